Background: an optimization exercise with open tools, aiming at small area. Do not read the settings as production practice.
In this exercise RTL edits were held to simulation tests only and were not proved equivalent to the original.
The runs stand in the order in which they began. Some may have run side by side, so a run need not build on the results above it, and the first need not be the original design.
The series may have gaps, and a smaller design here may also do less where the tests do not look.
The clock port is modelled as an ideal driver; clocking choices that lean on that would not hold on a real chip.
Power and IR drop assume default switching activity.

==> flow/design.v <==
module LT24Display #(
    parameter CLOCK_FREQ = 50000000,
    parameter WIDTH = 240,
    parameter HEIGHT = 320,
    parameter XBITS = 
    (WIDTH <= 2) ? 1 : 
    (WIDTH <= 4) ? 2 : 
    (WIDTH <= 8) ? 3 : 
    (WIDTH <= 16) ? 4 : 
    (WIDTH <= 32) ? 5 : 
    (WIDTH <= 64) ? 6 : 
    (WIDTH <= 128) ? 7 : 
    (WIDTH <= 256) ? 8 : 
    (WIDTH <= 512) ? 9 : 
    (WIDTH <= 1024) ? 10 : 
    (WIDTH <= 2048) ? 11 : 
    (WIDTH <= 4096) ? 12 : 
    (WIDTH <= 8192) ? 13 : 
    (WIDTH <= 16384) ? 14 : 
    (WIDTH <= 32768) ? 15 : 
    (WIDTH <= 65536) ? 16 : 
    (WIDTH <= 131072) ? 17 : 
    (WIDTH <= 262144) ? 18 : 
    (WIDTH <= 524288) ? 19 : 
    (WIDTH <= 1048576) ? 20 : 
    (WIDTH <= 2097152) ? 21 : 
    (WIDTH <= 4194304) ? 22 : 
    (WIDTH <= 8388608) ? 23 : 
    (WIDTH <= 16777216) ? 24 : 
    -1,
    parameter YBITS = 
    (HEIGHT <= 2) ? 1 : 
    (HEIGHT <= 4) ? 2 : 
    (HEIGHT <= 8) ? 3 : 
    (HEIGHT <= 16) ? 4 : 
    (HEIGHT <= 32) ? 5 : 
    (HEIGHT <= 64) ? 6 : 
    (HEIGHT <= 128) ? 7 : 
    (HEIGHT <= 256) ? 8 : 
    (HEIGHT <= 512) ? 9 : 
    (HEIGHT <= 1024) ? 10 : 
    (HEIGHT <= 2048) ? 11 : 
    (HEIGHT <= 4096) ? 12 : 
    (HEIGHT <= 8192) ? 13 : 
    (HEIGHT <= 16384) ? 14 : 
    (HEIGHT <= 32768) ? 15 : 
    (HEIGHT <= 65536) ? 16 : 
    (HEIGHT <= 131072) ? 17 : 
    (HEIGHT <= 262144) ? 18 : 
    (HEIGHT <= 524288) ? 19 : 
    (HEIGHT <= 1048576) ? 20 : 
    (HEIGHT <= 2097152) ? 21 : 
    (HEIGHT <= 4194304) ? 22 : 
    (HEIGHT <= 8388608) ? 23 : 
    (HEIGHT <= 16777216) ? 24 : 
    -1
)(
    input              clock,
    input              globalReset,
    output             resetApp,
    input  [XBITS-1:0] xAddr,
    input  [YBITS-1:0] yAddr,
    input  [     15:0] pixelData,
    input              pixelWrite,
    output reg         pixelReady,
    input              pixelRawMode,
    input  [      7:0] cmdData,
    input              cmdWrite,
    input              cmdDone,
    output reg         cmdReady,
    output             LT24Wr_n,
    output             LT24Rd_n,
    output             LT24CS_n,
    output             LT24RS,
    output             LT24Reset_n,
    output [     15:0] LT24Data,
    output             LT24LCDOn
);
assign LT24LCDOn = 1'b1;  
wire reset;  
ResetSynchroniser resetGen (
    .clock   (clock      ),  
    .resetIn (globalReset),  
    .resetOut(reset      )   
);
reg  [6:0] initDataRomAddr;
wire [6:0] initRomMaxAddr;
wire [8:0] initData;
LT24InitialData #(
    .WIDTH(WIDTH),
    .HEIGHT(HEIGHT)
) initDataRom (
    .clock   (clock          ),
    .addr    (initDataRomAddr),
    .initData(initData       ),
    .maxAddr (initRomMaxAddr )
);
reg        displayInitialised;
wire       displayReady;
reg        displayRegSelect;
reg [15:0] displayData;
reg        displayWrite;
reg [15:0] xAddrTemp;  
reg [15:0] yAddrTemp;  
reg [15:0] pixelDataTemp;
reg [3:0] stateMachine;
localparam INIT_STATE   = 4'b0000;  
localparam LOAD_STATE   = 4'b0001;  
localparam IDLE_STATE   = 4'b1111;  
localparam CASET_STATE  = 4'b1110;  
localparam XHADDR_STATE = 4'b1101;  
localparam XLADDR_STATE = 4'b1100;  
localparam PASET_STATE  = 4'b1011;  
localparam YHADDR_STATE = 4'b1010;  
localparam YLADDR_STATE = 4'b1001;  
localparam WRITE_STATE  = 4'b1000;  
localparam CMD_STATE    = 4'b0111;  
always @ (posedge clock or posedge reset) begin
    if (reset) begin
        displayRegSelect                <= 1'b1;
        displayData                     <= 16'b0;
        displayWrite                    <= 1'b0;
        displayInitialised              <= 1'b0;
        initDataRomAddr                 <= 7'b0;
        cmdReady                        <= 1'b0;                         
        pixelReady                      <= 1'b0;                         
        stateMachine                    <= INIT_STATE;                   
    end else begin
        case (stateMachine)
            INIT_STATE: begin  
                displayInitialised      <= 1'b0;                         
                initDataRomAddr         <= 7'b0;                         
                stateMachine            <= LOAD_STATE;                   
            end
            LOAD_STATE: begin  
                if (displayReady) begin  
                    displayData         <= {8'b0,initData[7:0]};         
                    displayRegSelect    <= initData[8];                  
                    displayWrite        <= 1'b1;                         
                    if (initDataRomAddr < initRomMaxAddr) begin
                        initDataRomAddr <= initDataRomAddr + 7'b1;       
                    end else begin
                        stateMachine    <= IDLE_STATE;                   
                    end
                end
            end
            IDLE_STATE: begin
                displayInitialised      <= 1'b1;                         
                if (displayReady && cmdWrite) begin
                    cmdReady            <= 1'b1;                         
                    pixelReady          <= 1'b0;                         
                    displayData         <= {8'b0,cmdData};               
                    displayWrite        <= 1'b1;                         
                    displayRegSelect    <= 1'b0;                         
                    stateMachine        <= CMD_STATE;                    
                end else if (displayReady && pixelWrite) begin
                    cmdReady            <= 1'b0;                         
                    pixelReady          <= 1'b1;                         
                    xAddrTemp           <= {{(16-XBITS){1'b0}},xAddr};   
                    yAddrTemp           <= {{(16-YBITS){1'b0}},yAddr};   
                    pixelDataTemp       <= pixelData;                    
                    if (pixelRawMode) begin
                        displayRegSelect<= 1'b1;                         
                        displayData     <= pixelData;                    
                    end else begin
                        displayRegSelect<= 1'b0;                         
                        displayData     <= 16'h2A;                       
                        stateMachine    <= CASET_STATE;                  
                    end
                    displayWrite        <= 1'b1;                         
                end else begin
                    cmdReady            <= 1'b0;                         
                    pixelReady          <= 1'b0;                         
                    displayWrite        <= 1'b0;                         
                end
            end
            CMD_STATE: begin
                cmdReady                <= displayReady;                 
                if (displayReady && cmdWrite) begin
                    displayData         <= {8'b0,cmdData};               
                    displayWrite        <= 1'b1;                         
                    if (cmdDone) begin
                        stateMachine    <= IDLE_STATE;
                    end
                end else begin
                    displayWrite        <= 1'b0;                         
                end
            end
            CASET_STATE: begin  
                pixelReady              <= 1'b0;                         
                if (displayReady) begin
                    displayRegSelect    <= 1'b1;                         
                    displayData         <= {8'b0,xAddrTemp[15:8]};       
                    displayWrite        <= 1'b1;                         
                    stateMachine        <= XHADDR_STATE;                 
                end
            end
            XHADDR_STATE: begin  
                if (displayReady) begin
                    displayRegSelect    <= 1'b1;                         
                    displayData         <= {8'b0,xAddrTemp[7:0]};        
                    displayWrite        <= 1'b1;                         
                    stateMachine        <= XLADDR_STATE;                 
                end
            end
            XLADDR_STATE: begin  
                if (displayReady) begin
                    stateMachine        <= PASET_STATE;                  
                    displayRegSelect    <= 1'b0;                         
                    displayData         <= 16'h2B;                       
                    displayWrite        <= 1'b1;                         
                end
            end
            PASET_STATE: begin  
                if (displayReady) begin
                    stateMachine        <= YHADDR_STATE;                 
                    displayRegSelect    <= 1'b1;                         
                    displayData         <= {8'b0,yAddrTemp[15:8]};       
                    displayWrite        <= 1'b1;                         
                end
            end
            YHADDR_STATE: begin  
                if (displayReady) begin
                    stateMachine        <= YLADDR_STATE;                 
                    displayRegSelect    <= 1'b1;                         
                    displayData         <= {8'b0,yAddrTemp[7:0]};        
                    displayWrite        <= 1'b1;                         
                end
            end
            YLADDR_STATE: begin  
                if (displayReady) begin
                    stateMachine        <= WRITE_STATE;                  
                    displayRegSelect    <= 1'b0;                         
                    displayData         <= 16'h2C;                       
                    displayWrite        <= 1'b1;                         
                end
            end
            WRITE_STATE: begin  
                if (displayReady) begin
                    stateMachine        <= IDLE_STATE;                   
                    displayRegSelect    <= 1'b1;                         
                    displayData         <= pixelDataTemp;                
                    displayWrite        <= 1'b1;                         
                end
            end
            default: begin
                stateMachine            <= INIT_STATE;                   
            end
        endcase        
    end
end
assign resetApp = reset || !displayInitialised;
LT24DisplayInterface #(
    .CLOCK_FREQ(CLOCK_FREQ)
) LT24Interface (
    .clock      (clock           ),  
    .reset      (reset           ),  
    .regSelect  (displayRegSelect),
    .data       (displayData     ),
    .write      (displayWrite    ),
    .ready      (displayReady    ),
    .LT24Wr_n   (LT24Wr_n        ),
    .LT24Rd_n   (LT24Rd_n        ),
    .LT24CS_n   (LT24CS_n        ),
    .LT24RS     (LT24RS          ),
    .LT24Reset_n(LT24Reset_n     ),
    .LT24Data   (LT24Data        )
);
endmodule
module LT24DisplayInterface #(
    parameter CLOCK_FREQ = 64'd50000000
)(
    input              clock,
    input              reset,
    input              regSelect,  
    input      [ 15:0] data,
    input              write,      
    output             ready,      
    output             LT24Wr_n,
    output             LT24Rd_n,
    output             LT24CS_n,
    output             LT24RS,
    output             LT24Reset_n,
    output     [ 15:0] LT24Data
);
localparam RESETTIME = 64'd120;  
localparam RESETCOUNT = (RESETTIME * CLOCK_FREQ) / 64'd1000;
localparam RESETBITS = 
    (RESETCOUNT+1 <= 2) ? 1 : 
    (RESETCOUNT+1 <= 4) ? 2 : 
    (RESETCOUNT+1 <= 8) ? 3 : 
    (RESETCOUNT+1 <= 16) ? 4 : 
    (RESETCOUNT+1 <= 32) ? 5 : 
    (RESETCOUNT+1 <= 64) ? 6 : 
    (RESETCOUNT+1 <= 128) ? 7 : 
    (RESETCOUNT+1 <= 256) ? 8 : 
    (RESETCOUNT+1 <= 512) ? 9 : 
    (RESETCOUNT+1 <= 1024) ? 10 : 
    (RESETCOUNT+1 <= 2048) ? 11 : 
    (RESETCOUNT+1 <= 4096) ? 12 : 
    (RESETCOUNT+1 <= 8192) ? 13 : 
    (RESETCOUNT+1 <= 16384) ? 14 : 
    (RESETCOUNT+1 <= 32768) ? 15 : 
    (RESETCOUNT+1 <= 65536) ? 16 : 
    (RESETCOUNT+1 <= 131072) ? 17 : 
    (RESETCOUNT+1 <= 262144) ? 18 : 
    (RESETCOUNT+1 <= 524288) ? 19 : 
    (RESETCOUNT+1 <= 1048576) ? 20 : 
    (RESETCOUNT+1 <= 2097152) ? 21 : 
    (RESETCOUNT+1 <= 4194304) ? 22 : 
    (RESETCOUNT+1 <= 8388608) ? 23 : 
    (RESETCOUNT+1 <= 16777216) ? 24 : 
    -1;  
localparam ZERO = 0;
localparam ONE = 1;
reg [RESETBITS-1:0] counter;
always @ (posedge clock or posedge reset) begin
    if (reset) begin
        counter <= ZERO[RESETBITS-1:0];                  
    end else if (counter < RESETCOUNT) begin  
        counter <= counter + ONE[RESETBITS-1:0];         
    end
end
reg writeDly;
always @ (posedge clock or posedge reset) begin
    if (reset) begin
        writeDly <= 1'b0;
    end else begin
        writeDly <= write && !writeDly;
    end
end
assign ready = !(counter < RESETCOUNT) && !(write && !writeDly);
assign LT24CS_n     = 1'b0;
assign LT24Rd_n     = 1'b1;
assign LT24Data     = data;
assign LT24RS       = regSelect;
assign LT24Wr_n     = writeDly;
assign LT24Reset_n  = !reset;
endmodule
module ResetSynchroniser (
    input clock,
    input resetIn,
    output resetOut
);
reg [3:0] resetSync;
always @ (posedge clock or posedge resetIn) begin
    if (resetIn) begin
        resetSync <= 4'hF;  
    end else begin
        resetSync <= {resetSync[2:0],1'b0};  
    end
end
assign resetOut = resetSync[3];
endmodule
module LT24InitialData #(
    parameter WIDTH  = 240,
    parameter HEIGHT = 320
)(
    input            clock,
    input      [6:0] addr,
    output reg [8:0] initData,
    output     [6:0] maxAddr
);
localparam MAX_X_PIXEL = WIDTH - 1;
localparam MAX_Y_PIXEL = HEIGHT - 1;
localparam INIT_LENGTH = 102;
assign maxAddr = INIT_LENGTH[6:0];  
always @ (posedge clock) begin
    case (addr)
        7'd000: initData <= {1'b0,8'hEF};
        7'd001: initData <= {1'b1,8'h03};
        7'd002: initData <= {1'b1,8'h80};
        7'd003: initData <= {1'b1,8'h02};
        7'd004: initData <= {1'b0,8'hCF};
        7'd005: initData <= {1'b1,8'h00};
        7'd006: initData <= {1'b1,8'h81};
        7'd007: initData <= {1'b1,8'hc0};
        7'd008: initData <= {1'b0,8'hED};
        7'd009: initData <= {1'b1,8'h64};
        7'd010: initData <= {1'b1,8'h03};
        7'd011: initData <= {1'b1,8'h12};
        7'd012: initData <= {1'b1,8'h81};
        7'd013: initData <= {1'b0,8'hE8};
        7'd014: initData <= {1'b1,8'h85};
        7'd015: initData <= {1'b1,8'h01};
        7'd016: initData <= {1'b1,8'h78};
        7'd017: initData <= {1'b0,8'hCB};
        7'd018: initData <= {1'b1,8'h39};
        7'd019: initData <= {1'b1,8'h2C};
        7'd020: initData <= {1'b1,8'h00};
        7'd021: initData <= {1'b1,8'h34};
        7'd022: initData <= {1'b1,8'h02};
        7'd023: initData <= {1'b0,8'hF7};
        7'd024: initData <= {1'b1,8'h20};
        7'd025: initData <= {1'b0,8'hEA};
        7'd026: initData <= {1'b1,8'h00};
        7'd027: initData <= {1'b1,8'h00};
        7'd028: initData <= {1'b0,8'hC0};
        7'd029: initData <= {1'b1,8'h23};
        7'd030: initData <= {1'b0,8'hC1};
        7'd031: initData <= {1'b1,8'h10};
        7'd032: initData <= {1'b0,8'hC5};
        7'd033: initData <= {1'b1,8'h3E};
        7'd034: initData <= {1'b1,8'h28};
        7'd035: initData <= {1'b0,8'hC7};
        7'd036: initData <= {1'b1,8'h86};
        7'd037: initData <= {1'b0,8'h36};
        7'd038: initData <= {1'b1,8'h48};
        7'd039: initData <= {1'b0,8'h3A};
        7'd040: initData <= {1'b1,8'h55};
        7'd041: initData <= {1'b0,8'hB1};
        7'd042: initData <= {1'b1,8'h00};
        7'd043: initData <= {1'b1,8'h1b};
        7'd044: initData <= {1'b0,8'hB6};
        7'd045: initData <= {1'b1,8'h08};
        7'd046: initData <= {1'b1,8'h82};
        7'd047: initData <= {1'b1,8'h27};
        7'd048: initData <= {1'b0,8'hF2};
        7'd049: initData <= {1'b1,8'h00};
        7'd050: initData <= {1'b0,8'h26};
        7'd051: initData <= {1'b1,8'h01};
        7'd052: initData <= {1'b0,8'hE0};
        7'd053: initData <= {1'b1,8'h0F};
        7'd054: initData <= {1'b1,8'h31};
        7'd055: initData <= {1'b1,8'h2B};
        7'd056: initData <= {1'b1,8'h0C};
        7'd057: initData <= {1'b1,8'h0E};
        7'd058: initData <= {1'b1,8'h08};
        7'd059: initData <= {1'b1,8'h4E};
        7'd060: initData <= {1'b1,8'hF1};
        7'd061: initData <= {1'b1,8'h37};
        7'd062: initData <= {1'b1,8'h07};
        7'd063: initData <= {1'b1,8'h10};
        7'd064: initData <= {1'b1,8'h03};
        7'd065: initData <= {1'b1,8'h0E};
        7'd066: initData <= {1'b1,8'h09};
        7'd067: initData <= {1'b1,8'h00};
        7'd068: initData <= {1'b0,8'hE1};
        7'd069: initData <= {1'b1,8'h00};
        7'd070: initData <= {1'b1,8'h0E};
        7'd071: initData <= {1'b1,8'h14};
        7'd072: initData <= {1'b1,8'h03};
        7'd073: initData <= {1'b1,8'h11};
        7'd074: initData <= {1'b1,8'h07};
        7'd075: initData <= {1'b1,8'h31};
        7'd076: initData <= {1'b1,8'hC1};
        7'd077: initData <= {1'b1,8'h48};
        7'd078: initData <= {1'b1,8'h08};
        7'd079: initData <= {1'b1,8'h0F};
        7'd080: initData <= {1'b1,8'h0C};
        7'd081: initData <= {1'b1,8'h31};
        7'd082: initData <= {1'b1,8'h36};
        7'd083: initData <= {1'b1,8'h0f};
        7'd084: initData <= {1'b0,8'hB1};
        7'd085: initData <= {1'b1,8'h00};
        7'd086: initData <= {1'b1,8'h01};
        7'd087: initData <= {1'b0,8'hf6};
        7'd088: initData <= {1'b1,8'h01};
        7'd089: initData <= {1'b1,8'h10};
        7'd090: initData <= {1'b1,8'h00};
        7'd091: initData <= {1'b0,8'h11};
        7'd092: initData <= {1'b0,8'h2A};
        7'd093: initData <= {1'b1,8'h00};
        7'd094: initData <= {1'b1,8'h00};
        7'd095: initData <= {1'b1,MAX_X_PIXEL[15:8]};
        7'd096: initData <= {1'b1,MAX_X_PIXEL[ 7:0]};
        7'd097: initData <= {1'b0,8'h2B};
        7'd098: initData <= {1'b1,8'h00};
        7'd099: initData <= {1'b1,8'h00};
        7'd100: initData <= {1'b1,MAX_Y_PIXEL[15:8]};
        7'd101: initData <= {1'b1,MAX_Y_PIXEL[ 7:0]};
        7'd102: initData <= {1'b0,8'h29};
        default: initData <= {1'b0,8'h00};  
    endcase
end
endmodule
module Xaddr#(
	parameter X_MAX = 240
	)(
	input wire			clock,
	input wire 			reset,
	input wire 			enable,
	output reg [7:0] 	x_addr
	);
	always @(posedge clock or posedge reset) begin 
		if (reset) begin 
			x_addr <= 0;
		end else if (enable) begin
			if (x_addr >= X_MAX) begin
				x_addr <= 8'd0;
			end else begin 
			x_addr <= x_addr + 8'd1;
			end
		end
	end
endmodule
module Yaddr#(
	parameter Y_MAX = 9'd320
	)(
	input wire			clock,
	input wire 			reset,
	input wire 			enable,
	output reg [8:0] 	y_addr
	);
	always @(posedge clock or posedge reset) begin 
		if (reset) begin 
			y_addr <= 9'd0;
		end else if (enable) begin
			if (y_addr >= Y_MAX) begin
				y_addr <= 9'd0;
			end else begin 
				y_addr <= y_addr + 9'd1;
			end
		end
	end
endmodule
module ClockDivider #(
	parameter CLOCK_IN = 50000000,						 
	parameter CLOCK_OUT = 128000,						 
	parameter HALF_CLOCK_RATIO = (CLOCK_IN/CLOCK_OUT)/2	 
	)(
	input 		clk_in,									 
	input			rst,								 
	output reg	clk_out,									 
	output		tick										 
);
	reg [23:0]	count;									 
	always @(posedge clk_in) begin		 
		 if(rst) begin
			count <=	24'd0;							 
			clk_out <= 1'b1;
		 end else begin
			if (count == (HALF_CLOCK_RATIO)-1) begin
				count <=	24'd0;						 
				clk_out <= ~clk_out;
			end else begin
				count <= count + 1'b1;					 
			end
		end
	end
	assign tick = !rst && (count == (HALF_CLOCK_RATIO)-1) && !clk_out;
endmodule
module Ball #(
	parameter SIZE = 9'd10,							 
	parameter MAX_Y = 9'd290,						 
	parameter MAX_X = 8'd239,						 
	parameter MIN_Y = 9'd30,						 
	parameter MIN_X = 8'd0,							 
	parameter START_Y = 9'd155,					 
	parameter START_X = 8'd115,					 
	parameter PADDLE_WIDTH = 9'd5,
	parameter PADDLE_HEIGHT = 8'd41
	)(
	input wire			reset,						 
	input wire			clock,						 
	input wire			tick,						 
	input wire	[7:0]	player_1_x,					 
	input	wire	[7:0]	player_2_x,					 
	output reg	[8:0]	ball_y,						 
	output reg	[7:0]	ball_x,						 
	output reg			player_1_scored,
	output reg			player_2_scored
	);
	reg direction_y, direction_x;					 
	reg [8:0]	next_y;
	reg [7:0]	next_x;
	reg			next_dir_y, next_dir_x, next_p1_scored, next_p2_scored;
	always @(posedge clock) begin								
		next_y = ball_y;
		next_x = ball_x;
		next_dir_y = direction_y;
		next_dir_x = direction_x;
		next_p1_scored = player_1_scored;
		next_p2_scored = player_2_scored;
		if (reset) begin
			next_y = START_Y;							 
			next_x = START_X;							 
			next_dir_y = 1;							 
			next_dir_x = 0;							 
			next_p1_scored = 1'b0;
			next_p2_scored = 1'b0;
		end else if (tick) begin
			if ((next_y == MIN_Y + PADDLE_WIDTH)  && (((next_x + SIZE) > player_1_x) && ((next_x) < player_1_x + PADDLE_HEIGHT))) begin				
				next_dir_y = ~next_dir_y;
				next_p1_scored = 1'b0;
				next_p2_scored = 1'b0;
			end else if (((next_y + SIZE) == MAX_Y) && (((next_x + SIZE) > player_2_x) && ((next_x) < player_1_x + PADDLE_HEIGHT))) begin
				next_dir_y = ~next_dir_y;
				next_p1_scored = 1'b0;
				next_p2_scored = 1'b0;
			end else if ((next_x	+ SIZE) == MAX_X || next_x == MIN_X) begin	 
				next_dir_x = ~next_dir_x;
				next_p1_scored = 1'b0;
				next_p2_scored = 1'b0;
			end
			if (next_dir_x == 1) begin
				next_x = next_x + 8'd1;
				next_p1_scored = 1'b0;
				next_p2_scored = 1'b0;
			end else begin
				next_x = next_x - 8'd1;
				next_p1_scored = 1'b0;
				next_p2_scored = 1'b0;
			end
			if (next_dir_y == 1) begin
				next_y = next_y + 9'd1;
				if (next_y > 9'd319) begin
					next_p1_scored = 1'b0;
					next_p2_scored = 1'b1;
					next_y = START_Y;
					next_x = START_X;
					next_dir_y = ~next_dir_y;
				end
			end else begin
				next_y = next_y - 9'd1;
				if (next_y < 9'd1) begin
					next_p1_scored = 1'b1;
					next_p2_scored = 1'b0;
					next_y = START_Y;
					next_x = START_X;
					next_dir_y = ~next_dir_y;
				end
			end
		end
		ball_y <= next_y;
		ball_x <= next_x;
		direction_y <= next_dir_y;
		direction_x <= next_dir_x;
		player_1_scored <= next_p1_scored;
		player_2_scored <= next_p2_scored;
	end
endmodule
module Paddle#(
	parameter WIDTH = 9'd5,						 
	parameter HEIGTH = 8'd40,					 
	parameter MAX_Y = 9'd320,					 
	parameter MAX_X = 8'd239,					 
	parameter MIN_Y = 9'd0,						 
	parameter MIN_X = 8'd0,						 
	parameter START_X = (MAX_X - MIN_X) / 2,	 
	parameter POSITION_Y = 30
	)(
	input wire 			reset,		 
	input wire 			clock,		 
	input wire 			tick,		 
	input wire 			up,			 
	input wire 			down,		 
	output reg [7:0]	paddle_x	 
	);
	always @(posedge clock or posedge reset) begin
		if (reset) begin
			paddle_x <= START_X;
		end else if (tick) begin
			if (up) begin
				if ((paddle_x + HEIGTH) < MAX_X) begin
					paddle_x <= paddle_x + 8'd1;
				end else begin 
					paddle_x <= MAX_X - HEIGTH;
				end
			end else if (down) begin
				if (paddle_x > MIN_X) begin
					paddle_x <= paddle_x - 8'd1;
				end else begin 
					paddle_x <= MIN_X;
				end
			end else begin 
				paddle_x <= paddle_x;
			end
		end
	end
endmodule
module Graphics #(
	parameter BACKGROUND_RGB	= 16'b0000000000000000,	 
	parameter BALL_RGB 			= 16'b0000011111000000,	 
	parameter PADDLE_1_RGB		= 16'b1111100000000000,	 
	parameter PADDLE_2_RGB		= 16'b0000000000111111,	 
	parameter BALL_SIZE			= 10,					 
	parameter PADDLE_WIDTH 		= 5,					 
	parameter PADDLE_HEIGTH 	= 40,					 
	parameter PADDLE_1_Y		= 9'd30,				 
	parameter PADDLE_2_Y		= 9'd290				 
	)(
	input wire			clock,		 
	input wire			reset,		 
	input wire [7:0]	ball_x,		 
	input wire [8:0]	ball_y,		 
	input wire [7:0]	paddle_1_x,	 
	input wire [7:0]	paddle_2_x,	 
	input wire [7:0]	pixel_x,	 
	input wire [8:0]	pixel_y,	 
	output reg [15:0]	pixel_rgb	 
	);
	always @(posedge clock or posedge reset) begin 
		if (reset) begin
		  pixel_rgb <= BACKGROUND_RGB;
		end else begin
			if (((pixel_x >= paddle_2_x) && (pixel_x <= (paddle_2_x + PADDLE_HEIGTH))) && ((pixel_y >= PADDLE_2_Y) && ((pixel_y <= (PADDLE_2_Y + PADDLE_WIDTH))))) begin
				pixel_rgb <= PADDLE_2_RGB;
			end else if (((pixel_x >= paddle_1_x) && (pixel_x <= (paddle_1_x + PADDLE_HEIGTH))) && (pixel_y >= PADDLE_1_Y && pixel_y <= (PADDLE_1_Y + PADDLE_WIDTH))) begin
				pixel_rgb <= PADDLE_1_RGB;
			end else if ((((pixel_y >= ball_y) && (pixel_y <= (ball_y + BALL_SIZE))) && ((pixel_x >= ball_x) && (pixel_x <= (ball_x + BALL_SIZE))))) begin
				pixel_rgb <= BALL_RGB;
			end else begin
				pixel_rgb <= BACKGROUND_RGB;
			end
		end
	end
endmodule	
module win (
    input clock,
    input tick,     
	 input reset,
	 input p1_scored,
	 input p2_scored,
	 output reg win1,
	 output reg win2,
	 output reg [3:0]	score1,
	 output reg [3:0]	score2,
	 output reg	update_score     
	 );
	localparam MAX_SCORE = 10;		
	always @ (posedge clock) begin
	   if (reset) begin 
		     score1 <= 4'b0;
			  score2 <= 4'b0;
			  win1 <= 0;
			  win2 <= 0;
			  update_score <= 0;
	   end else if (!tick) begin
	   end else if (p1_scored) begin     
		     score1 <= score1 + 1'b1;
			  update_score <= 1;
	   end else if (score1 == MAX_SCORE) begin     
		     win1 <= 1;
			  update_score <= 0;     
		 end else if (p2_scored) begin     
		     score2 <= score2 + 1'b1;
			  update_score <= 1;
		 end else if (score2 == MAX_SCORE) begin    
		     win2 <= 1;
			  update_score <= 0;
		 end else 
			update_score <= 0;
	end
endmodule
module BinaryToBCD #(
	parameter INPUT_LENGTH = 8,
	parameter N_DIGITS = 2
	)(
	input	wire								clock,
	input	wire								reset,
	input	wire								start,
	input wire	[INPUT_LENGTH-1:0]	binary,
	output 	 	[N_DIGITS*4-1:0]		bcd,
	output 									completed
	);
	localparam IDLE 					= 3'b000;
	localparam SHIFT					= 3'b001;
	localparam CHECK_SHIFT_INDEX	= 3'b010;
	localparam ADD						= 3'b011;
	localparam CHECK_DIGIT_INDEX	= 3'b100;
	localparam FINISHED				= 3'b101;
	reg [2:0] state;
	reg [7:0] loop_counter;
	reg [3:0] decimal_digit_index;
	reg [INPUT_LENGTH-1:0]	binary_buf;
	reg 	[N_DIGITS*4-1:0]	bcd_buf;
	reg							completed_buf;
	always @(posedge clock) begin
		if (reset) begin
			state <= IDLE;
			loop_counter <= 0;
			decimal_digit_index <= 0;
			completed_buf <= 1'b0;
		end else
		case (state)
			IDLE :
				begin
				completed_buf <= 1'b0;
				if (start == 1'b1) begin
					binary_buf <= binary;
					state <= SHIFT;
					bcd_buf <= 0;
					end else begin
					state <= IDLE;
					end
				end
			SHIFT	:
				begin
				bcd_buf <= bcd_buf << 1;
				bcd_buf[0] <= binary_buf[INPUT_LENGTH-1];
				binary_buf <= binary_buf << 1;
				state <= CHECK_SHIFT_INDEX;
				end
			CHECK_SHIFT_INDEX :
				begin
				if (loop_counter == (INPUT_LENGTH-1)) begin
					loop_counter <= 0;
					state <= FINISHED;
				end else begin
					loop_counter <= loop_counter + 1;
					state <= ADD;
					end
				end
			ADD :
				begin
				if (bcd_buf[(decimal_digit_index*4)+:4] > 4) begin
					bcd_buf[(decimal_digit_index*4)+:4] <= bcd_buf[(decimal_digit_index*4)+:4] + 3;
				end
				state <= CHECK_DIGIT_INDEX;
				end
			CHECK_DIGIT_INDEX:
				begin
				if (decimal_digit_index == N_DIGITS-1) begin
					decimal_digit_index <= 0;
					state <= SHIFT;
				end else begin
					decimal_digit_index <= decimal_digit_index + 1;
					state <= ADD;
				end
				end
			FINISHED :
				begin
				completed_buf <= 1'b1;
				state <= IDLE;
				end
			default:
				state <= IDLE;
		endcase
	end
	assign bcd = bcd_buf;
	assign completed = completed_buf;
endmodule 
module Display7Segment (
		input			 clock,		 
		input	   		 reset,		 
		input  	   [3:0] N_in,		 
		input			 update,	 
		output reg [6:0] N_out		 
	);
	always @(posedge clock or posedge reset) begin
		if (reset) begin
			N_out <= 7'b1000000;
		end else if (update)
		case (N_in)
			4'b0000: N_out <= 7'b1000000;
			4'b0001: N_out <= 7'b1111001;
			4'b0010: N_out <= 7'b0100100;
			4'b0011: N_out <= 7'b0110000;
			4'b0100: N_out <= 7'b0011001;
			4'b0101: N_out <= 7'b0010010;
			4'b0110: N_out <= 7'b0000010;
			4'b0111: N_out <= 7'b1111000;
			4'b1000: N_out <= 7'b0000000;
			4'b1001: N_out <= 7'b0010000;
			default: N_out <= 7'b1000000;
		endcase
	end
endmodule 
module led #(
    parameter COUNTER_BITS = 25
    ) (
    input clock,
	 input reset,
	 input right,
	 input left,
	output wire [9:1] led     
	 );
	reg [COUNTER_BITS-1:0] counter;     
	 reg enable;
	 reg [9:1] led_loop;
	 wire enable_loop;
	 assign enable_loop = enable;
	 assign led = led_loop;
	 always @ (posedge clock) begin
	     if (reset) begin
		      counter <= {COUNTER_BITS{1'b0}};
		  end else begin
		      counter <= counter+1'b1;     
		  end
	 end 
	 always @ (posedge clock) begin
	     if (reset) begin
		      enable <= 1'b0;
	     end else if (counter=={1'b0, {(COUNTER_BITS-1){1'b1}}}) begin     
		      enable <= 1'b1;
		  end else begin
		      enable <= 1'b0;
		  end 
	 end 
	 always @ (posedge clock) begin
	     if (reset) begin
		      led_loop <= 9'b100000000;     
		  end else if(enable_loop && left) begin
			  led_loop <= {led_loop[1], led_loop[9:2]};     
		  end else if(enable_loop && right) begin
			  led_loop <= {led_loop[8:1], led_loop[9]};     
		  end
	 end
endmodule
module Pong #(
	parameter LCD_WIDTH  = 240,
	parameter LCD_HEIGHT = 320,
	parameter CLOCK_FREQ = 12800     
	)(
	input wire	clock,
	input wire		player_1_up,
	input wire		player_1_down,
	input wire		player_2_up,
	input wire		player_2_down,     
	input wire 		pause,     
	input wire     globalReset,     
        output 		   resetApp,    
	output [13:0] 	display_score1,     
	output [13:0]	display_score2,
	output [8:0]	leds,     
   output        LT24Wr_n,
   output        LT24Rd_n,
   output        LT24CS_n,
   output        LT24RS,
   output        LT24Reset_n,
   output [15:0] LT24Data,
   output        LT24LCDOn
	);
	wire 	        game_clock;
	wire			game_tick;     
	wire [7:0]	paddle_1_x, paddle_2_x;     
	wire [7:0]	ball_x;     
	wire [8:0]	ball_y;     
	wire		pixelReady;     
	reg 		pixelWrite;     
	wire [15:0]	graphicOut;     
	reg  [15:0]	pixelData;    
	wire [8:0]	y_addr;
	wire [7:0] 	x_addr;
	wire p1_scores, p2_scores, p1_wins, p2_wins;     
	wire update_score;
	wire [3:0] score1;     
	wire [3:0] score2;
	wire [7:0] bcd_score1;     
	wire [7:0] bcd_score2;    
	wire conv_comp1, conv_comp2;
	LT24Display #(
		.WIDTH       (LCD_WIDTH  ),
		.HEIGHT      (LCD_HEIGHT ),
		.CLOCK_FREQ  (CLOCK_FREQ )
		) Display (
		.clock       (clock      ),
		.globalReset (globalReset),
		.resetApp    (resetApp   ),
		.xAddr       (x_addr      ),
		.yAddr       (y_addr      ),
		.pixelData   (pixelData  ),
		.pixelWrite  (pixelWrite ),
		.pixelReady  (pixelReady ),
		.pixelRawMode(1'b0       ),
		.cmdData     (8'b0       ),
		.cmdWrite    (1'b0       ),
		.cmdDone     (1'b0       ),
		.cmdReady    (           ),
		.LT24Wr_n    (LT24Wr_n   ),
		.LT24Rd_n    (LT24Rd_n   ),
		.LT24CS_n    (LT24CS_n   ),
		.LT24RS      (LT24RS     ),
		.LT24Reset_n (LT24Reset_n),
		.LT24Data    (LT24Data   ),
		.LT24LCDOn   (LT24LCDOn  )
		);
	reg resetGC;     
	Xaddr GameXaddr ( 
		.clock	(clock),
		.reset	(resetApp),
		.enable	(pixelReady),
		.x_addr	(x_addr)
		);
	wire YaddrEN = pixelReady && (x_addr == (LCD_WIDTH-1));
	Yaddr GameYaddr (
		.clock	(clock),
		.reset	(resetApp),
		.enable	(YaddrEN),
		.y_addr	(y_addr)
		);
	ClockDivider #(
		.CLOCK_IN	(CLOCK_FREQ),
		.CLOCK_OUT	(50)
		) GameClock (
		.clk_in		(clock),
		.rst			(resetGC),
		.clk_out		(game_clock),
		.tick			(game_tick)
		);
	Ball GameBall (
		.reset		(resetApp),									
		.clock		(clock),
		.tick		(game_tick),
		.player_1_x	(paddle_1_x),						
		.player_2_x	(paddle_2_x),						
		.ball_y		(ball_y),			
		.ball_x		(ball_x),
		.player_1_scored	(p1_scores),
		.player_2_scored	(p2_scores)
		);
	Paddle Paddle1 (
		.reset 		(resetApp),
		.clock		(clock),
		.tick		(game_tick),
		.up			(~player_1_up),
		.down			(~player_1_down),
		.paddle_x	(paddle_1_x)
	);
	Paddle#(
		.POSITION_Y (290)
		) Paddle2 (
		.reset 		(resetApp),
		.clock		(clock),
		.tick		(game_tick),
		.up			(~player_2_up),
		.down			(~player_2_down),
		.paddle_x	(paddle_2_x)
	);
	Graphics GameGraphics (
		.clock		(clock),
		.reset		(resetApp),
		.ball_x		(ball_x),
		.ball_y		(ball_y),
		.paddle_1_x	(paddle_1_x),
		.paddle_2_x	(paddle_2_x),
		.pixel_x		(x_addr),
		.pixel_y		(y_addr),
		.pixel_rgb	(graphicOut)
		);
	win GameScore(
		.clock		(clock),
		.tick		(game_tick),
		.reset		(resetApp),
		.p1_scored	(p1_scores),
		.p2_scored	(p2_scores),
		.win1			(p1_wins),
		.win2			(p2_wins),
		.score1		(score1),
		.score2		(score2),
		.update_score	(update_score)
	);
	BinaryToBCD #(
		.INPUT_LENGTH		(4),
		.N_DIGITS			(2)
	)converter1(
		.clock				(clock),
		.reset				(resetApp),
		.start				(update_score),
		.binary				(score1),
		.bcd					(bcd_score1),
		.completed			(conv_comp1)
	);
	Display7Segment score1digit1 (
		.clock			(clock),
		.reset			(resetApp),
		.N_in				(bcd_score1 [3:0]),
		.update			(conv_comp1),
		.N_out			(display_score1 [6:0])
	);
	Display7Segment score1digit2 (
		.clock			(clock),
		.reset			(resetApp),
		.N_in				(bcd_score1 [7:4]),
		.update			(conv_comp1),
		.N_out			(display_score1 [13:7])
	);
	BinaryToBCD #(
		.INPUT_LENGTH		(4),
		.N_DIGITS			(2)
	)converter2(
		.clock				(clock),
		.reset				(resetApp),
		.start				(update_score),
		.binary				(score2),
		.bcd					(bcd_score2),
		.completed			(conv_comp2)
	);
	Display7Segment score2digit1 (
		.clock			(clock),
		.reset			(resetApp),
		.N_in				(bcd_score2 [3:0]),
		.update			(conv_comp2),
		.N_out			(display_score2 [6:0])
	);
	Display7Segment score2digit2 (
		.clock			(clock),
		.reset			(resetApp),
		.N_in				(bcd_score2 [7:4]),
		.update			(conv_comp2),
		.N_out			(display_score2 [13:7])
	);
	led #(
		.COUNTER_BITS	($clog2(CLOCK_FREQ) - 1)
	) LightShow(
		.clock		(clock),
		.reset		(resetApp),
		.right		(p1_wins),
		.left			(p2_wins),
		.led			(leds)
	);
	always @ (posedge clock or posedge resetApp) begin
		if (resetApp) begin     
        pixelWrite <= 1'b0;
		end else begin
        pixelWrite <= 1'b1;
		end
	end
	always @ (posedge clock or posedge resetApp) begin
		if (resetApp) begin
			pixelData <= 16'b0;     
		end else if (pixelReady) begin
			pixelData <= graphicOut;
		end
	end
	reg [31:0] counter;
	always @(posedge clock) begin 
		if (resetApp) begin     
			counter <= 32'd0;
			resetGC <= 1'b1;     
		end else if (pause) begin     
			resetGC <= 1'b1;
		end else if ((p1_wins || p2_wins) && (counter < 7*CLOCK_FREQ)) begin     
			counter <= counter + 1;
			resetGC <= 1'b1;
		end else begin
			resetGC <= 1'b0;
		end
	end
endmodule
==> flow/run.sh <==
#!/bin/bash
# synth_recipe.tcl (not shown) runs the flow's synth.tcl, then flattens the netlist and writes it again
# the make line also repeats each setting of config.mk as NAME=value (left out here)
make -C /OpenROAD-flow-scripts/flow DESIGN_CONFIG=/design/flow/config.mk WORK_HOME=/design/flow/orfs CLKGATE_MAP_FILE= SYNTH_SCRIPT=/design/flow/synth_recipe.tcl finish
==> flow/config.mk <==
export PLATFORM = sky130hd
export DESIGN_NAME = Pong
export DESIGN_NICKNAME = Pong
export VERILOG_FILES = /design/flow/design.v
export SDC_FILE = /design/flow/constraint.sdc
export NUM_CORES = 4
export LEC_CHECK = 0
export CAP_MARGIN = 20
export CORE_MARGIN = 2
export CORE_UTILIZATION = 40
export PLACE_DENSITY = 0.6
export SLEW_MARGIN = 20
==> flow/constraint.sdc <==
create_clock -name core_clock -period 8.0 [get_ports {clock}]
set_input_delay 1.6000 -clock core_clock [delete_from_list [all_inputs] [get_ports {clock}]]
set_output_delay 1.6000 -clock core_clock [all_outputs]
set_load 0.01 [all_outputs]
==> results of run 1 <==
final cells by class:
type	count	area, µm²
fillers	4506	25400
inverters	116	438
repair buffers	78	743
clock inverters	9	134
multi-input cells	1684	10900
flip-flops and latches	307	7160
clock buffers	58	1090
well taps	607	759
kinds of logic (layout without fill, tap and decap cells):
family | after synthesis | after routing | share of synthesized area [%]
simple gates | 782 | 782 | 19.7
compound gates | 557 | 557 | 18.1
flops | 307 | 307 | 37.7
buf+inv | 237 | 261 | 4.95
fa+ha+maj | 160 | 160 | 10.6
xor+xnor | 125 | 125 | 5.87
mux | 55 | 55 | 3.07
other cells | 2 | 5 | 0.0396
metrics by stage:
| stage | utilization (%) | area, µm² | cells |
|---|---|---|---|
| after floorplan | - | 19000 | 2228 |
| after global placement | 42.9 | 20000 | 2792 |
| after detailed placement | 42.9 | 20000 | 2792 |
| after CTS | 45.5 | 21200 | 2859 |
| after global routing | 45.5 | 21200 | 2859 |
| final | 45.5 | 21200 | 2859 |
metal layers:
metal | vias to the layer above | global-route usage [%] | routed length, µm
met3 | 71 | 2.46 | 1930
met2 | 347 | 29.4 | 20600
met4 | 0 | 5.34 | 974
met1 | 7605 | 25.0 | 21400
li1 | 7913 | - | -
met5 | - | 0 | 0
sequential cells by signal, summed over array words and instances (netlist names), 8 cells and up:
name and count:
GameClock.count 24, Display.yAddrTemp 9, LightShow.counter 13, GameBall.ball_y 9, converter2.loop_counter 8, Display.initDataRom.initData 9
Display.LT24Interface.counter 11, Paddle1.paddle_x 8, GameBall.ball_x 8, LightShow.led_loop 9, GameYaddr.y_addr 9, converter1.bcd_buf 8
converter2.bcd_buf 8, converter1.loop_counter 8, Display.displayData 10, counter 32, Display.xAddrTemp 8, GameXaddr.x_addr 8
Paddle2.paddle_x 8
critical path, stage by stage (launching register included):
cell and delay (ns):
dfxtp_1 0.52, a21oi_1 0.15, nor3_1 0.23, xnor2_1 0.22, inv_1 0.14, ha_1 0.32
nand3_1 0.10, or3_1 0.32, o2111ai_1 0.14, o2111ai_1 0.16, a221o_2 0.45, nand2_1 0.16
xor2_1 0.49, ha_1 0.34, a21o_1 0.18, a21oi_1 0.21, nor2b_1 0.07, o21ai_0 0.22
a21oi_1 0.12, xor2_1 0.16, xnor2_1 0.14, nor4b_1 0.15, a311o_1 0.32
cell usage after synthesis (35+ instances only):
master / number
nand2_1: 222
nor2_1: 212
o21ai_0: 176
ha_1: 157
dfxtp_1: 154
a21oi_1: 149
inv_1: 111
clkbuf_1: 94
dfrtp_1: 88
xnor2_1: 66
nand3_1: 60
xor2_1: 58
nor3_1: 56
edfxtp_1: 44
mux2i_1: 38
nand2b_1: 35
nand4_1: 35
o22ai_1: 35
worst paths after layout:
path	endpoint	cells past startpoint	slack, ns	from
hold / removal	Display.resetGen.resetSync[2]	0	0.36	Display.resetGen.resetSync[1]
hold reg to reg	Display.resetGen.resetSync[2]	0	0.36	Display.resetGen.resetSync[1]
setup reg to reg	GameBall.ball_x[7]	22	2.58	GameBall.ball_x[3]
setup / recovery	GameBall.ball_x[7]	22	2.58	GameBall.ball_x[3]
min in group asynchronous	Display.initDataRomAddr[4]	2	0.38	Display.resetGen.resetSync[3]
max in group asynchronous	GameXaddr.x_addr[7]	6	5.52	Display.resetGen.resetSync[3]
==> reports/metrics.csv, run 1 <==
metric;value;unit
Tcrit/Tclk final;67.8;%
fmax;184;MHz
DR vias;15936;
clock latency (worst-skew pair);0.56;ns
ANT nets after route;0;
CP startpoint kind;register;
Post-synth EDFFs;44;
Slew @ Worst Pin;1.01;ns
H-Tree Depth;2;
worst slack at placement;2.59;ns
setup TNS after final layout;0;ns
Req. time, crit path;8.44;ns
P&R area growth vs syn;11.8;%
Core Rows;79;
cts bufs inserted;37;
unrepaired setup endpoints after global routing;false;
starting density of the core;40.7;%
vias per cell;5.57;
area leader, netlist;dfxtp_1;
RePlAce Congestion;0.875;
Core ar.;46700;µm²
final setup margin;2.58;ns
Pins Over Slew Limit;0;
share of layout cells above drive strength 1;5.82;%
All-Layer GR Usage;18.1;%
clk slew on worst S/H paths;0.06;ns
CTS tree;done;
Post-Route WL;44900;µm
vias in the first global route;15007;
fin crit period;5.42;ns
port bufs;63;
Hold Slack;0.356;ns
mapped cell area;19000;µm²
largest net degree at the start of global routing;65;
most frequent cells in the layout;221 x nand2_1, 212 x nor2_1, 175 x o21ai_0;
Final setup viols;0;
Crit. End Element;register;
Die Height;222;µm
width of the die;222;µm
post-CTS sizing;0;
drt first pass iters;17;
clk sink count;307;
ANT cells;0;
Clock Path Buffers;3;
DRC Markers;0;
Synth area leaders;dfxtp_1 16%, dfrtp_1 12%, ha_1 10%;
Relative slew margins;31.9;%
Hold Crit Class;register to register;
async set or reset register ratio after synthesis;35.5;%
Synth Register Bits;307;
Worst EP arrival;5.86;ns
Cells after Synth;2225;
max cap viols;0;
CP Class;register to register;
status;complete, no violations;
die area;49200;µm²
initial antenna violation count;0;
CTS root buf;clkbuf_16;
average wire per standard cell;15.7;µm
most common cell after layout, fill and taps aside;nand2_1;
drt initial violations;1320;
Warnings, synthesis;16;
Primary FF master, synth;dfxtp_1;
hold_buf cts;0;
io pins;67;
post-CTS setup buffer count;0;
first-pass GRT wire length;75300;µm
sequential element share of the synthesized area;37.7;%
Synth cell types;85;
Clock Skew;0.0222;ns
mean post-synth cell area;8.53;µm²
Hold Violations, Final;0;
fin nets;2390;
Crit Path Max Fanout;9;
total gr overflow;0;
post-synth top area share;16.2;%
HPWL after detailed placement;31100;µm
Power of run 1 is not shown: the default activity estimate is doubtful for this run.
==> inputs of run 2 (changes only) <==
==> flow/design.v (replaced) <==
module Pong #(
	parameter LCD_WIDTH  = 240,
	parameter LCD_HEIGHT = 320,
	parameter CLOCK_FREQ = 12800
	)(
	input wire	clock,
	input wire		player_1_up,
	input wire		player_1_down,
	input wire		player_2_up,
	input wire		player_2_down,
	input wire 		pause,
	input wire     globalReset,
	output 		   resetApp,
	output [13:0] 	display_score1,
	output [13:0]	display_score2,
	output [8:0]	leds,
	output        LT24Wr_n,
	output        LT24Rd_n,
	output        LT24CS_n,
	output        LT24RS,
	output        LT24Reset_n,
	output [15:0] LT24Data,
	output        LT24LCDOn
	);
	reg [3:0] resetSync;
	always @(posedge clock or posedge globalReset) begin
		if (globalReset) resetSync <= 4'hF;
		else             resetSync <= {resetSync[2:0], 1'b0};
	end
	wire reset = resetSync[3];
	reg [3:0] c;         
	reg [7:0] X;         
	reg [8:0] Y;         
	reg       pix;       
	wire cEnd   = (c == 4'd15);
	wire X239   = (X == 8'd239);
	wire X240   = (X == 8'd240);
	wire [7:0] xNext = X240 ? 8'd0 : X + 8'd1;
	wire [8:0] yNext = X239 ? ((Y == 9'd320) ? 9'd0 : Y + 9'd1) : Y;
	wire load   = cEnd & (pix | X240);      
	always @(posedge clock) begin
		if (reset) begin
			c <= 4'd0;
			X <= 8'd132;
			Y <= 9'd0;
			pix <= 1'b0;
		end else begin
			c <= c + 4'd1;
			if (cEnd) X <= xNext;
			if (cEnd & pix) Y <= yNext;
			if (load) pix <= 1'b1;
		end
	end
	wire initDone = pix | (X240 & c[3] & c[2] & c[1]);
	assign resetApp = reset | ~initDone;
	reg [16:0] W;        
	reg        done;     
	reg        resetGC;
	reg        win1, win2;
	wire winActive = (win1 | win2) & ~done;
	wire [16:0] Winc = W + 17'd1;
	always @(posedge clock) begin
		if (resetApp) begin
			W <= 17'd0;
			done <= 1'b0;
			resetGC <= 1'b1;
		end else begin
			resetGC <= pause | winActive;
			if (winActive) begin
				if (!pause) begin
					if (W == 17'd89599) begin
						done <= 1'b1;
						W <= 17'd0;
					end else begin
						W <= Winc;
					end
				end
			end else begin
				W <= resetGC ? 17'd0 : {9'd0, Winc[7:0]};
			end
		end
	end
	wire tick = ~resetGC & (&W[7:0]);
	reg [7:0] p1x, p2x;
	always @(posedge clock) begin
		if (resetApp) begin
			p1x <= 8'd119;
			p2x <= 8'd119;
		end else if (tick) begin
			if (!player_1_up) begin
				if (p1x != 8'd199) p1x <= p1x + 8'd1;
			end else if (!player_1_down) begin
				if (p1x != 8'd0) p1x <= p1x - 8'd1;
			end
			if (!player_2_up) begin
				if (p2x != 8'd199) p2x <= p2x + 8'd1;
			end else if (!player_2_down) begin
				if (p2x != 8'd0) p2x <= p2x - 8'd1;
			end
		end
	end
	reg [7:0] bx;
	reg [8:0] by;
	reg dx, dy;
	reg p1s, p2s;
	wire [8:0] bx10 = {1'b0, bx} + 9'd10;
	wire [7:0] p1h = p1x + 8'd41;
	wire hitX = bx < p1h;
	wire hit = hitX & (((by == 9'd35) & (bx10 > {1'b0, p1x})) | ((by == 9'd280) & (bx10 > {1'b0, p2x})));
	wire wall = (bx10 == 9'd239) | (bx == 8'd0);
	wire ndy = dy ^ hit;
	wire ndx = dx ^ (~hit & wall);
	wire [7:0] nbx = ndx ? bx + 8'd1 : bx - 8'd1;
	wire out2 = ndy & (by == 9'd319);
	wire out1 = ~ndy & (by == 9'd1);
	always @(posedge clock) begin
		if (resetApp) begin
			by <= 9'd155;
			bx <= 8'd115;
			dy <= 1'b1;
			dx <= 1'b0;
			p1s <= 1'b0;
			p2s <= 1'b0;
		end else if (tick) begin
			dx <= ndx;
			p1s <= out1;
			p2s <= out2;
			if (out1 | out2) begin
				by <= 9'd155;
				bx <= 8'd115;
				dy <= ~ndy;
			end else begin
				by <= ndy ? by + 9'd1 : by - 9'd1;
				bx <= nbx;
				dy <= ndy;
			end
		end
	end
	reg [3:0] s1, s2;
	reg [4:0] bt;        
	reg       who;       
	always @(posedge clock) begin
		if (resetApp) begin
			s1 <= 4'd0;
			s2 <= 4'd0;
			win1 <= 1'b0;
			win2 <= 1'b0;
			bt <= 5'd0;
		end else begin
			if (bt == 5'd23) begin
				bt <= 5'd0;
				if (who) s2 <= s2 + 4'd1;
				else     s1 <= s1 + 4'd1;
			end else if (bt != 5'd0) begin
				bt <= bt + 5'd1;
			end
			if (tick) begin
				if (p1s) begin
					bt <= 5'd1;
					who <= 1'b0;
				end else if (s1 == 4'd10) begin
					win1 <= 1'b1;
				end else if (p2s) begin
					bt <= 5'd1;
					who <= 1'b1;
				end else if (s2 == 4'd10) begin
					win2 <= 1'b1;
				end
			end
		end
	end
	function [13:0] seg2;
		input [3:0] s;
		reg [3:0] ones;
		begin
			ones = (s >= 4'd10) ? s - 4'd10 : s;
			case (ones)
				4'd0: seg2[6:0] = 7'b1000000;
				4'd1: seg2[6:0] = 7'b1111001;
				4'd2: seg2[6:0] = 7'b0100100;
				4'd3: seg2[6:0] = 7'b0110000;
				4'd4: seg2[6:0] = 7'b0011001;
				4'd5: seg2[6:0] = 7'b0010010;
				4'd6: seg2[6:0] = 7'b0000010;
				4'd7: seg2[6:0] = 7'b1111000;
				4'd8: seg2[6:0] = 7'b0000000;
				default: seg2[6:0] = 7'b0010000;
			endcase
			seg2[13:7] = (s >= 4'd10) ? 7'b1111001 : 7'b1000000;
		end
	endfunction
	assign display_score1 = seg2(reset ? 4'd0 : s1);
	assign display_score2 = seg2(reset ? 4'd0 : s2);
	reg [12:0] lc;
	reg [8:0] ledr;
	wire ledEn = (lc == 13'd4096);
	always @(posedge clock) begin
		if (resetApp) begin
			lc <= 13'd0;
			ledr <= 9'b100000000;
		end else begin
			lc <= lc + 13'd1;
			if (ledEn & win2)      ledr <= {ledr[0], ledr[8:1]};
			else if (ledEn & win1) ledr <= {ledr[7:0], ledr[8]};
		end
	end
	assign leds = ledr;
	wire [8:0] dxp1 = {1'b0, xNext} - {1'b0, p1x};
	wire [8:0] dxp2 = {1'b0, xNext} - {1'b0, p2x};
	wire [8:0] dxb  = {1'b0, xNext} - {1'b0, bx};
	wire [9:0] dyb  = {1'b0, yNext} - {1'b0, by};
	wire inP2 = (dxp2 <= 9'd40) & (yNext >= 9'd290) & (yNext <= 9'd295);
	wire inP1 = (dxp1 <= 9'd40) & (yNext >= 9'd30) & (yNext <= 9'd35);
	wire inB  = (dxb <= 9'd10) & (dyb <= 10'd10);
	wire [1:0] colour = inP2 ? 2'd3 : inP1 ? 2'd2 : inB ? 2'd1 : 2'd0;
	reg [1:0] pd, pt;
	always @(posedge clock) begin
		if (reset) pd <= 2'd0;
		else if (load) pd <= colour;
	end
	always @(posedge clock) begin
		if (load) pt <= pd;
	end
	function [8:0] rom;
		input [7:0] a;
		begin
			case (a)
        8'h40: rom = 9'h100;
        8'h41: rom = 9'h0ef;
        8'h42: rom = 9'h0ef;
        8'h43: rom = 9'h103;
        8'h44: rom = 9'h103;
        8'h45: rom = 9'h180;
        8'h46: rom = 9'h180;
        8'h47: rom = 9'h102;
        8'h48: rom = 9'h102;
        8'h49: rom = 9'h0cf;
        8'h4a: rom = 9'h0cf;
        8'h4b: rom = 9'h100;
        8'h4c: rom = 9'h100;
        8'h4d: rom = 9'h181;
        8'h4e: rom = 9'h181;
        8'h4f: rom = 9'h1c0;
        8'h50: rom = 9'h1c0;
        8'h51: rom = 9'h0ed;
        8'h52: rom = 9'h0ed;
        8'h53: rom = 9'h164;
        8'h54: rom = 9'h164;
        8'h55: rom = 9'h103;
        8'h56: rom = 9'h103;
        8'h57: rom = 9'h112;
        8'h58: rom = 9'h112;
        8'h59: rom = 9'h181;
        8'h5a: rom = 9'h181;
        8'h5b: rom = 9'h0e8;
        8'h5c: rom = 9'h0e8;
        8'h5d: rom = 9'h185;
        8'h5e: rom = 9'h185;
        8'h5f: rom = 9'h101;
        8'h60: rom = 9'h101;
        8'h61: rom = 9'h178;
        8'h62: rom = 9'h178;
        8'h63: rom = 9'h0cb;
        8'h64: rom = 9'h0cb;
        8'h65: rom = 9'h139;
        8'h66: rom = 9'h139;
        8'h67: rom = 9'h12c;
        8'h68: rom = 9'h12c;
        8'h69: rom = 9'h100;
        8'h6a: rom = 9'h100;
        8'h6b: rom = 9'h134;
        8'h6c: rom = 9'h134;
        8'h6d: rom = 9'h102;
        8'h6e: rom = 9'h102;
        8'h6f: rom = 9'h0f7;
        8'h70: rom = 9'h0f7;
        8'h71: rom = 9'h120;
        8'h72: rom = 9'h120;
        8'h73: rom = 9'h0ea;
        8'h74: rom = 9'h0ea;
        8'h75: rom = 9'h100;
        8'h76: rom = 9'h100;
        8'h77: rom = 9'h100;
        8'h78: rom = 9'h100;
        8'h79: rom = 9'h0c0;
        8'h7a: rom = 9'h0c0;
        8'h7b: rom = 9'h123;
        8'h7c: rom = 9'h123;
        8'h7d: rom = 9'h0c1;
        8'h7e: rom = 9'h0c1;
        8'h7f: rom = 9'h110;
        8'h80: rom = 9'h110;
        8'h81: rom = 9'h0c5;
        8'h82: rom = 9'h0c5;
        8'h83: rom = 9'h13e;
        8'h84: rom = 9'h13e;
        8'h85: rom = 9'h128;
        8'h86: rom = 9'h128;
        8'h87: rom = 9'h0c7;
        8'h88: rom = 9'h0c7;
        8'h89: rom = 9'h186;
        8'h8a: rom = 9'h186;
        8'h8b: rom = 9'h036;
        8'h8c: rom = 9'h036;
        8'h8d: rom = 9'h148;
        8'h8e: rom = 9'h148;
        8'h8f: rom = 9'h03a;
        8'h90: rom = 9'h03a;
        8'h91: rom = 9'h155;
        8'h92: rom = 9'h155;
        8'h93: rom = 9'h0b1;
        8'h94: rom = 9'h0b1;
        8'h95: rom = 9'h100;
        8'h96: rom = 9'h100;
        8'h97: rom = 9'h11b;
        8'h98: rom = 9'h11b;
        8'h99: rom = 9'h0b6;
        8'h9a: rom = 9'h0b6;
        8'h9b: rom = 9'h108;
        8'h9c: rom = 9'h108;
        8'h9d: rom = 9'h182;
        8'h9e: rom = 9'h182;
        8'h9f: rom = 9'h127;
        8'ha0: rom = 9'h127;
        8'ha1: rom = 9'h0f2;
        8'ha2: rom = 9'h0f2;
        8'ha3: rom = 9'h100;
        8'ha4: rom = 9'h100;
        8'ha5: rom = 9'h026;
        8'ha6: rom = 9'h026;
        8'ha7: rom = 9'h101;
        8'ha8: rom = 9'h101;
        8'ha9: rom = 9'h0e0;
        8'haa: rom = 9'h0e0;
        8'hab: rom = 9'h10f;
        8'hac: rom = 9'h10f;
        8'had: rom = 9'h131;
        8'hae: rom = 9'h131;
        8'haf: rom = 9'h12b;
        8'hb0: rom = 9'h12b;
        8'hb1: rom = 9'h10c;
        8'hb2: rom = 9'h10c;
        8'hb3: rom = 9'h10e;
        8'hb4: rom = 9'h10e;
        8'hb5: rom = 9'h108;
        8'hb6: rom = 9'h108;
        8'hb7: rom = 9'h14e;
        8'hb8: rom = 9'h14e;
        8'hb9: rom = 9'h1f1;
        8'hba: rom = 9'h1f1;
        8'hbb: rom = 9'h137;
        8'hbc: rom = 9'h137;
        8'hbd: rom = 9'h107;
        8'hbe: rom = 9'h107;
        8'hbf: rom = 9'h110;
        8'hc0: rom = 9'h110;
        8'hc1: rom = 9'h103;
        8'hc2: rom = 9'h103;
        8'hc3: rom = 9'h10e;
        8'hc4: rom = 9'h10e;
        8'hc5: rom = 9'h109;
        8'hc6: rom = 9'h109;
        8'hc7: rom = 9'h100;
        8'hc8: rom = 9'h100;
        8'hc9: rom = 9'h0e1;
        8'hca: rom = 9'h0e1;
        8'hcb: rom = 9'h100;
        8'hcc: rom = 9'h100;
        8'hcd: rom = 9'h10e;
        8'hce: rom = 9'h10e;
        8'hcf: rom = 9'h114;
        8'hd0: rom = 9'h114;
        8'hd1: rom = 9'h103;
        8'hd2: rom = 9'h103;
        8'hd3: rom = 9'h111;
        8'hd4: rom = 9'h111;
        8'hd5: rom = 9'h107;
        8'hd6: rom = 9'h107;
        8'hd7: rom = 9'h131;
        8'hd8: rom = 9'h131;
        8'hd9: rom = 9'h1c1;
        8'hda: rom = 9'h1c1;
        8'hdb: rom = 9'h148;
        8'hdc: rom = 9'h148;
        8'hdd: rom = 9'h108;
        8'hde: rom = 9'h108;
        8'hdf: rom = 9'h10f;
        8'he0: rom = 9'h10f;
        8'he1: rom = 9'h10c;
        8'he2: rom = 9'h10c;
        8'he3: rom = 9'h131;
        8'he4: rom = 9'h131;
        8'he5: rom = 9'h136;
        8'he6: rom = 9'h136;
        8'he7: rom = 9'h10f;
        8'he8: rom = 9'h10f;
        8'he9: rom = 9'h0b1;
        8'hea: rom = 9'h0b1;
        8'heb: rom = 9'h100;
        8'hec: rom = 9'h100;
        8'hed: rom = 9'h101;
        8'hee: rom = 9'h101;
        8'hef: rom = 9'h0f6;
        8'hf0: rom = 9'h0f6;
        8'hf1: rom = 9'h101;
        8'hf2: rom = 9'h101;
        8'hf3: rom = 9'h110;
        8'hf4: rom = 9'h110;
        8'hf5: rom = 9'h100;
        8'hf6: rom = 9'h100;
        8'hf7: rom = 9'h011;
        8'hf8: rom = 9'h011;
        8'hf9: rom = 9'h02a;
        8'hfa: rom = 9'h02a;
        8'hfb: rom = 9'h100;
        8'hfc: rom = 9'h100;
        8'hfd: rom = 9'h100;
        8'hfe: rom = 9'h100;
        8'hff: rom = 9'h100;
        8'h00: rom = 9'h100;
        8'h01: rom = 9'h1ef;
        8'h02: rom = 9'h1ef;
        8'h03: rom = 9'h02b;
        8'h04: rom = 9'h02b;
        8'h05: rom = 9'h100;
        8'h06: rom = 9'h100;
        8'h07: rom = 9'h100;
        8'h08: rom = 9'h100;
        8'h09: rom = 9'h101;
        8'h0a: rom = 9'h101;
        8'h0b: rom = 9'h13f;
        8'h0c: rom = 9'h13f;
        8'h0d: rom = 9'h029;
        8'h0e: rom = 9'h029;
        8'h0f: rom = 9'h029;
				default: rom = 9'h100;
			endcase
		end
	endfunction
	wire pre = X < 8'd228;
	wire [8:0] initWord = pre ? 9'h100 : rom({X[3:0], c});
	wire isP1 = pt == 2'd2;
	wire isB  = pt == 2'd1;
	wire isP2 = pt == 2'd3;
	reg [8:0] pixWord;
	always @(*) begin
		case (c[3:1])
			3'd0: pixWord = 9'h02A;
			3'd1: pixWord = 9'h100;
			3'd2: pixWord = {1'b1, X};
			3'd3: pixWord = 9'h02B;
			3'd4: pixWord = {8'h80, Y[8]};
			3'd5: pixWord = {1'b1, Y[7:0]};
			3'd6: pixWord = 9'h02C;
			default: pixWord = {1'b1, isB, isB, {6{isP2}}};
		endcase
	end
	wire [8:0] word = reset ? 9'h100 : pix ? pixWord : initWord;
	assign LT24RS = word[8];
	assign LT24Data = {{5{~reset & pix & (c[3:1] == 3'd7) & isP1}}, {3{~reset & pix & (c[3:1] == 3'd7) & isB}}, word[7:0]};
	assign LT24Wr_n = ~reset & (pix ? c[0] : (~pre & ~c[0] & ~(X == 8'd228 && c == 4'd0)));
	assign LT24Reset_n = ~reset;
	assign LT24CS_n = 1'b0;
	assign LT24Rd_n = 1'b1;
	assign LT24LCDOn = 1'b1;
endmodule
==> reports/metrics.csv, run 2 <==
metric;value;unit;change
status;complete, no violations;;unchanged
DRC Markers;0;;unchanged
most used cell, CP;a21oi_1;;unchanged
cts bufs inserted;17;;was 37
maximum vdd ir drop;0.128;mV;
CP Class;register to primary output;;was register to register
total gr overflow;0;;unchanged
overall power;1.57;mW;
top flop regs;W: 17 flops, lc: 13 flops;;was counter: 32 flops, GameClock.count: 24 flops, LightShow.counter: 13 flops
Hold Crit Class;register to register;;unchanged
Tcrit/Tclk final;72.8;%;was 67.8%
Synth cell types;92;;was 85
RePlAce Congestion;0.947;;was 0.875
clock power share;49.8;%;
CP startpoint kind;register;;unchanged
CP top delay family;compound AO/OA/AOI/OAI gates;;unchanged
Pins Over Slew Limit;0;;unchanged
Core ar.;27900;µm²;was 46,700 µm²
area leader, netlist;dfxtp_1;;unchanged
fin crit period;5.82;ns;was 5.42 ns
post-CTS setup buffer count;0;;unchanged
Crit Path Max Fanout;12;;was 9
P&R area growth vs syn;11.0;%;was 11.8%
vias per cell;5.81;;was 5.57
Relative slew margins;34.0;%;was 31.9%
Flop pwr share;40.0;%;
clock latency (worst-skew pair);0.43;ns;was 0.56 ns
Core Rows;61;;was 79
DP Area;12100;µm²;was 20,000 µm²
Cell Int Power;1.12;mW;
largest net degree at the start of global routing;71;;was 65
Synth Register Bits;124;;was 307
Pwr per Cell Area;124;nW/µm²;
share of layout cells above drive strength 1;5.22;%;was 5.82%
starting density of the core;40.8;%;was 40.7%
CP cell instances;inv_1 -> ha_1 -> and2_0 -> nor3_1 -> a21oi_1 -> o21ai_0 -> a31oi_1 -> a21oi_1 -> a221oi_1 -> o22a_1 -> clkdlybuf4s50_1;;was a21oi_1 -> nor3_1 -> xnor2_1 -> inv_1 -> ha_1 -> nand3_1 -> or3_1 -> o2111ai_1 -> o2111ai_1 -> a221o_2 -> nand2_1 -> xor2_1 -> ha_1 -> a21o_1 -> a21oi_1 -> nor2b_1 -> o21ai_0 -> a21oi_1 -> xor2_1 -> xnor2_1 -> nor4b_1 -> a311o_1
vias in the first global route;10598;;was 15.0k
CTS tree;done;;unchanged
Layout fillers;2834;;was 4,506
Final setup viols;0;;unchanged
sequential element share of the synthesized area;22.2;%;was 37.7%
Warnings, synthesis;1;;was 16
most frequent cell after synthesis;nor2_1;;was nand2_1
final instance area;12700;µm²;was 21,200 µm²
leakage;4.83;nW;
Die Height;173;µm;was 222 µm
clk sink count;124;;was 307
Multi-input gate area;8050;µm²;was 10,900 µm²
Clock Path Buffers;2;;was 3
port bufs;57;;was 63
mapped cell area;11400;µm²;was 19,000 µm²
width of the die;173;µm;was 222 µm
Req. time, crit path;6.40;ns;was 8.44 ns
die area;29900;µm²;was 49,200 µm²
fmax;172;MHz;was 184 MHz
sw power;0.447;mW;
fin nets;1657;;was 2,390
Hold Violations, Final;0;;unchanged
CTS root buf;clkbuf_16;;unchanged
Synth area leaders;dfxtp_1 21%, ha_1 12%, a21oi_1 6.1%;;was dfxtp_1 16%, dfrtp_1 12%, ha_1 10%
FF/Latch Area;2540;µm²;was 7160 µm²
most common cell after layout, fill and taps aside;nor2_1;;was nand2_1
largest reg by FF count;W;;was counter
slowest stage cell on the critical path;and2_0;;was dfxtp_1
post-synth top area share;20.5;%;was 16.2%
Primary FF master, synth;dfxtp_1;;unchanged
final core occ;45.3;%;was 45.5%
H-Tree Depth;4;;was 2
Cells after Synth;1552;;was 2,225
async set or reset register ratio after synthesis;3.23;%;was 35.5%
Commonest cells post-synth;158 x nor2_1, 150 x nand2_1, 140 x a21oi_1, 117 x dfxtp_1, 106 x ha_1;;was 222 x nand2_1, 212 x nor2_1, 176 x o21ai_0, 157 x ha_1, 154 x dfxtp_1
setup TNS after final layout;0;ns;unchanged
ANT cells;0;;unchanged
initial antenna violation count;0;;unchanged
drt initial violations;984;;was 1,320
Crit. End Element;primary output;;was register
clk slew on worst S/H paths;0.06;ns;about the same
All-Layer GR Usage;21.3;%;was 18.1%
final setup margin;2.18;ns;was 2.58 ns
max reg flops;17;;was 32
first-pass GRT wire length;53300;µm;was 75,300 µm
worst slack at placement;2.78;ns;was 2.59 ns
average wire per standard cell;16.6;µm;was 15.7 µm
DR vias;11220;;was 15.9k
max cap viols;0;;unchanged
Clock Skew;0.0142;ns;was 0.0222 ns
Slew @ Worst Pin;0.989;ns;was 1.01 ns
Critical path buffers and inverters;2;;was 1
Post-synth EDFFs;3;;was 44
most frequent cells in the layout;157 x nor2_1, 150 x nand2_1, 140 x a21oi_1;;was 221 x nand2_1, 212 x nor2_1, 175 x o21ai_0
Gate power share;10.1;%;
post-CTS sizing;0;;unchanged
sw frac;28.5;%;
unrepaired setup endpoints after global routing;false;;unchanged
Post-Route WL;32000;µm;was 44,900 µm
ANT nets after route;0;;unchanged
drt first pass iters;5;;was 17
max incr delay on CP;0.59;ns;was 0.52 ns
hold_buf cts;0;;unchanged
Worst EP arrival;4.22;ns;was 5.86 ns
mean post-synth cell area;7.35;µm²;was 8.53 µm²
HPWL after detailed placement;23100;µm;was 31,100 µm
io pins;67;;unchanged
-- run 2: changes by cell type after synthesis, moves of 25 or more --
cell | previous run | this run
xor2_1 | 58 | 32
inv_1 | 111 | 86
o21ai_0 | 176 | 93
dfxtp_1 | 154 | 117
dfrtp_1 | 88 | 0
edfxtp_1 | 44 | 3
nand2_1 | 222 | 150
clkbuf_1 | 94 | 60
nor2_1 | 212 | 158
ha_1 | 157 | 106
-- run 2: final cells by class --
cell class,count,area share [%]
clock buffers,17,3.36
clock inverters,15,1.37
inverters,90,2.67
multi-input cells,1238,63.6
flip-flops and latches,124,20.1
well taps,378,3.74
repair buffers,69,5.22
-- run 2: logic make-up (layout without fill, tap and decap cells) --
| logic type | count (synthesis) | in the layout | share of synthesized area (%) |
|---|---|---|---|
| AOI/OAI and AO/OA | 434 | 434 | 24.2 |
| other | 2 | 10 | 0.0658 |
| adders and majority gates | 110 | 110 | 12.3 |
| xor gates and xnor gates | 86 | 86 | 6.77 |
| muxes | 19 | 19 | 1.74 |
| DFF | 124 | 124 | 22.2 |
| buffers and inverters | 198 | 191 | 7.49 |
| and+or+nand+nor | 579 | 579 | 25.2 |
-- run 2: stage by stage --
step / cells / hold WS (ns)
6_report: 1931 / 0.358
5_1_grt: 1931 / 0.362
4_1_cts: 1931 / 0.358
3_5_place_dp: 1899 / 0.348
3_3_place_gp: 1899 / 0.346
2_1_floorplan: 1560 / 0.345
-- run 2: path summary, 6_finish.rpt --
path / start / end / slack [ns] / cells past startpoint
max in group asynchronous: globalReset / resetSync[3] / 6.44 / 2
setup reg to reg: bx[1] / bx[6] / 3.29 / 16
setup / recovery: c[1] / LT24Data[5] / 2.18 / 11
hold reg to reg: resetSync[1] / resetSync[2] / 0.36 / 0
hold / removal: resetSync[1] / resetSync[2] / 0.36 / 0
min in group asynchronous: globalReset / resetSync[0] / 1.54 / 2
-- run 2: power groups by stage --
stage	clock network, mW	logic, mW	registers [mW]
final	0.782	0.159	0.629
after global routing	0.831	0.175	0.629
after CTS	0.801	0.153	0.629
after detailed placement	0	0.152	0.642
after global placement	0	0.155	0.642
after floorplan	0	0.120	0.638
-- run 2: routing by layer --
| metal | up-vias | GRT usage (%) | share of wire [%] |
|---|---|---|---|
| li1 | 5542 | - | - |
| met1 | 5167 | 28.4 | 46 |
| met2 | 417 | 34.2 | 45 |
| met3 | 94 | 3.30 | 6.3 |
| met4 | 0 | 8.69 | 3.1 |
| met5 | - | 0 | 0 |
==> inputs of run 3 (changes only) <==
==> flow/design.v (replaced) <==
module Pong #(
	parameter LCD_WIDTH  = 240,
	parameter LCD_HEIGHT = 320,
	parameter CLOCK_FREQ = 12800
	)(
	input wire	clock,
	input wire		player_1_up,
	input wire		player_1_down,
	input wire		player_2_up,
	input wire		player_2_down,
	input wire 		pause,
	input wire     globalReset,
	output 		   resetApp,
	output [13:0] 	display_score1,
	output [13:0]	display_score2,
	output [8:0]	leds,
	output        LT24Wr_n,
	output        LT24Rd_n,
	output        LT24CS_n,
	output        LT24RS,
	output        LT24Reset_n,
	output [15:0] LT24Data,
	output        LT24LCDOn
	);
	reg [3:0] resetSync;
	always @(posedge clock or posedge globalReset) begin
		if (globalReset) resetSync <= 4'hF;
		else             resetSync <= {resetSync[2:0], 1'b0};
	end
	wire reset = resetSync[3];
	reg [12:0] Z;
	reg [7:0] X;         
	reg [8:0] Y;         
	reg       pix;       
	wire [3:0] c = Z[3:0];
	wire cEnd   = (c == 4'd15);
	wire X239   = (X == 8'd239);
	wire X240   = (X == 8'd240);
	wire [7:0] xNext = X240 ? 8'd0 : X + 8'd1;
	wire [8:0] yNext = X239 ? ((Y == 9'd320) ? 9'd0 : Y + 9'd1) : Y;
	wire load   = (c == 4'd14) & (pix | X240);      
	always @(posedge clock) begin
		if (reset) begin
			Z <= 13'h1FFF;
			X <= 8'd131;
			Y <= 9'd0;
			pix <= 1'b0;
		end else begin
			Z <= Z + 13'd1;
			if (cEnd) X <= xNext;
			if (cEnd & pix) Y <= yNext;
			if (load) pix <= 1'b1;
		end
	end
	wire initDone = pix | (X240 & c[3] & c[2] & (c[1] | c[0]));
	assign resetApp = reset | ~initDone;
	reg [16:0] W;        
	reg        done;     
	reg        resetGC;
	reg        win1, win2;
	wire winActive = (win1 | win2) & ~done;
	wire [16:0] Winc = W + 17'd1;
	always @(posedge clock) begin
		if (resetApp) begin
			W <= 17'd0;
			done <= 1'b0;
			resetGC <= 1'b1;
		end else begin
			resetGC <= pause | winActive;
			if (winActive) begin
				if (!pause) begin
					if (W == 17'd89599) begin
						done <= 1'b1;
						W <= 17'd0;
					end else begin
						W <= Winc;
					end
				end
			end else begin
				W <= resetGC ? 17'd0 : {9'd0, Winc[7:0]};
			end
		end
	end
	wire tick = ~resetGC & (&W[7:0]);
	reg [7:0] p1x, p2x;
	always @(posedge clock) begin
		if (resetApp) begin
			p1x <= 8'd119;
			p2x <= 8'd119;
		end else if (tick) begin
			if (!player_1_up) begin
				if (p1x != 8'd199) p1x <= p1x + 8'd1;
			end else if (!player_1_down) begin
				if (p1x != 8'd0) p1x <= p1x - 8'd1;
			end
			if (!player_2_up) begin
				if (p2x != 8'd199) p2x <= p2x + 8'd1;
			end else if (!player_2_down) begin
				if (p2x != 8'd0) p2x <= p2x - 8'd1;
			end
		end
	end
	reg [7:0] bx;
	reg [8:0] by;
	reg dx, dy;
	reg p1s, p2s;
	wire [8:0] bx10 = {1'b0, bx} + 9'd10;
	wire [7:0] p1h = p1x + 8'd41;
	wire hitX = bx < p1h;
	wire [7:0] pb = by[8] ? p2x : p1x;       
	wire hit = hitX & ((by == 9'd35) | (by == 9'd280)) & (bx10 > {1'b0, pb});
	wire wall = (bx10 == 9'd239) | (bx == 8'd0);
	wire ndy = dy ^ hit;
	wire ndx = dx ^ (~hit & wall);
	wire [7:0] nbx = ndx ? bx + 8'd1 : bx - 8'd1;
	wire out2 = ndy & (by == 9'd319);
	wire out1 = ~ndy & (by == 9'd1);
	always @(posedge clock) begin
		if (resetApp) begin
			by <= 9'd155;
			bx <= 8'd115;
			dy <= 1'b1;
			dx <= 1'b0;
			p1s <= 1'b0;
			p2s <= 1'b0;
		end else if (tick) begin
			dx <= ndx;
			p1s <= out1;
			p2s <= out2;
			if (out1 | out2) begin
				by <= 9'd155;
				bx <= 8'd115;
				dy <= ~ndy;
			end else begin
				by <= ndy ? by + 9'd1 : by - 9'd1;
				bx <= nbx;
				dy <= ndy;
			end
		end
	end
	reg [3:0] s1, s2;
	reg [4:0] bt;        
	reg       who;       
	always @(posedge clock) begin
		if (resetApp) begin
			s1 <= 4'd0;
			s2 <= 4'd0;
			win1 <= 1'b0;
			win2 <= 1'b0;
			bt <= 5'd0;
		end else begin
			if (bt == 5'd23) begin
				bt <= 5'd0;
				if (who) s2 <= s2 + 4'd1;
				else     s1 <= s1 + 4'd1;
			end else if (bt != 5'd0) begin
				bt <= bt + 5'd1;
			end
			if (tick) begin
				if (p1s) begin
					bt <= 5'd1;
					who <= 1'b0;
				end else if (s1 == 4'd10) begin
					win1 <= 1'b1;
				end else if (p2s) begin
					bt <= 5'd1;
					who <= 1'b1;
				end else if (s2 == 4'd10) begin
					win2 <= 1'b1;
				end
			end
		end
	end
	function [13:0] seg2;
		input [3:0] s;
		reg [3:0] ones;
		begin
			ones = (s >= 4'd10) ? s - 4'd10 : s;
			case (ones)
				4'd0: seg2[6:0] = 7'b1000000;
				4'd1: seg2[6:0] = 7'b1111001;
				4'd2: seg2[6:0] = 7'b0100100;
				4'd3: seg2[6:0] = 7'b0110000;
				4'd4: seg2[6:0] = 7'b0011001;
				4'd5: seg2[6:0] = 7'b0010010;
				4'd6: seg2[6:0] = 7'b0000010;
				4'd7: seg2[6:0] = 7'b1111000;
				4'd8: seg2[6:0] = 7'b0000000;
				default: seg2[6:0] = 7'b0010000;
			endcase
			seg2[13:7] = (s >= 4'd10) ? 7'b1111001 : 7'b1000000;
		end
	endfunction
	assign display_score1 = seg2(reset ? 4'd0 : s1);
	assign display_score2 = seg2(reset ? 4'd0 : s2);
	reg [8:0] ledr;
	wire ledEn = (Z == 13'd5837);    
	always @(posedge clock) begin
		if (resetApp) begin
			ledr <= 9'b100000000;
		end else begin
			if (ledEn & win2)      ledr <= {ledr[0], ledr[8:1]};
			else if (ledEn & win1) ledr <= {ledr[7:0], ledr[8]};
		end
	end
	assign leds = ledr;
	wire [7:0] pp = yNext[8] ? p2x : p1x;    
	wire [8:0] dxp = {1'b0, xNext} - {1'b0, pp};
	wire [8:0] dxb  = {1'b0, xNext} - {1'b0, bx};
	wire [9:0] dyb  = {1'b0, yNext} - {1'b0, by};
	wire inP  = (dxp <= 9'd40);
	wire inP2 = inP & (yNext >= 9'd290) & (yNext <= 9'd295);
	wire inP1 = inP & (yNext >= 9'd30) & (yNext <= 9'd35);
	wire inB  = (dxb <= 9'd10) & (dyb <= 10'd10);
	wire [1:0] colour = inP2 ? 2'd3 : inP1 ? 2'd2 : inB ? 2'd1 : 2'd0;
	reg [1:0] pd, pt;
	always @(posedge clock) begin
		if (reset) pd <= 2'd0;
		else if (load) pd <= colour;
	end
	always @(posedge clock) begin
		if (load) pt <= pd;
	end
	function [8:0] rom;
		input [6:0] a;
		begin
			case (a)
        7'h20: rom = 9'h0ef;
        7'h21: rom = 9'h103;
        7'h22: rom = 9'h180;
        7'h23: rom = 9'h102;
        7'h24: rom = 9'h0cf;
        7'h25: rom = 9'h100;
        7'h26: rom = 9'h181;
        7'h27: rom = 9'h1c0;
        7'h28: rom = 9'h0ed;
        7'h29: rom = 9'h164;
        7'h2a: rom = 9'h103;
        7'h2b: rom = 9'h112;
        7'h2c: rom = 9'h181;
        7'h2d: rom = 9'h0e8;
        7'h2e: rom = 9'h185;
        7'h2f: rom = 9'h101;
        7'h30: rom = 9'h178;
        7'h31: rom = 9'h0cb;
        7'h32: rom = 9'h139;
        7'h33: rom = 9'h12c;
        7'h34: rom = 9'h100;
        7'h35: rom = 9'h134;
        7'h36: rom = 9'h102;
        7'h37: rom = 9'h0f7;
        7'h38: rom = 9'h120;
        7'h39: rom = 9'h0ea;
        7'h3a: rom = 9'h100;
        7'h3b: rom = 9'h100;
        7'h3c: rom = 9'h0c0;
        7'h3d: rom = 9'h123;
        7'h3e: rom = 9'h0c1;
        7'h3f: rom = 9'h110;
        7'h40: rom = 9'h0c5;
        7'h41: rom = 9'h13e;
        7'h42: rom = 9'h128;
        7'h43: rom = 9'h0c7;
        7'h44: rom = 9'h186;
        7'h45: rom = 9'h036;
        7'h46: rom = 9'h148;
        7'h47: rom = 9'h03a;
        7'h48: rom = 9'h155;
        7'h49: rom = 9'h0b1;
        7'h4a: rom = 9'h100;
        7'h4b: rom = 9'h11b;
        7'h4c: rom = 9'h0b6;
        7'h4d: rom = 9'h108;
        7'h4e: rom = 9'h182;
        7'h4f: rom = 9'h127;
        7'h50: rom = 9'h0f2;
        7'h51: rom = 9'h100;
        7'h52: rom = 9'h026;
        7'h53: rom = 9'h101;
        7'h54: rom = 9'h0e0;
        7'h55: rom = 9'h10f;
        7'h56: rom = 9'h131;
        7'h57: rom = 9'h12b;
        7'h58: rom = 9'h10c;
        7'h59: rom = 9'h10e;
        7'h5a: rom = 9'h108;
        7'h5b: rom = 9'h14e;
        7'h5c: rom = 9'h1f1;
        7'h5d: rom = 9'h137;
        7'h5e: rom = 9'h107;
        7'h5f: rom = 9'h110;
        7'h60: rom = 9'h103;
        7'h61: rom = 9'h10e;
        7'h62: rom = 9'h109;
        7'h63: rom = 9'h100;
        7'h64: rom = 9'h0e1;
        7'h65: rom = 9'h100;
        7'h66: rom = 9'h10e;
        7'h67: rom = 9'h114;
        7'h68: rom = 9'h103;
        7'h69: rom = 9'h111;
        7'h6a: rom = 9'h107;
        7'h6b: rom = 9'h131;
        7'h6c: rom = 9'h1c1;
        7'h6d: rom = 9'h148;
        7'h6e: rom = 9'h108;
        7'h6f: rom = 9'h10f;
        7'h70: rom = 9'h10c;
        7'h71: rom = 9'h131;
        7'h72: rom = 9'h136;
        7'h73: rom = 9'h10f;
        7'h74: rom = 9'h0b1;
        7'h75: rom = 9'h100;
        7'h76: rom = 9'h101;
        7'h77: rom = 9'h0f6;
        7'h78: rom = 9'h101;
        7'h79: rom = 9'h110;
        7'h7a: rom = 9'h100;
        7'h7b: rom = 9'h011;
        7'h7c: rom = 9'h02a;
        7'h7d: rom = 9'h100;
        7'h7e: rom = 9'h100;
        7'h7f: rom = 9'h100;
        7'h00: rom = 9'h1ef;
        7'h01: rom = 9'h02b;
        7'h02: rom = 9'h100;
        7'h03: rom = 9'h100;
        7'h04: rom = 9'h101;
        7'h05: rom = 9'h13f;
        7'h06: rom = 9'h029;
        7'h07: rom = 9'h029;
				default: rom = 9'h100;
			endcase
		end
	endfunction
	wire pre = X < 8'd228;
	wire [8:0] initWord = pre ? 9'h100 : rom({X[3:0], c[3:1]});
	wire isP1 = pt == 2'd2;
	wire isB  = pt == 2'd1;
	wire isP2 = pt == 2'd3;
	wire pixW = (c == 4'd13) | (c == 4'd14);    
	reg [8:0] pixWord;
	always @(*) begin
		case (c)
			4'd15, 4'd0:  pixWord = 9'h02A;
			4'd1, 4'd2:   pixWord = 9'h100;
			4'd3, 4'd4:   pixWord = {1'b1, X};
			4'd5, 4'd6:   pixWord = 9'h02B;
			4'd7, 4'd8:   pixWord = {8'h80, Y[8]};
			4'd9, 4'd10:  pixWord = {1'b1, Y[7:0]};
			4'd11, 4'd12: pixWord = 9'h02C;
			default:      pixWord = {1'b1, isB, isB, {6{isP2}}};
		endcase
	end
	wire [8:0] word = reset ? 9'h100 : pix ? pixWord : initWord;
	assign LT24RS = word[8];
	assign LT24Data = {{5{~reset & pix & pixW & isP1}}, {3{~reset & pix & pixW & isB}}, word[7:0]};
	assign LT24Wr_n = ~reset & (pix ? ~c[0] : (~pre & c[0]));
	assign LT24Reset_n = ~reset;
	assign LT24CS_n = 1'b0;
	assign LT24Rd_n = 1'b1;
	assign LT24LCDOn = 1'b1;
endmodule
--- a/flow/config.mk
+++ b/flow/config.mk
@@ -6,7 +6,11 @@
 export NUM_CORES = 4
 export LEC_CHECK = 0
+export ABC_AREA = 1
 export CAP_MARGIN = 20
 export CORE_MARGIN = 2
 export CORE_UTILIZATION = 40
+export CTS_BUF_LIST = sky130_fd_sc_hd__clkbuf_8
+export CTS_CLUSTER_DIAMETER = 100
+export CTS_CLUSTER_SIZE = 40
 export PLACE_DENSITY = 0.6
 export SLEW_MARGIN = 20
==> reports/metrics.csv, run 3 <==
metric;value;unit;change
status;complete, no violations;;unchanged
CTS tree;done;;unchanged
RR Endpoint;pd[0];;was bx[6]
CP Class;register to primary output;;unchanged
Pwr per Cell Area;138;nW/µm²;was 124 nW/µm²
R2R cell count;22;;was 16
cts bufs inserted;17;;unchanged
Synth area leaders;dfxtp_1 21%, ha_1 11%, nand2_1 9.1%;;was dfxtp_1 21%, ha_1 12%, a21oi_1 6.1%
Warnings, synthesis;1;;unchanged
Synth cell types;65;;was 92
Post-synth EDFFs;3;;unchanged
fin crit period;5.78;ns;was 5.82 ns
Hold Startpoint;resetSync[2];;was resetSync[1]
post-synth top area share;21.1;%;was 20.5%
drt first pass iters;6;;was 5
Crit Path Max Fanout;30;;was 12
Clock Skew;0.0234;ns;was 0.0142 ns
unrepaired setup endpoints after global routing;false;;unchanged
io pins;67;;unchanged
width of the die;168;µm;was 173 µm
average wire per standard cell;15.1;µm;was 16.6 µm
most common cell after layout, fill and taps aside;nand2_1;;was nor2_1
Core ar.;26200;µm²;was 27,900 µm²
Post-Route WL;30000;µm;was 32,000 µm
R2R Setup Slk;3.89;ns;was 3.29 ns
vias in the first global route;10117;;was 10.6k
port bufs;57;;unchanged
drt initial violations;742;;was 984
most used cell, CP;o21ai_0;;was a21oi_1
max incr delay on CP;0.94;ns;was 0.59 ns
worst slack at placement;2.78;ns;about the same
Worst EP arrival;4.18;ns;was 4.22 ns
clock latency (worst-skew pair);0.46;ns;was 0.43 ns
final setup margin;2.22;ns;was 2.18 ns
die area;28100;µm²;was 29,900 µm²
post-CTS setup buffer count;0;;unchanged
mean post-synth cell area;6.60;µm²;was 7.35 µm²
DR vias;10743;;was 11.2k
first-pass GRT wire length;50400;µm;was 53,300 µm
HPWL after detailed placement;22800;µm;was 23,100 µm
P&R area growth vs syn;10.4;%;was 11.0%
CP cell instances;clkinv_1 -> nand2_1 -> ha_1 -> inv_1 -> o21ai_0 -> inv_1 -> nor2_1 -> o21ai_0 -> o21ai_0 -> clkdlybuf4s50_1;;was inv_1 -> ha_1 -> and2_0 -> nor3_1 -> a21oi_1 -> o21ai_0 -> a31oi_1 -> a21oi_1 -> a221oi_1 -> o22a_1 -> clkdlybuf4s50_1
Core Rows;59;;was 61
fin nets;1751;;was 1,657
CP endpoint;display_score2[4];;was LT24Data[5]
All-Layer GR Usage;21.7;%;was 21.3%
Final setup viols;0;;unchanged
sequential element share of the synthesized area;23.0;%;was 22.2%
async set or reset register ratio after synthesis;3.33;%;was 3.23%
mapped cell area;10700;µm²;was 11,400 µm²
setup TNS after final layout;0;ns;unchanged
share of layout cells above drive strength 1;6.57;%;was 5.22%
largest reg by FF count;W;;unchanged
max reg flops;17;;unchanged
Cells after Synth;1623;;was 1,552
R2R Path Start;X[2];;was bx[1]
total gr overflow;0;;unchanged
H-Tree Depth;4;;unchanged
CP startpoint kind;register;;unchanged
Req. time, crit path;6.40;ns;about the same
Relative slew margins;31.1;%;was 34.0%
DRC Markers;0;;unchanged
slowest stage cell on the critical path;dfstp_2;;was and2_0
fmax;173;MHz;was 172 MHz
post-CTS sizing;0;;unchanged
area leader, netlist;dfxtp_1;;unchanged
initial antenna violation count;0;;unchanged
overall power;1.64;mW;was 1.57 mW
maximum vdd ir drop;0.0758;mV;was 0.128 mV
Clock Path Buffers;2;;unchanged
Tcrit/Tclk final;72.2;%;was 72.8%
ANT cells;0;;unchanged
clk sink count;120;;was 124
leakage;5.22;nW;was 4.83 nW
Synth Register Bits;120;;was 124
hold_buf cts;0;;unchanged
largest net degree at the start of global routing;33;;was 71
Hold Crit Class;register to register;;unchanged
Die Height;168;µm;was 173 µm
vias per cell;5.39;;was 5.81
top flop regs;W: 17 flops, Z: 13 flops;;was W: 17 flops, lc: 13 flops
Crit. Startpoint;resetSync[3];;was c[1]
Slew @ Worst Pin;1.03;ns;was 0.989 ns
Pins Over Slew Limit;0;;unchanged
RePlAce Congestion;0.947;;about the same
max cap viols;0;;unchanged
Crit. End Element;primary output;;unchanged
Hold Violations, Final;0;;unchanged
CTS root buf;clkbuf_8;;was clkbuf_16
ANT nets after route;0;;unchanged
most frequent cell after synthesis;nand2_1;;was nor2_1
Commonest cells post-synth;260 x nand2_1, 239 x inv_1, 164 x nor2_1, 144 x o21ai_0, 136 x a21oi_1;;was 158 x nor2_1, 150 x nand2_1, 140 x a21oi_1, 117 x dfxtp_1, 106 x ha_1
starting density of the core;40.9;%;was 40.8%
Primary FF master, synth;dfxtp_1;;unchanged
clk slew on worst S/H paths;0.08;ns;was 0.06 ns
most frequent cells in the layout;260 x nand2_1, 240 x inv_1, 164 x nor2_1;;was 157 x nor2_1, 150 x nand2_1, 140 x a21oi_1
[run 3: worst min path at each step]
stage | depth (start not counted) | to | slack, ns
finish | 0 | resetSync[3] | 0.35
global route | 0 | resetSync[3] | 0.36
CTS | 0 | resetSync[3] | 0.36
detailed placement | 0 | resetSync[3] | 0.35
global placement | 0 | resetSync[1] | 0.35
floorplan | 0 | resetSync[1] | 0.35
[run 3: critical path, delay by kind of cell, from the launching register on]
| kind | cells | cell delay [ns] |
|---|---|---|
| flip-flops | 1 | 0.94 |
| buffers and inverters | 4 | 1.51 |
| adder cells (fa/ha/maj) | 1 | 0.16 |
| AO/OA/AOI/OAI | 3 | 0.66 |
| AND/OR/NAND/NOR | 2 | 0.45 |
[run 3: cells by family after synthesis]
kind of cell	Yosys count	synth area share [%]
buffers and inverters	318	12.2
other	2	0.0701
flip-flops	120	23.0
XOR/XNOR	42	3.58
AND/OR/NAND/NOR	637	27.3
adder cells (fa/ha/maj)	99	11.8
AO/OA/AOI/OAI	405	22.1
[run 3: cell type report]
| type | count | area, µm² |
|---|---|---|
| tap | 335 | 419 |
| sequential | 120 | 2460 |
| fill | 2685 | 14400 |
| multi-input combinational | 1193 | 6990 |
| clock buffer | 19 | 262 |
| inverter | 251 | 942 |
| clock inverter | 13 | 144 |
| timing repair buffer | 62 | 608 |
[run 3: through the flow]
stage / util (%) / cell area, µm² / hold slack, ns / instances
4_1_cts: 45.1 / 11800 / 0.359 / 1993
2_1_floorplan: - / 10700 / 0.345 / 1631
3_5_place_dp: 43.6 / 11400 / 0.347 / 1961
6_report: 45.1 / 11800 / 0.355 / 1993
5_1_grt: 45.1 / 11800 / 0.362 / 1993
3_3_place_gp: 43.6 / 11400 / 0.350 / 1961
[run 3: routing by layer]
layer  vias up  GRT usage [%]  share of wire [%]
met5         -              0                  0
li1       5472              -                  -
met2       319           36.0                 46
met3        52           3.69                5.5
met4         0           6.20                2.0
met1      4900           29.2                 47
[run 3: power breakdown]
group	switching [mW]	internal, mW
clock	0.277	0.296
combinational	0.276	0.133
sequential	0.0355	0.618
total	0.589	1.05
==> inputs of run 4 (changes only) <==
==> flow/flow/run.sh (new file) <==
#!/bin/bash
set -euo pipefail
W=$PWD
# synthesis script: synth_recipe.tcl sourcing a copy of ORFS synth.tcl whose abc call uses flow/area.abc
sed 's|^  log_cmd abc {\*}\$abc_args$|  log_cmd abc -script '"$W"'/flow/area.abc {*}[lrange $abc_args 2 end]|' \
  "$FLOW_HOME/scripts/synth.tcl" > "$W/synth_body.tcl"
if cmp -s "$FLOW_HOME/scripts/synth.tcl" "$W/synth_body.tcl"; then
  echo "run.sh: abc line not found in synth.tcl, using the standard ABC script" >&2
fi
sed "s|source \$::env(SCRIPTS_DIR)/synth.tcl|source $W/synth_body.tcl|" synth_recipe.tcl > "$W/my_synth.tcl"
export BUFFER_PORTS_ARGS="-buffer_cell sky130_fd_sc_hd__buf_1"
export CTS_ARGS="-sink_clustering_enable -repair_clock_nets -dont_use_dummy_load -buf_list sky130_fd_sc_hd__clkbuf_8 -root_buf sky130_fd_sc_hd__clkbuf_8 ${CTS_EXTRA:-}"
bash standard.sh SYNTH_SCRIPT="$W/my_synth.tcl" ADDER_MAP_FILE= finish > "$W/standard.log" 2>&1
==> flow/flow/area.abc (new file) <==
strash
balance
rewrite
refactor
balance
rewrite
rewrite -z
balance
refactor -z
rewrite -z
balance
balance
rewrite
refactor
balance
rewrite
rewrite -z
balance
refactor -z
rewrite -z
balance
dch -f
map -a
strash
dch -f
map -a
topo
==> flow/standard.sh (new file) <==
#!/bin/bash
# synth_recipe.tcl (not shown) runs the flow's synth.tcl, then flattens the netlist and writes it again
# the make line also repeats each setting of config.mk as NAME=value (left out here)
make -C /OpenROAD-flow-scripts/flow DESIGN_CONFIG=/design/flow/config.mk WORK_HOME=/design/flow/orfs CLKGATE_MAP_FILE= SYNTH_SCRIPT=/design/flow/synth_recipe.tcl "${@:-finish}"
==> flow/config.mk (replaced) <==
export PLATFORM = sky130hd
export DESIGN_NAME = Pong
export DESIGN_NICKNAME = Pong
export VERILOG_FILES = /design/flow/design.v
export SDC_FILE = /design/flow/constraint.sdc
export NUM_CORES = 4
export LEC_CHECK = 0
export CAP_MARGIN = 20
export CORE_MARGIN = 2
export CORE_UTILIZATION = 40
export PLACE_DENSITY = 0.6
export SLEW_MARGIN = 20
removed: flow/run.sh
==> reports/metrics.csv, run 4 <==
metric;value;unit;change
ANT nets after route;0;;unchanged
Post-synth EDFFs;3;;unchanged
RePlAce Congestion;0.945;;was 0.947
Hold Slack;0.357;ns;was 0.355 ns
leakage;3.05;nW;was 5.22 nW
P&R area growth vs syn;8.67;%;was 10.4%
hold_buf cts;0;;unchanged
port bufs;57;;unchanged
top flop regs;W: 17 flops, Z: 13 flops;;unchanged
Post-Route WL;26000;µm;was 30,000 µm
drt initial violations;739;;was 742
Gate power share;22.5;%;was 25.0%
Primary FF master, synth;dfxtp_1;;unchanged
post-CTS sizing;0;;unchanged
Crit. End Element;register;;was primary output
max incr delay on CP;0.71;ns;was 0.94 ns
Core ar.;21000;µm²;was 26,200 µm²
CP startpoint kind;register;;unchanged
Synth area leaders;dfxtp_1 26%, nor2_1 12%, clkinv_1 10%;;was dfxtp_1 21%, ha_1 11%, nand2_1 9.1%
area leader, netlist;dfxtp_1;;unchanged
clk sink count;120;;unchanged
CP top delay family;simple AND/OR/NAND/NOR gates;;was buffers and inverters
final core occ;44.3;%;was 45.1%
average wire per standard cell;14.8;µm;was 15.1 µm
most common cell after layout, fill and taps aside;nor2_1;;was nand2_1
Finished Layout Cells;1760;;was 1,993
Clock Skew;0.0278;ns;was 0.0234 ns
cts bufs inserted;17;;unchanged
post-CTS setup buffer count;0;;unchanged
Cell Int Power;0.894;mW;was 1.05 mW
Layout fillers;2295;;was 2,685
width of the die;150;µm;was 168 µm
Relative slew margins;31.9;%;was 31.1%
Multi-input gate area;5120;µm²;was 6990 µm²
max reg flops;17;;unchanged
post-synth top area share;26.4;%;was 21.1%
max cap viols;0;;unchanged
Hold Crit Class;register to register;;unchanged
most frequent cells in the layout;272 x nor2_1, 235 x clkinv_1, 171 x nand2_1;;was 260 x nand2_1, 240 x inv_1, 164 x nor2_1
mapped cell area;8580;µm²;was 10,700 µm²
Worst EP arrival;6.94;ns;was 4.18 ns
Hold Violations, Final;0;;unchanged
All-Layer GR Usage;23.3;%;was 21.7%
Final setup viols;0;;unchanged
Crit Path Max Fanout;21;;was 30
CP Class;register to register;;was register to primary output
DRC Markers;0;;unchanged
Clock Path Buffers;2;;unchanged
sw power;0.455;mW;was 0.589 mW
drt first pass iters;6;;unchanged
most frequent cell after synthesis;nor2_1;;was nand2_1
Warnings, synthesis;1;;unchanged
Req. time, crit path;8.36;ns;was 6.40 ns
starting density of the core;40.8;%;was 40.9%
Cells after Synth;1415;;was 1,623
Pins Over Slew Limit;0;;unchanged
Die Height;150;µm;was 168 µm
HPWL after detailed placement;19800;µm;was 22,800 µm
DP Area;9080;µm²;was 11,400 µm²
ANT cells;0;;unchanged
vias per cell;5.43;;was 5.39
Placed Cells;1742;;was 1,961
fin crit period;6.58;ns;was 5.78 ns
clock latency (worst-skew pair);0.45;ns;was 0.46 ns
sequential element share of the synthesized area;28.7;%;was 23.0%
CTS tree;done;;unchanged
clk slew on worst S/H paths;0.06;ns;was 0.08 ns
Tcrit/Tclk final;82.3;%;was 72.2%
Synth cell types;42;;was 65
FF/Latch Area;2460;µm²;about the same
final instance area;9320;µm²;was 11,800 µm²
setup TNS after final layout;0;ns;unchanged
status;complete, no violations;;unchanged
Critical path buffers and inverters;12;;was 4
Slew @ Worst Pin;1.01;ns;was 1.03 ns
CTS root buf;clkbuf_8;;unchanged
io pins;67;;unchanged
fmax;152;MHz;was 173 MHz
slowest stage cell on the critical path;dfxtp_1;;was dfstp_2
total gr overflow;0;;unchanged
maximum vdd ir drop;0.0866;mV;was 0.0758 mV
Pwr per Cell Area;145;nW/µm²;was 138 nW/µm²
fin nets;1494;;was 1,751
largest reg by FF count;W;;unchanged
clock power share;29.8;%;was 35.0%
vias in the first global route;8510;;was 10.1k
most used cell, CP;clkinv_1;;was o21ai_0
Commonest cells post-synth;272 x nor2_1, 235 x clkinv_1, 171 x nand2_1, 160 x o21ai_0, 136 x a21oi_1;;was 260 x nand2_1, 239 x inv_1, 164 x nor2_1, 144 x o21ai_0, 136 x a21oi_1
largest net degree at the start of global routing;32;;was 33
first-pass GRT wire length;42400;µm;was 50,400 µm
Synth Register Bits;120;;unchanged
H-Tree Depth;4;;unchanged
share of layout cells above drive strength 1;2.76;%;was 6.57%
mean post-synth cell area;6.06;µm²;was 6.60 µm²
Flop pwr share;47.7;%;was 39.9%
die area;22600;µm²;was 28,100 µm²
async set or reset register ratio after synthesis;3.33;%;unchanged
Core Rows;53;;was 59
unrepaired setup endpoints after global routing;false;;unchanged
sw frac;33.8;%;was 36.0%
DR vias;9557;;was 10.7k
initial antenna violation count;0;;unchanged
run 4: path summary, 6_finish.rpt:
kind	startpoint	end	slack [ns]	depth (start not counted)
max in group asynchronous	globalReset	resetSync[1]	6.81	2
worst max-delay path	X[0]	pd[0]	1.42	34
worst min register to register	resetSync[0]	resetSync[1]	0.36	0
min in group asynchronous	globalReset	resetSync[3]	1.17	2
worst min-delay path	resetSync[0]	resetSync[1]	0.36	0
worst max register to register	X[0]	pd[0]	1.42	34
run 4: metal layers:
layer	vias to the layer above	part of all wire (%)	routed length (µm)	GRT usage, %
li1	4979	-	-	-
met1	4275	49	12700	32.7
met2	258	43	11200	36.0
met3	45	5.5	1440	4.55
met4	0	2.4	632	7.64
met5	-	0	0	0
run 4: final cells by class:
class                           instances  area share (%)
Tap cell                              275            3.69
Clock buffer                           17            2.51
Timing Repair Buffer                   66            3.02
Multi-Input combinational cell       1047            54.9
Sequential cell                       120            26.4
Inverter                              235            9.46
run 4: power by group through the flow:
stage / sequential (mW) / combinational, mW / clock, mW
4_1_cts: 0.644 / 0.295 / 0.421
5_1_grt: 0.646 / 0.336 / 0.445
2_1_floorplan: 0.650 / 0.215 / 0
6_report: 0.644 / 0.303 / 0.402
3_3_place_gp: 0.657 / 0.301 / 0
3_5_place_dp: 0.657 / 0.294 / 0
run 4: cells by family after synthesis:
logic type,synth area share (%)
AOI/OAI and AO/OA,28.6
and+or+nand+nor,28.3
DFF,28.7
xor gates and xnor gates,2.14
buffers and inverters,12.1
adders and majority gates,0.117
other,0.0876
run 4: worst reg2reg max path, delay by kind of cell (launching register included):
kind	cells	cell delay, ns
AND/OR/NAND/NOR	13	2.41
AO/OA/AOI/OAI	9	1.35
buffers and inverters	12	2.06
flip-flops	1	0.71
run 4: metrics by stage:
step	total power, mW	worst slack, ns
CTS	1.36	1.46
global route	1.43	0.473
finish	1.35	1.42
global placement	0.958	1.69
floorplan	0.865	2.29
detailed placement	0.950	1.51
==> inputs of run 5 (changes only) <==
--- a/flow/flow/run.sh
+++ b/flow/flow/run.sh
@@ -10,4 +10,4 @@
 sed "s|source \$::env(SCRIPTS_DIR)/synth.tcl|source $W/synth_body.tcl|" synth_recipe.tcl > "$W/my_synth.tcl"
 export BUFFER_PORTS_ARGS="-buffer_cell sky130_fd_sc_hd__buf_1"
-export CTS_ARGS="-sink_clustering_enable -repair_clock_nets -dont_use_dummy_load -buf_list sky130_fd_sc_hd__clkbuf_8 -root_buf sky130_fd_sc_hd__clkbuf_8 ${CTS_EXTRA:-}"
+export CTS_ARGS="-sink_clustering_enable -repair_clock_nets -dont_use_dummy_load -buf_list \"sky130_fd_sc_hd__clkbuf_4 sky130_fd_sc_hd__clkbuf_8\" -root_buf sky130_fd_sc_hd__clkbuf_8 -sink_clustering_size 30 -sink_clustering_max_diameter 300"
 bash standard.sh SYNTH_SCRIPT="$W/my_synth.tcl" ADDER_MAP_FILE= finish > "$W/standard.log" 2>&1
==> flow/flow/area.abc (replaced) <==
strash
&get -n
&deepsyn -T 240
&put
dch -f
map -a
strash
dch -f
amap
topo
==> reports/metrics.csv, run 5 <==
metric;value;unit;change
vias per cell;5.84;;was 5.43
ANT nets after route;0;;unchanged
most frequent cells in the layout;255 x nor2_1, 157 x clkinv_1, 113 x dfxtp_1;;was 272 x nor2_1, 235 x clkinv_1, 171 x nand2_1
Relative slew margins;42.2;%;was 31.9%
first-pass GRT wire length;41000;µm;was 42,400 µm
Worst EP arrival;6.95;ns;was 6.94 ns
FF/Latch Area;2460;µm²;unchanged
hold_buf cts;0;;unchanged
Post-Route WL;25400;µm;was 26,000 µm
starting density of the core;41.0;%;was 40.8%
fmax;152;MHz;about the same
Multi-input gate area;4560;µm²;was 5120 µm²
Hold Violations, Final;0;;unchanged
post-synth top area share;29.3;%;was 26.4%
largest net degree at the start of global routing;32;;unchanged
RePlAce Congestion;0.984;;was 0.945
Synth cell types;54;;was 42
CTS tree;done;;unchanged
CP Class;register to register;;unchanged
Finished Layout Cells;1489;;was 1,760
sw frac;32.7;%;was 33.8%
CP startpoint kind;register;;unchanged
io pins;67;;unchanged
Flop pwr share;48.7;%;was 47.7%
most common cell after layout, fill and taps aside;nor2_1;;unchanged
Commonest cells post-synth;255 x nor2_1, 157 x clkinv_1, 113 x dfxtp_1, 102 x o21ai_0, 92 x nand2_1;;was 272 x nor2_1, 235 x clkinv_1, 171 x nand2_1, 160 x o21ai_0, 136 x a21oi_1
fin nets;1238;;was 1,494
Core Rows;50;;was 53
DR vias;8703;;was 9,557
HPWL after detailed placement;19300;µm;was 19,800 µm
clk sink count;120;;unchanged
max reg flops;17;;unchanged
port bufs;57;;unchanged
DRC Markers;0;;unchanged
Crit Path Max Fanout;13;;was 21
Core ar.;18800;µm²;was 21,000 µm²
sequential element share of the synthesized area;31.8;%;was 28.7%
Placed Cells;1472;;was 1,742
Hold Slack;0.353;ns;was 0.357 ns
total gr overflow;0;;unchanged
async set or reset register ratio after synthesis;3.33;%;unchanged
area leader, netlist;dfxtp_1;;unchanged
max cap viols;0;;unchanged
Synth Register Bits;120;;unchanged
ANT cells;0;;unchanged
leakage;2.69;nW;was 3.05 nW
fin crit period;6.59;ns;was 6.58 ns
clock latency (worst-skew pair);0.44;ns;was 0.45 ns
Crit. End Element;register;;unchanged
Cell Int Power;0.877;mW;was 0.894 mW
Req. time, crit path;8.36;ns;about the same
setup TNS after final layout;0;ns;unchanged
Warnings, synthesis;1;;unchanged
vias in the first global route;7784;;was 8,510
Tcrit/Tclk final;82.3;%;about the same
Pins Over Slew Limit;0;;unchanged
clock power share;30.4;%;was 29.8%
All-Layer GR Usage;25.3;%;was 23.3%
CTS root buf;clkbuf_8;;unchanged
max incr delay on CP;0.58;ns;was 0.71 ns
Pwr per Cell Area;154;nW/µm²;was 145 nW/µm²
unrepaired setup endpoints after global routing;false;;unchanged
top flop regs;W: 17 flops, Z: 13 flops;;unchanged
post-CTS setup buffer count;0;;unchanged
Die Height;143;µm;was 150 µm
sw power;0.427;mW;was 0.455 mW
mean post-synth cell area;6.69;µm²;was 6.06 µm²
die area;20500;µm²;was 22,600 µm²
post-CTS sizing;0;;unchanged
drt first pass iters;5;;was 6
Post-synth EDFFs;3;;unchanged
status;complete, no violations;;unchanged
maximum vdd ir drop;0.105;mV;was 0.0866 mV
P&R area growth vs syn;9.52;%;was 8.67%
largest reg by FF count;W;;unchanged
drt initial violations;821;;was 739
most used cell, CP;nor2_1;;was clkinv_1
mapped cell area;7730;µm²;was 8580 µm²
Synth area leaders;dfxtp_1 29%, nor2_1 12%, clkinv_1 7.6%;;was dfxtp_1 26%, nor2_1 12%, clkinv_1 10%
slowest stage cell on the critical path;dfxtp_1;;unchanged
Gate power share;21.0;%;was 22.5%
overall power;1.30;mW;was 1.35 mW
initial antenna violation count;0;;unchanged
Hold Crit Class;register to register;;unchanged
H-Tree Depth;4;;unchanged
share of layout cells above drive strength 1;2.69;%;was 2.76%
Cells after Synth;1156;;was 1,415
Layout fillers;1983;;was 2,295
R2R Setup Slk;1.41;ns;was 1.42 ns
clk slew on worst S/H paths;0.07;ns;was 0.06 ns
Clock Skew;0.0357;ns;was 0.0278 ns
Clock Path Buffers;2;;unchanged
cts bufs inserted;17;;unchanged
average wire per standard cell;17.1;µm;was 14.8 µm
width of the die;143;µm;was 150 µm
most frequent cell after synthesis;nor2_1;;unchanged
Final setup viols;0;;unchanged
final core occ;45.0;%;was 44.3%
Primary FF master, synth;dfxtp_1;;unchanged
Slew @ Worst Pin;0.845;ns;was 1.01 ns
run 5: final timing paths:
kind,from,end,cells past startpoint
max,X[0],pd[0],29
min,resetSync[1],resetSync[2],0
max reg2reg,X[0],pd[0],29
min reg2reg,resetSync[1],resetSync[2],0
max in group asynchronous,globalReset,resetSync[1],2
min in group asynchronous,globalReset,resetSync[2],2
run 5: through the flow:
step	worst slack, ns	instance area (µm²)
finish	1.41	8470
global route	0.630	8470
CTS	1.51	8470
detailed placement	1.55	8230
global placement	1.93	8230
floorplan	2.51	7760
run 5: logic make-up after synthesis:
logic type      Yosys count  synth area share, %
buf+inv                 178                 9.66
simple gates            496                 27.9
compound gates          359                 30.4
flops                   120                 31.8
xor+xnor                  1                0.113
other cells               2               0.0972
run 5: layout make-up:
class | instances | share of cell area [%]
clock buffers | 17 | 2.76
repair buffers | 69 | 3.59
inverters | 157 | 6.96
multi-input cells | 866 | 53.8
flip-flops and latches | 120 | 29.0
well taps | 260 | 3.84
run 5: critical path, delay by kind of cell, from the launching register on:
| family | cells | cell delay [ns] |
|---|---|---|
| and+or+nand+nor | 17 | 3.47 |
| buffers and inverters | 4 | 1.13 |
| AOI/OAI and AO/OA | 8 | 1.33 |
| DFF | 1 | 0.58 |
run 5: routing by layer:
metal / part of all wire (%) / vias up / track usage [%]
met1: 46 / 3934 / 36.1
met5: 0 / - / 0
li1: - / 4318 / -
met2: 43 / 382 / 37.5
met4: 3.4 / 0 / 9.22
met3: 8.1 / 69 / 5.03
run 5: power by group through the flow:
stage / logic (mW) / registers [mW] / clock network [mW]
6_report: 0.273 / 0.634 / 0.396
5_1_grt: 0.293 / 0.636 / 0.439
4_1_cts: 0.262 / 0.634 / 0.413
3_5_place_dp: 0.261 / 0.647 / 0
3_3_place_gp: 0.271 / 0.647 / 0
2_1_floorplan: 0.167 / 0.650 / 0
==> inputs of run 6 (changes only) <==
--- a/flow/flow/run.sh
+++ b/flow/flow/run.sh
@@ -10,4 +10,4 @@
 sed "s|source \$::env(SCRIPTS_DIR)/synth.tcl|source $W/synth_body.tcl|" synth_recipe.tcl > "$W/my_synth.tcl"
 export BUFFER_PORTS_ARGS="-buffer_cell sky130_fd_sc_hd__buf_1"
-export CTS_ARGS="-sink_clustering_enable -repair_clock_nets -dont_use_dummy_load -buf_list \"sky130_fd_sc_hd__clkbuf_4 sky130_fd_sc_hd__clkbuf_8\" -root_buf sky130_fd_sc_hd__clkbuf_8 -sink_clustering_size 30 -sink_clustering_max_diameter 300"
+export CTS_ARGS="-sink_clustering_enable -repair_clock_nets -dont_use_dummy_load -buf_list sky130_fd_sc_hd__clkbuf_8 -root_buf sky130_fd_sc_hd__clkbuf_8 ${CTS_EXTRA:-}"
 bash standard.sh SYNTH_SCRIPT="$W/my_synth.tcl" ADDER_MAP_FILE= finish > "$W/standard.log" 2>&1
==> reports/metrics.csv, run 6 <==
metric;value;unit;change
Critical path buffers and inverters;4;;unchanged
Clock Skew;0.0357;ns;unchanged
Slew @ Worst Pin;0.845;ns;unchanged
RR Endpoint;pd[0];;unchanged
CP top delay family;simple AND/OR/NAND/NOR gates;;unchanged
fmax;152;MHz;unchanged
Synth area leaders;dfxtp_1 29%, nor2_1 12%, clkinv_1 7.6%;;unchanged
CTS tree;done;;unchanged
vias in the first global route;7784;;unchanged
Gate power share;21.0;%;about the same
CTS root buf;clkbuf_8;;unchanged
Tcrit/Tclk final;82.3;%;unchanged
share of layout cells above drive strength 1;2.69;%;unchanged
Pins Over Slew Limit;0;;unchanged
sw power;0.427;mW;unchanged
worst slack at placement;1.55;ns;unchanged
setup TNS after final layout;0;ns;unchanged
fin nets;1238;;unchanged
Crit. Startpoint;X[0];;unchanged
top flop regs;W: 17 flops, Z: 13 flops;;unchanged
vias per cell;5.84;;unchanged
largest reg by FF count;W;;unchanged
max incr delay on CP;0.58;ns;about the same
fin crit period;6.59;ns;unchanged
post-CTS setup buffer count;0;;unchanged
Die Height;143;µm;unchanged
sequential element share of the synthesized area;31.8;%;unchanged
clk sink count;120;;unchanged
DRC Markers;0;;unchanged
leakage;2.69;nW;unchanged
drt first pass iters;5;;unchanged
Worst EP arrival;6.95;ns;about the same
largest net degree at the start of global routing;32;;unchanged
RePlAce Congestion;0.984;;unchanged
width of the die;143;µm;unchanged
CP Class;register to register;;unchanged
max cap viols;0;;unchanged
starting density of the core;41.0;%;unchanged
post-synth top area share;29.3;%;unchanged
Hold Crit Class;register to register;;unchanged
average wire per standard cell;17.1;µm;unchanged
clk slew on worst S/H paths;0.07;ns;about the same
HPWL after detailed placement;19300;µm;unchanged
cts bufs inserted;17;;unchanged
mean post-synth cell area;6.69;µm²;unchanged
Post-synth EDFFs;3;;unchanged
io pins;67;;unchanged
clock latency (worst-skew pair);0.44;ns;about the same
most common cell after layout, fill and taps aside;nor2_1;;unchanged
most frequent cells in the layout;255 x nor2_1, 157 x clkinv_1, 113 x dfxtp_1;;unchanged
mapped cell area;7730;µm²;unchanged
final instance area;8470;µm²;unchanged
DR vias;8703;;unchanged
Levels on crit path;29;;unchanged
total gr overflow;0;;unchanged
post-CTS sizing;0;;unchanged
Commonest cells post-synth;255 x nor2_1, 157 x clkinv_1, 113 x dfxtp_1, 102 x o21ai_0, 92 x nand2_1;;unchanged
CP startpoint kind;register;;unchanged
status;complete, no violations;;unchanged
CP endpoint;pd[0];;unchanged
Crit Path Max Fanout;13;;unchanged
Post-Route WL;25400;µm;unchanged
slowest stage cell on the critical path;dfxtp_1;;unchanged
maximum vdd ir drop;0.105;mV;unchanged
Crit. End Element;register;;unchanged
R2R Path Start;X[0];;unchanged
Warnings, synthesis;1;;unchanged
Hold Startpoint;resetSync[1];;unchanged
H-Tree Depth;4;;unchanged
initial antenna violation count;0;;unchanged
final setup margin;1.41;ns;unchanged
R2R Setup Slk;1.41;ns;about the same
Hold Slack;0.353;ns;unchanged
sw frac;32.7;%;unchanged
Synth Register Bits;120;;unchanged
max reg flops;17;;unchanged
R2R cell count;29;;unchanged
most frequent cell after synthesis;nor2_1;;unchanged
first-pass GRT wire length;41000;µm;unchanged
All-Layer GR Usage;25.3;%;unchanged
Synth cell types;54;;unchanged
async set or reset register ratio after synthesis;3.33;%;unchanged
DP Area;8230;µm²;unchanged
Pwr per Cell Area;154;nW/µm²;unchanged
Final setup viols;0;;unchanged
most used cell, CP;nor2_1;;unchanged
clock power share;30.4;%;about the same
P&R area growth vs syn;9.52;%;unchanged
Req. time, crit path;8.36;ns;about the same
Clock Path Buffers;2;;unchanged
Relative slew margins;42.2;%;unchanged
hold_buf cts;0;;unchanged
Primary FF master, synth;dfxtp_1;;unchanged
ANT cells;0;;unchanged
Core Rows;50;;unchanged
Cells after Synth;1156;;unchanged
ANT nets after route;0;;unchanged
unrepaired setup endpoints after global routing;false;;unchanged
Core ar.;18800;µm²;unchanged
drt initial violations;821;;unchanged
Cell Int Power;0.877;mW;unchanged
Hold Violations, Final;0;;unchanged
die area;20500;µm²;unchanged
area leader, netlist;dfxtp_1;;unchanged
port bufs;57;;unchanged
Flop pwr share;48.7;%;about the same
==> run 6: cell families (layout without fill, tap and decap cells) <==
logic type / count (synthesis) / count (layout) / share of synthesized area [%]
AND/OR/NAND/NOR: 496 / 496 / 27.9
AO/OA/AOI/OAI: 359 / 359 / 30.4
buffers and inverters: 178 / 243 / 9.66
flip-flops: 120 / 120 / 31.8
other: 2 / 10 / 0.0972
XOR/XNOR: 1 / 1 / 0.113
==> run 6: worst min path at each step <==
stage	slack (ns)	depth (start not counted)	endpoint
floorplan	0.35	0	resetSync[1]
global placement	0.35	0	resetSync[2]
detailed placement	0.35	0	resetSync[3]
CTS	0.35	0	resetSync[2]
global route	0.36	0	resetSync[2]
finish	0.35	0	resetSync[2]
==> run 6: final cells by class <==
| class | instances | area [µm²] |
|---|---|---|
| Clock buffer | 17 | 234 |
| Fill cell | 1983 | 10400 |
| Tap cell | 260 | 325 |
| Inverter | 157 | 589 |
| Sequential cell | 120 | 2460 |
| Timing Repair Buffer | 69 | 304 |
| Multi-Input combinational cell | 866 | 4560 |
==> run 6: worst reg2reg max path, delay by kind of cell (launching register included) <==
kind / cells / cell delay, ns
buf+inv: 4 / 1.14
simple gates: 17 / 3.47
compound gates: 8 / 1.34
flops: 1 / 0.58
==> run 6: power groups by stage <==
| stage | clock network, mW | logic [mW] | registers (mW) |
|---|---|---|---|
| global route | 0.439 | 0.293 | 0.636 |
| CTS | 0.413 | 0.262 | 0.634 |
| detailed placement | 0 | 0.261 | 0.647 |
| finish | 0.396 | 0.273 | 0.634 |
| floorplan | 0 | 0.167 | 0.650 |
| global placement | 0 | 0.271 | 0.647 |
==> run 6: metal layers <==
layer  global-route usage, %  share of wire (%)  up-vias
met5                       0                  0        -
met4                    9.22                3.4        0
met3                    5.03                8.1       69
met2                    37.5                 43      382
met1                    36.1                 46     3934
li1                        -                  -     4318
==> run 6: per-stage QoR <==
step	utilization [%]	power, mW	cells
2_1_floorplan	-	0.817	1164
3_3_place_gp	43.7	0.918	1472
3_5_place_dp	43.7	0.908	1472
4_1_cts	45.0	1.31	1489
5_1_grt	45.0	1.37	1489
6_report	45.0	1.30	1489
==> inputs of run 7 (changes only) <==
--- a/flow/flow/run.sh
+++ b/flow/flow/run.sh
@@ -10,4 +10,5 @@
 sed "s|source \$::env(SCRIPTS_DIR)/synth.tcl|source $W/synth_body.tcl|" synth_recipe.tcl > "$W/my_synth.tcl"
 export BUFFER_PORTS_ARGS="-buffer_cell sky130_fd_sc_hd__buf_1"
-export CTS_ARGS="-sink_clustering_enable -repair_clock_nets -dont_use_dummy_load -buf_list sky130_fd_sc_hd__clkbuf_8 -root_buf sky130_fd_sc_hd__clkbuf_8 ${CTS_EXTRA:-}"
+export PRE_CTS_TCL="$W/flow/cts_hook.tcl"
+export CTS_ARGS="-clk_nets clock -dont_use_dummy_load -buf_list sky130_fd_sc_hd__clkbuf_8 -root_buf sky130_fd_sc_hd__clkbuf_8"
 bash standard.sh SYNTH_SCRIPT="$W/my_synth.tcl" ADDER_MAP_FILE= finish > "$W/standard.log" 2>&1
==> flow/flow/cts_hook.tcl (new file) <==
# PRE_CTS hook: build the clock tree by hand (TritonCTS is then run on the
# clock port net only, where it finds a single sink and adds nothing).
# The clock port drives one root clkbuf_8, which drives one clkbuf_8 per
# cluster of about 13 flip-flops (k-means on their placed locations).
source [file join [file dirname [info script]] manual_cts.tcl]
set nsinks [llength [[[ord::get_db_block] findNet clock] getITerms]]
set nleaf [expr {max(2, int(ceil($nsinks / 13.0)))}]
manual_cts $nleaf sky130_fd_sc_hd__clkbuf_8 sky130_fd_sc_hd__clkbuf_8
set_propagated_clock [all_clocks]
==> flow/flow/manual_cts.tcl (new file) <==
# Manual clock tree: the clock port drives NLEAF clock buffers, each driving
# one cluster of flip-flop clock pins (k-means on the pins' placed locations).
proc manual_cts { nleaf bufname {rootbuf {}} } {
  set block [ord::get_db_block]
  set db [ord::get_db]
  set master [$db findMaster $bufname]
  set clk [$block findNet clock]
  set sinks {}
  foreach it [$clk getITerms] {
    set inst [$it getInst]
    set bb [$inst getBBox]
    lappend sinks [list $it [expr {([$bb xMin] + [$bb xMax]) / 2}] [expr {([$bb yMin] + [$bb yMax]) / 2}]]
  }
  set n [llength $sinks]
  # initial centres: sinks sorted by x, picked evenly
  set sorted [lsort -integer -index 1 $sinks]
  set cx {}; set cy {}
  for {set k 0} {$k < $nleaf} {incr k} {
    set s [lindex $sorted [expr {int(($k + 0.5) * $n / $nleaf)}]]
    lappend cx [lindex $s 1]; lappend cy [lindex $s 2]
  }
  set cap [expr {int(ceil(double($n) / $nleaf)) + 2}]
  for {set iter 0} {$iter < 30} {incr iter} {
    # balanced assignment: greedy by distance with a capacity per cluster
    set pairs {}
    set i 0
    foreach s $sinks {
      for {set k 0} {$k < $nleaf} {incr k} {
        set d [expr {abs([lindex $s 1] - [lindex $cx $k]) + abs([lindex $s 2] - [lindex $cy $k])}]
        lappend pairs [list $d $i $k]
      }
      incr i
    }
    set pairs [lsort -integer -index 0 $pairs]
    array unset asg; array unset cnt
    for {set k 0} {$k < $nleaf} {incr k} { set cnt($k) 0 }
    foreach p $pairs {
      lassign $p d i k
      if {[info exists asg($i)] || $cnt($k) >= $cap} continue
      set asg($i) $k; incr cnt($k)
    }
    set ncx {}; set ncy {}
    for {set k 0} {$k < $nleaf} {incr k} { set sx($k) 0; set sy($k) 0 }
    for {set i 0} {$i < $n} {incr i} {
      set k $asg($i); set s [lindex $sinks $i]
      set sx($k) [expr {$sx($k) + [lindex $s 1]}]; set sy($k) [expr {$sy($k) + [lindex $s 2]}]
    }
    for {set k 0} {$k < $nleaf} {incr k} {
      if {$cnt($k) > 0} { lappend ncx [expr {$sx($k) / $cnt($k)}]; lappend ncy [expr {$sy($k) / $cnt($k)}] } else { lappend ncx [lindex $cx $k]; lappend ncy [lindex $cy $k] }
    }
    set cx $ncx; set cy $ncy
  }
  set drv $clk
  if {$rootbuf ne {}} {
    set rinst [odb::dbInst_create $block [$db findMaster $rootbuf] "clkbuf_root"]
    set drv [odb::dbNet_create $block "clknet_root"]
    $drv setSigType CLOCK
    set rsx 0; set rsy 0
    foreach x $cx y $cy { set rsx [expr {$rsx + $x}]; set rsy [expr {$rsy + $y}] }
    $rinst setLocation [expr {$rsx / $nleaf}] [expr {$rsy / $nleaf}]
    $rinst setPlacementStatus PLACED
    [$rinst findITerm A] connect $clk
    [$rinst findITerm X] connect $drv
  }
  for {set k 0} {$k < $nleaf} {incr k} {
    set inst [odb::dbInst_create $block $master "clkbuf_leaf_$k"]
    set net [odb::dbNet_create $block "clknet_leaf_$k"]
    $net setSigType CLOCK
    $inst setLocation [lindex $cx $k] [lindex $cy $k]
    $inst setPlacementStatus PLACED
    [$inst findITerm A] connect $drv
    [$inst findITerm X] connect $net
    set nets($k) $net
  }
  for {set i 0} {$i < $n} {incr i} {
    set it [lindex [lindex $sinks $i] 0]
    $it disconnect
    $it connect $nets($asg($i))
  }
  puts "manual_cts: $n sinks in $nleaf clusters: [array get cnt]"
}
--- a/flow/config.mk
+++ b/flow/config.mk
@@ -9,4 +9,5 @@
 export CORE_MARGIN = 2
 export CORE_UTILIZATION = 40
+export GPL_TIMING_DRIVEN = 0
 export PLACE_DENSITY = 0.6
 export SLEW_MARGIN = 20
==> reports/metrics.csv, run 7 <==
metric;value;unit;change
io pins;67;;unchanged
Synth area leaders;dfxtp_1 29%, nor2_1 12%, clkinv_1 7.6%;;unchanged
mean post-synth cell area;6.69;µm²;unchanged
average wire per standard cell;16.4;µm;was 17.1 µm
unrepaired setup endpoints after global routing;false;;unchanged
die area;20500;µm²;unchanged
Post-synth EDFFs;3;;unchanged
Core ar.;18800;µm²;unchanged
largest net degree at the start of global routing;32;;unchanged
DR vias;8648;;was 8,703
share of layout cells above drive strength 1;3.57;%;was 2.69%
Layout fillers;2076;;was 1,983
DP Area;8310;µm²;was 8230 µm²
Worst Hold End;resetSync[2];;unchanged
Crit Path Max Fanout;13;;unchanged
Post-Route WL;24500;µm;was 25,400 µm
Crit. End Element;register;;unchanged
Slew @ Worst Pin;0.978;ns;was 0.845 ns
Synth cell types;54;;unchanged
most used cell, CP;nor2_1;;unchanged
drt initial violations;776;;was 821
RePlAce Congestion;0.952;;was 0.984
drt first pass iters;6;;was 5
max cap viols;0;;unchanged
mapped cell area;7730;µm²;unchanged
largest reg by FF count;W;;unchanged
top flop regs;W: 17 flops, Z: 13 flops;;unchanged
Hold Startpoint;resetSync[1];;unchanged
Pwr per Cell Area;144;nW/µm²;was 154 nW/µm²
starting density of the core;41.0;%;unchanged
final core occ;45.2;%;was 45.0%
Multi-input gate area;4570;µm²;was 4560 µm²
Finished Layout Cells;1494;;was 1,489
Tcrit/Tclk final;90.9;%;was 82.3%
max incr delay on CP;0.70;ns;was 0.58 ns
first-pass GRT wire length;39400;µm;was 41,000 µm
CP startpoint kind;register;;unchanged
R2R Setup Slk;0.73;ns;was 1.41 ns
status;complete, no violations;;unchanged
Cells after Synth;1156;;unchanged
initial antenna violation count;0;;unchanged
Clock Skew;0.0308;ns;was 0.0357 ns
fin nets;1243;;was 1,238
width of the die;143;µm;unchanged
slowest stage cell on the critical path;dfxtp_1;;unchanged
P&R area growth vs syn;10.1;%;was 9.52%
most common cell after layout, fill and taps aside;nor2_1;;unchanged
area leader, netlist;dfxtp_1;;unchanged
DRC Markers;0;;unchanged
Relative slew margins;34.1;%;was 42.2%
ANT cells;0;;unchanged
final instance area;8510;µm²;was 8470 µm²
fmax;137;MHz;was 152 MHz
CP Class;register to register;;unchanged
R2R Path Start;X[0];;unchanged
Primary FF master, synth;dfxtp_1;;unchanged
port bufs;57;;unchanged
fin crit period;7.27;ns;was 6.59 ns
sequential element share of the synthesized area;31.8;%;unchanged
ANT nets after route;0;;unchanged
FF/Latch Area;2460;µm²;about the same
RR Endpoint;pd[0];;unchanged
Hold Violations, Final;0;;unchanged
Hold Slack;0.357;ns;was 0.353 ns
vias per cell;5.79;;was 5.84
Hold Path Depth;0;;unchanged
most frequent cells in the layout;253 x nor2_1, 155 x clkinv_1, 112 x dfxtp_1;;was 255 x nor2_1, 157 x clkinv_1, 113 x dfxtp_1
All-Layer GR Usage;23.4;%;was 25.3%
post-synth top area share;29.3;%;unchanged
clock latency (worst-skew pair);0.43;ns;was 0.44 ns
Hold Crit Class;register to register;;unchanged
vias in the first global route;7591;;was 7,784
R2R cell count;28;;was 29
post-CTS setup buffer count;0;;unchanged
max reg flops;17;;unchanged
HPWL after detailed placement;18600;µm;was 19,300 µm
clk slew on worst S/H paths;0.08;ns;was 0.07 ns
most frequent cell after synthesis;nor2_1;;unchanged
Commonest cells post-synth;255 x nor2_1, 157 x clkinv_1, 113 x dfxtp_1, 102 x o21ai_0, 92 x nand2_1;;unchanged
Synth Register Bits;120;;unchanged
Placed Cells;1482;;was 1,472
Req. time, crit path;8.36;ns;about the same
Core Rows;50;;unchanged
Warnings, synthesis;1;;unchanged
Die Height;143;µm;unchanged
maximum vdd ir drop;0.105;mV;about the same
total gr overflow;0;;unchanged
leakage;2.72;nW;was 2.69 nW
Worst EP arrival;7.64;ns;was 6.95 ns
async set or reset register ratio after synthesis;3.33;%;unchanged
Final setup viols;0;;unchanged
Pins Over Slew Limit;0;;unchanged
==> run 7: cell counts after synthesis <==
Identical to the previous run, type by type.
==> run 7: cell type report <==
| type | count | share of cell area [%] |
|---|---|---|
| tap | 260 | 3.82 |
| multi-input combinational | 866 | 53.7 |
| inverter | 157 | 7.01 |
| buffer | 32 | 3.63 |
| timing repair buffer | 59 | 2.93 |
| sequential | 120 | 28.9 |
==> run 7: worst max path at each step <==
| stage | depth (start not counted) | endpoint | startpoint | slack [ns] |
|---|---|---|---|---|
| after detailed placement | 28 | pd[0] | X[1] | -0.09 |
| after global placement | 28 | pd[0] | X[1] | -0.24 |
| after global routing | 28 | pd[0] | X[0] | 0.04 |
| after floorplan | 28 | pd[0] | X[1] | 2.51 |
| after CTS | 28 | pd[0] | X[1] | 0.33 |
| final | 28 | pd[0] | X[0] | 0.73 |
==> run 7: worst max-delay path: cells and delay by family, from the launching register on <==
kind / cells / cell delay [ns]
AND/OR/NAND/NOR: 17 / 3.77
flip-flops: 1 / 0.70
buffers and inverters: 3 / 1.01
AO/OA/AOI/OAI: 8 / 1.73
==> run 7: stage by stage <==
step | power, mW | setup TNS (ns) | worst slack (ns)
after floorplan | 0.817 | 0 | 2.51
after global placement | 0.909 | -0.269 | -0.238
after detailed placement | 0.900 | -0.0931 | -0.0931
after CTS | 1.22 | 0 | 0.325
after global routing | 1.28 | 0 | 0.0434
final | 1.22 | 0 | 0.727
==> run 7: timing repair <==
action	4_1_cts	5_1_grt
hold buffers	0	0
pin swaps	0	0
resized for setup	1	5
setup endpoints to repair	1	2
==> run 7: kinds of logic after synthesis <==
kind of cell	count (synthesis)	share of synthesized area, %
simple gates	496	27.9
compound gates	359	30.4
buf+inv	178	9.66
flops	120	31.8
other cells	2	0.0972
xor+xnor	1	0.113
==> run 7: power by group <==
group | switching (mW) | internal (mW) | total [mW]
Clock | 0.200 | 0.123 | 0.323
Combinational | 0.175 | 0.0718 | 0.247
Sequential | 0.0357 | 0.616 | 0.652
==> run 7: routing by layer <==
layer	GRT usage, %	routed length [µm]	up-vias
met5	0	0	-
li1	-	-	4325
met1	34.4	11400	3913
met2	36.3	10400	350
met4	6.62	814	0
met3	2.55	1920	60
==> inputs of run 8 (changes only) <==
--- a/flow/config.mk
+++ b/flow/config.mk
@@ -9,5 +9,4 @@
 export CORE_MARGIN = 2
 export CORE_UTILIZATION = 40
-export GPL_TIMING_DRIVEN = 0
 export PLACE_DENSITY = 0.6
 export SLEW_MARGIN = 20
==> reports/metrics.csv, run 8 <==
metric;value;unit;change
clock latency (worst-skew pair);0.43;ns;about the same
final setup margin;1.43;ns;was 0.727 ns
DR vias;8648;;unchanged
Synth cell types;54;;unchanged
slowest stage cell on the critical path;dfxtp_1;;unchanged
fin crit period;6.57;ns;was 7.27 ns
maximum vdd ir drop;0.0952;mV;was 0.105 mV
CP Class;register to register;;unchanged
mapped cell area;7730;µm²;unchanged
largest net degree at the start of global routing;32;;unchanged
Warnings, synthesis;1;;unchanged
max incr delay on CP;0.60;ns;was 0.70 ns
post-synth top area share;29.3;%;unchanged
sequential element share of the synthesized area;31.8;%;unchanged
multiplexer share of the synthesized area;0;%;unchanged
width of the die;143;µm;unchanged
area leader, netlist;dfxtp_1;;unchanged
Crit Path Max Fanout;13;;unchanged
initial antenna violation count;0;;unchanged
Tcrit/Tclk final;82.2;%;was 90.9%
setup TNS after final layout;0;ns;unchanged
P&R area growth vs syn;8.45;%;was 10.1%
fin nets;1232;;was 1,243
worst slack at placement;1.55;ns;was -0.0931 ns
overall power;1.22;mW;about the same
Synth Area in Adders;0;%;unchanged
io pins;67;;unchanged
RePlAce Congestion;0.984;;was 0.952
fmax;152;MHz;was 137 MHz
max reg flops;17;;unchanged
Core ar.;18800;µm²;unchanged
port bufs;57;;unchanged
Placed Cells;1472;;was 1,482
vias per cell;5.83;;was 5.79
unrepaired setup endpoints after global routing;false;;unchanged
leakage;2.65;nW;was 2.72 nW
Hold Startpoint;resetSync[0];;was resetSync[1]
drt initial violations;865;;was 776
post-CTS sizing;0;;was 1
Req. time, crit path;8.37;ns;was 8.36 ns
most frequent cell after synthesis;nor2_1;;unchanged
Synth Area in Compound Gates;30.4;%;unchanged
Clock Skew;0.0170;ns;was 0.0308 ns
clk slew on worst S/H paths;0.08;ns;about the same
Commonest cells post-synth;255 x nor2_1, 157 x clkinv_1, 113 x dfxtp_1, 102 x o21ai_0, 92 x nand2_1;;unchanged
HPWL after detailed placement;19300;µm;was 18,600 µm
mean post-synth cell area;6.69;µm²;unchanged
Slew @ Worst Pin;0.899;ns;was 0.978 ns
post-CTS setup buffer count;0;;unchanged
Crit. End Element;register;;unchanged
max cap viols;0;;unchanged
share of layout cells above drive strength 1;2.21;%;was 3.57%
async set or reset register ratio after synthesis;3.33;%;unchanged
Synth Area in Simple Gates;27.9;%;unchanged
first-pass GRT wire length;40800;µm;was 39,400 µm
Crit. Startpoint;X[0];;unchanged
Layout fillers;2000;;was 2,076
R2R Path Start;X[0];;unchanged
DRC Markers;0;;unchanged
Synth Register Bits;120;;unchanged
most frequent cells in the layout;255 x nor2_1, 157 x clkinv_1, 113 x dfxtp_1;;was 253 x nor2_1, 155 x clkinv_1, 112 x dfxtp_1
die area;20500;µm²;unchanged
most common cell after layout, fill and taps aside;nor2_1;;unchanged
Pins Over Slew Limit;0;;unchanged
Hold Violations, Final;0;;unchanged
main combinational cell family by area after synthesis;compound AO/OA/AOI/OAI gates;;unchanged
ANT cells;0;;unchanged
Hold Slack;0.358;ns;was 0.357 ns
Synth area leaders;dfxtp_1 29%, nor2_1 12%, clkinv_1 7.6%;;unchanged
Primary FF master, synth;dfxtp_1;;unchanged
status;complete, no violations;;unchanged
final core occ;44.5;%;was 45.2%
largest reg by FF count;W;;unchanged
drt first pass iters;7;;was 6
starting density of the core;41.0;%;unchanged
Hold Crit Class;register to register;;unchanged
total gr overflow;0;;unchanged
Worst EP arrival;6.94;ns;was 7.64 ns
Synth Area in XOR/XNOR;0.113;%;unchanged
Pwr per Cell Area;146;nW/µm²;was 144 nW/µm²
Post-Route WL;25200;µm;was 24,500 µm
top flop regs;W: 17 flops, Z: 13 flops;;unchanged
vias in the first global route;7744;;was 7,591
DP Area;8230;µm²;was 8310 µm²
Die Height;143;µm;unchanged
most used cell, CP;nor2_1;;unchanged
Post-synth EDFFs;3;;unchanged
Relative slew margins;38.5;%;was 34.1%
final instance area;8380;µm²;was 8510 µm²
All-Layer GR Usage;24.4;%;was 23.4%
ANT nets after route;0;;unchanged
hold_buf cts;0;;unchanged
Cells after Synth;1156;;unchanged
Final setup viols;0;;unchanged
CP startpoint kind;register;;unchanged
average wire per standard cell;17.0;µm;was 16.4 µm
Finished Layout Cells;1483;;was 1,494
Core Rows;50;;unchanged
==> run 8: cell counts after synthesis <==
Identical to the previous run, type by type.
==> run 8: final cells by class <==
| class | count | area, µm² | share of cell area (%) |
|---|---|---|---|
| plain buffers | 11 | 151 | 1.81 |
| well taps | 260 | 325 | 3.88 |
| multi-input cells | 866 | 4560 | 54.3 |
| inverters | 157 | 589 | 7.03 |
| repair buffers | 69 | 304 | 3.63 |
| flip-flops and latches | 120 | 2460 | 29.3 |
==> run 8: per-layer routing <==
metal  share of wire, %  vias to the layer above  track usage, %
met5                  0                        -               0
met4                3.5                        0            7.56
met3                7.6                       66            2.85
met2                 42                      364            37.1
met1                 46                     3914            35.9
li1                   -                     4304               -
==> run 8: logic make-up after synthesis <==
group | count (synthesis)
xor gates and xnor gates | 1
DFF | 120
and+or+nand+nor | 496
buffers and inverters | 178
AOI/OAI and AO/OA | 359
other | 2
==> run 8: path summary, 6_finish.rpt <==
kind / endpoint / cells past startpoint / slack [ns]
max: pd[0] / 29 / 1.43
min: resetSync[1] / 0 / 0.36
max reg2reg: pd[0] / 29 / 1.43
min reg2reg: resetSync[1] / 0 / 0.36
max in group asynchronous: resetSync[2] / 2 / 6.80
min in group asynchronous: resetSync[0] / 2 / 1.18
==> run 8: report_power, final <==
part	leakage (nW)	switching [mW]	total, mW	internal, mW
clock network	0.0791	0.195	0.318	0.123
logic	1.59	0.197	0.272	0.0746
registers	0.982	0.0182	0.634	0.615
==> run 8: critical path, delay by kind of cell, from the launching register on <==
| family | cells | cell delay, ns |
|---|---|---|
| DFF | 1 | 0.60 |
| AOI/OAI and AO/OA | 8 | 1.31 |
| buffers and inverters | 4 | 1.12 |
| and+or+nand+nor | 17 | 3.45 |
==> inputs of run 9 (changes only) <==
--- a/flow/config.mk
+++ b/flow/config.mk
@@ -6,7 +6,7 @@
 export NUM_CORES = 4
 export LEC_CHECK = 0
-export CAP_MARGIN = 20
+export CAP_MARGIN = 0
 export CORE_MARGIN = 2
 export CORE_UTILIZATION = 40
 export PLACE_DENSITY = 0.6
-export SLEW_MARGIN = 20
+export SLEW_MARGIN = 0
==> reports/metrics.csv, run 9 <==
metric;value;unit;change
Tcrit/Tclk final;82.2;%;unchanged
Hold Violations, Final;0;;unchanged
Pwr per Cell Area;146;nW/µm²;unchanged
HPWL after detailed placement;19300;µm;unchanged
vias per cell;5.83;;unchanged
mean post-synth cell area;6.69;µm²;unchanged
post-CTS setup buffer count;0;;unchanged
DR vias;8648;;unchanged
max reg flops;17;;unchanged
clk slew on worst S/H paths;0.08;ns;about the same
All-Layer GR Usage;24.4;%;unchanged
mapped cell area;7730;µm²;unchanged
fin nets;1232;;unchanged
drt initial violations;865;;unchanged
slowest stage cell on the critical path;dfxtp_1;;unchanged
Pins Over Slew Limit;0;;unchanged
io pins;67;;unchanged
average wire per standard cell;17.0;µm;unchanged
status;complete, no violations;;unchanged
area leader, netlist;dfxtp_1;;unchanged
FF/Latch Area;2460;µm²;unchanged
Layout fillers;2000;;unchanged
Synth cell types;54;;unchanged
clock latency (worst-skew pair);0.43;ns;about the same
width of the die;143;µm;unchanged
Die Height;143;µm;unchanged
Hold Crit Class;register to register;;unchanged
Multi-input gate area;4560;µm²;unchanged
share of layout cells above drive strength 1;2.21;%;unchanged
ANT nets after route;0;;unchanged
clock power share;26.0;%;about the same
fmax;152;MHz;unchanged
Primary FF master, synth;dfxtp_1;;unchanged
Clock Skew;0.0170;ns;unchanged
RePlAce Congestion;0.984;;unchanged
Req. time, crit path;8.37;ns;about the same
DRC Markers;0;;unchanged
Gate power share;22.2;%;about the same
sw power;0.411;mW;unchanged
Cell Int Power;0.813;mW;unchanged
initial antenna violation count;0;;unchanged
Cells after Synth;1156;;unchanged
fin crit period;6.57;ns;unchanged
Post-Route WL;25200;µm;unchanged
largest net degree at the start of global routing;32;;unchanged
most frequent cell after synthesis;nor2_1;;unchanged
Final setup viols;0;;unchanged
port bufs;57;;unchanged
ANT cells;0;;unchanged
starting density of the core;41.0;%;unchanged
Crit. End Element;register;;unchanged
hold_buf cts;0;;unchanged
most frequent cells in the layout;255 x nor2_1, 157 x clkinv_1, 113 x dfxtp_1;;unchanged
P&R area growth vs syn;8.45;%;unchanged
CP Class;register to register;;unchanged
setup TNS after final layout;0;ns;unchanged
most used cell, CP;nor2_1;;unchanged
most common cell after layout, fill and taps aside;nor2_1;;unchanged
drt first pass iters;7;;unchanged
max cap viols;0;;unchanged
post-CTS sizing;0;;unchanged
sw frac;33.6;%;unchanged
Core ar.;18800;µm²;unchanged
maximum vdd ir drop;0.0952;mV;unchanged
total gr overflow;0;;unchanged
largest reg by FF count;W;;unchanged
Core Rows;50;;unchanged
top flop regs;W: 17 flops, Z: 13 flops;;unchanged
max incr delay on CP;0.60;ns;about the same
vias in the first global route;7744;;unchanged
Post-synth EDFFs;3;;unchanged
Warnings, synthesis;1;;unchanged
first-pass GRT wire length;40800;µm;unchanged
async set or reset register ratio after synthesis;3.33;%;unchanged
die area;20500;µm²;unchanged
Hold Slack;0.358;ns;unchanged
sequential element share of the synthesized area;31.8;%;unchanged
Slew @ Worst Pin;0.899;ns;unchanged
Synth Register Bits;120;;unchanged
Relative slew margins;38.5;%;unchanged
Commonest cells post-synth;255 x nor2_1, 157 x clkinv_1, 113 x dfxtp_1, 102 x o21ai_0, 92 x nand2_1;;unchanged
Worst EP arrival;6.94;ns;about the same
CP startpoint kind;register;;unchanged
post-synth top area share;29.3;%;unchanged
leakage;2.65;nW;unchanged
Crit Path Max Fanout;13;;unchanged
Flop pwr share;51.8;%;about the same
unrepaired setup endpoints after global routing;false;;unchanged
Synth area leaders;dfxtp_1 29%, nor2_1 12%, clkinv_1 7.6%;;unchanged
[run 9: cell counts after synthesis]
No cell type changed its count.
[run 9: power by group through the flow]
stage	clock network (mW)	registers, mW	logic (mW)
global placement	0	0.647	0.271
finish	0.318	0.634	0.272
floorplan	0	0.650	0.167
CTS	0.334	0.633	0.262
detailed placement	0	0.647	0.261
global route	0.358	0.636	0.293
[run 9: final cells by class]
type,count,share of cell area [%]
timing repair buffer,69,3.63
multi-input combinational,866,54.3
buffer,11,1.81
tap,260,3.88
sequential,120,29.3
inverter,157,7.03
[run 9: path summary, 6_finish.rpt]
check | start | slack (ns) | cells after the start | endpoint
max in group asynchronous | globalReset | 6.80 | 2 | resetSync[2]
max reg2reg | X[0] | 1.43 | 29 | pd[0]
min reg2reg | resetSync[0] | 0.36 | 0 | resetSync[1]
min | resetSync[0] | 0.36 | 0 | resetSync[1]
max | X[0] | 1.43 | 29 | pd[0]
min in group asynchronous | globalReset | 1.18 | 2 | resetSync[0]
[run 9: logic make-up after synthesis]
logic type	share of synthesized area, %
other	0.0972
xor gates and xnor gates	0.113
buffers and inverters	9.66
and+or+nand+nor	27.9
DFF	31.8
AOI/OAI and AO/OA	30.4
[run 9: per-stage QoR]
step / power, mW / utilization (%) / std cells / setup slack, ns / cell area (µm²)
after floorplan: 0.817 / - / 1164 / 2.51 / 7760
after global placement: 0.918 / 43.7 / 1472 / 1.93 / 8230
after detailed placement: 0.908 / 43.7 / 1472 / 1.55 / 8230
after CTS: 1.23 / 44.5 / 1483 / 1.50 / 8380
after global routing: 1.29 / 44.5 / 1483 / 0.627 / 8380
final: 1.22 / 44.5 / 1483 / 1.43 / 8380
[run 9: routing by layer]
metal	vias to the layer above	global-route usage [%]	wire, µm
met2	364	37.1	10700
met4	0	7.56	892
li1	4304	-	-
met3	66	2.85	1910
met1	3914	35.9	11700
met5	-	0	0
[run 9: worst max-delay path: cells and delay by family, from the launching register on]
kind,cells,cell delay [ns]
AND/OR/NAND/NOR,17,3.45
flip-flops,1,0.60
AO/OA/AOI/OAI,8,1.31
buffers and inverters,4,1.12
==> inputs of run 10 (changes only) <==
--- a/flow/design.v
+++ b/flow/design.v
@@ -194,15 +194,16 @@
 	assign display_score1 = seg2(reset ? 4'd0 : s1);
 	assign display_score2 = seg2(reset ? 4'd0 : s2);
-	reg [8:0] ledr;
+	reg [3:0] ledp;
 	wire ledEn = (Z == 13'd5837);    
 	always @(posedge clock) begin
 		if (resetApp) begin
-			ledr <= 9'b100000000;
-		end else begin
-			if (ledEn & win2)      ledr <= {ledr[0], ledr[8:1]};
-			else if (ledEn & win1) ledr <= {ledr[7:0], ledr[8]};
+			ledp <= 4'd8;
+		end else if (ledEn & win2) begin
+			ledp <= (ledp == 4'd0) ? 4'd8 : ledp - 4'd1;
+		end else if (ledEn & win1) begin
+			ledp <= (ledp == 4'd8) ? 4'd0 : ledp + 4'd1;
 		end
 	end
-	assign leds = ledr;
+	assign leds = 9'd1 << ledp;
 	wire [7:0] pp = yNext[8] ? p2x : p1x;    
 	wire [8:0] dxp = {1'b0, xNext} - {1'b0, pp};
--- a/flow/config.mk
+++ b/flow/config.mk
@@ -6,7 +6,7 @@
 export NUM_CORES = 4
 export LEC_CHECK = 0
-export CAP_MARGIN = 0
+export CAP_MARGIN = 20
 export CORE_MARGIN = 2
 export CORE_UTILIZATION = 40
 export PLACE_DENSITY = 0.6
-export SLEW_MARGIN = 0
+export SLEW_MARGIN = 20
==> reports/metrics.csv, run 10 <==
metric;value;unit;change
status;complete, no violations;;unchanged
Layout fillers;1990;;was 2,000
Cell Int Power;0.762;mW;was 0.813 mW
most common cell after layout, fill and taps aside;nor2_1;;unchanged
Die Height;142;µm;was 143 µm
most frequent cell after synthesis;nor2_1;;unchanged
io pins;67;;unchanged
sw frac;33.2;%;was 33.6%
fmax;164;MHz;was 152 MHz
Slew @ Worst Pin;0.952;ns;was 0.899 ns
async set or reset register ratio after synthesis;3.48;%;was 3.33%
Finished Layout Cells;1461;;was 1,483
vias per cell;5.92;;was 5.83
post-CTS sizing;0;;unchanged
total gr overflow;0;;unchanged
CP top delay family;simple AND/OR/NAND/NOR gates;;unchanged
leakage;2.54;nW;was 2.65 nW
Synth cell types;50;;was 54
fin nets;1236;;was 1,232
maximum vdd ir drop;0.0978;mV;was 0.0952 mV
HPWL after detailed placement;19800;µm;was 19,300 µm
ANT cells;0;;unchanged
Hold Slack;0.360;ns;was 0.358 ns
Worst EP arrival;6.44;ns;was 6.94 ns
slowest stage cell on the critical path;dfxtp_1;;unchanged
Req. time, crit path;8.34;ns;was 8.37 ns
initial antenna violation count;0;;unchanged
mean post-synth cell area;6.51;µm²;was 6.69 µm²
CP Class;register to register;;unchanged
fin crit period;6.10;ns;was 6.57 ns
clock latency (worst-skew pair);0.41;ns;was 0.43 ns
Pwr per Cell Area;140;nW/µm²;was 146 nW/µm²
Tcrit/Tclk final;76.2;%;was 82.2%
starting density of the core;40.7;%;was 41.0%
post-synth top area share;28.4;%;was 29.3%
Pins Over Slew Limit;0;;unchanged
DR vias;8642;;was 8,648
Crit Path Max Fanout;17;;was 13
Critical path buffers and inverters;5;;was 4
hold_buf cts;0;;unchanged
Core ar.;18700;µm²;was 18,800 µm²
Post-Route WL;25700;µm;was 25,200 µm
width of the die;142;µm;was 143 µm
Placed Cells;1451;;was 1,472
Core Rows;50;;unchanged
Multi-input gate area;4480;µm²;was 4560 µm²
max cap viols;0;;unchanged
largest net degree at the start of global routing;38;;was 32
Relative slew margins;34.9;%;was 38.5%
setup TNS after final layout;0;ns;unchanged
ANT nets after route;0;;unchanged
top flop regs;W: 17 flops, Z: 13 flops;;unchanged
sw power;0.379;mW;was 0.411 mW
Final setup viols;0;;unchanged
FF/Latch Area;2360;µm²;was 2460 µm²
clk slew on worst S/H paths;0.09;ns;was 0.08 ns
Gate power share;19.6;%;was 22.2%
All-Layer GR Usage;24.7;%;was 24.4%
Clock Skew;0.0145;ns;was 0.0170 ns
final core occ;43.7;%;was 44.5%
die area;20100;µm²;was 20,500 µm²
Warnings, synthesis;1;;unchanged
Primary FF master, synth;dfxtp_1;;unchanged
Synth Register Bits;115;;was 120
RePlAce Congestion;1.02;;was 0.984
final instance area;8170;µm²;was 8380 µm²
largest reg by FF count;W;;unchanged
DP Area;8030;µm²;was 8230 µm²
overall power;1.14;mW;was 1.22 mW
clock power share;26.3;%;was 26.0%
Hold Crit Class;register to register;;unchanged
sequential element share of the synthesized area;31.0;%;was 31.8%
Cells after Synth;1168;;was 1,156
max incr delay on CP;0.73;ns;was 0.60 ns
max reg flops;17;;unchanged
Synth area leaders;dfxtp_1 28%, nor2_1 14%, clkinv_1 8.5%;;was dfxtp_1 29%, nor2_1 12%, clkinv_1 7.6%
mapped cell area;7610;µm²;was 7730 µm²
most used cell, CP;nor2_1;;unchanged
port bufs;57;;unchanged
share of layout cells above drive strength 1;1.63;%;was 2.21%
first-pass GRT wire length;40900;µm;was 40,800 µm
vias in the first global route;7762;;was 7,744
worst slack at placement;2.12;ns;was 1.55 ns
area leader, netlist;dfxtp_1;;unchanged
drt initial violations;743;;was 865
Commonest cells post-synth;277 x nor2_1, 172 x clkinv_1, 108 x dfxtp_1, 85 x o21ai_0, 83 x nand2_1;;was 255 x nor2_1, 157 x clkinv_1, 113 x dfxtp_1, 102 x o21ai_0, 92 x nand2_1
CP startpoint kind;register;;unchanged
Flop pwr share;54.2;%;was 51.8%
P&R area growth vs syn;7.38;%;was 8.45%
average wire per standard cell;17.6;µm;was 17.0 µm
final setup margin;1.90;ns;was 1.43 ns
drt first pass iters;5;;was 7
DRC Markers;0;;unchanged
Crit. End Element;register;;unchanged
unrepaired setup endpoints after global routing;false;;unchanged
Post-synth EDFFs;3;;unchanged
post-CTS setup buffer count;0;;unchanged
most frequent cells in the layout;277 x nor2_1, 172 x clkinv_1, 108 x dfxtp_1;;was 255 x nor2_1, 157 x clkinv_1, 113 x dfxtp_1
Hold Violations, Final;0;;unchanged
## run 10: changes by cell type after synthesis, moves of 9 or more
| cell | delta |
|---|---|
| nand2_1 | -9 |
| nor2_1 | +22 |
| nor3_1 | +20 |
| o221ai_1 | -10 |
| a211oi_1 | -12 |
| a21oi_1 | +21 |
| o21ai_0 | -17 |
| clkinv_1 | +15 |
## run 10: path summary, 6_finish.rpt
kind	start	endpoint	slack (ns)	cells past startpoint
setup / recovery	X[1]	pd[0]	1.90	27
hold / removal	resetSync[2]	resetSync[3]	0.36	0
setup reg to reg	X[1]	pd[0]	1.90	27
hold reg to reg	resetSync[2]	resetSync[3]	0.36	0
max in group asynchronous	globalReset	resetSync[3]	6.79	2
min in group asynchronous	globalReset	resetSync[0]	1.19	2
## run 10: kinds of logic (layout without fill, tap and decap cells)
| group | after synthesis | in the layout | synth area share (%) |
|---|---|---|---|
| xor gates and xnor gates | 2 | 2 | 0.230 |
| DFF | 115 | 115 | 31.0 |
| AOI/OAI and AO/OA | 340 | 340 | 28.9 |
| and+or+nand+nor | 516 | 516 | 29.2 |
| buffers and inverters | 193 | 244 | 10.6 |
| other | 2 | 10 | 0.0987 |
## run 10: power by group through the flow
stage	clock network, mW	logic [mW]	registers [mW]
CTS	0.312	0.215	0.617
finish	0.300	0.223	0.618
global placement	0	0.226	0.631
global route	0.332	0.241	0.621
detailed placement	0	0.213	0.630
floorplan	0	0.152	0.620
## run 10: cell type report
type                            count  area share [%]
Tap cell                          234            3.58
Multi-Input combinational cell    868            54.9
Inverter                          172            7.90
Sequential cell                   115            28.9
Buffer                             10            1.68
Timing Repair Buffer               62            3.08
## run 10: routing by layer
| layer | share of wire [%] | global-route usage, % | vias up |
|---|---|---|---|
| met5 | 0 | 0 | - |
| met4 | 3.0 | 6.42 | 0 |
| met3 | 6.7 | 2.26 | 61 |
| met2 | 45 | 41.0 | 377 |
| met1 | 45 | 34.6 | 3944 |
| li1 | - | - | 4260 |
==> inputs of run 11 (changes only) <==
--- a/flow/design.v
+++ b/flow/design.v
@@ -34,10 +34,11 @@
 	reg       pix;       
 	wire [3:0] c = Z[3:0];
-	wire cEnd   = (c == 4'd15);
 	wire X239   = (X == 8'd239);
 	wire X240   = (X == 8'd240);
+	wire X0     = (X == 8'd0);
 	wire [7:0] xNext = X240 ? 8'd0 : X + 8'd1;
 	wire [8:0] yNext = X239 ? ((Y == 9'd320) ? 9'd0 : Y + 9'd1) : Y;
-	wire load   = (c == 4'd14) & (pix | X240);      
+	wire step   = pix ? (c == 4'd13) : ((c == 4'd15) | (X240 & (c == 4'd13)));
+	wire load   = (c == 4'd14) & (pix | X0);      
 	always @(posedge clock) begin
 		if (reset) begin
@@ -48,10 +49,10 @@
 		end else begin
 			Z <= Z + 13'd1;
-			if (cEnd) X <= xNext;
-			if (cEnd & pix) Y <= yNext;
+			if (step) X <= xNext;
+			if (step & pix) Y <= yNext;
 			if (load) pix <= 1'b1;
 		end
 	end
-	wire initDone = pix | (X240 & c[3] & c[2] & (c[1] | c[0]));
+	wire initDone = pix | X0 | (X240 & (c == 4'd13));
 	assign resetApp = reset | ~initDone;
 	reg [16:0] W;        
@@ -155,5 +156,5 @@
 				else     s1 <= s1 + 4'd1;
 			end else if (bt != 5'd0) begin
-				bt <= bt + 5'd1;
+				bt <= {bt[3:0], bt[4] ^ bt[2]};    
 			end
 			if (tick) begin
@@ -206,11 +207,11 @@
 	end
 	assign leds = 9'd1 << ledp;
-	wire [7:0] pp = yNext[8] ? p2x : p1x;    
-	wire [8:0] dxp = {1'b0, xNext} - {1'b0, pp};
-	wire [8:0] dxb  = {1'b0, xNext} - {1'b0, bx};
-	wire [9:0] dyb  = {1'b0, yNext} - {1'b0, by};
+	wire [7:0] pp = Y[8] ? p2x : p1x;    
+	wire [8:0] dxp = {1'b0, X} - {1'b0, pp};
+	wire [8:0] dxb  = {1'b0, X} - {1'b0, bx};
+	wire [9:0] dyb  = {1'b0, Y} - {1'b0, by};
 	wire inP  = (dxp <= 9'd40);
-	wire inP2 = inP & (yNext >= 9'd290) & (yNext <= 9'd295);
-	wire inP1 = inP & (yNext >= 9'd30) & (yNext <= 9'd35);
+	wire inP2 = inP & (Y >= 9'd290) & (Y <= 9'd295);
+	wire inP1 = inP & (Y >= 9'd30) & (Y <= 9'd35);
 	wire inB  = (dxb <= 9'd10) & (dyb <= 10'd10);
 	wire [1:0] colour = inP2 ? 2'd3 : inP1 ? 2'd2 : inB ? 2'd1 : 2'd0;
@@ -335,5 +336,5 @@
 		end
 	endfunction
-	wire pre = X < 8'd228;
+	wire pre = X[7] & (X < 8'd228);    
 	wire [8:0] initWord = pre ? 9'h100 : rom({X[3:0], c[3:1]});
 	wire isP1 = pt == 2'd2;
==> reports/metrics.csv, run 11 <==
metric;value;unit;change
Worst EP arrival;4.33;ns;was 6.44 ns
leakage;2.40;nW;was 2.54 nW
Synth cell types;50;;unchanged
Cells after Synth;1070;;was 1,168
Pins Over Slew Limit;0;;unchanged
initial antenna violation count;0;;unchanged
largest reg by FF count;W;;unchanged
Pwr per Cell Area;139;nW/µm²;was 140 nW/µm²
max cap viols;0;;unchanged
Layout fillers;1873;;was 1,990
overall power;1.08;mW;was 1.14 mW
fmax;169;MHz;was 164 MHz
mean post-synth cell area;6.77;µm²;was 6.51 µm²
ANT nets after route;0;;unchanged
vias in the first global route;7206;;was 7,762
Commonest cells post-synth;243 x nor2_1, 150 x clkinv_1, 108 x dfxtp_1, 77 x o21ai_0, 71 x nand2_1;;was 277 x nor2_1, 172 x clkinv_1, 108 x dfxtp_1, 85 x o21ai_0, 83 x nand2_1
port bufs;57;;unchanged
Multi-input gate area;4200;µm²;was 4480 µm²
clk slew on worst S/H paths;0.08;ns;was 0.09 ns
Hold Crit Class;register to register;;unchanged
DR vias;7936;;was 8,642
share of layout cells above drive strength 1;1.60;%;was 1.63%
width of the die;139;µm;was 142 µm
total gr overflow;0;;unchanged
post-synth top area share;29.9;%;was 28.4%
drt initial violations;825;;was 743
FF/Latch Area;2360;µm²;unchanged
unrepaired setup endpoints after global routing;false;;unchanged
Clock Skew;0.0314;ns;was 0.0145 ns
async set or reset register ratio after synthesis;3.48;%;unchanged
post-CTS sizing;0;;unchanged
first-pass GRT wire length;37000;µm;was 40,900 µm
Core ar.;17800;µm²;was 18,700 µm²
most frequent cells in the layout;243 x nor2_1, 150 x clkinv_1, 108 x dfxtp_1;;was 277 x nor2_1, 172 x clkinv_1, 108 x dfxtp_1
CP cell instances;clkinv_1 -> nor2_1 -> clkinv_1 -> nor2_1 -> a311oi_1 -> o21ai_0 -> a2111oi_0 -> a311o_1 -> o21a_1 -> a21oi_1 -> a31o_1 -> buf_1;;
Final setup viols;0;;unchanged
sequential element share of the synthesized area;32.6;%;was 31.0%
RePlAce Congestion;1.03;;was 1.02
Crit Path Max Fanout;15;;was 17
most frequent cell after synthesis;nor2_1;;unchanged
Warnings, synthesis;1;;unchanged
hold_buf cts;0;;unchanged
slowest stage cell on the critical path;dfxtp_1;;unchanged
mapped cell area;7240;µm²;was 7610 µm²
post-CTS setup buffer count;0;;unchanged
Core Rows;49;;was 50
average wire per standard cell;16.8;µm;was 17.6 µm
fin nets;1136;;was 1,236
ANT cells;0;;unchanged
max incr delay on CP;0.73;ns;about the same
Synth Register Bits;115;;unchanged
P&R area growth vs syn;7.41;%;was 7.38%
Synth area leaders;dfxtp_1 30%, nor2_1 13%, clkinv_1 7.8%;;was dfxtp_1 28%, nor2_1 14%, clkinv_1 8.5%
DRC Markers;0;;unchanged
CP Class;register to primary output;;was register to register
Req. time, crit path;6.40;ns;was 8.34 ns
maximum vdd ir drop;0.174;mV;was 0.0978 mV
Tcrit/Tclk final;74.1;%;was 76.2%
Relative slew margins;35.7;%;was 34.9%
clock latency (worst-skew pair);0.41;ns;about the same
drt first pass iters;6;;was 5
setup TNS after final layout;0;ns;unchanged
top flop regs;W: 17 flops, Z: 13 flops;;unchanged
io pins;67;;unchanged
Hold Violations, Final;0;;unchanged
Post-Route WL;22700;µm;was 25,700 µm
CP startpoint kind;register;;unchanged
Post-synth EDFFs;3;;unchanged
Die Height;139;µm;was 142 µm
max reg flops;17;;unchanged
most common cell after layout, fill and taps aside;nor2_1;;unchanged
area leader, netlist;dfxtp_1;;unchanged
fin crit period;5.93;ns;was 6.10 ns
starting density of the core;40.6;%;was 40.7%
status;complete, no violations;;unchanged
Primary FF master, synth;dfxtp_1;;unchanged
die area;19200;µm²;was 20,100 µm²
Crit. End Element;primary output;;was register
All-Layer GR Usage;22.7;%;was 24.7%
Slew @ Worst Pin;0.964;ns;was 0.952 ns
largest net degree at the start of global routing;27;;was 38
HPWL after detailed placement;17300;µm;was 19,800 µm
vias per cell;5.85;;was 5.92
## run 11: cell count changes in the layout (fill, tap and decap cells not counted), moves of 5 or more
cell | previous run | this run
clkinv_1 | 172 | 150
nor3_1 | 75 | 64
a21oi_1 | 71 | 57
o21ai_0 | 85 | 76
nor2_1 | 277 | 243
a211oi_1 | 23 | 31
a221oi_1 | 10 | 5
o221ai_1 | 18 | 25
nor4_1 | 20 | 8
nand2_1 | 83 | 71
o22ai_1 | 44 | 32
## run 11: final timing paths
path	startpoint	endpoint	slack (ns)	cells after the start
setup / recovery	Z[2]	LT24Data[3]	2.07	12
hold / removal	resetSync[0]	resetSync[1]	0.36	0
setup reg to reg	Z[2]	Y[8]	2.37	22
hold reg to reg	resetSync[0]	resetSync[1]	0.36	0
max in group asynchronous	globalReset	resetSync[0]	6.76	2
min in group asynchronous	globalReset	resetSync[3]	1.22	2
## run 11: cell families (layout without fill, tap and decap cells)
family                 after synthesis  in the layout  synth area share (%)
buffers and inverters              171            220                  9.95
AO/OA/AOI/OAI                      326            326                  30.1
flip-flops                         115            115                  32.6
AND/OR/NAND/NOR                    456            456                  27.3
other                                2             10                 0.104
## run 11: through the flow
| step | utilization, % | cells | instance area, µm² | setup WS (ns) | hold WS [ns] |
|---|---|---|---|---|---|
| 5_1_grt | 43.6 | 1356 | 7780 | 1.63 | 0.364 |
| 3_5_place_dp | 42.8 | 1346 | 7640 | 2.61 | 0.347 |
| 2_1_floorplan | - | 1078 | 7270 | 3.30 | 0.345 |
| 4_1_cts | 43.6 | 1356 | 7780 | 2.19 | 0.361 |
| 6_report | 43.6 | 1356 | 7780 | 2.07 | 0.359 |
| 3_3_place_gp | 42.8 | 1346 | 7640 | 2.46 | 0.350 |
## run 11: layout make-up
class / instances / share of cell area (%)
tap: 229 / 3.68
inverter: 150 / 7.24
sequential: 115 / 30.3
multi-input combinational: 792 / 54.0
buffer: 10 / 1.77
timing repair buffer: 60 / 3.04
## run 11: metal layers
metal,vias up,GRT usage [%],part of all wire [%]
li1,3952,-,-
met1,3561,31.5,46
met2,329,37.1,44
met4,0,8.00,4.8
met5,-,0,0
met3,94,2.04,5.9
## run 11: where the power goes
| group | switching [mW] | internal [mW] |
|---|---|---|
| Sequential | 0.0243 | 0.589 |
| Clock | 0.185 | 0.112 |
| Combinational | 0.123 | 0.0450 |
| Total | 0.332 | 0.746 |
## run 11: worst max-delay path, delay by kind of cell (launching register included)
kind	cells	cell delay [ns]
buffers and inverters	3	1.00
AOI/OAI and AO/OA	7	1.48
and+or+nand+nor	2	0.73
DFF	1	0.73
==> inputs of run 12 (changes only) <==
--- a/flow/design.v
+++ b/flow/design.v
@@ -156,5 +156,5 @@
 				else     s1 <= s1 + 4'd1;
 			end else if (bt != 5'd0) begin
-				bt <= {bt[3:0], bt[4] ^ bt[2]};    
+				bt <= bt + 5'd1;
 			end
 			if (tick) begin
==> reports/metrics.csv, run 12 <==
metric;value;unit;change
DRC Markers;0;;unchanged
fin crit period;6.04;ns;was 5.93 ns
total gr overflow;0;;unchanged
vias in the first global route;7455;;was 7,206
Cells after Synth;1113;;was 1,070
Synth area leaders;dfxtp_1 29%, nor2_1 13%, clkinv_1 7.3%;;was dfxtp_1 30%, nor2_1 13%, clkinv_1 7.8%
first-pass GRT wire length;38400;µm;was 37,000 µm
most common cell after layout, fill and taps aside;nor2_1;;unchanged
maximum vdd ir drop;0.141;mV;was 0.174 mV
final core occ;43.9;%;was 43.6%
Post-Route WL;23700;µm;was 22,700 µm
Final setup viols;0;;unchanged
most frequent cells in the layout;252 x nor2_1, 144 x clkinv_1, 108 x dfxtp_1;;was 243 x nor2_1, 150 x clkinv_1, 108 x dfxtp_1
Core Rows;49;;unchanged
clock latency (worst-skew pair);0.42;ns;was 0.41 ns
DR vias;8289;;was 7,936
Clock Skew;0.0239;ns;was 0.0314 ns
clock power share;26.9;%;was 27.5%
Finished Layout Cells;1400;;was 1,356
post-synth top area share;29.2;%;was 29.9%
status;complete, no violations;;unchanged
Commonest cells post-synth;252 x nor2_1, 144 x clkinv_1, 108 x dfxtp_1, 96 x nand2_1, 85 x o21ai_0;;was 243 x nor2_1, 150 x clkinv_1, 108 x dfxtp_1, 77 x o21ai_0, 71 x nand2_1
unrepaired setup endpoints after global routing;false;;unchanged
DP Area;7800;µm²;was 7640 µm²
post-CTS setup buffer count;0;;unchanged
RePlAce Congestion;1.02;;was 1.03
fin nets;1180;;was 1,136
leakage;2.48;nW;was 2.40 nW
Core ar.;18100;µm²;was 17,800 µm²
Crit Path Max Fanout;16;;was 15
fmax;166;MHz;was 169 MHz
setup TNS after final layout;0;ns;unchanged
largest net degree at the start of global routing;31;;was 27
port bufs;57;;unchanged
drt initial violations;899;;was 825
sequential element share of the synthesized area;31.9;%;was 32.6%
Warnings, synthesis;1;;unchanged
Post-synth EDFFs;3;;unchanged
sw power;0.369;mW;was 0.332 mW
Pwr per Cell Area;142;nW/µm²;was 139 nW/µm²
Placed Cells;1390;;was 1,346
Req. time, crit path;8.32;ns;was 6.40 ns
CP Class;register to register;;was register to primary output
FF/Latch Area;2360;µm²;unchanged
die area;19600;µm²;was 19,200 µm²
ANT nets after route;0;;unchanged
HPWL after detailed placement;17800;µm;was 17,300 µm
P&R area growth vs syn;7.30;%;was 7.41%
ANT cells;0;;unchanged
post-CTS sizing;0;;unchanged
final instance area;7940;µm²;was 7780 µm²
most frequent cell after synthesis;nor2_1;;unchanged
drt first pass iters;21;;was 6
Crit. End Element;register;;was primary output
average wire per standard cell;16.9;µm;was 16.8 µm
All-Layer GR Usage;23.3;%;was 22.7%
vias per cell;5.92;;was 5.85
final setup margin;1.96;ns;was 2.07 ns
clk slew on worst S/H paths;0.10;ns;was 0.08 ns
Layout fillers;1918;;was 1,873
Slew @ Worst Pin;1.07;ns;was 0.964 ns
Cell Int Power;0.761;mW;was 0.746 mW
Pins Over Slew Limit;0;;unchanged
starting density of the core;40.9;%;was 40.6%
Die Height;140;µm;was 139 µm
Gate power share;18.6;%;was 15.6%
Multi-input gate area;4370;µm²;was 4200 µm²
Relative slew margins;26.6;%;was 35.7%
Hold Violations, Final;0;;unchanged
CP startpoint kind;register;;unchanged
io pins;67;;unchanged
share of layout cells above drive strength 1;1.54;%;was 1.60%
width of the die;140;µm;was 139 µm
Tcrit/Tclk final;75.5;%;was 74.1%
mean post-synth cell area;6.65;µm²;was 6.77 µm²
hold_buf cts;0;;unchanged
max reg flops;17;;unchanged
max cap viols;0;;unchanged
largest reg by FF count;W;;unchanged
top flop regs;W: 17 flops, Z: 13 flops;;unchanged
initial antenna violation count;0;;unchanged
mapped cell area;7400;µm²;was 7240 µm²
async set or reset register ratio after synthesis;3.48;%;unchanged
Worst EP arrival;6.36;ns;was 4.33 ns
Synth cell types;51;;was 50
Hold Crit Class;register to register;;unchanged
Primary FF master, synth;dfxtp_1;;unchanged
area leader, netlist;dfxtp_1;;unchanged
worst slack at placement;2.24;ns;was 2.61 ns
Synth Register Bits;115;;unchanged
Flop pwr share;54.5;%;was 56.9%
sw frac;32.7;%;was 30.8%
[run 12: cell types whose count changed after synthesis, sizes merged, moves of 6 or more]
cell	before	now
nor4	8	16
clkinv	150	144
a31oi	10	23
nor2	243	252
o21ai	77	85
nand2	71	96
[run 12: metrics by stage]
| stage | power [mW] | hold WS (ns) |
|---|---|---|
| 2_1_floorplan | 0.762 | 0.345 |
| 3_3_place_gp | 0.840 | 0.346 |
| 3_5_place_dp | 0.830 | 0.349 |
| 4_1_cts | 1.13 | 0.365 |
| 5_1_grt | 1.18 | 0.367 |
| 6_report | 1.13 | 0.363 |
[run 12: final timing paths]
check                        startpoint           end  slack, ns  depth (start not counted)
min reg2reg                resetSync[2]  resetSync[3]       0.36                          0
max in group asynchronous   globalReset  resetSync[2]       6.79                          2
max                               by[8]         bx[7]       1.96                         24
min                        resetSync[2]  resetSync[3]       0.36                          0
max reg2reg                       by[8]         bx[7]       1.96                         24
min in group asynchronous   globalReset  resetSync[1]       1.19                          2
[run 12: cells by family (layout without fill, tap and decap cells)]
group	after synthesis	after routing	synth area share [%]
AOI/OAI and AO/OA	332	332	29.4
DFF	115	115	31.9
xor gates and xnor gates	1	1	0.118
and+or+nand+nor	498	498	29.1
buffers and inverters	165	215	9.44
other	2	10	0.101
[run 12: routing by layer]
| metal | wire (µm) | GRT usage (%) |
|---|---|---|
| met5 | 0 | 0 |
| met4 | 830 | 7.76 |
| met3 | 1610 | 2.97 |
| met2 | 10400 | 37.6 |
| met1 | 10800 | 32.4 |
[run 12: final cells by class]
cell class	instances	area share [%]
Tap cell	229	3.61
Buffer	10	1.73
Inverter	144	6.81
Timing Repair Buffer	61	3.07
Multi-Input combinational cell	841	55.1
Sequential cell	115	29.7
[run 12: power groups by stage]
stage	clock network, mW	logic, mW	registers [mW]
after global placement	0	0.212	0.628
after CTS	0.313	0.203	0.615
after detailed placement	0	0.202	0.628
after global routing	0.331	0.227	0.619
after floorplan	0	0.142	0.620
final	0.304	0.211	0.615
[run 12: worst max-delay path, cell delays in order, from the launching register on]
cell and delay, ns:
dfxtp_1 0.75, clkinv_1 0.53, o22ai_1 0.37, clkinv_1 0.14
o22ai_1 0.22, o21a_1 0.15, a31oi_1 0.04, o32a_1 0.31
a221o_1 0.27, o211ai_1 0.10, o211ai_1 0.12, o21a_1 0.12
a2111oi_0 0.84, xor2_1 0.21, clkinv_1 0.13, nor2_1 0.07
nor2_1 0.23, clkinv_1 0.13, nor2_1 0.26, o221ai_1 0.23
clkinv_1 0.12, o221ai_1 0.18, nor2_1 0.19, nor2_1 0.06
a211oi_1 0.18

afterwards: timing with drivers on the ports:
Ports are ideal in the flow. The routed layouts listed here were re-timed in OpenROAD. Step 1, drivers: a clkbuf_16 drives clock and a buf_2 each remaining input, both assumed. Step 2, shift: input delay + t, output delay - t, t = (earliest + latest rising clock arrival at the registers) / 2. This alone moves slack from input paths to output paths. Slacks: no drivers / after step 1 / after step 2; pairs: no drivers / after step 1.
run	t (ns)	setup slack, ns	hold slack, ns
run 1	0.598	2.576 / 2.576 / 2.576	0.356 / 0.356 / 0.356
run 2	0.473	2.177 / 2.128 / 2.601	0.358 / 0.358 / 0.358
run 3	0.491	2.223 / 2.179 / 2.670	0.355 / 0.355 / 0.355
run 4	0.471	1.415 / 1.415 / 1.415	0.357 / 0.357 / 0.357
run 5	0.466	1.414 / 1.414 / 1.414	0.353 / 0.353 / 0.353
run 6	0.466	1.414 / 1.414 / 1.414	0.353 / 0.353 / 0.353
run 7	0.453	0.727 / 0.727 / 0.727	0.357 / 0.357 / 0.357
run 8	0.457	1.427 / 1.427 / 1.427	0.358 / 0.358 / 0.358
run 9	0.457	1.427 / 1.427 / 1.427	0.358 / 0.358 / 0.358
run 10	0.436	1.903 / 1.903 / 1.903	0.360 / 0.360 / 0.360
run 11	0.429	2.075 / 2.039 / 2.371	0.359 / 0.359 / 0.359
run 12	0.441	1.962 / 1.962 / 1.962	0.363 / 0.363 / 0.363
After both steps setup and hold are still met in every run listed.
